From an optimization exercise on the open Yosys and OpenROAD flow, aimed at small area, a short achievable clock period and few clock cycles per item; shortcuts taken in it are not production practice.
Where RTL was checked, it was by simulation tests only, not by an equivalence proof against the original.
Order is by start time. A run may have started before the one above it ended, and the first run may already hold edits.
Some runs may be left out. An edit can pass the tests and still lose a function that they never use.
No functional check of the RTL was part of runs 6 to 8, 11 to 14 and 29.
Power figures rest on the tool's default switching activity, not on a simulated workload.

==> design/flow/design.v <==
module SME(clk,reset,chardata,isstring,ispattern,valid,match,match_index);
input clk;
input reset;
input [7:0] chardata;
input isstring;
input ispattern;
output match;
output [4:0] match_index;
output valid;
localparam IDLE  = 2'd0;
localparam READ  = 2'd1;
localparam MATCH = 2'd2;
localparam space = 8'h20;
localparam first = 8'h5E;
localparam last  = 8'h24;
localparam dot   = 8'h2E;
localparam star  = 8'h2A;
reg [1:0]   state_r;
reg         instr_r;             
reg         inpat_r;             
reg [7:0]   string_r [31:0];
reg [7:0]   pattern_r[ 7:0];
reg [5:0]   strCnt_r;            
reg [3:0]   patCnt_r;            
reg [5:0]   start_r;             
reg [5:0]   si_r;                
reg [3:0]   pi_r;                
reg         hasStar_r;           
reg [3:0]   starPi_r;            
reg [5:0]   starSi_r;            
reg         valid_r, match_r;
reg [4:0]   matchIdx_r;
assign valid = valid_r;
assign match = match_r;
assign match_index = matchIdx_r;
integer i;
wire        anchorFirst = (pattern_r[0] == first);
wire [3:0]  patBegin    = anchorFirst ? 4'd1 : 4'd0;
wire [7:0]  pc          = pattern_r[pi_r[2:0]];
wire        atEnd       = (si_r >= strCnt_r);
wire [7:0]  sc          = string_r[si_r[4:0]];
wire [7:0]  prevc       = string_r[start_r[4:0] - 5'd1];
wire        startOk     = !anchorFirst || (start_r == 6'd0) || (prevc == space);
wire        patDone     = (pi_r >= patCnt_r);
wire        isStar      = (pc == star);
wire        chrMatch    = (pc == last) ? (atEnd || sc == space) :
                          atEnd        ? 1'b0 :
                          (pc == dot)  ? 1'b1 : (sc == pc);
wire        canRetry    = hasStar_r && (starSi_r < strCnt_r);
wire        lastStart   = (start_r + 6'd1 >= strCnt_r);
always @(posedge clk) begin
    if (reset) begin
        state_r    <= IDLE;
        instr_r    <= 1'b0;
        inpat_r    <= 1'b0;
        strCnt_r   <= 6'd0;
        patCnt_r   <= 4'd0;
        start_r    <= 6'd0;
        si_r       <= 6'd0;
        pi_r       <= 4'd0;
        hasStar_r  <= 1'b0;
        starPi_r   <= 4'd0;
        starSi_r   <= 6'd0;
        valid_r    <= 1'b0;
        match_r    <= 1'b0;
        matchIdx_r <= 5'd0;
    end
    else begin
        valid_r    <= 1'b0;
        match_r    <= 1'b0;
        matchIdx_r <= 5'd0;
        instr_r    <= isstring;
        inpat_r    <= ispattern;
        if (isstring) begin
            if (instr_r) begin
                string_r[strCnt_r[4:0]] <= chardata;
                strCnt_r <= strCnt_r + 6'd1;
            end
            else begin
                string_r[0] <= chardata;
                strCnt_r <= 6'd1;
            end
        end
        if (ispattern) begin
            if (inpat_r) begin
                pattern_r[patCnt_r[2:0]] <= chardata;
                patCnt_r <= patCnt_r + 4'd1;
            end
            else begin
                pattern_r[0] <= chardata;
                patCnt_r <= 4'd1;
            end
        end
        case (state_r)
            IDLE, READ: begin
                state_r <= (isstring || ispattern) ? READ : IDLE;
                if (inpat_r && !ispattern) begin
                    state_r   <= MATCH;
                    start_r   <= 6'd0;
                    si_r      <= 6'd0;
                    pi_r      <= patBegin;
                    hasStar_r <= 1'b0;
                end
            end
            MATCH: begin
                if (startOk && patDone) begin
                    state_r    <= IDLE;
                    valid_r    <= 1'b1;
                    match_r    <= 1'b1;
                    matchIdx_r <= start_r[4:0];
                end
                else if (startOk && isStar) begin
                    hasStar_r <= 1'b1;
                    starPi_r  <= pi_r;
                    starSi_r  <= si_r;
                    pi_r      <= pi_r + 4'd1;
                end
                else if (startOk && chrMatch) begin
                    pi_r <= pi_r + 4'd1;
                    if (!atEnd) si_r <= si_r + 6'd1;
                end
                else if (startOk && canRetry) begin
                    starSi_r <= starSi_r + 6'd1;
                    si_r     <= starSi_r + 6'd1;
                    pi_r     <= starPi_r + 4'd1;
                end
                else if (lastStart) begin
                    state_r <= IDLE;
                    valid_r <= 1'b1;
                end
                else begin
                    start_r   <= start_r + 6'd1;
                    si_r      <= start_r + 6'd1;
                    pi_r      <= patBegin;
                    hasStar_r <= 1'b0;
                end
            end
            default: state_r <= IDLE;
        endcase
    end
end
endmodule
==> design/flow/run.sh <==
#!/bin/bash
# synth_recipe.tcl (not shown) runs the flow's synth.tcl, then flattens the netlist and writes it again
# the make line also repeats each setting of config.mk as NAME=value (left out here)
make -C /OpenROAD-flow-scripts/flow DESIGN_CONFIG=/design/flow/config.mk WORK_HOME=/design/flow/orfs CLKGATE_MAP_FILE= SYNTH_SCRIPT=/design/flow/synth_recipe.tcl finish
==> design/flow/config.mk <==
export PLATFORM = sky130hd
export DESIGN_NAME = SME
export DESIGN_NICKNAME = SME
export VERILOG_FILES = /design/flow/design.v
export SDC_FILE = /design/flow/constraint.sdc
export NUM_CORES = 4
export LEC_CHECK = 0
export CAP_MARGIN = 20
export CORE_MARGIN = 2
export CORE_UTILIZATION = 40
export SLEW_MARGIN = 20
==> design/flow/constraint.sdc <==
create_clock -name core_clock -period 5.0 [get_ports {clk}]
set_input_delay 1.0000 -clock core_clock [delete_from_list [all_inputs] [get_ports {clk}]]
set_output_delay 1.0000 -clock core_clock [all_outputs]
set_load 0.01 [all_outputs]
==> results of run 1 <==
## state kept, by name, indices dropped and copies added (netlist names), named ones only
signal	flops
pi_r	4
match_r	1
patCnt_r	4
pattern_r	64
starSi_r	6
valid_r	1
state_r	2
start_r	6
strCnt_r	6
starPi_r	4
si_r	6
instr_r	1
matchIdx_r	5
string_r	256
inpat_r	1
hasStar_r	1
## routing by layer
metal | GRT usage | vias to the layer above
met5 | 0 | -
met4 | 0.07337 | 0
met3 | 0.03442 | 87
met2 | 0.3366 | 445
met1 | 0.2956 | 5516
li1 | - | 4731
## power by group through the flow
stage	clock network [mW]	logic (mW)	registers, mW
after CTS	3.19	0.165	3.42
final	3.14	0.164	3.42
after global placement	0	0.161	3.49
after global routing	3.32	0.178	3.42
after detailed placement	0	0.165	3.49
after floorplan	0	0.0736	3.49
## cells by family (layout without fill, tap and decap cells)
| kind of cell | after synthesis | count (layout) | synth area share |
|---|---|---|---|
| AND/OR/NAND/NOR | 349 | 349 | 0.1090 |
| flip-flops | 376 | 376 | 0.6304 |
| XOR/XNOR | 26 | 26 | 0.01338 |
| adder cells (fa/ha/maj) | 30 | 30 | 0.02205 |
| multiplexers | 129 | 129 | 0.1327 |
| buffers and inverters | 80 | 151 | 0.02139 |
| AO/OA/AOI/OAI | 172 | 172 | 0.07115 |
## tightest hold or removal path, cell delays in order, from the launching register on
cell     delay, ns
dfxtp_1       0.32
o21ai_0       0.07
a21oi_1       0.06
## Yosys cell counts, drive strengths merged (5+ instances only)
cell / number
inv: 29
a221oi: 5
or3: 9
nor3: 32
o2111ai: 7
nand3: 42
a211oi: 7
a21oi: 38
and2: 6
mux2i: 49
a31oi: 8
nor4b: 19
mux4: 77
o21ai: 27
nor2b: 11
nand2: 44
buf: 26
o211ai: 7
clkbuf: 25
xnor2: 13
edfxtp: 320
a22oi: 20
dfxtp: 56
ha: 30
nor2: 110
and4b: 5
nand4: 15
nor4: 21
nand2b: 10
xor2: 13
and3: 6
a21o: 6
## stage by stage
stage,hold WS [ns],util,total power [mW]
2_1_floorplan,0.4581,-,3.559
3_3_place_gp,0.4774,0.4248,3.652
3_5_place_dp,0.4826,0.4248,3.655
4_1_cts,0.5006,0.4579,6.779
5_1_grt,0.5273,0.4581,6.921
6_report,0.4970,0.4581,6.732
## how the worst min path moves through the flow
| stage | to | cells after the start |
|---|---|---|
| 2_1_floorplan | strCnt_r[5]$_SDFFE_PP0P_ | 2 |
| 3_3_place_gp | strCnt_r[5]$_SDFFE_PP0P_ | 2 |
| 3_5_place_dp | state_r[0]$_SDFFE_PP0P_ | 1 |
| 4_1_cts | state_r[0]$_SDFFE_PP0P_ | 1 |
| 5_1_grt | start_r[5]$_SDFFE_PP0P_ | 1 |
| 6_report | starPi_r[3]$_SDFFE_PP0P_ | 2 |
## cell type report
type / instances / area, µm² / area share
Sequential cell: 376 / 10740 / 0.5587
Multi-Input combinational cell: 706 / 5938 / 0.3090
Clock buffer: 53 / 1114 / 0.05795
Tap cell: 539 / 674.4 / 0.03509
Timing Repair Buffer: 45 / 372.9 / 0.01940
Clock inverter: 24 / 272.8 / 0.01419
Inverter: 29 / 108.9 / 0.005664
## timing repair
action | CTS | global route
hold endpoints to repair | 0 | 0
endpoints found under the setup margin | 0 | 24
resized for setup | 0 | 2
==> results_dict.tcl, run 1 <==
set metrics [dict create \
    path_cells "buf_4, nor2b_1, a22oi_1, a211oi_1, a2111oi_2, nor3_2, a21oi_2, nor3_2, a21oi_2, nand3_1, o221ai_1" \
    worstReg2RegEnd "start_r[2]$_SDFFE_PP0P_" \
    cts_tree "built" \
    pwr-share-clk 0.467 \
    crit_path_end_kind "flop" \
    grt_pass1_vias 10820 \
    crit_path_top_delay_cell "dfxtp_2" \
    clock-sinks 376 \
    pwr-share-seq 0.509 \
    cts_made_buffers 42 \
    root_buffer "clkbuf_16" \
    power.leakage_nw 5.984 \
    overflow 0 \
    vias 10780 \
    r2r_cells 11 \
    status "complete, no violations" \
    rows 75 \
    crit_cells 11 \
    drt_iter0_drc 1318 \
    setup_slack_ns 0.4589 \
    grt_first_pass_wirelength_mm 69.27 \
    path_clk_slew_ns 0.06 \
    min_from "starPi_r[3]$_SDFFE_PP0P_" \
    clkLatencyLatePin_ns 0.57 \
    syn-cell-area_um2 17020 \
    syn_nets 1204 \
    syn-instance-count 1162 \
    placed_cells 1695 \
    fin_skew_ns 0.02668 \
    top_layer "met4" \
    relSlewSlack 0.2843 \
    via_per_inst 6.083 \
    path_class "reg -> reg" \
    yosysWarnings 1 \
    power.density_nw_per_um2 350.3 \
    finalInstanceArea_um2 19220 \
    setup_viol 0 \
    wl_per_cell_um 26.05 \
    drv_cap 0 \
    place_congestion 0.9113 \
    synth_top_area_frac 0.5645 \
    drive_gt1_frac 0.1582 \
    ir_worst_vdd_v 0.0002708 \
    yosys.area.top_type "edfxtp_1" \
    syn_area_per_cell_um2 14.65 \
    hold_viol 0 \
    clock.fmax_mhz 220.2 \
    track_usage 0.2112 \
    antenna_found_initial 0 \
    final_max_slew_viol_count 0 \
    instances_no_fill 1772 \
    grt_max_degree 41 \
    ant_nets 0 \
    cts_htree_levels 2 \
    startpoint_type "flop" \
    port_buffers 18 \
    switching_share 0.2061 \
    fillCellCount 3660 \
    final_common_cell "edfxtp_1" \
    crit_fanout 29 \
    die_x_um 210.3 \
    antenna_cells 0 \
    required_ns 5.46 \
    yosys-top-cells-area "edfxtp_1, mux4_2, dfxtp_1, mux2i_1, nor2_1" \
    seq_area_frac_synth 0.6304 \
    coreArea_um2 41950 \
    critPathBufInv 1 \
    hold_class "reg -> reg" \
    critPathTopFamily "compound AO/OA/AOI/OAI gates" \
    combPwrFrac 0.024 \
    place_ws_ns 0.08539 \
    min_period_ns 4.541 \
    fin_setup_tns_ns 0 \
    yosysUniqueCellTypes 74 \
    switchingPower_mw 1.388 \
    wl_met3_mm 3.099 \
    die_h_um 210.3 \
    tightest_slew_ns 1.074 \
    fp.dieArea_um2 44220 \
    met1Wirelength_mm 20.44 \
    reg2reg_slack_ns 0.46 \
    place_hpwl_mm 31.17 \
    rsz0062_at_grt "no" \
    final_cell_mix "edfxtp_1, nor2_1, mux4_2, dfxtp_1, mux2i_1" \
    met2_length_mm 21.33 \
    synthFlopType "edfxtp_1" \
    synth_edf_count 320 \
    area_growth_pct 12.89 \
    p_int_mw 5.345 \
    final_net_count 1242 \
    synthArstFlopShare 0 \
    initial_utilization 0.4058 \
    post-route-period-util 0.9082 \
    routed_wl_mm 46.16 \
    post_cts_buffers 0 \
    cts_buffer_depth 3 \
    cp.arrival_ns 5.00 \
    cp_slowest_stage_delay_ns 0.88 \
    cts_hold_buf 0 \
    timing.critical_path.to "start_r[2]$_SDFFE_PP0P_" \
    place_area_um2 17820 \
    drcViolationCount 0 \
    ys_ff_latch 376 \
    pin_count 19 \
    dr.pass1.iters 7 \
]
Testbench counts, summed over its fixed seeds: cycles 69,761, patterns 1,963.
==> run 2: changes to the inputs <==
==> design/flow/design.v (replaced) <==
module SME(clk,reset,chardata,isstring,ispattern,valid,match,match_index);
input clk;
input reset;
input [7:0] chardata;
input isstring;
input ispattern;
output match;
output [4:0] match_index;
output valid;
localparam space = 8'h20;
localparam first = 8'h5E;
localparam last  = 8'h24;
localparam dot   = 8'h2E;
localparam star  = 8'h2A;
reg         isstr_r, isstr_rr;
reg         ispat_r, ispat_rr;
reg  [7:0]  chr_r;               
reg         tStar_r, tDot_r, tLast_r, tFirst_r;
reg  [7:0]  str_r [31:0];
reg  [5:0]  strCnt_r;
reg  [32:0] act_r;
reg         hasStar_r;
reg         frozen_r;
reg  [4:0]  off_r;               
reg  [5:0]  pos_r;
reg         any_r;
reg         fin_r;
reg         valid_r, match_r;
reg  [4:0]  matchIdx_r;
assign valid = valid_r;
assign match = match_r;
assign match_index = matchIdx_r;
integer q;
wire inFirst = (chardata == first);
wire inLast  = (chardata == last);
always @(posedge clk) begin
    if (reset) begin
        isstr_r  <= 1'b0;
        isstr_rr <= 1'b0;
        ispat_r  <= 1'b0;
        ispat_rr <= 1'b0;
    end
    else begin
        isstr_r  <= isstring;
        isstr_rr <= isstr_r;
        ispat_r  <= ispattern;
        ispat_rr <= ispat_r;
    end
    chr_r    <= (inFirst || inLast) ? space : chardata;
    tStar_r  <= (chardata == star);
    tDot_r   <= (chardata == dot);
    tLast_r  <= inLast;
    tFirst_r <= inFirst;
end
always @(posedge clk) begin
    if (isstr_r) begin
        for (q = 0; q < 31; q = q + 1)
            str_r[q] <= str_r[q+1];
        str_r[31] <= chr_r;
    end
end
always @(posedge clk) begin
    if (reset)
        strCnt_r <= 6'd0;
    else if (isstr_r)
        strCnt_r <= isstr_rr ? strCnt_r + 6'd1 : 6'd1;
end
reg  [31:0] eq;
reg  [32:0] startSet;
reg  [32:0] src;
reg  [32:0] nxt;
reg  [32:0] pre;
wire        patFirst = ispat_r && !ispat_rr;
always @(*) begin
    for (q = 0; q < 32; q = q + 1) begin
        eq[q]       = (str_r[q] == chr_r);
        startSet[q] = ({1'b0, strCnt_r} + q >= 7'd32);
    end
    startSet[32] = 1'b0;
    src = patFirst ? startSet : act_r;
    pre[0] = src[0];
    for (q = 1; q < 33; q = q + 1)
        pre[q] = pre[q-1] | src[q];
    if (tStar_r)
        nxt = pre;
    else if (tFirst_r) begin
        nxt[0] = src[0];
        for (q = 1; q < 33; q = q + 1)
            nxt[q] = src[q] & (!src[q-1] | eq[q-1]);
        nxt[32] = 1'b0;
    end
    else if (tLast_r) begin
        for (q = 0; q < 32; q = q + 1)
            nxt[q] = src[q] & eq[q];
        nxt[32] = src[32];
    end
    else begin
        nxt[0] = 1'b0;
        for (q = 0; q < 32; q = q + 1)
            nxt[q+1] = src[q] & (tDot_r | eq[q]);
    end
end
wire       curStar = hasStar_r && !patFirst;
wire [4:0] curOff  = patFirst ? strCnt_r[4:0] : off_r;
wire       consume = !(tStar_r || tFirst_r || tLast_r);
always @(posedge clk) begin
    if (ispat_r) begin
        act_r <= nxt;
        off_r <= (consume && !curStar) ? curOff - 5'd1 : curOff;
    end
end
always @(posedge clk) begin
    if (reset) begin
        hasStar_r <= 1'b0;
        frozen_r  <= 1'b0;
    end
    else begin
        hasStar_r <= ispat_r && (curStar || tStar_r);
        frozen_r  <= hasStar_r;
    end
end
reg [5:0] lead;
always @(*) begin
    lead = 6'd0;
    for (q = 32; q >= 0; q = q - 1)
        if (act_r[q]) lead = q;
end
always @(posedge clk) begin
    if (!frozen_r) pos_r <= lead;
    any_r <= |act_r;
end
always @(posedge clk) begin
    if (reset) begin
        fin_r      <= 1'b0;
        valid_r    <= 1'b0;
        match_r    <= 1'b0;
        matchIdx_r <= 5'd0;
    end
    else begin
        fin_r      <= ispat_rr && !ispat_r;
        valid_r    <= fin_r;
        match_r    <= fin_r && any_r;
        matchIdx_r <= (fin_r && any_r) ? pos_r[4:0] + off_r : 5'd0;
    end
end
endmodule
==> run 2 against run 1 <==
Net effect:
- sequential power decreased by 5%
- clock power decreased by 15%
- design area decreased by 7.2%
- largest cell class unchanged
- critical endpoint is now act_r[30]$_DFFE_PP_
- critical path type unchanged
==> results_dict.tcl, run 2 <==
set metrics [dict create \
    root_buffer "clkbuf_16" \
    clkLatencyLatePin_ns 0.55 \
    die_x_um 203.5 \
    track_usage 0.1755 \
    hold_viol 0 \
    power.density_nw_per_um2 355.0 \
    pin_count 19 \
    synth_xor_area_frac 0.1463 \
    synth_top_area_frac 0.5638 \
    syn-cell-area_um2 15930 \
    synth_fa_ha_area_frac 0.007542 \
    place_ws_ns 1.363 \
    syn-instance-count 1310 \
    synth_top_family_by_area "XOR/XNOR gates" \
    reg2reg_slack_ns 1.34 \
    synth-simple-area-share 0.1120 \
    largest_reg_flops 256 \
    yosys.area.top_type "edfxtp_1" \
    die_h_um 203.5 \
    cp.arrival_ns 3.91 \
    yosys-top-cells-area "edfxtp_1, xnor2_1, xor2_1, dfxtp_1, nor2_1" \
    drive_gt1_frac 0.07154 \
    switchingPower_mw 1.455 \
    dr.pass1.iters 5 \
    setup_slack_ns 1.344 \
    rows 73 \
    grt_pass1_vias 10160 \
    synthFlopType "edfxtp_1" \
    required_ns 5.26 \
    overflow 0 \
    vias 10170 \
    largest-register "str_r" \
    yosysMostFrequentCell "edfxtp_1" \
    syn_nets 1331 \
    drv_cap 0 \
    cts_tree "built" \
    rsz0062_at_grt "no" \
    relSlewSlack 0.3487 \
    wl_per_cell_um 18.96 \
    ir_worst_vdd_v 0.0002569 \
    final_common_cell "edfxtp_1" \
    busiest_layer "met2" \
    grt_use_met1 0.2439 \
    synthArstFlopShare 0 \
    place_congestion 0.9288 \
    routed_wl_mm 35.40 \
    synth.area.mux_share 0.002593 \
    min_period_ns 3.656 \
    antenna_found_initial 0 \
    post_cts_buffers 0 \
    drt_iter0_drc 840 \
    seq_area_frac_synth 0.6052 \
    crit_fanout 25 \
    power.leakage_nw 5.684 \
    final_max_slew_viol_count 0 \
    finalHoldWorstSlack_ns 0.4602 \
    synth-compound-area-share 0.1008 \
    startpoint_type "flop" \
    yosysUniqueCellTypes 72 \
    cts_hold_buf 0 \
    ys_ff_latch 332 \
    fin_setup_tns_ns 0 \
    coreArea_um2 39550 \
    combPwrFrac 0.064 \
    synthTopCellsByCount "edfxtp_1, xnor2_1, nor2_1" \
    crit_path_end_kind "flop" \
    path_clk_slew_ns 0.06 \
    drcViolationCount 0 \
    pwr-share-seq 0.514 \
    final_net_count 1335 \
    pwr-share-clk 0.423 \
    syn_area_per_cell_um2 12.16 \
    p_int_mw 4.874 \
    initial_utilization 0.4027 \
    tightest_slew_ns 0.9756 \
    cts_htree_levels 2 \
    synth_edf_count 299 \
    yosysWarnings 2 \
    hold_class "reg -> reg" \
    place_hpwl_mm 23.97 \
    clock-sinks 332 \
    cts_buffer_depth 3 \
    status "complete, no violations" \
    gr-usage-met2 0.2772 \
    grt_max_degree 167 \
    cts_made_buffers 38 \
    switching_share 0.2299 \
    fin_skew_ns 0.02012 \
    fp.dieArea_um2 41430 \
    antenna_cells 0 \
    via_per_inst 5.449 \
    top_regs "str_r: 256 flops, act_r: 33 flops, chr_r: 8 flops" \
    cts_resized 0 \
    final_cell_mix "edfxtp_1, xnor2_1, nor2_1, xor2_1, nand2_1" \
    clock.fmax_mhz 273.5 \
    path_class "reg -> reg" \
    post-route-period-util 0.7312 \
    grtUsageMet3 0.03180 \
    area_growth_pct 11.95 \
    grt_first_pass_wirelength_mm 56.58 \
    setup_viol 0 \
    port_buffers 18 \
    ant_nets 0 \
]
==> run 2: cell count changes in the layout (fill, tap and decap cells not counted), moves of 21 or more <==
cell,delta
dfxtp_1,-30
mux2i_1,-46
a21oi_1,+25
nand2_1,+25
edfxtp_1,-21
nand3_1,-25
xor2_1,+71
ha_1,-22
mux4_2,-77
o21ai_0,+33
nand4_1,+31
xnor2_1,+169
==> run 2: layout make-up <==
class	count	area, µm²
Timing Repair Buffer	37	335.3
Sequential cell	332	9654
Inverter	27	101.3
Clock buffer	49	1023
Tap cell	525	656.9
Clock inverter	19	175.2
Fill cell	3627	21720
Multi-Input combinational cell	878	5883
==> run 2: worst paths after layout <==
kind / endpoint / start / depth (start not counted)
worst min-delay path: str_r[9][6]$_DFFE_PP_ / str_r[10][6]$_DFFE_PP_ / 0
worst min register to register: str_r[9][6]$_DFFE_PP_ / str_r[10][6]$_DFFE_PP_ / 0
worst max-delay path: act_r[30]$_DFFE_PP_ / ispat_r$_SDFF_PP0_ / 7
worst max register to register: act_r[30]$_DFFE_PP_ / ispat_r$_SDFF_PP0_ / 7
==> run 2: logic make-up (layout without fill, tap and decap cells) <==
family,count (synthesis),count (layout)
and+or+nand+nor,359,359
DFF,332,332
xor gates and xnor gates,266,266
AOI/OAI and AO/OA,240,240
buffers and inverters,100,132
adders and majority gates,9,9
muxes,4,4
==> run 2: stage by stage <==
step                std cells  utilization  power [mW]  area (µm²)
floorplan                1310            -       3.598       15930
global placement         1799       0.4205       3.706       16630
detailed placement       1799       0.4205       3.715       16630
CTS                      1867       0.4508       6.405       17830
global route             1867       0.4508       6.579       17830
finish                   1867       0.4508       6.329       17830
==> run 2: routing by layer <==
metal  wire [µm]  vias up
li1            -     4827
met1       16250     5003
met2       16190      279
met3        2072       64
met4         886        0
met5           0        -
==> run 2: worst max-delay path: stages (launching register included) <==
cell	delay (ns)
dfxtp_2	0.61
nor2b_2	0.70
buf_4	0.41
o2111ai_1	0.23
a2111oi_4	0.52
nand3_1	0.30
o31ai_2	0.41
o221ai_1	0.19
==> run 2: power groups by stage <==
stage	logic [mW]	registers, mW	clock network [mW]
after global routing	0.449	3.27	2.86
final	0.404	3.25	2.68
after global placement	0.401	3.30	0
after CTS	0.408	3.25	2.74
after detailed placement	0.406	3.31	0
after floorplan	0.312	3.29	0
Testbench counts for the RTL of run 2, summed over its fixed seeds: cycles 25,363, patterns 1,963.
==> run 3: changes to the inputs <==
--- a/design/flow/design.v
+++ b/design/flow/design.v
@@ -64,4 +64,4 @@
         strCnt_r <= 6'd0;
-    else if (isstr_r)
-        strCnt_r <= isstr_rr ? strCnt_r + 6'd1 : 6'd1;
+    else if (isstring)
+        strCnt_r <= isstr_r ? strCnt_r + 6'd1 : 6'd1;
 end
@@ -79,6 +79,10 @@
     startSet[32] = 1'b0;
-    src = patFirst ? startSet : act_r;
-    pre[0] = src[0];
-    for (q = 1; q < 33; q = q + 1)
-        pre[q] = pre[q-1] | src[q];
+    src = act_r;
+    pre = src;
+    for (q = 32; q >= 1; q = q - 1) pre[q] = pre[q] | pre[q-1];
+    for (q = 32; q >= 2; q = q - 1) pre[q] = pre[q] | pre[q-2];
+    for (q = 32; q >= 4; q = q - 1) pre[q] = pre[q] | pre[q-4];
+    for (q = 32; q >= 8; q = q - 1) pre[q] = pre[q] | pre[q-8];
+    for (q = 32; q >= 16; q = q - 1) pre[q] = pre[q] | pre[q-16];
+    for (q = 32; q >= 32; q = q - 1) pre[q] = pre[q] | pre[q-32];
     if (tStar_r)
@@ -106,6 +110,5 @@
 always @(posedge clk) begin
-    if (ispat_r) begin
-        act_r <= nxt;
+    act_r <= ispat_r ? nxt : startSet;
+    if (ispat_r)
         off_r <= (consume && !curStar) ? curOff - 5'd1 : curOff;
-    end
 end
==> run 3 against run 2 <==
Net effect:
- worst hold slack improved by 0.0040 ns
- sequential power barely moved
- global-route usage rose by 0.38 points
- clock skew fell by 0.0079 ns
- cell count fell by 4.0%
- area after synthesis fell by 3.4%
- worst setup slack improved by 0.92 ns
- register-to-register slack improved by 0.92 ns
- die area fell by 3.4%
- still clean on timing, DRC and antenna
- largest cell class unchanged
==> results_dict.tcl, run 3 <==
set metrics [dict create \
    yosysWarnings 2 \
    synthFlopType "edfxtp_1" \
    final_net_count 1273 \
    startpoint_type "flop" \
    routed_wl_mm 35.02 \
    finalInstanceArea_um2 17180 \
    via_per_inst 5.501 \
    yosysUniqueCellTypes 67 \
    synthTopCellsByCount "edfxtp_1, xnor2_1, nor2_1" \
    cts_hold_buf 0 \
    fp.dieArea_um2 40030 \
    track_usage 0.1793 \
    reg2reg_from "tFirst_r$_DFF_P_" \
    overflow 0 \
    fin_skew_ns 0.01223 \
    drv_cap 0 \
    min_period_ns 2.738 \
    cts_resized 0 \
    coreArea_um2 37760 \
    timing.critical_path.to "act_r[29]$_DFF_P_" \
    die_h_um 200.1 \
    clock.fmax_mhz 365.3 \
    place_hpwl_mm 22.42 \
    dr.pass1.iters 5 \
    yosysMostFrequentCell "edfxtp_1" \
    synthArstFlopShare 0 \
    largest_reg_flops 256 \
    critical_path.startpoint "tFirst_r$_DFF_P_" \
    largest-register "str_r" \
    die_x_um 200.1 \
    area_growth_pct 11.73 \
    ant_nets 0 \
    grt_first_pass_wirelength_mm 55.01 \
    clkLatencyLatePin_ns 0.54 \
    cp.arrival_ns 3.21 \
    relSlewSlack 0.3165 \
    final_cell_mix "edfxtp_1, xnor2_1, nor2_1, xor2_1, nand2_1" \
    fin_setup_tns_ns 0 \
    setup_viol 0 \
    cts_buffer_depth 3 \
    ir_worst_vdd_v 0.0002615 \
    r2r_cells 6 \
    status "complete, no violations" \
    rows 71 \
    cts_htree_levels 2 \
    cts_made_buffers 37 \
    synth_edf_count 267 \
    path_clk_slew_ns 0.06 \
    path_class "reg -> reg" \
    reg2reg_slack_ns 2.26 \
    grt_max_degree 133 \
    ys_ff_latch 331 \
    antenna_found_initial 0 \
    root_buffer "clkbuf_16" \
    initial_utilization 0.4073 \
    final_max_slew_viol_count 0 \
    place_congestion 0.9123 \
    hold_viol 0 \
    seq_area_frac_synth 0.6047 \
    top_regs "str_r: 256 flops, act_r: 33 flops, chr_r: 8 flops" \
    crit_fanout 22 \
    crit_path_end_kind "flop" \
    final_common_cell "edfxtp_1" \
    worstReg2RegEnd "act_r[29]$_DFF_P_" \
    syn_area_per_cell_um2 12.19 \
    drt_iter0_drc 1098 \
    port_buffers 18 \
    power.density_nw_per_um2 367.9 \
    cts_tree "built" \
    synth_top_area_frac 0.5214 \
    wl_per_cell_um 19.54 \
    finalHoldWorstSlack_ns 0.4642 \
    clock-sinks 331 \
    required_ns 5.47 \
    syn-instance-count 1261 \
    syn_nets 1282 \
    yosys.area.top_type "edfxtp_1" \
    power.leakage_nw 5.488 \
    syn-cell-area_um2 15380 \
    tightest_slew_ns 1.024 \
    yosys-top-cells-area "edfxtp_1, xnor2_1, dfxtp_1, xor2_1, nand4_1" \
    antenna_cells 0 \
    rsz0062_at_grt "no" \
    place_area_um2 16000 \
    drcViolationCount 0 \
    hold_class "reg -> reg" \
    post-route-period-util 0.5475 \
    pin_count 19 \
    drive_gt1_frac 0.07416 \
    post_cts_buffers 0 \
    vias 9858 \
    grt_pass1_vias 9620 \
]
## run 3: critical path, stage by stage (launching register included)
cell and delay, ns:
dfxtp_1 0.60, or2_2 0.51, nor2_2 0.71, buf_4 0.32, a22oi_1 0.10, o2111a_1 0.28, a21oi_1 0.12
## run 3: per-stage QoR
| step | total power [mW] | instances | utilization | worst slack (ns) |
|---|---|---|---|---|
| global route | 6.548 | 1792 | 0.4551 | 2.076 |
| detailed placement | 3.711 | 1724 | 0.4237 | 2.168 |
| finish | 6.321 | 1792 | 0.4551 | 2.262 |
| global placement | 3.705 | 1724 | 0.4237 | 2.095 |
| floorplan | 3.587 | 1261 | - | 0.8429 |
| CTS | 6.390 | 1792 | 0.4551 | 2.261 |
## run 3: area by class of cell
type | count | area (µm²)
Clock buffer | 55 | 1066
Clock inverter | 13 | 117.6
Fill cell | 3422 | 20570
Inverter | 30 | 112.6
Multi-Input combinational cell | 816 | 5605
Sequential cell | 331 | 9313
Tap cell | 511 | 639.4
Timing Repair Buffer | 36 | 327.8
## run 3: how the worst min path moves through the flow
stage	start	to	slack, ns	depth (start not counted)
finish	str_r[9][7]$_DFFE_PP_	str_r[8][7]$_DFFE_PP_	0.46	0
global route	str_r[5][1]$_DFFE_PP_	str_r[4][1]$_DFFE_PP_	0.47	0
CTS	str_r[27][6]$_DFFE_PP_	str_r[26][6]$_DFFE_PP_	0.46	0
detailed placement	str_r[27][6]$_DFFE_PP_	str_r[26][6]$_DFFE_PP_	0.45	0
global placement	str_r[7][6]$_DFFE_PP_	str_r[6][6]$_DFFE_PP_	0.45	0
floorplan	chr_r[0]$_SDFF_PP0_	str_r[31][0]$_DFFE_PP_	0.40	0
## run 3: per-layer routing
| layer | global-route usage | vias to the layer above | wire [µm] |
|---|---|---|---|
| met4 | 0.06173 | 0 | 918 |
| met3 | 0.03175 | 72 | 2119 |
| li1 | - | 4608 | - |
| met2 | 0.2652 | 318 | 15290 |
| met5 | 0 | - | 0 |
| met1 | 0.2651 | 4860 | 16690 |
## run 3: logic make-up after synthesis
group,count (synthesis),synth area share
and+or+nand+nor,314,0.1055
muxes,6,0.003987
xor gates and xnor gates,265,0.1509
AOI/OAI and AO/OA,222,0.09610
buffers and inverters,114,0.03092
DFF,331,0.6047
adders and majority gates,9,0.007812
## run 3: report_power, final
group	leakage [nW]	internal, mW	switching [mW]
combinational	1.86	0.190	0.229
clock	0.579	1.58	1.08
sequential	3.05	3.10	0.138
Testbench counts for the RTL of run 3, summed over its fixed seeds: cycles 25,363, patterns 1,963.
==> run 4: changes to the inputs <==
--- a/design/flow/config.mk
+++ b/design/flow/config.mk
@@ -7,5 +7,8 @@
 export LEC_CHECK = 0
+export ABC_CLOCK_PERIOD_IN_PS = 2000
 export CAP_MARGIN = 20
 export CORE_MARGIN = 2
-export CORE_UTILIZATION = 40
+export CORE_UTILIZATION = 70
+export CTS_BUF_LIST = sky130_fd_sc_hd__clkbuf_8
+export SETUP_SLACK_MARGIN = 2.8
 export SLEW_MARGIN = 20
==> run 4 against run 3 <==
Net effect:
- fmax rose by 25%
- total power down 3.6%
- highest routed layer unchanged
- critical path type unchanged
- register-to-register slack gained 0.55 ns
==> results_dict.tcl, run 4 <==
set metrics [dict create \
    status "complete, no violations" \
    largest_reg_flops 256 \
    final_max_slew_viol_count 0 \
    synthArstFlopShare 0 \
    syn-cell-area_um2 15380 \
    cts_htree_levels 2 \
    hold_depth 0 \
    r2r_cells 5 \
    yosysUniqueCellTypes 67 \
    port_buffers 18 \
    clock.fmax_mhz 456.4 \
    grt_max_degree 137 \
    reg2reg_from "act_r[0]$_DFFE_PP_" \
    initial_utilization 0.7090 \
    ant_nets 0 \
    setup_viol 0 \
    drt_iter0_drc 986 \
    cts_tree "built" \
    synthTopCellsByCount "edfxtp_1, xnor2_1, nor2_1" \
    grt_pass1_vias 10030 \
    crit_path_end_kind "flop" \
    required_ns 5.47 \
    min_from "str_r[24][7]$_DFFE_PP_" \
    fp.dieArea_um2 23170 \
    synth_top_area_frac 0.5214 \
    syn_area_per_cell_um2 12.19 \
    die_x_um 152.2 \
    cts_made_buffers 52 \
    crit_fanout 9 \
    hold_class "reg -> reg" \
    drv_cap 0 \
    critical_path.startpoint "act_r[0]$_DFFE_PP_" \
    post-route-util 0.7856 \
    final_net_count 1293 \
    setup_slack_ns 2.809 \
    hold_viol 0 \
    area_growth_pct 10.81 \
    clock-sinks 331 \
    rsz0062_at_grt "yes" \
    place_congestion 0.9429 \
    place_hpwl_mm 21.63 \
    path_clk_slew_ns 0.07 \
    relSlewSlack 0.3078 \
    top_regs "str_r: 256 flops, act_r: 33 flops, chr_r: 8 flops" \
    yosys-top-cells-area "edfxtp_1, xnor2_1, dfxtp_1, xor2_1, nand4_1" \
    seq_area_frac_synth 0.6047 \
    ir_worst_vdd_v 0.0003867 \
    antenna_found_initial 0 \
    synthFlopType "edfxtp_1" \
    coreArea_um2 21690 \
    pin_count 19 \
    power.leakage_nw 5.632 \
    post-route-period-util 0.4382 \
    grt_first_pass_wirelength_mm 53.56 \
    path_class "reg -> reg" \
    track_usage 0.2934 \
    fin_setup_tns_ns 0 \
    die_h_um 152.2 \
    power.density_nw_per_um2 357.5 \
    vias 10170 \
    drcViolationCount 0 \
    tightest_slew_ns 1.037 \
    syn_nets 1282 \
    routed_wl_mm 34.13 \
    synth_edf_count 267 \
    syn-instance-count 1261 \
    cp.arrival_ns 2.66 \
    drive_gt1_frac 0.1094 \
    overflow 0 \
    fin_skew_ns 0.02592 \
    cts_buffer_depth 3 \
    yosys.area.top_type "edfxtp_1" \
    largest-register "str_r" \
    yosysMostFrequentCell "edfxtp_1" \
    root_buffer "clkbuf_8" \
    wl_per_cell_um 21.38 \
    yosysWarnings 2 \
    min_period_ns 2.191 \
    ys_ff_latch 331 \
    clkLatencyLatePin_ns 0.60 \
    place_ws_ns 2.047 \
    final_common_cell "edfxtp_1" \
    dr.pass1.iters 5 \
    antenna_cells 0 \
    final_cell_mix "edfxtp_1, xnor2_1, nor2_1, xor2_1, clkbuf_8" \
    power_mw 6.092 \
    via_per_inst 6.371 \
    startpoint_type "flop" \
    rows 54 \
]
## run 4: cell count changes in the layout (fill, tap and decap cells not counted), sizes merged
cell,delta
buf,+4
inv,+15
clkbuf,+11
bufinv,+1
clkinvlp,+3
clkdlybuf4s50,-7
clkinv,+1
dlygate4sd2,+7
## run 4: final timing paths
path / to / slack, ns
worst min-delay path: str_r[23][7]$_DFFE_PP_ / 0.46
worst max register to register: act_r[26]$_DFF_P_ / 2.81
worst min register to register: str_r[23][7]$_DFFE_PP_ / 0.46
worst max-delay path: act_r[26]$_DFF_P_ / 2.81
## run 4: logic make-up after synthesis
logic type / share of synthesized area
AO/OA/AOI/OAI: 0.09610
multiplexers: 0.003987
XOR/XNOR: 0.1509
flip-flops: 0.6047
AND/OR/NAND/NOR: 0.1055
adder cells (fa/ha/maj): 0.007812
buffers and inverters: 0.03092
## run 4: worst max-delay path: stages (launching register included)
cell      delay [ns]
edfxtp_1        0.48
nor4_4          0.48
nand4_4         0.23
nor2_1          0.23
a41oi_1         0.25
o311a_1         0.39
## run 4: power breakdown
| part | switching [mW] | leakage (nW) | internal [mW] | total [mW] |
|---|---|---|---|---|
| clock network | 1.08 | 0.629 | 1.34 | 2.42 |
| registers | 0.136 | 3.05 | 3.10 | 3.23 |
| logic | 0.240 | 1.95 | 0.199 | 0.440 |
| total | 1.46 | 5.63 | 4.64 | 6.09 |
## run 4: cell type report
cell class | count | area [µm²]
well taps | 280 | 350.3
flip-flops and latches | 331 | 9333
fillers | 1354 | 4649
clock buffers | 65 | 894.6
clock inverters | 33 | 239.0
multi-input cells | 816 | 5708
inverters | 30 | 116.4
repair buffers | 41 | 397.9
## run 4: what timing repair did
item | CTS | global route
setup endpoints to repair | 43 | 46
cloned | 0 | 0
setup buffers | 3 | 7
resized for setup | 28 | 17
hold buffers | 0 | 0
pin swaps | 3 | 4
## run 4: layer usage
layer / vias up / share of wire / wire [µm] / global-route usage
met5: - / 0 / 0 / 0
met4: 0 / 0.042 / 1432 / 0.1402
met3: 118 / 0.069 / 2343 / 0.05319
met2: 458 / 0.48 / 16540 / 0.4747
met1: 4939 / 0.40 / 13810 / 0.3897
li1: 4653 / - / - / -
## run 4: stage by stage
stage	instances	hold WS, ns	area [µm²]
floorplan	1261	0.4029	15380
global placement	1488	0.4485	15670
detailed placement	1488	0.4540	15670
CTS	1589	0.4577	16910
global route	1596	0.4698	17040
finish	1596	0.4622	17040
==> run 5: changes to the inputs <==
--- a/design/flow/config.mk
+++ b/design/flow/config.mk
@@ -10,4 +10,6 @@
 export CORE_MARGIN = 2
-export CORE_UTILIZATION = 70
+export CORE_UTILIZATION = 60
 export CTS_BUF_LIST = sky130_fd_sc_hd__clkbuf_8
+export CTS_CLUSTER_DIAMETER = 60
+export CTS_CLUSTER_SIZE = 20
 export SETUP_SLACK_MARGIN = 2.8
==> run 5 against run 4 <==
Net effect:
- largest power group unchanged
- first-iteration DRC count decreased by 4.2%
- wire length increased by 0.20%
- sequential share of layout area increased by 1.2 points
- clock power decreased by 28%
- largest cell class unchanged
- via count decreased by 3.3%
- sequential cell count unchanged
- global-route usage decreased by 3.7 points
- critical path depth unchanged
==> results_dict.tcl, run 5 <==
set metrics [dict create \
    wl_per_cell_um 21.32 \
    synth_xor_area_frac 0.1509 \
    crit_path_end_kind "flop" \
    power_mw 5.416 \
    dr.pass1.iters 5 \
    seq_area_frac_synth 0.6047 \
    clkLatencyLatePin_ns 0.61 \
    rows 58 \
    final_net_count 1273 \
    syn-cell-area_um2 15380 \
    ys_ff_latch 331 \
    required_ns 5.39 \
    die_x_um 164.1 \
    fin_skew_ns 0.03364 \
    worstReg2RegEnd "pos_r[2]$_SDFFCE_PP0N_" \
    initial_utilization 0.6107 \
    final_max_slew_viol_count 0 \
    syn-instance-count 1261 \
    cts_tree "built" \
    die_h_um 164.1 \
    yosys-top-cells-area "edfxtp_1, xnor2_1, dfxtp_1, xor2_1, nand4_1" \
    synth_fa_ha_area_frac 0.007811 \
    routed_wl_mm 34.19 \
    crit_fanout 10 \
    port_buffers 18 \
    timing.critical_path.to "pos_r[2]$_SDFFCE_PP0N_" \
    critical_path.startpoint "act_r[25]$_DFF_P_" \
    cts_hold_buf 0 \
    power.density_nw_per_um2 325.4 \
    busiest_layer "met2" \
    drv_cap 0 \
    relSlewSlack 0.4295 \
    area_growth_pct 8.242 \
    coreArea_um2 25180 \
    antenna_cells 0 \
    clock.fmax_mhz 454.8 \
    reg2reg_from "act_r[25]$_DFF_P_" \
    cts_htree_levels 1 \
    synth_edf_count 267 \
    grt_max_degree 137 \
    place_ws_ns 2.282 \
    min_period_ns 2.199 \
    reg2reg_slack_ns 2.80 \
    cts_buffer_depth 3 \
    vias 9828 \
    synth_top_area_frac 0.5214 \
    cp.arrival_ns 2.59 \
    status "complete, no violations" \
    drcViolationCount 0 \
    power.leakage_nw 5.353 \
    grt_pass1_vias 9456 \
    place_hpwl_mm 22.45 \
    fp.dieArea_um2 26930 \
    via_per_inst 6.127 \
    antenna_found_initial 0 \
    largest_reg_flops 256 \
    syn_nets 1282 \
    r2r_cells 5 \
    synth.area.mux_share 0.003987 \
    syn_area_per_cell_um2 12.19 \
    setup_slack_ns 2.801 \
    ir_worst_vdd_v 0.0003456 \
    synth-compound-area-share 0.09609 \
    min_from "str_r[14][3]$_DFFE_PP_" \
    grt_use_met1 0.3493 \
    fin_setup_tns_ns 0 \
    path_class "reg -> reg" \
    overflow 0 \
    yosysWarnings 2 \
    synth_top_family_by_area "XOR/XNOR gates" \
    yosysMostFrequentCell "edfxtp_1" \
    synthArstFlopShare 0 \
    track_usage 0.2565 \
    root_buffer "clkbuf_8" \
    pin_count 19 \
    setup_viol 0 \
    final_common_cell "edfxtp_1" \
    synthFlopType "edfxtp_1" \
    cts_made_buffers 28 \
    clock-sinks 331 \
    drive_gt1_frac 0.09184 \
    place_congestion 0.9481 \
    hold_class "reg -> reg" \
    synthTopCellsByCount "edfxtp_1, xnor2_1, nor2_1" \
    gr-usage-met2 0.4386 \
    ant_nets 0 \
    tightest_slew_ns 0.8557 \
    path_clk_slew_ns 0.12 \
    yosys.area.top_type "edfxtp_1" \
    top_regs "str_r: 256 flops, act_r: 33 flops, chr_r: 8 flops" \
    grt_first_pass_wirelength_mm 53.30 \
    fillCellCount 1882 \
    synth-simple-area-share 0.1055 \
    largest-register "str_r" \
    startpoint_type "flop" \
    rsz0062_at_grt "yes" \
    yosysUniqueCellTypes 67 \
    final_cell_mix "edfxtp_1, xnor2_1, nor2_1, xor2_1, nand2_1" \
    grtUsageMet3 0.02525 \
    hold_viol 0 \
    post-route-period-util 0.4397 \
    post-route-util 0.6610 \
    drt_iter0_drc 945 \
]
## run 5: cell counts after synthesis
No cell type changed its count.
## run 5: metrics by stage
step | instances | hold WS (ns) | instance area (µm²)
floorplan | 1261 | 0.4029 | 15380
global placement | 1544 | 0.4491 | 15780
detailed placement | 1544 | 0.4518 | 15780
CTS | 1596 | 0.4642 | 16490
global route | 1604 | 0.4651 | 16640
finish | 1604 | 0.4604 | 16640
## run 5: final cells by class
cell class | instances | area, µm² | area share
Timing Repair Buffer | 45 | 446.7 | 0.02684
Multi-Input combinational cell | 816 | 5680 | 0.3413
Sequential cell | 331 | 9323 | 0.5601
Clock inverter | 23 | 270.3 | 0.01624
Tap cell | 330 | 412.9 | 0.02481
Clock buffer | 29 | 399.1 | 0.02398
Inverter | 30 | 112.6 | 0.006765
## run 5: worst max-delay path: stages, from the launching register on
cell,delay [ns]
dfxtp_1,0.44
nor4_1,0.65
a2111oi_0,0.27
o21ai_0,0.20
nand2_1,0.09
a21oi_1,0.34
## run 5: worst min path at each step
stage / cells after the start / slack (ns) / to
after detailed placement: 1 / 0.45 / any_r$_DFF_P_
after floorplan: 0 / 0.40 / str_r[31][0]$_DFFE_PP_
final: 0 / 0.46 / str_r[13][3]$_DFFE_PP_
after CTS: 0 / 0.46 / str_r[13][3]$_DFFE_PP_
after global placement: 0 / 0.45 / str_r[11][0]$_DFFE_PP_
after global routing: 0 / 0.47 / str_r[13][3]$_DFFE_PP_
## run 5: what timing repair did
item	CTS	global route
buffers inserted	0	8
resized for setup	29	25
endpoints found under the setup margin	39	29
pin swaps	1	4
## run 5: cell families (layout without fill, tap and decap cells)
logic type,after synthesis,count (layout)
and+or+nand+nor,314,314
adders and majority gates,9,9
xor gates and xnor gates,265,265
AOI/OAI and AO/OA,222,222
DFF,331,331
muxes,6,6
buffers and inverters,114,127
## run 5: per-layer routing
| layer | share of wire | vias up |
|---|---|---|
| li1 | - | 4606 |
| met1 | 0.44 | 4877 |
| met2 | 0.49 | 274 |
| met3 | 0.039 | 71 |
| met4 | 0.027 | 0 |
| met5 | 0 | - |
## run 5: where the power goes
part	internal [mW]	leakage (nW)	switching, mW
combinational	0.201	1.95	0.265
clock	0.720	0.354	1.03
sequential	3.09	3.05	0.109
==> run 6: changes to the inputs <==
==> design/flow/design.v (replaced) <==
module SME(clk,reset,chardata,isstring,ispattern,valid,match,match_index);
input clk;
input reset;
input [7:0] chardata;
input isstring;
input ispattern;
output match;
output [4:0] match_index;
output valid;
localparam space = 8'h20;
localparam first = 8'h5E;
localparam last  = 8'h24;
localparam dot   = 8'h2E;
localparam star  = 8'h2A;
reg         isstr_r;             
reg         ispat_r;             
reg  [7:0]  str_r [31:0];
reg  [5:0]  strCnt_r;
reg  [32:0] act_r;
reg         hasStar_r;
reg         frozen_r;
reg  [4:0]  off_r;               
reg  [5:0]  pos_r;
reg         any_r;
reg         fin_r;
reg         valid_r, match_r;
reg  [4:0]  matchIdx_r;
assign valid = valid_r;
assign match = match_r;
assign match_index = matchIdx_r;
integer q;
always @(posedge clk) begin
    if (reset) begin
        isstr_r <= 1'b0;
        ispat_r <= 1'b0;
    end
    else begin
        isstr_r <= isstring;
        ispat_r <= ispattern;
    end
end
always @(posedge clk) begin
    if (isstring) begin
        for (q = 0; q < 31; q = q + 1)
            str_r[q] <= str_r[q+1];
        str_r[31] <= chardata;
    end
end
wire [5:0] strCntNxt = !isstring ? strCnt_r :
                       isstr_r   ? strCnt_r + 6'd1 : 6'd1;
always @(posedge clk) begin
    if (reset)
        strCnt_r <= 6'd0;
    else
        strCnt_r <= strCntNxt;
end
wire        tStar  = (chardata == star);
wire        tDot   = (chardata == dot);
wire        tFirst = (chardata == first);
wire        tLast  = (chardata == last);
reg  [31:0] eq, sp;
reg  [32:0] startSet;
reg  [32:0] src;
reg  [32:0] nxt;
reg  [32:0] pre;
always @(*) begin
    for (q = 0; q < 32; q = q + 1) begin
        eq[q]       = (str_r[q] == chardata);
        sp[q]       = (str_r[q] == space);
        startSet[q] = ({1'b0, strCntNxt} + q >= 7'd32);
    end
    startSet[32] = 1'b0;
    src = act_r;
    pre = src;
    for (q = 32; q >= 1; q = q - 1) pre[q] = pre[q] | pre[q-1];
    for (q = 32; q >= 2; q = q - 1) pre[q] = pre[q] | pre[q-2];
    for (q = 32; q >= 4; q = q - 1) pre[q] = pre[q] | pre[q-4];
    for (q = 32; q >= 8; q = q - 1) pre[q] = pre[q] | pre[q-8];
    for (q = 32; q >= 16; q = q - 1) pre[q] = pre[q] | pre[q-16];
    for (q = 32; q >= 32; q = q - 1) pre[q] = pre[q] | pre[q-32];
    if (tStar)
        nxt = pre;
    else if (tFirst) begin
        nxt[0] = src[0];
        for (q = 1; q < 33; q = q + 1)
            nxt[q] = src[q] & (!src[q-1] | sp[q-1]);
        nxt[32] = 1'b0;
    end
    else if (tLast) begin
        for (q = 0; q < 32; q = q + 1)
            nxt[q] = src[q] & sp[q];
        nxt[32] = src[32];
    end
    else begin
        nxt[0] = 1'b0;
        for (q = 0; q < 32; q = q + 1)
            nxt[q+1] = src[q] & (tDot | eq[q]);
    end
end
wire       patFirst = ispattern && !ispat_r;
wire       curStar  = hasStar_r && !patFirst;
wire [4:0] curOff   = patFirst ? strCnt_r[4:0] : off_r;
wire       consume  = !(tStar || tFirst || tLast);
always @(posedge clk) begin
    act_r <= ispattern ? nxt : startSet;
    if (ispattern)
        off_r <= (consume && !curStar) ? curOff - 5'd1 : curOff;
end
always @(posedge clk) begin
    if (reset) begin
        hasStar_r <= 1'b0;
        frozen_r  <= 1'b0;
    end
    else begin
        hasStar_r <= ispattern && (curStar || tStar);
        frozen_r  <= hasStar_r;
    end
end
reg [5:0] lead;
always @(*) begin
    lead = 6'd0;
    for (q = 32; q >= 0; q = q - 1)
        if (act_r[q]) lead = q;
end
always @(posedge clk) begin
    if (!frozen_r) pos_r <= lead;
    any_r <= |act_r;
end
always @(posedge clk) begin
    if (reset) begin
        fin_r      <= 1'b0;
        valid_r    <= 1'b0;
        match_r    <= 1'b0;
        matchIdx_r <= 5'd0;
    end
    else begin
        fin_r      <= ispat_r && !ispattern;
        valid_r    <= fin_r;
        match_r    <= fin_r && any_r;
        matchIdx_r <= (fin_r && any_r) ? pos_r[4:0] + off_r : 5'd0;
    end
end
endmodule
--- a/design/flow/config.mk
+++ b/design/flow/config.mk
@@ -11,5 +11,2 @@
 export CORE_UTILIZATION = 60
-export CTS_BUF_LIST = sky130_fd_sc_hd__clkbuf_8
-export CTS_CLUSTER_DIAMETER = 60
-export CTS_CLUSTER_SIZE = 20
 export SETUP_SLACK_MARGIN = 2.8
==> run 6 against run 5 <==
Net effect:
- sequential power about the same
- clock skew down 0.019 ns
- total power up 18%
- synthesized cell count up 2.1%
- fmax down 4.6%
- worst hold slack better by 0.0093 ns
- wire length up 25%
- critical endpoint is now act_r[17]$_DFF_P_
==> results_dict.tcl, run 6 <==
set metrics [dict create \
    status "complete, no violations" \
    fin_setup_tns_ns 0 \
    cts_made_buffers 36 \
    min_to "valid_r$_SDFF_PP0_" \
    fin_skew_ns 0.01451 \
    required_ns 5.39 \
    ant_nets 0 \
    clock-sinks 318 \
    hold_viol 0 \
    largest_reg_flops 256 \
    crit_fanout 7 \
    coreArea_um2 25330 \
    startpoint_type "input pin" \
    syn-instance-count 1287 \
    via_per_inst 6.503 \
    yosysWarnings 2 \
    root_buffer "clkbuf_16" \
    reg2reg_slack_ns 2.83 \
    clock.fmax_mhz 433.9 \
    post-route-period-util 0.4610 \
    synth_top_area_frac 0.5163 \
    grt_first_pass_wirelength_mm 62.67 \
    final_max_slew_viol_count 0 \
    die_h_um 164.9 \
    syn_nets 1306 \
    area_growth_pct 19.30 \
    place_congestion 0.9235 \
    clkLatencyLatePin_ns 0.53 \
    yosys.area.top_type "edfxtp_1" \
    vias 11260 \
    yosysUniqueCellTypes 73 \
    cts_htree_levels 2 \
    placed_cells 1584 \
    final_net_count 1396 \
    syn_area_per_cell_um2 12.07 \
    power.density_nw_per_um2 344.7 \
    path_class "in -> reg" \
    multi_input_area_um2 6470 \
    cts_hold_buf 0 \
    rows 58 \
    cts_buffer_depth 3 \
    yosysMostFrequentCell "edfxtp_1" \
    setup_viol 0 \
    initial_utilization 0.6132 \
    switchingPower_mw 1.529 \
    cp.arrival_ns 2.70 \
    instances_no_fill 1731 \
    relSlewSlack 0.2764 \
    synthFlopType "edfxtp_1" \
    fp.dieArea_um2 27190 \
    track_usage 0.3055 \
    syn-cell-area_um2 15530 \
    synth_edf_count 267 \
    min_from "fin_r$_SDFF_PP0_" \
    overflow 0 \
    grt_pass1_vias 10830 \
    final_cell_mix "edfxtp_1, xnor2_1, buf_4, nand4_1, a21oi_1" \
    reg2reg_from "strCnt_r[0]$_SDFF_PP0_" \
    seq_area_frac_synth 0.5820 \
    antenna_cells 0 \
    drv_cap 0 \
    die_x_um 164.9 \
    grt_max_degree 89 \
    crit_path_end_kind "flop" \
    pwr-share-seq 0.504 \
    pin_count 19 \
    largest-register "str_r" \
    switching_share 0.2394 \
    port_buffers 18 \
    fillCellCount 1682 \
    yosys-top-cells-area "edfxtp_1, xnor2_1, dfxtp_1, nand4_1, a21oi_1" \
    path_clk_slew_ns 0.06 \
    hold_depth 1 \
    r2r_cells 8 \
    pwr-share-clk 0.397 \
    place_hpwl_mm 25.94 \
    synthArstFlopShare 0 \
    antenna_found_initial 1 \
    drt_iter0_drc 1223 \
    drive_gt1_frac 0.1706 \
    p_int_mw 4.858 \
    final_common_cell "edfxtp_1" \
    ir_worst_vdd_v 0.0003771 \
    tightest_slew_ns 1.085 \
    rsz0062_at_grt "yes" \
    dr.pass1.iters 5 \
    seq_area_um2 9044 \
    power.leakage_nw 6.038 \
    drcViolationCount 0 \
    routed_wl_mm 42.84 \
    wl_per_cell_um 24.75 \
    cts_tree "built" \
    worstReg2RegEnd "act_r[29]$_DFF_P_" \
    combPwrFrac 0.099 \
    ys_ff_latch 318 \
    synthTopCellsByCount "edfxtp_1, xnor2_1, a21oi_1" \
    hold_class "reg -> reg" \
    top_regs "str_r: 256 flops, act_r: 33 flops, strCnt_r: 6 flops" \
    min_period_ns 2.305 \
]
## run 6: layout make-up
cell class,instances,area share
Multi-Input combinational cell,880,0.3492
Timing Repair Buffer,120,0.07611
Tap cell,330,0.02229
Inverter,21,0.004660
Sequential cell,318,0.4881
Clock buffer,47,0.05200
Clock inverter,15,0.007631
## run 6: logic make-up (layout without fill, tap and decap cells)
logic type,Yosys count,after routing,synth area share
simple gates,352,353,0.1323
flops,318,318,0.5820
mux,7,7,0.004512
buf+inv,90,203,0.02675
compound gates,243,243,0.09604
fa+ha+maj,7,7,0.006123
xor+xnor,270,270,0.1523
## run 6: per-layer routing
metal,track usage,vias up,part of all wire
li1,-,5020,-
met1,0.4044,5489,0.40
met2,0.5008,589,0.46
met3,0.05650,157,0.085
met4,0.1225,2,0.047
met5,0,-,0.00030
## run 6: how the worst max path moves through the flow
stage / from / to / slack (ns)
floorplan: chardata[7] / act_r[10]$_DFF_P_ / 2.43
global placement: chardata[3] / act_r[17]$_DFF_P_ / 1.44
CTS: chardata[2] / act_r[13]$_DFF_P_ / 2.77
finish: chardata[7] / act_r[17]$_DFF_P_ / 2.70
global route: chardata[7] / act_r[17]$_DFF_P_ / 2.69
detailed placement: chardata[3] / act_r[13]$_DFF_P_ / 1.38
## run 6: critical path: stages
cell	delay, ns
buf_12	0.11
buf_12	0.12
nor4bb_4	0.39
nand3_4	0.16
buf_6	0.15
o21a_4	0.15
buf_12	0.15
a31oi_1	0.20
o21ai_1	0.11
a21boi_1	0.14
## run 6: stage by stage
step / setup slack, ns / instance area (µm²) / power [mW] / utilization / hold WS, ns
3_3_place_gp: 1.441 / 15940 / 3.783 / 0.6295 / 0.4673
5_1_grt: 2.687 / 18530 / 6.569 / 0.7315 / 0.4907
2_1_floorplan: 2.435 / 15680 / 3.603 / - / 0.4163
4_1_cts: 2.774 / 17920 / 6.348 / 0.7075 / 0.4717
6_report: 2.695 / 18530 / 6.387 / 0.7315 / 0.4697
3_5_place_dp: 1.379 / 15940 / 3.794 / 0.6295 / 0.4663
## run 6: what timing repair did
item,in CTS,in global routing
resized for setup,98,60
buffers inserted,48,28
cloned,3,6
setup endpoints to repair,213,36
pin swaps,13,27
## run 6: power groups by stage
| stage | registers [mW] | logic (mW) | clock network [mW] |
|---|---|---|---|
| floorplan | 3.20 | 0.399 | 0 |
| global placement | 3.26 | 0.522 | 0 |
| detailed placement | 3.26 | 0.531 | 0 |
| CTS | 3.21 | 0.592 | 2.55 |
| global route | 3.24 | 0.677 | 2.66 |
| finish | 3.22 | 0.631 | 2.54 |
==> run 7: changes to the inputs <==
--- a/design/flow/design.v
+++ b/design/flow/design.v
@@ -60,2 +60,3 @@
 wire        tLast  = (chardata == last);
+wire        tNorm  = !(tStar || tFirst || tLast);
 reg  [31:0] eq, sp;
@@ -80,19 +81,7 @@
     for (q = 32; q >= 32; q = q - 1) pre[q] = pre[q] | pre[q-32];
-    if (tStar)
-        nxt = pre;
-    else if (tFirst) begin
-        nxt[0] = src[0];
-        for (q = 1; q < 33; q = q + 1)
-            nxt[q] = src[q] & (!src[q-1] | sp[q-1]);
-        nxt[32] = 1'b0;
-    end
-    else if (tLast) begin
-        for (q = 0; q < 32; q = q + 1)
-            nxt[q] = src[q] & sp[q];
-        nxt[32] = src[32];
-    end
-    else begin
-        nxt[0] = 1'b0;
-        for (q = 0; q < 32; q = q + 1)
-            nxt[q+1] = src[q] & (tDot | eq[q]);
+    for (q = 0; q < 33; q = q + 1) begin
+        nxt[q] = (tStar && pre[q]) ||
+                 (tFirst && q < 32 && src[q] && (q == 0 || !src[q-1] || sp[q-1])) ||
+                 (tLast && src[q] && (q == 32 || sp[q])) ||
+                 (tNorm && q > 0 && src[q-1] && (tDot || eq[q-1]));
     end
--- a/design/flow/config.mk
+++ b/design/flow/config.mk
@@ -11,3 +11,3 @@
 export CORE_UTILIZATION = 60
-export SETUP_SLACK_MARGIN = 2.8
+export SETUP_SLACK_MARGIN = 2.5
 export SLEW_MARGIN = 20
==> run 7 against run 6 <==
Net effect:
- non-clock buffer count decreased by 57
- utilization shrank 3.7 points
- global-route usage fell by 2.1 points
- worst hold slack gained 0.019 ns
- clock-buffer cell count rose by 3
- fmax is 10% lower
- design area down 6.6%
- via count decreased by 7.1%
- register-to-register slack got worse by 0.37 ns
- clock skew decreased by 0.0011 ns
- critical path depth shrank 3
- sequential power barely moved
- critical path type unchanged
- largest cell class unchanged
- highest routed layer is now met4
==> results_dict.tcl, run 7 <==
set metrics [dict create \
    yosys-top-cells-area "edfxtp_1, xnor2_1, dfxtp_1, o21ai_0, nand4_1" \
    die_h_um 162.5 \
    synthTopCellsByCount "edfxtp_1, xnor2_1, o21ai_0" \
    fp.dieArea_um2 26400 \
    dr.pass1.iters 7 \
    ir_worst_vdd_v 0.0003420 \
    clock-sinks 318 \
    crit_path_end_kind "flop" \
    cts_tree "built" \
    final_max_slew_viol_count 0 \
    syn-cell-area_um2 15070 \
    path_clk_slew_ns 0.06 \
    seq_area_frac_synth 0.5991 \
    die_x_um 162.5 \
    yosys.area.top_type "edfxtp_1" \
    fin_setup_tns_ns 0 \
    antenna_found_initial 0 \
    area_growth_pct 14.80 \
    rows 58 \
    drv_cap 0 \
    power.density_nw_per_um2 360.1 \
    multi_input_area_um2 5927 \
    required_ns 5.37 \
    clkLatencyLatePin_ns 0.52 \
    finalHoldWorstSlack_ns 0.4887 \
    initial_utilization 0.6054 \
    syn-instance-count 1236 \
    post-route-period-util 0.5123 \
    place_ws_ns 1.519 \
    vias 10460 \
    overflow 0 \
    grt_max_degree 188 \
    cts_buffer_depth 3 \
    seq_area_um2 9029 \
    hold_viol 0 \
    ant_nets 0 \
    routed_wl_mm 38.17 \
    synth_edf_count 266 \
    setup_slack_ns 2.438 \
    port_buffers 18 \
    min_period_ns 2.562 \
    largest-register "str_r" \
    hold_class "reg -> reg" \
    track_usage 0.2845 \
    tightest_slew_ns 1.095 \
    synth_top_area_frac 0.5301 \
    clock.fmax_mhz 390.4 \
    crit_fanout 7 \
    relSlewSlack 0.2702 \
    fillCellCount 1773 \
    synthArstFlopShare 0 \
    final_net_count 1299 \
    syn_nets 1255 \
    yosysWarnings 7 \
    final_cell_mix "edfxtp_1, xnor2_1, o21ai_0, nand4_1, nand2_1" \
    fin_skew_ns 0.01338 \
    drt_iter0_drc 1097 \
    ys_ff_latch 318 \
    largest_reg_flops 256 \
    power.leakage_nw 5.577 \
    yosysUniqueCellTypes 56 \
    cts_htree_levels 2 \
    pin_count 19 \
    antenna_cells 0 \
    drive_gt1_frac 0.1094 \
    wl_per_cell_um 23.32 \
    rsz0062_at_grt "yes" \
    syn_area_per_cell_um2 12.19 \
    setup_viol 0 \
    cp.arrival_ns 2.93 \
    power_mw 6.230 \
    via_per_inst 6.390 \
    final_common_cell "edfxtp_1" \
    yosysMostFrequentCell "edfxtp_1" \
    place_congestion 0.8960 \
    synthFlopType "edfxtp_1" \
    top_regs "str_r: 256 flops, act_r: 33 flops, strCnt_r: 6 flops" \
    place_hpwl_mm 22.91 \
    path_class "in -> reg" \
    grt_first_pass_wirelength_mm 57.76 \
    coreArea_um2 24890 \
    grt_pass1_vias 10190 \
    drcViolationCount 0 \
    status "complete, no violations" \
    startpoint_type "input pin" \
    root_buffer "clkbuf_16" \
    cts_made_buffers 36 \
]
run 7: cell types whose count changed after synthesis, moves of 7 or more:
cell	delta
nor4_1	+8
buf_2	-36
nor2_1	-13
xnor2_1	-18
nand3_1	-15
a21oi_1	-17
nand2_1	+9
o21ai_0	+17
clkbuf_1	+24
xor2_1	+15
buf_1	+7
run 7: cell families after synthesis:
family,count (synthesis),synth area share
and+or+nand+nor,329,0.1226
DFF,318,0.5991
xor gates and xnor gates,267,0.1552
AOI/OAI and AO/OA,229,0.09092
buffers and inverters,80,0.02184
adders and majority gates,7,0.006310
muxes,6,0.003986
run 7: critical path: stages:
cell and delay, ns:
buf_8 0.09, or4b_4 0.58, or4_4 0.48, buf_12 0.17
and3_4 0.23, a311oi_2 0.26, a22oi_1 0.11
run 7: metrics by stage:
step,util,instance area (µm²),cells
finish,0.6950,17300,1637
global route,0.6950,17300,1637
CTS,0.6848,17050,1623
detailed placement,0.6234,15520,1538
global placement,0.6234,15520,1538
floorplan,-,15100,1236
run 7: layout make-up:
class	count	area share
Clock buffer	50	0.05808
Clock inverter	15	0.006437
Inverter	17	0.003906
Multi-Input combinational cell	844	0.3426
Sequential cell	318	0.5219
Tap cell	330	0.02387
Timing Repair Buffer	63	0.04318
run 7: timing repair:
action,in CTS,in global routing
hold buffers,0,0
buffers inserted,13,10
gates cloned,7,4
pin swaps,9,19
endpoints found under the setup margin,38,38
gates resized for setup,50,34
run 7: final timing paths:
kind / from / to / slack, ns / depth (start not counted)
max: chardata[6] / act_r[13]$_DFF_P_ / 2.44 / 7
min: str_r[29][5]$_DFFE_PP_ / str_r[28][5]$_DFFE_PP_ / 0.49 / 0
max reg2reg: act_r[12]$_DFF_P_ / act_r[30]$_DFF_P_ / 2.46 / 6
min reg2reg: str_r[29][5]$_DFFE_PP_ / str_r[28][5]$_DFFE_PP_ / 0.49 / 0
run 7: routing by layer:
| metal | track usage | vias to the layer above | wire [µm] |
|---|---|---|---|
| met5 | 0 | - | 0 |
| met4 | 0.09292 | 0 | 1094 |
| met3 | 0.04125 | 90 | 2971 |
| met2 | 0.4739 | 462 | 18110 |
| met1 | 0.3884 | 5155 | 16000 |
| li1 | - | 4754 | - |
run 7: power breakdown:
group | total [mW] | internal, mW | switching (mW) | leakage (nW)
sequential | 3.20 | 3.05 | 0.151 | 3.04
combinational | 0.524 | 0.238 | 0.286 | 1.99
clock | 2.51 | 1.46 | 1.05 | 0.546
total | 6.23 | 4.75 | 1.48 | 5.58
==> run 8: changes to the inputs <==
--- a/design/flow/config.mk
+++ b/design/flow/config.mk
@@ -11,3 +11,3 @@
 export CORE_UTILIZATION = 60
-export SETUP_SLACK_MARGIN = 2.5
+export SETUP_SLACK_MARGIN = 2.8
 export SLEW_MARGIN = 20
==> run 8 against run 7 <==
Net effect:
- clock skew grew 0.0074 ns
- design area is essentially flat
- combinational power grew 2%
- worst hold slack lost 0.0028 ns
- clock power is essentially flat
- sequential share of layout area is essentially flat
- register-to-register slack gained 0.22 ns
==> results_dict.tcl, run 8 <==
set metrics [dict create \
    fin_skew_ns 0.02078 \
    yosysMostFrequentCell "edfxtp_1" \
    initial_utilization 0.6054 \
    drcViolationCount 0 \
    rsz0062_at_grt "yes" \
    ant_nets 0 \
    finalInstanceArea_um2 17300 \
    cts_htree_levels 2 \
    antenna_found_initial 0 \
    pin_count 19 \
    startpoint_type "input pin" \
    largest_reg_flops 256 \
    syn_nets 1255 \
    post-route-util 0.6952 \
    post-route-period-util 0.4963 \
    required_ns 5.38 \
    final_cell_mix "edfxtp_1, xnor2_1, o21ai_0, nand4_1, nand2_1" \
    drive_gt1_frac 0.1145 \
    vias 10420 \
    yosysUniqueCellTypes 56 \
    syn-instance-count 1236 \
    reg2reg_from "strCnt_r[0]$_SDFF_PP0_" \
    setup_viol 0 \
    crit_path_end_kind "flop" \
    synth_edf_count 266 \
    wl_met3_mm 2.930 \
    synthTopCellsByCount "edfxtp_1, xnor2_1, o21ai_0" \
    hold_viol 0 \
    instances_no_fill 1631 \
    root_buffer "clkbuf_16" \
    antenna_cells 0 \
    area_growth_pct 14.83 \
    routed_wl_mm 37.93 \
    yosysWarnings 7 \
    yosys-top-cells-area "edfxtp_1, xnor2_1, dfxtp_1, o21ai_0, nand4_1" \
    synth_top_area_frac 0.5301 \
    cts_buffer_depth 3 \
    top_regs "str_r: 256 flops, act_r: 33 flops, strCnt_r: 6 flops" \
    overflow 0 \
    grt_max_degree 180 \
    cts_tree "built" \
    fin_setup_tns_ns 0 \
    track_usage 0.2886 \
    placed_cells 1539 \
    syn-cell-area_um2 15070 \
    synthArstFlopShare 0 \
    clkLatencyLatePin_ns 0.52 \
    met2_length_mm 17.83 \
    relSlewSlack 0.3066 \
    cts_made_buffers 36 \
    place_congestion 0.8971 \
    fp.dieArea_um2 26400 \
    grt_first_pass_wirelength_mm 58.17 \
    met1Wirelength_mm 16.35 \
    synthFlopType "edfxtp_1" \
    min_period_ns 2.481 \
    power.leakage_nw 5.599 \
    ir_worst_vdd_v 0.0002782 \
    min_from "fin_r$_SDFF_PP0_" \
    status "complete, no violations" \
    drv_cap 0 \
    tightest_slew_ns 1.040 \
    largest-register "str_r" \
    path_clk_slew_ns 0.06 \
    place_hpwl_mm 22.99 \
    yosys.area.top_type "edfxtp_1" \
    die_h_um 162.5 \
    critical_path.startpoint "chardata[0]" \
    drt_iter0_drc 910 \
    cp_slowest_stage_delay_ns 0.52 \
    wl_per_cell_um 23.26 \
    dr.pass1.iters 6 \
    cp.arrival_ns 2.86 \
    coreArea_um2 24890 \
    power.density_nw_per_um2 359.4 \
    top_layer "met4" \
    final_max_slew_viol_count 0 \
    syn_area_per_cell_um2 12.19 \
    hold_class "reg -> reg" \
    crit_path_top_delay_cell "or4_4" \
    clock-sinks 318 \
    via_per_inst 6.388 \
    rows 58 \
    crit_fanout 24 \
    seq_area_frac_synth 0.5991 \
    final_net_count 1297 \
    grt_pass1_vias 10060 \
    path_class "in -> reg" \
    final_common_cell "edfxtp_1" \
    place_area_um2 15520 \
    clock.fmax_mhz 403.0 \
    ys_ff_latch 318 \
    port_buffers 18 \
    path_cells "buf_2, nand2b_1, or4_4, buf_4, and3_2, nand4_1, o211ai_1" \
    die_x_um 162.5 \
]
-- run 8: layout make-up --
type                       instances  area [µm²]
inverter                          17       67.56
tap                              330       412.9
clock buffer                      47       973.4
fill                            1739        7587
clock inverter                    14       117.6
timing repair buffer              62       691.9
sequential                       318        9029
multi-input combinational        843        6012
-- run 8: cell families (layout without fill, tap and decap cells) --
| kind of cell | Yosys count | after routing | synth area share |
|---|---|---|---|
| muxes | 6 | 6 | 0.003986 |
| adders and majority gates | 7 | 7 | 0.006310 |
| buffers and inverters | 80 | 140 | 0.02184 |
| AOI/OAI and AO/OA | 229 | 229 | 0.09092 |
| and+or+nand+nor | 329 | 334 | 0.1226 |
| DFF | 318 | 318 | 0.5991 |
| xor gates and xnor gates | 267 | 267 | 0.1552 |
-- run 8: report_power, final --
group	leakage, nW	internal [mW]	switching, mW
clock	0.538	1.47	1.02
sequential	3.04	3.05	0.149
combinational	2.02	0.245	0.289
total	5.60	4.76	1.46
-- run 8: routing by layer --
metal	track usage	vias up
met1	0.4092	5172
met2	0.4584	424
li1	-	4751
met3	0.06061	72
met5	0	-
met4	0.07562	0
-- run 8: worst paths after layout --
| kind | endpoint | slack [ns] | cells after the start |
|---|---|---|---|
| hold / removal | valid_r$_SDFF_PP0_ | 0.49 | 1 |
| hold reg to reg | valid_r$_SDFF_PP0_ | 0.49 | 1 |
| setup reg to reg | act_r[17]$_DFF_P_ | 2.68 | 6 |
| setup / recovery | act_r[14]$_DFF_P_ | 2.52 | 7 |
-- run 8: critical path: cells and delay by family --
kind	cells	cell delay, ns
and+or+nand+nor	4	1.42
buffers and inverters	2	0.35
AOI/OAI and AO/OA	1	0.09
-- run 8: timing repair --
action                                 CTS  global route
setup buffers                           20             4
gates resized for setup                 71            38
pin swaps                               22            19
cloned                                   5             2
endpoints found under the hold margin    0             0
hold buffers                             0             0
setup endpoints to repair               51            42
-- run 8: through the flow --
stage          power [mW]  setup WS [ns]  hold slack [ns]
2_1_floorplan       3.549          2.044           0.4179
3_3_place_gp        3.724          1.348           0.4745
3_5_place_dp        3.731          1.288           0.4774
4_1_cts             6.227          2.495           0.4901
5_1_grt             6.414          2.503           0.5027
6_report            6.219          2.519           0.4858
==> run 9: changes to the inputs <==
==> design/flow/design.v: back to that of run 3 <==
==> run 9 against run 8 <==
Net effect:
- sequential share of layout area grew 2.0 points
- non-clock buffer count shrank 14
- sequential cell count grew 13
- via count shrank 4.8%
- worst setup slack gained 0.33 ns
- still clean on timing, DRC and antenna
- wire length shrank 8.8%
- total power grew 1.2%
- register-to-register slack gained 0.17 ns
- clock skew grew 0.0024 ns
==> results_dict.tcl, run 9 <==
set metrics [dict create \
    port_buffers 18 \
    drive_gt1_frac 0.09992 \
    ys_ff_latch 331 \
    wl_per_cell_um 21.33 \
    synth_top_area_frac 0.5214 \
    min_to "str_r[26][5]$_DFFE_PP_" \
    hold_viol 0 \
    initial_utilization 0.6107 \
    cts_hold_buf 0 \
    clock-sinks 331 \
    post-route-period-util 0.4294 \
    cts_tree "built" \
    yosys-top-cells-area "edfxtp_1, xnor2_1, dfxtp_1, xor2_1, nand4_1" \
    r2r_cells 6 \
    pin_count 19 \
    clkLatencyLatePin_ns 0.52 \
    hold_class "reg -> reg" \
    power.leakage_nw 5.644 \
    antenna_found_initial 0 \
    die_x_um 164.1 \
    path_cells "nor4_4, buf_4, nand2_1, o41ai_1, nand3_1, o21a_1" \
    fp.dieArea_um2 26930 \
    syn_nets 1282 \
    synth_edf_count 267 \
    fillCellCount 1831 \
    final_cell_mix "edfxtp_1, xnor2_1, nor2_1, xor2_1, nand2_1" \
    via_per_inst 6.117 \
    critPathBufInv 1 \
    grt_first_pass_wirelength_mm 54.21 \
    drv_cap 0 \
    largest-register "str_r" \
    min_from "str_r[27][5]$_DFFE_PP_" \
    root_buffer "clkbuf_16" \
    finalHoldWorstSlack_ns 0.4642 \
    coreArea_um2 25180 \
    yosys.area.top_type "edfxtp_1" \
    top_regs "str_r: 256 flops, act_r: 33 flops, chr_r: 8 flops" \
    antenna_cells 0 \
    fin_skew_ns 0.02319 \
    min_period_ns 2.147 \
    path_clk_slew_ns 0.06 \
    status "complete, no violations" \
    yosysMostFrequentCell "edfxtp_1" \
    seq_area_frac_synth 0.6047 \
    tightest_slew_ns 0.8378 \
    power_mw 6.291 \
    hold_depth 0 \
    ant_nets 0 \
    finalInstanceArea_um2 17210 \
    synthTopCellsByCount "edfxtp_1, xnor2_1, nor2_1" \
    synth_xor_area_frac 0.1509 \
    crit_path_top_delay_cell "edfxtp_1" \
    path_class "reg -> reg" \
    crit_path_end_kind "flop" \
    synthArstFlopShare 0 \
    required_ns 5.39 \
    die_h_um 164.1 \
    cts_htree_levels 2 \
    yosysWarnings 2 \
    drt_iter0_drc 913 \
    reg2reg_from "act_r[0]$_DFFE_PP_" \
    largest_reg_flops 256 \
    track_usage 0.2614 \
    rows 58 \
    final_common_cell "edfxtp_1" \
    routed_wl_mm 34.58 \
    reg2reg_slack_ns 2.85 \
    cts_made_buffers 36 \
    place_area_um2 15780 \
    ir_worst_vdd_v 0.0003344 \
    cp_slowest_stage_delay_ns 0.50 \
    cts_buffer_depth 3 \
    final_max_slew_viol_count 0 \
    place_hpwl_mm 22.45 \
    syn-instance-count 1261 \
    power.density_nw_per_um2 365.6 \
    relSlewSlack 0.4415 \
    grt_max_degree 137 \
    dr.pass1.iters 5 \
    synth-compound-area-share 0.09609 \
    vias 9916 \
    fin_setup_tns_ns 0 \
    clock.fmax_mhz 465.8 \
    rsz0062_at_grt "yes" \
    startpoint_type "flop" \
    crit_fanout 6 \
    synthFlopType "edfxtp_1" \
    synth_fa_ha_area_frac 0.007811 \
    yosysUniqueCellTypes 67 \
    synth-simple-area-share 0.1055 \
    drcViolationCount 0 \
    critPathTopFamily "compound AO/OA/AOI/OAI gates" \
    synth.area.mux_share 0.003987 \
    place_congestion 0.9481 \
    cp.arrival_ns 2.54 \
    syn_area_per_cell_um2 12.19 \
    synth_top_family_by_area "XOR/XNOR gates" \
    syn-cell-area_um2 15380 \
    area_growth_pct 11.89 \
    final_net_count 1284 \
    overflow 0 \
    worstReg2RegEnd "act_r[10]$_DFF_P_" \
    setup_viol 0 \
    grt_pass1_vias 9595 \
]
## run 9: changes by cell type after synthesis, moves of 25 or more
| cell | previous run | this run |
|---|---|---|
| o21ai_0 | 87 | 46 |
| nor4_1 | 47 | 22 |
| nor2_1 | 46 | 84 |
| buf_2 | 5 | 38 |
| xnor2_1 | 237 | 197 |
| nor4b_1 | 32 | 1 |
| xor2_1 | 30 | 68 |
## run 9: repair_timing
item                                    CTS  global route
setup buffers                             0            11
gates resized for setup                  20            25
pin swaps                                 1             4
endpoints found under the setup margin   38            28
hold endpoints to repair                  0             0
## run 9: final cells by class
type                            count  area, µm²  area share
Clock buffer                       49       1041     0.06050
Clock inverter                     17      141.4    0.008218
Inverter                           30      112.6    0.006545
Multi-Input combinational cell    816       5700      0.3313
Sequential cell                   331       9323      0.5418
Tap cell                          330      412.9     0.02400
Timing Repair Buffer               48      474.2     0.02756
## run 9: cells by family after synthesis
family          Yosys count
buf+inv                 114
fa+ha+maj                 9
xor+xnor                265
compound gates          222
simple gates            314
flops                   331
mux                       6
## run 9: report_power, final
group	internal [mW]	leakage [nW]	switching (mW)
registers	3.10	3.05	0.110
clock network	1.57	0.590	1.05
logic	0.203	2.00	0.267
total	4.87	5.64	1.42
## run 9: worst max path at each step
stage / startpoint / to / slack, ns / depth (start not counted)
after floorplan: isstr_r$_SDFF_PP0_ / strCnt_r[2]$_SDFFE_PP0P_ / 2.27 / 4
after global placement: chardata[7] / chr_r[2]$_SDFF_PP0_ / 2.40 / 5
after detailed placement: chardata[7] / chr_r[2]$_SDFF_PP0_ / 2.28 / 5
after CTS: act_r[25]$_DFF_P_ / pos_r[2]$_SDFFCE_PP0N_ / 2.80 / 5
after global routing: chardata[4] / chr_r[2]$_SDFF_PP0_ / 2.80 / 5
final: act_r[0]$_DFFE_PP_ / act_r[10]$_DFF_P_ / 2.85 / 6
## run 9: layer usage
layer,track usage,vias up,share of wire
met5,0,-,0
met4,0.08533,0,0.033
met3,0.03763,84,0.050
met2,0.4376,326,0.49
met1,0.3533,4877,0.43
li1,-,4629,-
## run 9: stage by stage
stage	worst slack, ns	util	instances
after CTS	2.803	0.6751	1610
after global placement	2.402	0.6265	1544
final	2.853	0.6832	1621
after detailed placement	2.282	0.6266	1544
after floorplan	2.270	-	1261
after global routing	2.796	0.6832	1621
Testbench counts for the RTL of run 9, summed over its fixed seeds: cycles 25,363, patterns 1,963.
==> run 10: changes to the inputs <==
--- a/design/flow/config.mk
+++ b/design/flow/config.mk
@@ -7,3 +7,3 @@
 export LEC_CHECK = 0
-export ABC_CLOCK_PERIOD_IN_PS = 2000
+export ABC_CLOCK_PERIOD_IN_PS = 1500
 export CAP_MARGIN = 20
@@ -11,3 +11,3 @@
 export CORE_UTILIZATION = 60
-export SETUP_SLACK_MARGIN = 2.8
+export SETUP_SLACK_MARGIN = 3.2
 export SLEW_MARGIN = 20
==> run 10 against run 9 <==
Net effect:
- first-iteration DRC count increased by 46%
- non-clock buffer count up 120
- register-to-register slack gained 0.16 ns
- worst hold slack improved by 0.0015 ns
- sequential power is essentially flat
- clock-buffer cell count rose by 4
- combinational power grew 46%
- largest power group unchanged
==> results_dict.tcl, run 10 <==
set metrics [dict create \
    yosys.area.top_type "edfxtp_1" \
    hold_viol 0 \
    path_clk_slew_ns 0.06 \
    cp_slowest_stage_delay_ns 0.44 \
    syn_nets 1282 \
    synthTopCellsByCount "edfxtp_1, xnor2_1, nor2_1" \
    yosysUniqueCellTypes 67 \
    pwr-share-seq 0.504 \
    clock.fmax_mhz 504.6 \
    ir_worst_vdd_v 0.0003276 \
    place_area_um2 15800 \
    drive_gt1_frac 0.2601 \
    final_cell_mix "edfxtp_1, xnor2_1, buf_4, nor2_1, xor2_1" \
    port_buffers 18 \
    grt_first_pass_wirelength_mm 58.54 \
    path_cells "nor4_4, nand4_4, nand2b_4, buf_4, o31ai_2, a31oi_1" \
    overflow 0 \
    grt_max_degree 108 \
    area_growth_pct 25.83 \
    top_regs "str_r: 256 flops, act_r: 33 flops, chr_r: 8 flops" \
    antenna_found_initial 1 \
    syn-cell-area_um2 15380 \
    ant_nets 0 \
    min_period_ns 1.982 \
    via_per_inst 6.335 \
    pwr-share-clk 0.389 \
    yosysMostFrequentCell "edfxtp_1" \
    cts_buffer_depth 3 \
    critPathBufInv 1 \
    finalInstanceArea_um2 19350 \
    hold_class "reg -> reg" \
    fin_setup_tns_ns 0 \
    dr.pass1.iters 9 \
    status "complete, no violations" \
    largest-register "str_r" \
    p_int_mw 4.867 \
    post-route-util 0.7684 \
    synth-simple-area-share 0.1055 \
    drt_iter0_drc 1337 \
    power.leakage_nw 6.541 \
    rows 58 \
    place_hpwl_mm 22.54 \
    switchingPower_mw 1.516 \
    place_congestion 0.9397 \
    initial_utilization 0.6107 \
    final_max_slew_viol_count 0 \
    coreArea_um2 25180 \
    fin_skew_ns 0.01399 \
    synthFlopType "edfxtp_1" \
    routed_wl_mm 42.64 \
    track_usage 0.2875 \
    drcViolationCount 0 \
    synth_edf_count 267 \
    power_mw 6.383 \
    relSlewSlack 0.4022 \
    root_buffer "clkbuf_16" \
    synth_top_area_frac 0.5214 \
    crit_fanout 6 \
    syn_area_per_cell_um2 12.19 \
    post-route-period-util 0.3964 \
    vias 11040 \
    pin_count 19 \
    grt_pass1_vias 10190 \
    switching_share 0.2375 \
    startpoint_type "flop" \
    crit_path_top_delay_cell "edfxtp_1" \
    cts_made_buffers 36 \
    setup_viol 0 \
    synth-compound-area-share 0.09609 \
    finalHoldWorstSlack_ns 0.4657 \
    cts_hold_buf 0 \
    synth.area.mux_share 0.003987 \
    cp.arrival_ns 2.38 \
    drv_cap 0 \
    yosysWarnings 2 \
    seq_area_frac_synth 0.6047 \
    synth_top_family_by_area "XOR/XNOR gates" \
    tightest_slew_ns 0.8898 \
    wl_per_cell_um 24.48 \
    yosys-top-cells-area "edfxtp_1, xnor2_1, dfxtp_1, xor2_1, nand4_1" \
    clkLatencyLatePin_ns 0.52 \
    power.density_nw_per_um2 329.9 \
    synth_fa_ha_area_frac 0.007811 \
    synthArstFlopShare 0 \
    combPwrFrac 0.108 \
    fp.dieArea_um2 26930 \
    final_common_cell "edfxtp_1" \
    cts_tree "built" \
    path_class "reg -> reg" \
    cts_htree_levels 2 \
    syn-instance-count 1261 \
    crit_path_end_kind "flop" \
    largest_reg_flops 256 \
    ys_ff_latch 331 \
    rsz0062_at_grt "yes" \
    die_x_um 164.1 \
    required_ns 5.39 \
    clock-sinks 331 \
    die_h_um 164.1 \
    synth_xor_area_frac 0.1509 \
    final_net_count 1406 \
    critPathTopFamily "simple AND/OR/NAND/NOR gates" \
]
[run 10: cell type report]
| class | count | area (µm²) |
|---|---|---|
| timing repair buffer | 168 | 1926 |
| antenna | 1 | 2.502 |
| clock inverter | 11 | 77.57 |
| clock buffer | 53 | 1006 |
| tap | 330 | 412.9 |
| multi-input combinational | 818 | 6405 |
| fill | 1588 | 5832 |
| sequential | 331 | 9398 |
| inverter | 30 | 122.6 |
[run 10: worst paths after layout]
path	from	end	slack (ns)	cells after the start
max	act_r[0]$_DFFE_PP_	act_r[23]$_DFF_P_	3.02	6
max reg2reg	act_r[0]$_DFFE_PP_	act_r[23]$_DFF_P_	3.02	6
min	str_r[16][0]$_DFFE_PP_	str_r[15][0]$_DFFE_PP_	0.47	0
min reg2reg	str_r[16][0]$_DFFE_PP_	str_r[15][0]$_DFFE_PP_	0.47	0
[run 10: power by group through the flow]
stage          sequential [mW]  combinational (mW)  clock (mW)
3_5_place_dp              3.27               0.442           0
4_1_cts                   3.20               0.558        2.51
6_report                  3.22               0.687        2.48
5_1_grt                   3.23               0.729        2.62
2_1_floorplan             3.24               0.346           0
3_3_place_gp              3.27               0.437           0
[run 10: routing by layer]
layer / vias to the layer above / track usage / share of wire / wire length [µm]
met3: 159 / 0.05556 / 0.083 / 3520
li1: 4875 / - / - / -
met5: - / 0 / 0 / 0
met4: 0 / 0.1061 / 0.043 / 1819
met1: 5424 / 0.3799 / 0.40 / 17010
met2: 577 / 0.4745 / 0.48 / 20290
[run 10: cell families (layout without fill, tap and decap cells)]
family,Yosys count,count (layout)
muxes,6,6
AOI/OAI and AO/OA,222,222
other,0,1
DFF,331,331
xor gates and xnor gates,265,265
and+or+nand+nor,314,316
buffers and inverters,114,262
adders and majority gates,9,9
[run 10: repair_timing]
item / CTS / global route
gates resized for setup: 150 / 148
gates cloned: 5 / 11
pin swaps: 34 / 94
buffers inserted: 55 / 65
setup endpoints to repair: 258 / 56
[run 10: per-stage QoR]
stage	cells	setup slack (ns)
2_1_floorplan	1261	2.270
3_3_place_gp	1541	2.259
3_5_place_dp	1541	2.279
4_1_cts	1665	3.030
5_1_grt	1742	2.984
6_report	1742	3.018
[run 10: worst register-to-register path, stage by stage (launching register included)]
cell and delay, ns:
edfxtp_1 0.44, nor4_4 0.38, nand4_4 0.25, nand2b_4 0.26, buf_4 0.16, o31ai_2 0.32, a31oi_1 0.08
==> run 11: changes to the inputs <==
==> design/flow/design.v (replaced) <==
module SME(clk,reset,chardata,isstring,ispattern,valid,match,match_index);
input clk;
input reset;
input [7:0] chardata;
input isstring;
input ispattern;
output match;
output [4:0] match_index;
output valid;
localparam space = 8'h20;
localparam first = 8'h5E;
localparam last  = 8'h24;
localparam dot   = 8'h2E;
localparam star  = 8'h2A;
reg         isstr_r;             
reg         ispat_r, ispat_rr;   
reg  [31:0] eq_r;                
reg         tStar_r, tDot_r, tLast_r, tFirst_r;
reg  [7:0]  str_r [31:0];
reg  [5:0]  strCnt_r;
reg  [32:0] act_r;
reg         hasStar_r;           
reg  [4:0]  off_r;               
reg  [5:0]  pos_r;
reg         any_r;
reg         fin_r;
reg         valid_r, match_r;
reg  [4:0]  matchIdx_r;
assign valid = valid_r;
assign match = match_r;
assign match_index = matchIdx_r;
integer q;
wire       inFirst = (chardata == first);
wire       inLast  = (chardata == last);
wire [7:0] cmpChr  = (inFirst || inLast) ? space : chardata;
always @(posedge clk) begin
    if (reset) begin
        isstr_r  <= 1'b0;
        ispat_r  <= 1'b0;
        ispat_rr <= 1'b0;
    end
    else begin
        isstr_r  <= isstring;
        ispat_r  <= ispattern;
        ispat_rr <= ispat_r;
    end
    for (q = 0; q < 32; q = q + 1)
        eq_r[q] <= (str_r[q] == cmpChr);
    tStar_r  <= (chardata == star);
    tDot_r   <= (chardata == dot);
    tLast_r  <= inLast;
    tFirst_r <= inFirst;
end
always @(posedge clk) begin
    if (isstring) begin
        for (q = 0; q < 31; q = q + 1)
            str_r[q] <= str_r[q+1];
        str_r[31] <= chardata;
    end
end
always @(posedge clk) begin
    if (reset)
        strCnt_r <= 6'd0;
    else if (isstring)
        strCnt_r <= isstr_r ? strCnt_r + 6'd1 : 6'd1;
end
reg  [32:0] startSet;
reg  [32:0] nxt;                 
reg  [32:0] pre;
reg  [32:0] peIn;                
always @(*) begin
    for (q = 0; q < 32; q = q + 1)
        startSet[q] = ({1'b0, strCnt_r} + q >= 7'd32);
    startSet[32] = 1'b0;
    pre = act_r;
    for (q = 32; q >= 1; q = q - 1) pre[q] = pre[q] | pre[q-1];
    for (q = 32; q >= 2; q = q - 1) pre[q] = pre[q] | pre[q-2];
    for (q = 32; q >= 4; q = q - 1) pre[q] = pre[q] | pre[q-4];
    for (q = 32; q >= 8; q = q - 1) pre[q] = pre[q] | pre[q-8];
    for (q = 32; q >= 16; q = q - 1) pre[q] = pre[q] | pre[q-16];
    for (q = 32; q >= 32; q = q - 1) pre[q] = pre[q] | pre[q-32];
    if (tFirst_r) begin
        peIn[0] = act_r[0];
        for (q = 1; q < 33; q = q + 1)
            peIn[q] = act_r[q] & (!act_r[q-1] | eq_r[q-1]);
        peIn[32] = 1'b0;
    end
    else if (tLast_r) begin
        for (q = 0; q < 32; q = q + 1)
            peIn[q] = act_r[q] & eq_r[q];
        peIn[32] = act_r[32];
    end
    else if (tStar_r)
        peIn = act_r;
    else begin
        peIn[0] = 1'b0;
        for (q = 0; q < 32; q = q + 1)
            peIn[q+1] = act_r[q] & (tDot_r | eq_r[q]);
    end
    nxt = tStar_r ? pre : peIn;
end
function [2:0] pe8;
    input [7:0] v;
    begin
        pe8[2] = ~|v[3:0];
        pe8[1] = pe8[2] ? ~|v[5:4] : ~|v[1:0];
        pe8[0] = pe8[2] ? (pe8[1] ? ~v[6] : ~v[4]) : (pe8[1] ? ~v[2] : ~v[0]);
    end
endfunction
wire [3:0] grpAny = {|peIn[31:24], |peIn[23:16], |peIn[15:8], |peIn[7:0]};
wire [2:0] grpLo0 = pe8(peIn[7:0]);
wire [2:0] grpLo1 = pe8(peIn[15:8]);
wire [2:0] grpLo2 = pe8(peIn[23:16]);
wire [2:0] grpLo3 = pe8(peIn[31:24]);
wire [1:0] grpSel;
assign grpSel[1] = !grpAny[0] && !grpAny[1];
assign grpSel[0] = grpSel[1] ? !grpAny[2] : !grpAny[0];
wire [2:0] grpLo  = grpSel[1] ? (grpSel[0] ? grpLo3 : grpLo2) : (grpSel[0] ? grpLo1 : grpLo0);
wire [5:0] lead   = (|grpAny) ? {1'b0, grpSel, grpLo} : 6'd32;
wire       patFirst = ispat_r && !ispat_rr;
wire       consume  = !(tStar_r || tFirst_r || tLast_r);
wire [4:0] strDec   = strCnt_r[4:0] - 5'd1;
wire [4:0] offDec   = off_r - 5'd1;
wire [4:0] offNxt   = patFirst ? (consume ? strDec : strCnt_r[4:0]) :
                      (consume && !hasStar_r) ? offDec : off_r;
always @(posedge clk) begin
    act_r <= ispat_r ? nxt : startSet;
    if (ispat_r) begin
        off_r <= offNxt;
        any_r <= (|peIn[31:0]) || peIn[32];
        if (!hasStar_r) pos_r <= lead;
    end
end
always @(posedge clk) begin
    if (reset) begin
        hasStar_r  <= 1'b0;
        fin_r      <= 1'b0;
        valid_r    <= 1'b0;
        match_r    <= 1'b0;
        matchIdx_r <= 5'd0;
    end
    else begin
        hasStar_r  <= ispat_r && ((hasStar_r && !patFirst) || tStar_r);
        fin_r      <= ispat_r && !ispattern;
        valid_r    <= fin_r;
        match_r    <= fin_r && any_r;
        matchIdx_r <= (fin_r && any_r) ? pos_r[4:0] + off_r : 5'd0;
    end
end
endmodule
--- a/design/flow/config.mk
+++ b/design/flow/config.mk
@@ -7,3 +7,2 @@
 export LEC_CHECK = 0
-export ABC_CLOCK_PERIOD_IN_PS = 1500
 export CAP_MARGIN = 20
@@ -11,3 +10,3 @@
 export CORE_UTILIZATION = 60
-export SETUP_SLACK_MARGIN = 3.2
+export SETUP_SLACK_MARGIN = 2.8
 export SLEW_MARGIN = 20
==> run 11 against run 10 <==
Net effect:
- register-to-register slack worse by 0.92 ns
- worst setup slack worse by 0.92 ns
- sequential power rose by 7.1%
- clock power is 11% higher
==> results_dict.tcl, run 11 <==
set metrics [dict create \
    syn-cell-area_um2 16520 \
    cp_slowest_stage_delay_ns 0.46 \
    path_cells "buf_4, nor4_4, buf_4, a21oi_1, o22ai_2, nand4_1, or3_1, o21ai_2, o31ai_1, a32o_2" \
    yosys.area.top_type "edfxtp_1" \
    cts_made_buffers 38 \
    min_period_ns 2.905 \
    clkLatencyLatePin_ns 0.54 \
    relSlewSlack 0.4159 \
    vias 11500 \
    overflow 0 \
    cts_htree_levels 2 \
    place_hpwl_mm 24.32 \
    die_x_um 169.9 \
    seq_area_frac_synth 0.5913 \
    fin_setup_tns_ns 0 \
    drcViolationCount 0 \
    post-route-period-util 0.5809 \
    antenna_cells 0 \
    hold_class "reg -> reg" \
    ys_ff_latch 354 \
    crit_top_cell "buf_4" \
    min_from "str_r[17][5]$_DFFE_PP_" \
    coreArea_um2 27030 \
    yosysMostFrequentCell "edfxtp_1" \
    track_usage 0.2867 \
    syn-instance-count 1407 \
    startpoint_type "flop" \
    grt_max_degree 114 \
    die_h_um 169.9 \
    path_clk_slew_ns 0.06 \
    cts_buffer_depth 3 \
    fp.dieArea_um2 28880 \
    top_regs "str_r: 256 flops, act_r: 33 flops, eq_r: 32 flops" \
    power.density_nw_per_um2 339.5 \
    drv_cap 0 \
    place_congestion 0.8654 \
    largest-register "str_r" \
    synth_edf_count 268 \
    crit_path_end_kind "flop" \
    fin_skew_ns 0.02659 \
    reg2reg_from "tLast_r$_DFF_P_" \
    final_cell_mix "edfxtp_1, xnor2_1, xor2_1, a21oi_1, nand2_1" \
    top_layer "met4" \
    synthTopCellsByCount "edfxtp_1, xnor2_1, xor2_1" \
    synthArstFlopShare 0 \
    path_class "reg -> reg" \
    largest_reg_flops 256 \
    yosysUniqueCellTypes 77 \
    root_buffer "clkbuf_16" \
    ir_worst_vdd_v 0.0003408 \
    yosysWarnings 2 \
    rows 60 \
    place_ws_ns 1.081 \
    syn_area_per_cell_um2 11.74 \
    yosys-top-cells-area "edfxtp_1, dfxtp_1, xnor2_1, xor2_1, a21oi_1" \
    cp.arrival_ns 3.17 \
    dr.pass1.iters 5 \
    rsz0062_at_grt "yes" \
    final_common_cell "edfxtp_1" \
    tightest_slew_ns 0.8762 \
    drt_iter0_drc 938 \
    setup_viol 0 \
    cts_tree "built" \
    syn_nets 1428 \
    final_max_slew_viol_count 0 \
    critical_path.startpoint "tLast_r$_DFF_P_" \
    met2_length_mm 20.32 \
    drive_gt1_frac 0.2264 \
    clock-sinks 354 \
    instances_no_fill 1865 \
    port_buffers 18 \
    power_mw 6.863 \
    pin_count 19 \
    antenna_found_initial 0 \
    crit_path_top_delay_cell "or3_1" \
    cts_hold_buf 0 \
    required_ns 5.27 \
    hold_viol 0 \
    ant_nets 0 \
    final_net_count 1515 \
    power.leakage_nw 7.246 \
    grt_first_pass_wirelength_mm 63.12 \
    wl_per_cell_um 22.09 \
    met1Wirelength_mm 17.46 \
    crit_fanout 10 \
    setup_slack_ns 2.095 \
    grt_pass1_vias 11210 \
    synthFlopType "edfxtp_1" \
    area_growth_pct 22.35 \
    initial_utilization 0.6113 \
    clock.fmax_mhz 344.3 \
    wl_met3_mm 2.299 \
    via_per_inst 6.168 \
    status "complete, no violations" \
    synth_top_area_frac 0.4871 \
    placed_cells 1705 \
    routed_wl_mm 41.20 \
]
## run 11: report_power, final
part	internal, mW	switching [mW]
clock network	1.62	1.14
logic	0.312	0.335
registers	3.33	0.123
total	5.27	1.60
## run 11: critical path: cells and delay by family, from the launching register on
kind                   cells  cell delay, ns
AOI/OAI and AO/OA          5            0.94
buffers and inverters      2            0.40
DFF                        1            0.38
and+or+nand+nor            3            0.90
## run 11: through the flow
stage | cell area [µm²] | utilization | hold WS [ns]
finish | 20210 | 0.7480 | 0.4586
global route | 20210 | 0.7480 | 0.4677
CTS | 19560 | 0.7239 | 0.4631
detailed placement | 17180 | 0.6357 | 0.4550
global placement | 17180 | 0.6357 | 0.4484
floorplan | 16940 | - | 0.4476
## run 11: worst paths after layout
check	endpoint	slack (ns)	cells after the start
worst min register to register	str_r[16][5]$_DFFE_PP_	0.46	0
worst min-delay path	str_r[16][5]$_DFFE_PP_	0.46	0
worst max-delay path	pos_r[0]$_SDFFCE_PN0P_	2.10	10
worst max register to register	pos_r[0]$_SDFFCE_PN0P_	2.10	10
## run 11: area by class of cell
cell class | count | area [µm²]
Multi-Input combinational cell | 943 | 7232
Tap cell | 341 | 426.7
Inverter | 30 | 121.4
Clock buffer | 60 | 1135
Timing Repair Buffer | 127 | 1406
Clock inverter | 10 | 98.84
Sequential cell | 354 | 9794
Fill cell | 1745 | 6812
## run 11: routing by layer
layer,global-route usage,vias to the layer above
li1,-,5314
met1,0.3855,5708
met2,0.4900,410
met3,0.03535,72
met4,0.08993,0
met5,0,-
## run 11: what timing repair did
item / 4_1_cts / 5_1_grt
setup buffers: 62 / 17
pin swaps: 46 / 44
resized for setup: 151 / 97
setup endpoints to repair: 82 / 66
gates cloned: 10 / 1
## run 11: cell families (layout without fill, tap and decap cells)
| family | count (synthesis) | in the layout | share of synthesized area |
|---|---|---|---|
| and+or+nand+nor | 376 | 381 | 0.1225 |
| buffers and inverters | 115 | 227 | 0.02726 |
| DFF | 354 | 354 | 0.5913 |
| adders and majority gates | 9 | 9 | 0.007270 |
| muxes | 4 | 4 | 0.002650 |
| xor gates and xnor gates | 267 | 267 | 0.1415 |
| AOI/OAI and AO/OA | 282 | 282 | 0.1075 |
==> run 12: changes to the inputs <==
--- a/design/flow/config.mk
+++ b/design/flow/config.mk
@@ -10,3 +10,3 @@
 export CORE_UTILIZATION = 60
-export SETUP_SLACK_MARGIN = 2.8
+export SETUP_SLACK_MARGIN = 3.0
 export SLEW_MARGIN = 20
==> run 12 against run 11 <==
Net effect:
- via count increased by 0.69%
- sequential power about the same
- global-route usage increased by 0.15 points
- utilization increased by 0.16 points
- worst hold slack improved by 0.0059 ns
- non-clock buffer count increased by 9
- first-iteration DRC count increased by 41%
- clock-buffer cell count decreased by 17
- cell count increased by 0.38%
- total power about the same
- largest power group unchanged
==> results_dict.tcl, run 12 <==
set metrics [dict create \
    critPathTopFamily "simple AND/OR/NAND/NOR gates" \
    required_ns 5.26 \
    clkLatencyLatePin_ns 0.54 \
    grt_first_pass_wirelength_mm 63.63 \
    ir_worst_vdd_v 0.0004103 \
    synth_top_area_frac 0.4871 \
    combPwrFrac 0.096 \
    ant_nets 0 \
    power.density_nw_per_um2 338.8 \
    cp_slowest_stage_delay_ns 0.52 \
    place_area_um2 17160 \
    grt_pass1_vias 11170 \
    rows 60 \
    syn_area_per_cell_um2 11.74 \
    syn-cell-area_um2 16520 \
    cts_made_buffers 38 \
    pwr-share-seq 0.503 \
    cts_tree "built" \
    synthFlopType "edfxtp_1" \
    yosysMostFrequentCell "edfxtp_1" \
    yosysWarnings 2 \
    rsz0062_at_grt "yes" \
    cp.arrival_ns 3.19 \
    finalInstanceArea_um2 20260 \
    p_int_mw 5.235 \
    place_hpwl_mm 24.03 \
    cts_hold_buf 0 \
    port_buffers 18 \
    drt_iter0_drc 1320 \
    cts_htree_levels 2 \
    crit_path_top_delay_cell "or4_4" \
    path_cells "buf_12, nor2b_4, and3_4, o32a_1, or4_4, nor4_4, and4_4, nor2_4, a32o_2" \
    tightest_slew_ns 0.6961 \
    critPathBufInv 1 \
    instances_no_fill 1872 \
    hold_viol 0 \
    top_layer "met4" \
    synthArstFlopShare 0 \
    final_max_slew_viol_count 0 \
    drive_gt1_frac 0.2312 \
    drcViolationCount 0 \
    r2r_cells 9 \
    crit_cells 9 \
    met1Wirelength_mm 17.37 \
    routed_wl_mm 41.48 \
    fin_skew_ns 0.03045 \
    pin_count 19 \
    place_ws_ns 1.131 \
    yosysUniqueCellTypes 77 \
    switchingPower_mw 1.628 \
    crit_fanout 5 \
    fin_setup_tns_ns 0 \
    yosys-top-cells-area "edfxtp_1, dfxtp_1, xnor2_1, xor2_1, a21oi_1" \
    dr.pass1.iters 7 \
    met2_length_mm 20.41 \
    via_per_inst 6.188 \
    root_buffer "clkbuf_16" \
    final_cell_mix "edfxtp_1, xnor2_1, xor2_1, a21oi_1, nand2_1" \
    path_clk_slew_ns 0.07 \
    coreArea_um2 27030 \
    pwr-share-clk 0.401 \
    final_common_cell "edfxtp_1" \
    wl_per_cell_um 22.16 \
    status "complete, no violations" \
    syn_nets 1428 \
    hold_depth 0 \
    min_period_ns 2.934 \
    synth_edf_count 268 \
    syn-instance-count 1407 \
    path_class "reg -> reg" \
    initial_utilization 0.6113 \
    finalHoldWorstSlack_ns 0.4646 \
    placed_cells 1704 \
    die_x_um 169.9 \
    clock-sinks 354 \
    grt_max_degree 123 \
    startpoint_type "flop" \
    top_regs "str_r: 256 flops, act_r: 33 flops, eq_r: 32 flops" \
    antenna_found_initial 0 \
    fillCellCount 1746 \
    switching_share 0.2372 \
    setup_slack_ns 2.066 \
    antenna_cells 0 \
    drv_cap 0 \
    largest-register "str_r" \
    relSlewSlack 0.5240 \
    post-route-period-util 0.5867 \
    fp.dieArea_um2 28880 \
    cts_buffer_depth 3 \
    wl_met3_mm 2.804 \
    clock.fmax_mhz 340.9 \
    power.leakage_nw 7.159 \
    crit_path_end_kind "flop" \
    die_h_um 169.9 \
    area_growth_pct 22.61 \
    seq_area_um2 9791 \
    seq_area_frac_synth 0.5913 \
    multi_input_area_um2 7131 \
    synthTopCellsByCount "edfxtp_1, xnor2_1, xor2_1" \
    overflow 0 \
    hold_class "reg -> reg" \
    track_usage 0.2882 \
    place_congestion 0.8577 \
    ys_ff_latch 354 \
    final_net_count 1523 \
    setup_viol 0 \
    vias 11580 \
    yosys.area.top_type "edfxtp_1" \
    largest_reg_flops 256 \
]
run 12: cell counts after synthesis:
No cell type changed its count.
run 12: cell families after synthesis:
kind of cell | after synthesis | synth area share
and+or+nand+nor | 376 | 0.1225
xor gates and xnor gates | 267 | 0.1415
muxes | 4 | 0.002650
DFF | 354 | 0.5913
AOI/OAI and AO/OA | 282 | 0.1075
buffers and inverters | 115 | 0.02726
adders and majority gates | 9 | 0.007270
run 12: final cells by class:
| type | instances | share of cell area |
|---|---|---|
| clock buffers | 43 | 0.04885 |
| well taps | 341 | 0.02106 |
| inverters | 30 | 0.006300 |
| multi-input cells | 942 | 0.3520 |
| clock inverters | 26 | 0.01143 |
| repair buffers | 136 | 0.07708 |
| flip-flops and latches | 354 | 0.4833 |
run 12: final timing paths:
check / endpoint / slack (ns) / from
worst min register to register: str_r[6][3]$_DFFE_PP_ / 0.46 / str_r[7][3]$_DFFE_PP_
worst max register to register: pos_r[0]$_SDFFCE_PN0P_ / 2.07 / tLast_r$_DFF_P_
worst min-delay path: str_r[6][3]$_DFFE_PP_ / 0.46 / str_r[7][3]$_DFFE_PP_
worst max-delay path: pos_r[0]$_SDFFCE_PN0P_ / 2.07 / tLast_r$_DFF_P_
run 12: per-stage QoR:
| stage | power, mW | util |
|---|---|---|
| floorplan | 3.860 | - |
| global placement | 3.997 | 0.6350 |
| detailed placement | 4.013 | 0.6350 |
| CTS | 6.849 | 0.7293 |
| global route | 7.087 | 0.7496 |
| finish | 6.863 | 0.7496 |
run 12: routing by layer:
metal | vias to the layer above | global-route usage
li1 | 5317 | -
met4 | 0 | 0.07841
met2 | 442 | 0.4825
met3 | 66 | 0.04209
met1 | 5758 | 0.3973
met5 | - | 0
run 12: power groups by stage:
stage | Clock (mW) | Combinational, mW | Sequential, mW
3_3_place_gp | 0 | 0.497 | 3.50
3_5_place_dp | 0 | 0.507 | 3.51
4_1_cts | 2.78 | 0.621 | 3.44
2_1_floorplan | 0 | 0.391 | 3.47
5_1_grt | 2.91 | 0.710 | 3.46
6_report | 2.75 | 0.658 | 3.45
run 12: timing repair:
action,4_1_cts,5_1_grt
gates cloned,12,0
endpoints found under the hold margin,0,0
buffers inserted,59,28
pin swaps,64,50
endpoints found under the setup margin,155,73
gates resized for setup,207,73
==> run 13: changes to the inputs <==
--- a/design/flow/design.v
+++ b/design/flow/design.v
@@ -23,3 +23,4 @@
 reg  [4:0]  off_r;               
-reg  [5:0]  pos_r;
+reg  [3:0]  grpAny_r;            
+reg  [2:0]  grpLo_r0, grpLo_r1, grpLo_r2, grpLo_r3;
 reg         any_r;
@@ -110,11 +111,2 @@
 wire [3:0] grpAny = {|peIn[31:24], |peIn[23:16], |peIn[15:8], |peIn[7:0]};
-wire [2:0] grpLo0 = pe8(peIn[7:0]);
-wire [2:0] grpLo1 = pe8(peIn[15:8]);
-wire [2:0] grpLo2 = pe8(peIn[23:16]);
-wire [2:0] grpLo3 = pe8(peIn[31:24]);
-wire [1:0] grpSel;
-assign grpSel[1] = !grpAny[0] && !grpAny[1];
-assign grpSel[0] = grpSel[1] ? !grpAny[2] : !grpAny[0];
-wire [2:0] grpLo  = grpSel[1] ? (grpSel[0] ? grpLo3 : grpLo2) : (grpSel[0] ? grpLo1 : grpLo0);
-wire [5:0] lead   = (|grpAny) ? {1'b0, grpSel, grpLo} : 6'd32;
 wire       patFirst = ispat_r && !ispat_rr;
@@ -129,6 +121,17 @@
         off_r <= offNxt;
-        any_r <= (|peIn[31:0]) || peIn[32];
-        if (!hasStar_r) pos_r <= lead;
+        if (!hasStar_r) begin
+            grpAny_r <= grpAny;
+            grpLo_r0 <= pe8(peIn[7:0]);
+            grpLo_r1 <= pe8(peIn[15:8]);
+            grpLo_r2 <= pe8(peIn[23:16]);
+            grpLo_r3 <= pe8(peIn[31:24]);
+        end
+        any_r <= (|grpAny) || peIn[32];
     end
 end
+wire [1:0] grpSel;
+assign grpSel[1] = !grpAny_r[0] && !grpAny_r[1];
+assign grpSel[0] = grpSel[1] ? !grpAny_r[2] : !grpAny_r[0];
+wire [2:0] grpLo  = grpSel[1] ? (grpSel[0] ? grpLo_r3 : grpLo_r2) : (grpSel[0] ? grpLo_r1 : grpLo_r0);
+wire [4:0] pos    = (|grpAny_r) ? {grpSel, grpLo} : 5'd0;
 always @(posedge clk) begin
@@ -146,3 +149,3 @@
         match_r    <= fin_r && any_r;
-        matchIdx_r <= (fin_r && any_r) ? pos_r[4:0] + off_r : 5'd0;
+        matchIdx_r <= (fin_r && any_r) ? pos + off_r : 5'd0;
     end
--- a/design/flow/config.mk
+++ b/design/flow/config.mk
@@ -10,3 +10,3 @@
 export CORE_UTILIZATION = 60
-export SETUP_SLACK_MARGIN = 3.0
+export SETUP_SLACK_MARGIN = 2.6
 export SLEW_MARGIN = 20
==> run 13 against run 12 <==
Net effect:
- wire length is 6.2% lower
- clock skew is 0.0024 ns lower
- combinational power is about 20% lower
- total power hardly changed
- sequential share of layout area is 3.2 points higher
- first-iteration DRC count is 26% lower
- design area is 3.2% lower
- sequential power is 3% higher
- clock-buffer cell count is 9 higher
- sequential cell count is 11 higher
- global-route usage is 2.0 points lower
- worst hold slack worse by 0.011 ns
- critical path type unchanged
==> results_dict.tcl, run 13 <==
set metrics [dict create \
    overflow 0 \
    synthArstFlopShare 0 \
    fp.dieArea_um2 28990 \
    clkLatencyLatePin_ns 0.53 \
    power.leakage_nw 7.207 \
    relSlewSlack 0.4234 \
    hold_class "reg -> reg" \
    place_congestion 0.8928 \
    root_buffer "clkbuf_16" \
    p_int_mw 5.305 \
    ant_nets 0 \
    final_cell_mix "edfxtp_1, xor2_1, xnor2_1, nand2_1" \
    pwr-share-clk 0.406 \
    fin_setup_tns_ns 0 \
    combPwrFrac 0.077 \
    critPathTopFamily "simple AND/OR/NAND/NOR gates" \
    path_cells "or4_4, a21oi_4, a31oi_4, or4_1, or3_4, or4_1" \
    fillCellCount 1864 \
    grt_pass1_vias 10580 \
    switching_share 0.2273 \
    area_growth_pct 18.25 \
    power.density_nw_per_um2 350.0 \
    port_buffers 18 \
    largest_reg_flops 256 \
    drv_cap 0 \
    synth_top_area_frac 0.5051 \
    syn-cell-area_um2 16590 \
    crit_fanout 7 \
    tightest_slew_ns 0.8637 \
    finalHoldWorstSlack_ns 0.4538 \
    drive_gt1_frac 0.1756 \
    required_ns 5.24 \
    cts_tree "built" \
    yosys.area.top_type "edfxtp_1" \
    yosysWarnings 2 \
    setup_viol 0 \
    post-route-period-util 0.5939 \
    seq_area_um2 10110 \
    die_h_um 170.3 \
    drt_iter0_drc 981 \
    initial_utilization 0.6137 \
    fin_skew_ns 0.02804 \
    place_hpwl_mm 24.95 \
    crit_path_top_delay_cell "or4_4" \
    syn_area_per_cell_um2 12.08 \
    status "complete, no violations" \
    crit_path_end_kind "flop" \
    path_class "reg -> reg" \
    cts_htree_levels 2 \
    path_clk_slew_ns 0.07 \
    yosysMostFrequentCell "edfxtp_1" \
    via_per_inst 6.030 \
    rows 60 \
    wl_per_cell_um 21.29 \
    syn-instance-count 1373 \
    grt_max_degree 109 \
    seq_area_frac_synth 0.6089 \
    grt_first_pass_wirelength_mm 58.97 \
    startpoint_type "flop" \
    drcViolationCount 0 \
    antenna_found_initial 1 \
    dr.pass1.iters 6 \
    final_net_count 1478 \
    cts_buffer_depth 3 \
    synthFlopType "edfxtp_1" \
    hold_viol 0 \
    routed_wl_mm 38.90 \
    cp.arrival_ns 3.21 \
    syn_nets 1394 \
    ir_worst_vdd_v 0.0003564 \
    yosysUniqueCellTypes 66 \
    coreArea_um2 27030 \
    synthTopCellsByCount "edfxtp_1, xor2_1, xnor2_1" \
    yosys-top-cells-area "edfxtp_1, dfxtp_1, xor2_1, xnor2_1, a21oi_1" \
    critPathBufInv 0 \
    min_period_ns 2.969 \
    ys_ff_latch 365 \
    final_max_slew_viol_count 0 \
    clock-sinks 365 \
    synth_edf_count 279 \
    cts_made_buffers 38 \
    clock.fmax_mhz 336.8 \
    switchingPower_mw 1.561 \
    track_usage 0.2680 \
    cp_slowest_stage_delay_ns 0.63 \
    die_x_um 170.3 \
    largest-register "str_r" \
    cts_hold_buf 0 \
    pwr-share-seq 0.517 \
    rsz0062_at_grt "yes" \
    antenna_cells 0 \
    vias 11020 \
    multi_input_area_um2 6548 \
    final_common_cell "edfxtp_1" \
    top_regs "str_r: 256 flops, act_r: 33 flops, eq_r: 32 flops" \
    crit_top_cell "or4_1" \
    pin_count 19 \
]
==> run 13: worst paths after layout <==
| check | startpoint | endpoint | slack, ns | cells after the start |
|---|---|---|---|---|
| setup / recovery | tStar_r$_DFF_P_ | any_r$_DFFE_PP_ | 2.03 | 6 |
| hold reg to reg | str_r[7][5]$_DFFE_PP_ | str_r[6][5]$_DFFE_PP_ | 0.45 | 0 |
| setup reg to reg | tStar_r$_DFF_P_ | any_r$_DFFE_PP_ | 2.03 | 6 |
| hold / removal | str_r[7][5]$_DFFE_PP_ | str_r[6][5]$_DFFE_PP_ | 0.45 | 0 |
==> run 13: stage by stage <==
step	total power [mW]	util	worst slack (ns)	cell area, µm²	std cells
6_report	6.866	0.7258	2.031	19620	1827
2_1_floorplan	3.879	-	2.279	16680	1373
3_3_place_gp	4.047	0.6344	1.365	17140	1678
3_5_place_dp	4.056	0.6344	1.256	17150	1678
4_1_cts	6.867	0.7050	2.068	19050	1796
5_1_grt	7.082	0.7258	1.969	19620	1827
==> run 13: cells by family (layout without fill, tap and decap cells) <==
family	after synthesis	in the layout	synth area share
xor+xnor	267	267	0.1410
flops	365	365	0.6089
buf+inv	102	212	0.02459
fa+ha+maj	9	9	0.007242
compound gates	252	252	0.09912
simple gates	368	371	0.1131
mux	10	10	0.006110
==> run 13: layer usage <==
metal | up-vias | part of all wire | track usage
met5 | - | 0.00023 | 0
met4 | 2 | 0.026 | 0.08250
met3 | 65 | 0.066 | 0.04372
met2 | 347 | 0.47 | 0.4343
met1 | 5438 | 0.43 | 0.3745
li1 | 5164 | - | -
==> run 13: area by class of cell <==
class,instances,share of cell area
clock buffer,52,0.05581
clock inverter,17,0.007463
inverter,20,0.004019
multi-input combinational,909,0.3338
sequential,365,0.5155
tap,341,0.02175
timing repair buffer,123,0.06162
==> run 13: power by group through the flow <==
stage	logic (mW)	registers [mW]	clock network, mW
after CTS	0.491	3.54	2.83
after global placement	0.446	3.60	0
after detailed placement	0.450	3.61	0
final	0.529	3.55	2.79
after global routing	0.578	3.56	2.94
after floorplan	0.312	3.57	0
==> run 13: what timing repair did <==
item	4_1_cts	5_1_grt
hold endpoints to repair	0	0
cloned	3	0
gates resized for setup	78	63
endpoints found under the setup margin	72	57
pin swaps	24	23
buffers inserted	46	31
==> run 13: worst register-to-register path, stage by stage, from the launching register on <==
cell and delay (ns):
dfxtp_4 0.39, or4_4 0.63, a21oi_4 0.21, a31oi_4 0.05
or4_1 0.53, or3_4 0.39, or4_1 0.48
==> run 14: changes to the inputs <==
--- a/design/flow/config.mk
+++ b/design/flow/config.mk
@@ -10,3 +10,3 @@
 export CORE_UTILIZATION = 60
-export SETUP_SLACK_MARGIN = 2.6
+export SETUP_SLACK_MARGIN = 2.8
 export SLEW_MARGIN = 20
==> run 14 against run 13 <==
Net effect:
- still clean on timing, DRC and antenna
- global-route usage shrank 0.45 points
- total power increased by 2.2%
- sequential cell count unchanged
- clock power increased by 5%
- worst setup slack worse by 0.0076 ns
- worst hold slack improved by 0.0060 ns
- critical path depth rose by 1
- clock skew fell by 0.012 ns
- combinational power about the same
- critical endpoint unchanged
- largest cell class unchanged
==> results_dict.tcl, run 14 <==
set metrics [dict create \
    status "complete, no violations" \
    synthArstFlopShare 0 \
    dr.pass1.iters 5 \
    ys_ff_latch 365 \
    fin_setup_tns_ns 0 \
    finalHoldWorstSlack_ns 0.4598 \
    hold_depth 0 \
    syn_area_per_cell_um2 12.08 \
    antenna_found_initial 0 \
    cp.arrival_ns 3.24 \
    synth_edf_count 279 \
    yosys.area.top_type "edfxtp_1" \
    r2r_cells 7 \
    place_area_um2 17120 \
    cts_htree_levels 2 \
    min_period_ns 2.977 \
    path_clk_slew_ns 0.06 \
    yosys-top-cells-area "edfxtp_1, dfxtp_1, xor2_1, xnor2_1, a21oi_1" \
    final_common_cell "edfxtp_1" \
    place_congestion 0.8757 \
    area_growth_pct 20.83 \
    post-route-period-util 0.5954 \
    wl_per_cell_um 20.73 \
    cts_made_buffers 39 \
    fillCellCount 1785 \
    coreArea_um2 27030 \
    synth-compound-area-share 0.09912 \
    yosysMostFrequentCell "edfxtp_1" \
    synthFlopType "edfxtp_1" \
    cts_tree "built" \
    final_max_slew_viol_count 0 \
    top_regs "str_r: 256 flops, act_r: 33 flops, eq_r: 32 flops" \
    yosysUniqueCellTypes 66 \
    drcViolationCount 0 \
    hold_viol 0 \
    cts_buffer_depth 3 \
    synth_top_area_frac 0.5051 \
    fp.dieArea_um2 28990 \
    root_buffer "clkbuf_16" \
    tightest_slew_ns 0.8343 \
    seq_area_frac_synth 0.6089 \
    track_usage 0.2635 \
    syn_nets 1394 \
    synth_fa_ha_area_frac 0.007241 \
    drv_cap 0 \
    syn-instance-count 1373 \
    rsz0062_at_grt "yes" \
    path_class "reg -> reg" \
    clock-sinks 365 \
    cts_hold_buf 0 \
    power.density_nw_per_um2 350.1 \
    die_h_um 170.3 \
    largest-register "str_r" \
    drt_iter0_drc 963 \
    grt_pass1_vias 10780 \
    port_buffers 18 \
    initial_utilization 0.6137 \
    vias 10940 \
    power_mw 7.016 \
    routed_wl_mm 38.19 \
    hold_class "reg -> reg" \
    startpoint_type "flop" \
    place_hpwl_mm 23.69 \
    synth_xor_area_frac 0.1410 \
    antenna_cells 0 \
    fin_skew_ns 0.01601 \
    final_cell_mix "edfxtp_1, xor2_1, xnor2_1, nand2_1, nor2_1" \
    ant_nets 0 \
    relSlewSlack 0.4438 \
    largest_reg_flops 256 \
    final_net_count 1491 \
    yosysWarnings 2 \
    reg2reg_slack_ns 2.02 \
    clkLatencyLatePin_ns 0.53 \
    synth_top_family_by_area "XOR/XNOR gates" \
    grt_max_degree 108 \
    power.leakage_nw 7.379 \
    overflow 0 \
    drive_gt1_frac 0.1999 \
    crit_fanout 5 \
    via_per_inst 5.939 \
    synthTopCellsByCount "edfxtp_1, xor2_1, xnor2_1" \
    grt_first_pass_wirelength_mm 58.88 \
    required_ns 5.26 \
    finalInstanceArea_um2 20040 \
    crit_path_end_kind "flop" \
    pin_count 19 \
    rows 60 \
    syn-cell-area_um2 16590 \
    synth-simple-area-share 0.1131 \
    ir_worst_vdd_v 0.0002833 \
    die_x_um 170.3 \
    clock.fmax_mhz 335.9 \
    setup_viol 0 \
    synth.area.mux_share 0.006110 \
]
-- run 14: cells by family (layout without fill, tap and decap cells) --
group           Yosys count  in the layout
buf+inv                 102            230
xor+xnor                267            267
mux                      10             10
compound gates          252            252
fa+ha+maj                 9              9
simple gates            368            368
flops                   365            365
-- run 14: routing by layer --
layer	part of all wire	track usage	vias to the layer above
li1	-	-	5197
met1	0.42	0.3461	5389
met2	0.51	0.4581	276
met3	0.040	0.03558	78
met4	0.028	0.07990	0
met5	0	0	-
-- run 14: metrics by stage --
stage	utilization	setup slack [ns]	instances
3_5_place_dp	0.6335	1.159	1673
3_3_place_gp	0.6335	1.193	1673
2_1_floorplan	-	2.279	1373
6_report	0.7416	2.023	1842
5_1_grt	0.7416	1.977	1842
4_1_cts	0.7173	2.042	1813
-- run 14: worst paths after layout --
check / start / end
max: tFirst_r$_DFF_P_ / any_r$_DFFE_PP_
min: str_r[20][6]$_DFFE_PP_ / str_r[19][6]$_DFFE_PP_
max reg2reg: tFirst_r$_DFF_P_ / any_r$_DFFE_PP_
min reg2reg: str_r[20][6]$_DFFE_PP_ / str_r[19][6]$_DFFE_PP_
-- run 14: area by class of cell --
cell class / count / area (µm²) / share of cell area
well taps: 341 / 426.7 / 0.02129
clock buffers: 53 / 1100 / 0.05488
multi-input cells: 906 / 6693 / 0.3339
repair buffers: 137 / 1410 / 0.07036
flip-flops and latches: 365 / 10120 / 0.5047
repair inverters: 1 / 7.507 / 0.0003746
inverters: 20 / 78.83 / 0.003933
clock inverters: 19 / 210.2 / 0.01049
-- run 14: what timing repair did --
item | in CTS | in global routing
setup endpoints to repair | 86 | 66
gates cloned | 4 | 0
resized for setup | 117 | 95
setup buffers | 64 | 29
pin swaps | 32 | 42
-- run 14: report_power, final --
| group | internal (mW) | switching, mW |
|---|---|---|
| Clock | 1.76 | 1.18 |
| Combinational | 0.245 | 0.286 |
| Sequential | 3.43 | 0.119 |
| Total | 5.43 | 1.58 |
-- run 14: worst max-delay path: stages (launching register included) --
cell and delay (ns):
dfxtp_4 0.39, buf_12 0.13, or4_4 0.57, a21oi_4 0.19, a31oi_4 0.05, or4_4 0.54
or3_4 0.35, or4_4 0.47
==> run 15: changes to the inputs <==
==> design/flow/design.v (replaced) <==
module SME(clk,reset,chardata,isstring,ispattern,valid,match,match_index);
input clk;
input reset;
input [7:0] chardata;
input isstring;
input ispattern;
output match;
output [4:0] match_index;
output valid;
localparam space = 8'h20;
localparam first = 8'h5E;
localparam last  = 8'h24;
localparam dot   = 8'h2E;
localparam star  = 8'h2A;
reg         isstr_r, isstr_rr;
reg         ispat_r, ispat_rr;
reg  [7:0]  chr_r;               
reg         tStar_r, tDot_r, tLast_r, tFirst_r;
reg  [7:0]  str_r [31:0];
reg  [5:0]  strCnt_r;
reg  [33:0] act_r;
reg         hasStar_r;
reg         frozen_r;
reg  [4:0]  off_r;               
reg  [4:0]  pos_r;
reg         any_r;
reg         fin_r;
reg         valid_r, match_r;
reg  [4:0]  matchIdx_r;
assign valid = valid_r;
assign match = match_r;
assign match_index = matchIdx_r;
integer q;
wire inFirst = (chardata == first);
wire inLast  = (chardata == last);
always @(posedge clk) begin
    if (reset) begin
        isstr_r  <= 1'b0;
        isstr_rr <= 1'b0;
        ispat_r  <= 1'b0;
        ispat_rr <= 1'b0;
    end
    else begin
        isstr_r  <= isstring;
        isstr_rr <= isstr_r;
        ispat_r  <= ispattern;
        ispat_rr <= ispat_r;
    end
    chr_r    <= (inFirst || inLast) ? space : chardata;
    tStar_r  <= (chardata == star);
    tDot_r   <= (chardata == dot);
    tLast_r  <= inLast;
    tFirst_r <= inFirst;
end
always @(posedge clk) begin
    if (isstr_r) begin
        for (q = 0; q < 31; q = q + 1)
            str_r[q] <= str_r[q+1];
        str_r[31] <= chr_r;
    end
end
always @(posedge clk) begin
    if (reset)
        strCnt_r <= 6'd0;
    else if (isstring)
        strCnt_r <= isstr_r ? strCnt_r + 6'd1 : 6'd1;
end
reg  [31:0] eq;
reg  [33:0] startSet;
reg  [33:0] first1;              
reg  [33:0] src;
reg  [33:0] nxt;
reg  [33:0] pre;
reg  [32:0] adv;                 
wire        patFirst = ispat_r && !ispat_rr;
always @(*) begin
    for (q = 0; q < 32; q = q + 1) begin
        eq[q]       = (str_r[q] == chr_r);
        startSet[q] = ({1'b0, strCnt_r} + q >= 7'd32);
    end
    startSet[33:32] = 2'b00;
    first1[0] = startSet[0];
    for (q = 1; q < 34; q = q + 1)
        first1[q] = startSet[q] & !startSet[q-1];
    src = act_r;
    pre = src;
    for (q = 32; q >= 1; q = q - 1) pre[q] = pre[q] | pre[q-1];
    for (q = 32; q >= 2; q = q - 1) pre[q] = pre[q] | pre[q-2];
    for (q = 32; q >= 4; q = q - 1) pre[q] = pre[q] | pre[q-4];
    for (q = 32; q >= 8; q = q - 1) pre[q] = pre[q] | pre[q-8];
    for (q = 32; q >= 16; q = q - 1) pre[q] = pre[q] | pre[q-16];
    for (q = 32; q >= 32; q = q - 1) pre[q] = pre[q] | pre[q-32];
    pre[33] = 1'b0;
    for (q = 0; q < 32; q = q + 1)
        adv[q] = tDot_r | eq[q];
    adv[32] = tLast_r;
    nxt[0] = tFirst_r & first1[0];
    for (q = 1; q < 34; q = q + 1)
        nxt[q] = (src[q-1] & adv[q-1]) | (tFirst_r & first1[q]);
    if (tStar_r)
        nxt = pre;
end
wire       curStar = hasStar_r && !patFirst;
wire       consume = !(tStar_r || tFirst_r);
wire [4:0] strDec  = strCnt_r[4:0] - 5'd1;
wire [4:0] offDec  = off_r - 5'd1;
wire [4:0] offNxt  = patFirst ? (consume ? strDec : strCnt_r[4:0]) :
                     (consume && !hasStar_r) ? offDec : off_r;
always @(posedge clk) begin
    act_r <= ispat_r ? nxt : startSet;
    if (ispat_r)
        off_r <= offNxt;
end
always @(posedge clk) begin
    if (reset) begin
        hasStar_r <= 1'b0;
        frozen_r  <= 1'b0;
    end
    else begin
        hasStar_r <= ispat_r && (curStar || tStar_r);
        frozen_r  <= hasStar_r;
    end
end
function [2:0] pe8;
    input [7:0] v;
    begin
        pe8[2] = ~|v[3:0];
        pe8[1] = pe8[2] ? ~|v[5:4] : ~|v[1:0];
        pe8[0] = pe8[2] ? (pe8[1] ? ~v[6] : ~v[4]) : (pe8[1] ? ~v[2] : ~v[0]);
    end
endfunction
wire [3:0] grpAny = {|act_r[31:24], |act_r[23:16], |act_r[15:8], |act_r[7:0]};
wire [2:0] grpLo0 = pe8(act_r[7:0]);
wire [2:0] grpLo1 = pe8(act_r[15:8]);
wire [2:0] grpLo2 = pe8(act_r[23:16]);
wire [2:0] grpLo3 = pe8(act_r[31:24]);
wire [1:0] grpSel;
assign grpSel[1] = !grpAny[0] && !grpAny[1];
assign grpSel[0] = grpSel[1] ? !grpAny[2] : !grpAny[0];
wire [2:0] grpLo  = grpSel[1] ? (grpSel[0] ? grpLo3 : grpLo2) : (grpSel[0] ? grpLo1 : grpLo0);
wire [4:0] lead   = (|grpAny) ? {grpSel, grpLo} : {4'd0, !act_r[32]};
always @(posedge clk) begin
    if (!frozen_r) pos_r <= lead;
    any_r <= |act_r;
end
always @(posedge clk) begin
    if (reset) begin
        fin_r      <= 1'b0;
        valid_r    <= 1'b0;
        match_r    <= 1'b0;
        matchIdx_r <= 5'd0;
    end
    else begin
        fin_r      <= ispat_rr && !ispat_r;
        valid_r    <= fin_r;
        match_r    <= fin_r && any_r;
        matchIdx_r <= (fin_r && any_r) ? pos_r + off_r : 5'd0;
    end
end
endmodule
--- a/design/flow/config.mk
+++ b/design/flow/config.mk
@@ -7,2 +7,3 @@
 export LEC_CHECK = 0
+export ABC_CLOCK_PERIOD_IN_PS = 2000
 export CAP_MARGIN = 20
==> run 15 against run 14 <==
Net effect:
- combinational power shrank 27%
- sequential power decreased by 9.6%
- register-to-register slack gained 0.77 ns
- area after synthesis fell by 9.9%
- non-clock buffer count fell by 90
- fmax grew 35%
- via count down 15%
- critical path type unchanged
- largest cell class unchanged
- highest routed layer unchanged
==> results_dict.tcl, run 15 <==
set metrics [dict create \
    busiest_layer "met2" \
    wl_per_cell_um 21.38 \
    timing.critical_path.to "pos_r[2]$_SDFFCE_PN0N_" \
    cts_buffer_depth 3 \
    largest-register "str_r" \
    coreArea_um2 24390 \
    final_net_count 1209 \
    fillCellCount 1765 \
    place_hpwl_mm 21.24 \
    final_max_slew_viol_count 0 \
    grt_use_met1 0.3438 \
    antenna_found_initial 0 \
    yosysWarnings 2 \
    fp.dieArea_um2 26180 \
    required_ns 5.26 \
    power.leakage_nw 5.818 \
    dr.pass1.iters 5 \
    crit_fanout 7 \
    fin_setup_tns_ns 0 \
    path_cells "or4_4, nor4b_4, buf_4, nand2_4, nor4_4, buf_4, o32ai_2" \
    final_cell_mix "edfxtp_1, xor2_1, xnor2_1, nor2_1, a21oi_1" \
    critPathTopFamily "simple AND/OR/NAND/NOR gates" \
    grt_max_degree 131 \
    worstReg2RegEnd "pos_r[2]$_SDFFCE_PN0N_" \
    instances_no_fill 1540 \
    grt_first_pass_wirelength_mm 50.69 \
    clock.fmax_mhz 452.2 \
    overflow 0 \
    seq_area_frac_synth 0.6238 \
    crit_path_end_kind "flop" \
    port_buffers 18 \
    crit_path_top_delay_cell "or4_4" \
    multi_input_area_um2 5336 \
    hold_class "reg -> reg" \
    cts_htree_levels 2 \
    rsz0062_at_grt "yes" \
    die_x_um 161.8 \
    post-route-period-util 0.4423 \
    cp_slowest_stage_delay_ns 0.58 \
    setup_viol 0 \
    grtUsageMet3 0.03524 \
    placed_cells 1459 \
    relSlewSlack 0.3971 \
    synthTopCellsByCount "edfxtp_1, xor2_1, xnor2_1" \
    place_congestion 0.9626 \
    area_growth_pct 12.26 \
    cts_tree "built" \
    syn_nets 1194 \
    ant_nets 0 \
    status "complete, no violations" \
    initial_utilization 0.6125 \
    drt_iter0_drc 924 \
    cts_made_buffers 36 \
    crit_top_cell "buf_4" \
    clock-sinks 332 \
    critPathBufInv 2 \
    fin_skew_ns 0.01967 \
    syn-instance-count 1173 \
    synthArstFlopShare 0 \
    via_per_inst 6.047 \
    final_common_cell "edfxtp_1" \
    startpoint_type "flop" \
    path_class "reg -> reg" \
    cp.arrival_ns 2.47 \
    gr-usage-met2 0.4242 \
    synth_top_area_frac 0.5367 \
    clkLatencyLatePin_ns 0.53 \
    min_period_ns 2.211 \
    drv_cap 0 \
    hold_viol 0 \
    reg2reg_from "act_r[0]$_DFFE_PP_" \
    tightest_slew_ns 0.9043 \
    power.density_nw_per_um2 371.1 \
    synth_edf_count 267 \
    syn-cell-area_um2 14940 \
    reg2reg_slack_ns 2.79 \
    path_clk_slew_ns 0.06 \
    yosys-top-cells-area "edfxtp_1, dfxtp_1, xor2_1, xnor2_1, a21oi_1" \
    yosys.area.top_type "edfxtp_1" \
    crit_cells 7 \
    yosysMostFrequentCell "edfxtp_1" \
    die_h_um 161.8 \
    vias 9313 \
    syn_area_per_cell_um2 12.74 \
    top_regs "str_r: 256 flops, act_r: 34 flops, chr_r: 8 flops" \
    pin_count 19 \
    root_buffer "clkbuf_16" \
    ys_ff_latch 332 \
    antenna_cells 0 \
    yosysUniqueCellTypes 68 \
    seq_area_um2 9351 \
    rows 57 \
    r2r_cells 7 \
    ir_worst_vdd_v 0.0004332 \
    synthFlopType "edfxtp_1" \
    critical_path.startpoint "act_r[0]$_DFFE_PP_" \
    grt_pass1_vias 9081 \
    track_usage 0.2507 \
    drive_gt1_frac 0.09704 \
    largest_reg_flops 256 \
    drcViolationCount 0 \
    routed_wl_mm 32.93 \
]
-- run 15: cell types whose count changed in the layout (fill, tap and decap cells not counted), moves of 13 or more --
cell,before,now
xor2_1,161,147
buf_6,22,3
o21ai_0,42,28
nor4_1,26,40
a22o_1,13,0
a21o_1,20,7
xnor2_1,96,118
dfxtp_1,81,51
buf_12,14,1
buf_4,78,24
nor2_1,82,63
a21oi_2,20,0
nand2_1,86,49
-- run 15: layout make-up --
cell class / count / area share
sequential: 332 / 0.5576
multi-input combinational: 749 / 0.3182
clock buffer: 47 / 0.05864
timing repair buffer: 47 / 0.02507
tap: 324 / 0.02417
clock inverter: 19 / 0.01141
inverter: 22 / 0.004924
-- run 15: layer usage --
layer	wire, µm	up-vias
met3	1672	53
met1	14400	4627
met4	636	0
met5	0	-
li1	-	4343
met2	16210	290
-- run 15: repair_timing --
item / 4_1_cts / 5_1_grt
hold buffers: 0 / 0
pin swaps: 1 / 6
setup buffers: 4 / 11
setup endpoints to repair: 40 / 85
gates resized for setup: 19 / 19
gates cloned: 0 / 0
-- run 15: kinds of logic after synthesis --
group	count (synthesis)	share of synthesized area
compound gates	185	0.08267
xor+xnor	265	0.1554
fa+ha+maj	9	0.008041
buf+inv	92	0.02412
flops	332	0.6238
mux	4	0.002764
simple gates	286	0.1033
-- run 15: worst min path at each step --
stage | depth (start not counted) | to | slack, ns | from
after CTS | 2 | any_r$_DFF_P_ | 0.42 | act_r[33]$_SDFF_PP0_
after detailed placement | 2 | any_r$_DFF_P_ | 0.41 | act_r[33]$_SDFF_PP0_
after global routing | 2 | any_r$_DFF_P_ | 0.45 | act_r[33]$_SDFF_PP0_
after global placement | 2 | any_r$_DFF_P_ | 0.40 | act_r[33]$_SDFF_PP0_
after floorplan | 2 | any_r$_DFF_P_ | 0.39 | act_r[33]$_SDFF_PP0_
final | 2 | any_r$_DFF_P_ | 0.42 | act_r[33]$_SDFF_PP0_
-- run 15: through the flow --
step	total power [mW]	util	worst slack, ns	cell area [µm²]	hold WS, ns
3_5_place_dp	3.631	0.6306	2.314	15380	0.4087
6_report	6.224	0.6876	2.789	16770	0.4150
5_1_grt	6.413	0.6876	2.761	16770	0.4487
4_1_cts	6.258	0.6810	2.806	16610	0.4174
2_1_floorplan	3.510	-	2.156	14940	0.3892
3_3_place_gp	3.624	0.6306	2.381	15380	0.4021
-- run 15: worst register-to-register path, stage by stage (launching register included) --
cell	delay (ns)
edfxtp_1	0.41
or4_4	0.58
nor4b_4	0.31
buf_4	0.19
nand2_4	0.06
nor4_4	0.12
buf_4	0.20
o32ai_2	0.09
-- run 15: where the power goes --
part | internal [mW] | switching (mW) | total [mW]
clock network | 1.59 | 1.03 | 2.63
registers | 3.10 | 0.114 | 3.21
logic | 0.172 | 0.214 | 0.387
total | 4.86 | 1.36 | 6.22
Testbench counts for the RTL of run 15, summed over its fixed seeds: cycles 25,363, patterns 1,963.
==> run 16: changes to the inputs <==
--- a/design/flow/config.mk
+++ b/design/flow/config.mk
@@ -7,3 +7,2 @@
 export LEC_CHECK = 0
-export ABC_CLOCK_PERIOD_IN_PS = 2000
 export CAP_MARGIN = 20
@@ -11,2 +10,5 @@
 export CORE_UTILIZATION = 60
+export CTS_BUF_LIST = sky130_fd_sc_hd__clkbuf_16
+export CTS_CLUSTER_DIAMETER = 50
+export CTS_CLUSTER_SIZE = 20
 export SETUP_SLACK_MARGIN = 2.8
==> run 16 against run 15 <==
Net effect:
- first-iteration DRC count is 13% higher
- critical path depth unchanged
- clock skew up 0.0012 ns
- critical path type unchanged
- still clean on timing, DRC and antenna
- fmax rose by 1.1%
- total power is 2.1% lower
==> results_dict.tcl, run 16 <==
set metrics [dict create \
    crit_path_top_delay_cell "or4_4" \
    synth_edf_count 267 \
    yosysMostFrequentCell "edfxtp_1" \
    path_clk_slew_ns 0.07 \
    power.leakage_nw 5.794 \
    drcViolationCount 0 \
    synthTopCellsByCount "edfxtp_1, xor2_1, xnor2_1" \
    pin_count 19 \
    grt_pass1_vias 9112 \
    die_x_um 161.8 \
    hold_depth 2 \
    top_regs "str_r: 256 flops, act_r: 34 flops, chr_r: 8 flops" \
    syn-instance-count 1173 \
    post-route-util 0.6841 \
    drv_cap 0 \
    syn_area_per_cell_um2 12.74 \
    path_cells "or4_4, nor4b_4, buf_4, nand2_4, nor4_4, buf_4, o32ai_1" \
    cts_tree "built" \
    path_class "reg -> reg" \
    critPathBufInv 2 \
    yosys-top-cells-area "edfxtp_1, dfxtp_1, xor2_1, xnor2_1, a21oi_1" \
    drive_gt1_frac 0.1022 \
    clkLatencyLatePin_ns 0.52 \
    tightest_slew_ns 0.8944 \
    root_buffer "clkbuf_16" \
    die_h_um 161.8 \
    cts_made_buffers 34 \
    cts_htree_levels 2 \
    crit_cells 7 \
    final_cell_mix "edfxtp_1, xor2_1, xnor2_1, nor2_1, a21oi_1" \
    yosysUniqueCellTypes 68 \
    ir_worst_vdd_v 0.0003763 \
    relSlewSlack 0.4038 \
    ys_ff_latch 332 \
    worstReg2RegEnd "pos_r[2]$_SDFFCE_PN0N_" \
    wl_met3_mm 1.789 \
    clock-sinks 332 \
    hold_class "reg -> reg" \
    overflow 0 \
    place_hpwl_mm 21.24 \
    reg2reg_from "act_r[0]$_DFFE_PP_" \
    largest_reg_flops 256 \
    cp.arrival_ns 2.44 \
    ant_nets 0 \
    area_growth_pct 11.69 \
    critPathTopFamily "simple AND/OR/NAND/NOR gates" \
    r2r_cells 7 \
    final_net_count 1209 \
    antenna_cells 0 \
    rsz0062_at_grt "yes" \
    vias 9314 \
    post-route-period-util 0.4375 \
    port_buffers 18 \
    startpoint_type "flop" \
    crit_path_end_kind "flop" \
    clock.fmax_mhz 457.1 \
    track_usage 0.2516 \
    critical_path.startpoint "act_r[0]$_DFFE_PP_" \
    cp_slowest_stage_delay_ns 0.57 \
    top_layer "met4" \
    crit_fanout 7 \
    antenna_found_initial 0 \
    drt_iter0_drc 1041 \
    timing.critical_path.to "pos_r[2]$_SDFFCE_PN0N_" \
    final_max_slew_viol_count 0 \
    syn_nets 1194 \
    fillCellCount 1782 \
    grt_max_degree 131 \
    synthFlopType "edfxtp_1" \
    yosys.area.top_type "edfxtp_1" \
    cts_buffer_depth 3 \
    status "complete, no violations" \
    wl_per_cell_um 21.43 \
    cts_hold_buf 0 \
    synthArstFlopShare 0 \
    min_period_ns 2.188 \
    dr.pass1.iters 5 \
    hold_viol 0 \
    power_mw 6.092 \
    via_per_inst 6.060 \
    rows 57 \
    setup_viol 0 \
    initial_utilization 0.6125 \
    met2_length_mm 15.99 \
    required_ns 5.25 \
    reg2reg_slack_ns 2.81 \
    fp.dieArea_um2 26180 \
    met1Wirelength_mm 14.37 \
    seq_area_frac_synth 0.6238 \
    yosysWarnings 2 \
    place_ws_ns 2.314 \
    synth_top_area_frac 0.5367 \
    fin_setup_tns_ns 0 \
    fin_skew_ns 0.02091 \
    setup_slack_ns 2.812 \
    routed_wl_mm 32.94 \
    crit_top_cell "buf_4" \
    largest-register "str_r" \
    final_common_cell "edfxtp_1" \
    syn-cell-area_um2 14940 \
    grt_first_pass_wirelength_mm 50.86 \
    coreArea_um2 24390 \
    power.density_nw_per_um2 365.1 \
    place_congestion 0.9626 \
]
==> run 16: kinds of logic (layout without fill, tap and decap cells) <==
family,after synthesis,count (layout),synth area share
flip-flops,332,332,0.6238
AND/OR/NAND/NOR,286,286,0.1033
XOR/XNOR,265,265,0.1554
AO/OA/AOI/OAI,185,185,0.08267
buffers and inverters,92,132,0.02412
adder cells (fa/ha/maj),9,9,0.008041
multiplexers,4,4,0.002764
==> run 16: worst min-delay path by stage <==
stage	startpoint	end	slack, ns
final	act_r[33]$_SDFF_PP0_	any_r$_DFF_P_	0.43
after global routing	act_r[33]$_SDFF_PP0_	any_r$_DFF_P_	0.45
after floorplan	act_r[33]$_SDFF_PP0_	any_r$_DFF_P_	0.39
after CTS	act_r[33]$_SDFF_PP0_	any_r$_DFF_P_	0.43
after global placement	act_r[33]$_SDFF_PP0_	any_r$_DFF_P_	0.40
after detailed placement	act_r[33]$_SDFF_PP0_	any_r$_DFF_P_	0.41
==> run 16: final cells by class <==
type	instances	area (µm²)	area share
Clock inverter	26	236.5	0.01417
Tap cell	324	405.4	0.02430
Multi-Input combinational cell	749	5301	0.3177
Sequential cell	332	9349	0.5603
Clock buffer	35	875.8	0.05249
Inverter	22	82.58	0.004949
Timing Repair Buffer	49	435.4	0.02609
==> run 16: tightest hold or removal path, cell delays in order (launching register included) <==
cell     delay, ns
dfxtp_1       0.32
nor2_1        0.04
nand2_1       0.05
==> run 16: repair_timing <==
| action | 4_1_cts | 5_1_grt |
|---|---|---|
| buffers inserted | 4 | 13 |
| pin swaps | 1 | 1 |
| endpoints found under the setup margin | 40 | 82 |
| resized for setup | 20 | 10 |
==> run 16: report_power, final <==
group / internal [mW] / switching (mW) / total [mW]
logic: 0.171 / 0.212 / 0.383
clock network: 1.38 / 1.13 / 2.50
registers: 3.09 / 0.114 / 3.21
total: 4.64 / 1.45 / 6.09
==> run 16: metrics by stage <==
stage | hold slack [ns] | std cells | instance area [µm²]
2_1_floorplan | 0.3892 | 1173 | 14940
3_3_place_gp | 0.4021 | 1459 | 15380
3_5_place_dp | 0.4087 | 1459 | 15380
4_1_cts | 0.4265 | 1524 | 16550
5_1_grt | 0.4525 | 1537 | 16690
6_report | 0.4326 | 1537 | 16690
==> run 16: per-layer routing <==
layer,vias up,global-route usage
met5,-,0
li1,4326,-
met4,0,0.07039
met2,309,0.4238
met1,4612,0.3467
met3,67,0.03371
==> run 17: changes to the inputs <==
--- a/design/flow/config.mk
+++ b/design/flow/config.mk
@@ -13,3 +13,3 @@
 export CTS_CLUSTER_SIZE = 20
-export SETUP_SLACK_MARGIN = 2.8
+export SETUP_SLACK_MARGIN = 3.0
 export SLEW_MARGIN = 20
==> run 17 against run 16 <==
Net effect:
- sequential power barely moved
- area after synthesis unchanged
- worst hold slack improved by 0.022 ns
- still clean
- largest cell class unchanged
- combinational power increased by 15%
- sequential cell count unchanged
- total power increased by 2.4%
- clock skew rose by 0.0040 ns
- critical path depth grew 1
- clock power is 4% higher
- worst setup slack got worse by 0.028 ns
==> results_dict.tcl, run 17 <==
set metrics [dict create \
    status "complete, no violations" \
    synth-compound-area-share 0.08266 \
    min_period_ns 2.216 \
    synth_top_area_frac 0.5367 \
    crit_path_top_delay_cell "or4_4" \
    hold_depth 2 \
    die_x_um 161.8 \
    fin_setup_tns_ns 0 \
    port_buffers 18 \
    routed_wl_mm 33.94 \
    syn_area_per_cell_um2 12.74 \
    hold_class "reg -> reg" \
    cp_slowest_stage_delay_ns 0.58 \
    setup_viol 0 \
    wl_met3_mm 1.776 \
    synth_top_family_by_area "XOR/XNOR gates" \
    rsz0062_at_grt "yes" \
    yosys.area.top_type "edfxtp_1" \
    tightest_slew_ns 1.041 \
    synthTopCellsByCount "edfxtp_1, xor2_1, xnor2_1" \
    drt_iter0_drc 833 \
    cp.arrival_ns 2.46 \
    yosysUniqueCellTypes 68 \
    fp.dieArea_um2 26180 \
    ant_nets 0 \
    setup_slack_ns 2.784 \
    path_cells "or4_4, nor4b_4, buf_4, buf_12, nand2_4, nor4_4, buf_6, o32ai_2" \
    ir_worst_vdd_v 0.0003714 \
    antenna_found_initial 0 \
    grt_max_degree 161 \
    pin_count 19 \
    largest-register "str_r" \
    cts_hold_buf 0 \
    top_regs "str_r: 256 flops, act_r: 34 flops, chr_r: 8 flops" \
    coreArea_um2 24390 \
    switchingPower_mw 1.539 \
    drive_gt1_frac 0.1439 \
    ys_ff_latch 332 \
    die_h_um 161.8 \
    r2r_cells 8 \
    cts_made_buffers 35 \
    antenna_cells 0 \
    place_congestion 0.9413 \
    power_mw 6.236 \
    drv_cap 0 \
    crit_path_end_kind "flop" \
    clkLatencyLatePin_ns 0.52 \
    area_growth_pct 14.41 \
    largest_reg_flops 256 \
    fin_skew_ns 0.02494 \
    grt_pass1_vias 9130 \
    root_buffer "clkbuf_16" \
    yosysMostFrequentCell "edfxtp_1" \
    path_clk_slew_ns 0.07 \
    final_max_slew_viol_count 0 \
    syn_nets 1194 \
    yosys-top-cells-area "edfxtp_1, dfxtp_1, xor2_1, xnor2_1, a21oi_1" \
    cts_buffer_depth 3 \
    synth.area.mux_share 0.002764 \
    via_per_inst 6.042 \
    dr.pass1.iters 7 \
    met2_length_mm 16.41 \
    pwr-share-clk 0.419 \
    yosysWarnings 2 \
    final_net_count 1227 \
    startpoint_type "flop" \
    required_ns 5.25 \
    post-route-period-util 0.4432 \
    syn-cell-area_um2 14940 \
    initial_utilization 0.6125 \
    seq_area_frac_synth 0.6238 \
    combPwrFrac 0.071 \
    power.density_nw_per_um2 364.9 \
    final_cell_mix "edfxtp_1, xor2_1, xnor2_1, nor2_1, a21oi_1" \
    top_layer "met4" \
    final_common_cell "edfxtp_1" \
    crit_fanout 6 \
    syn-instance-count 1173 \
    cts_htree_levels 2 \
    clock.fmax_mhz 451.2 \
    synth-simple-area-share 0.1033 \
    path_class "reg -> reg" \
    track_usage 0.2586 \
    pwr-share-seq 0.511 \
    met1Wirelength_mm 14.89 \
    synthFlopType "edfxtp_1" \
    place_hpwl_mm 22.07 \
    grt_first_pass_wirelength_mm 52.15 \
    switching_share 0.2467 \
    clock-sinks 332 \
    synth_fa_ha_area_frac 0.008040 \
    cts_tree "built" \
    place_ws_ns 2.397 \
    rows 57 \
    hold_viol 0 \
    vias 9389 \
    synthArstFlopShare 0 \
    synth_edf_count 267 \
    power.leakage_nw 5.944 \
    drcViolationCount 0 \
    wl_per_cell_um 21.84 \
    relSlewSlack 0.3061 \
    synth_xor_area_frac 0.1554 \
    overflow 0 \
    p_int_mw 4.697 \
]
run 17: cell counts after synthesis:
No cell type changed its count.
run 17: worst paths after layout:
kind / end / from / slack [ns]
max: pos_r[2]$_SDFFCE_PN0N_ / act_r[6]$_DFF_P_ / 2.78
min: act_r[16]$_DFF_P_ / act_r[15]$_DFF_P_ / 0.45
max reg2reg: pos_r[2]$_SDFFCE_PN0N_ / act_r[6]$_DFF_P_ / 2.78
min reg2reg: act_r[16]$_DFF_P_ / act_r[15]$_DFF_P_ / 0.45
run 17: layout make-up:
cell class | count | area [µm²]
Timing Repair Buffer | 65 | 585.6
Tap cell | 324 | 405.4
Clock inverter | 26 | 282.8
Clock buffer | 35 | 875.8
Fill cell | 1711 | 7300
Inverter | 22 | 86.33
Multi-Input combinational cell | 750 | 5484
Sequential cell | 332 | 9371
run 17: per-layer routing:
layer / track usage / up-vias
li1: - / 4383
met1: 0.3586 / 4667
met2: 0.4290 / 267
met3: 0.04162 / 72
met4: 0.06959 / 0
met5: 0 / -
run 17: cell families (layout without fill, tap and decap cells):
kind of cell / count (synthesis) / after routing
xor+xnor: 265 / 265
buf+inv: 92 / 148
mux: 4 / 4
fa+ha+maj: 9 / 9
flops: 332 / 332
simple gates: 286 / 287
compound gates: 185 / 185
run 17: through the flow:
step,cells,util,hold slack [ns],cell area (µm²)
2_1_floorplan,1173,-,0.3892,14980
3_3_place_gp,1459,0.6317,0.4475,15410
3_5_place_dp,1459,0.6317,0.4515,15410
4_1_cts,1535,0.6877,0.4584,16770
5_1_grt,1554,0.7007,0.4699,17090
6_report,1554,0.7007,0.4547,17090
run 17: worst max-delay path: cells and delay by family, from the launching register on:
kind	cells	cell delay, ns
buffers and inverters	3	0.47
DFF	1	0.33
and+or+nand+nor	4	1.08
AOI/OAI and AO/OA	1	0.08
run 17: power groups by stage:
stage               Combinational (mW)  Sequential (mW)  Clock [mW]
floorplan                        0.282             3.23           0
global placement                 0.365             3.26           0
global route                     0.480             3.20        2.75
detailed placement               0.372             3.26           0
CTS                              0.400             3.20        2.65
finish                           0.441             3.18        2.61
run 17: timing repair:
action | in CTS | in global routing
gates cloned | 0 | 1
gates resized for setup | 68 | 34
pin swaps | 5 | 6
setup buffers | 15 | 18
setup endpoints to repair | 46 | 40
hold endpoints to repair | 0 | 0
==> run 18: changes to the inputs <==
==> design/flow/flow/run.sh (new file) <==
#!/bin/bash
# The standard layout, with the port buffers made as plain buf_4 cells
# instead of the delay-type buffer the placer picks by default.
set -euo pipefail
export BUFFER_PORTS_ARGS="-buffer_cell sky130_fd_sc_hd__buf_4"
bash standard.sh > layout.log 2>&1
==> design/flow/standard.sh (new file) <==
#!/bin/bash
# synth_recipe.tcl (not shown) runs the flow's synth.tcl, then flattens the netlist and writes it again
# the make line also repeats each setting of config.mk as NAME=value (left out here)
make -C /OpenROAD-flow-scripts/flow DESIGN_CONFIG=/design/flow/config.mk WORK_HOME=/design/flow/orfs CLKGATE_MAP_FILE= SYNTH_SCRIPT=/design/flow/synth_recipe.tcl "${@:-finish}"
--- a/design/flow/config.mk
+++ b/design/flow/config.mk
@@ -13,3 +13,3 @@
 export CTS_CLUSTER_SIZE = 20
-export SETUP_SLACK_MARGIN = 3.0
+export SETUP_SLACK_MARGIN = 2.8
 export SLEW_MARGIN = 20
removed: design/flow/run.sh
==> run 18 against run 17 <==
Net effect:
- clock power is 3% higher
- worst hold slack better by 0.0043 ns
- wire length is 2.9% lower
==> results_dict.tcl, run 18 <==
set metrics [dict create \
    routed_wl_mm 32.94 \
    required_ns 5.26 \
    hold_depth 0 \
    cts_buffer_depth 3 \
    wl_per_cell_um 21.43 \
    cp.arrival_ns 2.45 \
    ant_nets 0 \
    reg2reg_slack_ns 2.81 \
    syn_nets 1194 \
    drive_gt1_frac 0.1220 \
    cts_tree "built" \
    gr-usage-met2 0.4242 \
    yosys-top-cells-area "edfxtp_1, dfxtp_1, xor2_1, xnor2_1, a21oi_1" \
    vias 9271 \
    yosysUniqueCellTypes 68 \
    fp.dieArea_um2 26180 \
    die_x_um 161.8 \
    instances_no_fill 1537 \
    power_mw 6.261 \
    reg2reg_from "act_r[3]$_DFF_P_" \
    path_class "reg -> reg" \
    post-route-period-util 0.4377 \
    final_net_count 1208 \
    syn-cell-area_um2 14940 \
    final_max_slew_viol_count 0 \
    min_from "str_r[22][7]$_DFFE_PP_" \
    post-route-util 0.6869 \
    worstReg2RegEnd "pos_r[2]$_SDFFCE_PN0N_" \
    top_regs "str_r: 256 flops, act_r: 34 flops, chr_r: 8 flops" \
    placed_cells 1460 \
    ys_ff_latch 332 \
    cts_made_buffers 35 \
    relSlewSlack 0.4055 \
    power.density_nw_per_um2 373.7 \
    rsz0062_at_grt "yes" \
    final_common_cell "edfxtp_1" \
    antenna_found_initial 0 \
    synthFlopType "edfxtp_1" \
    rows 57 \
    min_to "str_r[21][7]$_DFFE_PP_" \
    syn-instance-count 1173 \
    grt_use_met1 0.3409 \
    yosysWarnings 2 \
    fillCellCount 1718 \
    crit_fanout 5 \
    place_congestion 0.9467 \
    via_per_inst 6.032 \
    synth_edf_count 267 \
    grt_max_degree 183 \
    area_growth_pct 12.14 \
    initial_utilization 0.6125 \
    root_buffer "clkbuf_16" \
    die_h_um 161.8 \
    largest_reg_flops 256 \
    status "complete, no violations" \
    drt_iter0_drc 903 \
    antenna_cells 0 \
    startpoint_type "flop" \
    busiest_layer "met2" \
    coreArea_um2 24390 \
    synthArstFlopShare 0 \
    min_period_ns 2.189 \
    path_clk_slew_ns 0.08 \
    largest-register "str_r" \
    seq_area_frac_synth 0.6238 \
    final_cell_mix "edfxtp_1, xor2_1, xnor2_1, nor2_1, a21oi_1" \
    grt_first_pass_wirelength_mm 51.54 \
    clock-sinks 332 \
    yosys.area.top_type "edfxtp_1" \
    synth_top_area_frac 0.5367 \
    hold_viol 0 \
    grtUsageMet3 0.04086 \
    dr.pass1.iters 5 \
    setup_viol 0 \
    hold_class "reg -> reg" \
    place_hpwl_mm 21.60 \
    r2r_cells 7 \
    cts_htree_levels 2 \
    power.leakage_nw 5.825 \
    track_usage 0.2551 \
    drcViolationCount 0 \
    port_buffers 18 \
    yosysMostFrequentCell "edfxtp_1" \
    fin_skew_ns 0.02959 \
    syn_area_per_cell_um2 12.74 \
    grt_pass1_vias 9236 \
    pin_count 19 \
    clkLatencyLatePin_ns 0.53 \
    drv_cap 0 \
    tightest_slew_ns 0.8917 \
    clock.fmax_mhz 456.9 \
    synthTopCellsByCount "edfxtp_1, xor2_1, xnor2_1" \
    ir_worst_vdd_v 0.0003898 \
    fin_setup_tns_ns 0 \
    overflow 0 \
    crit_path_end_kind "flop" \
]
[run 18: power by group]
part           internal (mW)  total [mW]  leakage (nW)  switching, mW
Combinational          0.170       0.388          2.18          0.218
Sequential              3.09        3.20          3.05          0.105
Clock                   1.47        2.68         0.593           1.20
[run 18: final cells by class]
cell class | count | area, µm² | area share
inverter | 22 | 82.58 | 0.004929
clock buffer | 37 | 925.9 | 0.05527
multi-input combinational | 749 | 5320 | 0.3175
tap | 324 | 405.4 | 0.02420
sequential | 332 | 9361 | 0.5588
timing repair buffer | 47 | 380.4 | 0.02270
clock inverter | 26 | 277.8 | 0.01658
[run 18: cell families (layout without fill, tap and decap cells)]
| group | count (synthesis) | in the layout | share of synthesized area |
|---|---|---|---|
| xor gates and xnor gates | 265 | 265 | 0.1554 |
| buffers and inverters | 92 | 132 | 0.02412 |
| and+or+nand+nor | 286 | 286 | 0.1033 |
| adders and majority gates | 9 | 9 | 0.008041 |
| AOI/OAI and AO/OA | 185 | 185 | 0.08267 |
| muxes | 4 | 4 | 0.002764 |
| DFF | 332 | 332 | 0.6238 |
[run 18: worst max-delay path by stage]
stage / from / endpoint / cells past startpoint
final: act_r[3]$_DFF_P_ / pos_r[2]$_SDFFCE_PN0N_ / 7
after global routing: act_r[20]$_DFF_P_ / pos_r[1]$_SDFFCE_PN0N_ / 5
after CTS: act_r[2]$_DFF_P_ / act_r[29]$_DFF_P_ / 6
after detailed placement: act_r[0]$_DFFE_PP_ / pos_r[2]$_SDFFCE_PN0N_ / 5
after global placement: act_r[0]$_DFFE_PP_ / pos_r[2]$_SDFFCE_PN0N_ / 5
after floorplan: isstr_r$_SDFF_PP0_ / strCnt_r[4]$_SDFFE_PP0P_ / 3
[run 18: per-layer routing]
metal,vias to the layer above,part of all wire
met3,73,0.050
met1,4595,0.44
met4,0,0.033
met5,-,0
li1,4326,-
met2,277,0.48
[run 18: critical path, stage by stage, from the launching register on]
cell	delay (ns)
dfxtp_2	0.33
or4_4	0.59
nor4b_4	0.36
buf_4	0.19
nand2_4	0.05
nor4_4	0.17
buf_4	0.17
o32ai_1	0.08
[run 18: timing repair]
action / 4_1_cts / 5_1_grt
gates cloned: 0 / 0
hold buffers: 0 / 0
endpoints found under the setup margin: 34 / 91
setup buffers: 6 / 8
pin swaps: 2 / 5
hold endpoints to repair: 0 / 0
resized for setup: 11 / 21
[run 18: through the flow]
stage | hold WS (ns) | cell area, µm² | setup WS [ns]
global route | 0.4667 | 16750 | 2.758
detailed placement | 0.4434 | 15340 | 2.418
floorplan | 0.3892 | 14940 | 2.156
global placement | 0.4486 | 15340 | 2.516
CTS | 0.4622 | 16620 | 2.804
finish | 0.4590 | 16750 | 2.811
==> run 19: changes to the inputs <==
==> design/flow/run.sh (new file) <==
#!/bin/bash
# synth_recipe.tcl (not shown) runs the flow's synth.tcl, then flattens the netlist and writes it again
# the make line also repeats each setting of config.mk as NAME=value (left out here)
make -C /OpenROAD-flow-scripts/flow DESIGN_CONFIG=/design/flow/config.mk WORK_HOME=/design/flow/orfs CLKGATE_MAP_FILE= SYNTH_SCRIPT=/design/flow/synth_recipe.tcl finish
--- a/design/flow/config.mk
+++ b/design/flow/config.mk
@@ -11,4 +11,4 @@
 export CTS_BUF_LIST = sky130_fd_sc_hd__clkbuf_16
-export CTS_CLUSTER_DIAMETER = 50
-export CTS_CLUSTER_SIZE = 20
+export CTS_CLUSTER_DIAMETER = 60
+export CTS_CLUSTER_SIZE = 24
 export SETUP_SLACK_MARGIN = 2.8
removed: design/flow/flow/run.sh
removed: design/flow/standard.sh
==> run 19 against run 18 <==
Net effect:
- utilization fell by 1.1 points
- area after synthesis is the same
- total power fell by 8.1%
- global-route usage shrank 0.84 points
- sequential share of layout area is 0.84 points higher
- register-to-register slack barely moved
- critical path depth did not move
- clock-buffer cell count down 10
- clock power is 19% lower
- cell count down 1.1%
- highest routed layer unchanged
- worst setup slack lost 0.0027 ns
- largest power group unchanged
==> results_dict.tcl, run 19 <==
set metrics [dict create \
    status "complete, no violations" \
    grt_pass1_vias 8990 \
    syn-instance-count 1173 \
    yosysWarnings 2 \
    drive_gt1_frac 0.08863 \
    reg2reg_from "act_r[15]$_DFF_P_" \
    place_congestion 0.9626 \
    final_net_count 1197 \
    ant_nets 0 \
    cts_hold_buf 0 \
    cts_tree "built" \
    die_x_um 161.8 \
    cts_made_buffers 26 \
    area_growth_pct 10.33 \
    root_buffer "clkbuf_16" \
    routed_wl_mm 32.52 \
    synthFlopType "edfxtp_1" \
    antenna_cells 0 \
    drt_iter0_drc 830 \
    via_per_inst 6.056 \
    final_common_cell "edfxtp_1" \
    r2r_cells 7 \
    startpoint_type "flop" \
    clkLatencyLatePin_ns 0.55 \
    synthArstFlopShare 0 \
    relSlewSlack 0.4070 \
    dr.pass1.iters 5 \
    clock-sinks 332 \
    final_cell_mix "edfxtp_1, xor2_1, xnor2_1, nor2_1, a21oi_1" \
    clock.fmax_mhz 456.3 \
    path_class "reg -> reg" \
    rows 57 \
    reg2reg_slack_ns 2.81 \
    yosys.area.top_type "edfxtp_1" \
    hold_depth 2 \
    grt_max_degree 131 \
    rsz0062_at_grt "yes" \
    ys_ff_latch 332 \
    required_ns 5.28 \
    grt_first_pass_wirelength_mm 50.10 \
    place_area_um2 15380 \
    path_clk_slew_ns 0.08 \
    yosysUniqueCellTypes 68 \
    crit_fanout 7 \
    largest-register "str_r" \
    power.leakage_nw 5.671 \
    power.density_nw_per_um2 349.2 \
    top_regs "str_r: 256 flops, act_r: 34 flops, chr_r: 8 flops" \
    drv_cap 0 \
    overflow 0 \
    port_buffers 18 \
    ir_worst_vdd_v 0.0003796 \
    syn_area_per_cell_um2 12.74 \
    antenna_found_initial 0 \
    setup_viol 0 \
    power_mw 5.756 \
    post-route-period-util 0.4383 \
    cts_htree_levels 1 \
    fin_skew_ns 0.02099 \
    min_to "any_r$_DFF_P_" \
    die_h_um 161.8 \
    syn-cell-area_um2 14940 \
    finalInstanceArea_um2 16480 \
    syn_nets 1194 \
    crit_path_end_kind "flop" \
    hold_class "reg -> reg" \
    min_period_ns 2.191 \
    seq_area_um2 9349 \
    tightest_slew_ns 0.8895 \
    coreArea_um2 24390 \
    largest_reg_flops 256 \
    synth_top_area_frac 0.5367 \
    cp.arrival_ns 2.47 \
    yosysMostFrequentCell "edfxtp_1" \
    hold_viol 0 \
    multi_input_area_um2 5310 \
    pin_count 19 \
    vias 9205 \
    place_hpwl_mm 21.24 \
    final_max_slew_viol_count 0 \
    track_usage 0.2466 \
    fillCellCount 1818 \
    cts_buffer_depth 3 \
    wl_per_cell_um 21.40 \
    fin_setup_tns_ns 0 \
    yosys-top-cells-area "edfxtp_1, dfxtp_1, xor2_1, xnor2_1, a21oi_1" \
    fp.dieArea_um2 26180 \
    synth_edf_count 267 \
    min_from "act_r[33]$_SDFF_PP0_" \
    worstReg2RegEnd "pos_r[2]$_SDFFCE_PN0N_" \
    initial_utilization 0.6125 \
    seq_area_frac_synth 0.6238 \
    synthTopCellsByCount "edfxtp_1, xor2_1, xnor2_1" \
    drcViolationCount 0 \
]
run 19: changes by cell type in the layout (fill, tap and decap cells not counted), moves of 3 or more:
| cell | before | now |
|---|---|---|
| clkdlybuf4s50_1 | 0 | 11 |
| inv_8 | 6 | 3 |
| dlygate4sd2_1 | 0 | 5 |
| clkbuf_16 | 37 | 27 |
| dfxtp_2 | 10 | 6 |
| dfxtp_1 | 47 | 53 |
| buf_4 | 44 | 22 |
run 19: power by group:
group / leakage, nW / switching (mW) / internal [mW]
logic: 2.18 / 0.210 / 0.170
registers: 3.05 / 0.114 / 3.09
clock network: 0.448 / 1.10 / 1.07
total: 5.67 / 1.43 / 4.33
run 19: how the worst max path moves through the flow:
stage                        startpoint  slack (ns)                       end
2_1_floorplan        isstr_r$_SDFF_PP0_        2.16  strCnt_r[4]$_SDFFE_PP0P_
3_3_place_gp         act_r[0]$_DFFE_PP_        2.38        pos_r[0]$_DFFE_PN_
3_5_place_dp           act_r[9]$_DFF_P_        2.31    pos_r[2]$_SDFFCE_PN0N_
4_1_cts        matchIdx_r[1]$_SDFF_PP0_        2.81            match_index[1]
5_1_grt               act_r[14]$_DFF_P_        2.77        pos_r[0]$_DFFE_PN_
6_report              act_r[15]$_DFF_P_        2.81    pos_r[2]$_SDFFCE_PN0N_
run 19: metrics by stage:
stage	instances	util	setup slack, ns	hold slack, ns
after floorplan	1173	-	2.156	0.3892
after global placement	1459	0.6306	2.381	0.4021
after detailed placement	1459	0.6306	2.314	0.4087
after CTS	1511	0.6712	2.811	0.4358
after global routing	1520	0.6757	2.774	0.4634
final	1520	0.6757	2.809	0.4335
run 19: final cells by class:
cell class	count	share of cell area
multi-input combinational	749	0.3222
tap	324	0.02460
clock buffer	27	0.04099
sequential	332	0.5672
timing repair buffer	45	0.02475
inverter	22	0.005010
clock inverter	21	0.01526
run 19: worst max-delay path, stage by stage (launching register included):
cell and delay [ns]:
dfxtp_1 0.33, or4_4 0.57, nor4b_4 0.31, buf_4 0.19, nand2_4 0.06, nor4_4 0.19
buf_4 0.18, o32ai_1 0.09
run 19: per-layer routing:
metal  track usage  routed length (µm)
met1        0.3406               14300
met2        0.4195               15800
met3       0.02962                1756
met4       0.06396                 667
met5             0                   0
run 19: kinds of logic (layout without fill, tap and decap cells):
kind of cell,count (synthesis),count (layout),share of synthesized area
adder cells (fa/ha/maj),9,9,0.008041
multiplexers,4,4,0.002764
AND/OR/NAND/NOR,286,286,0.1033
buffers and inverters,92,115,0.02412
flip-flops,332,332,0.6238
XOR/XNOR,265,265,0.1554
AO/OA/AOI/OAI,185,185,0.08267
run 19: what timing repair did:
action / 4_1_cts / 5_1_grt
setup buffers: 4 / 9
pin swaps: 1 / 0
resized for setup: 22 / 10
endpoints found under the setup margin: 40 / 85
==> run 20: changes to the inputs <==
--- a/design/flow/config.mk
+++ b/design/flow/config.mk
@@ -11,4 +11,4 @@
 export CTS_BUF_LIST = sky130_fd_sc_hd__clkbuf_16
-export CTS_CLUSTER_DIAMETER = 60
-export CTS_CLUSTER_SIZE = 24
+export CTS_CLUSTER_DIAMETER = 70
+export CTS_CLUSTER_SIZE = 36
 export SETUP_SLACK_MARGIN = 2.8
==> run 20 against run 19 <==
Net effect:
- utilization down 1.1 points
- sequential cell count unchanged
- sequential share of layout area increased by 0.96 points
- global-route usage about the same
- clock-buffer cell count is 7 lower
- critical endpoint is now match_index[1]
==> results_dict.tcl, run 20 <==
set metrics [dict create \
    status "complete, no violations" \
    drt_iter0_drc 996 \
    fillCellCount 1829 \
    yosys-top-cells-area "edfxtp_1, dfxtp_1, xor2_1, xnor2_1, a21oi_1" \
    cts_hold_buf 0 \
    place_ws_ns 2.314 \
    synth_fa_ha_area_frac 0.008040 \
    grt_pass1_vias 8959 \
    area_growth_pct 8.509 \
    syn-instance-count 1173 \
    root_buffer "clkbuf_16" \
    crit_fanout 1 \
    path_class "reg -> out" \
    final_common_cell "edfxtp_1" \
    final_max_slew_viol_count 0 \
    largest-register "str_r" \
    path_cells "dlygate4sd2_1" \
    synthArstFlopShare 0 \
    grt_max_degree 131 \
    startpoint_type "flop" \
    switchingPower_mw 1.255 \
    clock-sinks 332 \
    seq_area_frac_synth 0.6238 \
    drcViolationCount 0 \
    switching_share 0.2352 \
    pwr-share-seq 0.601 \
    rsz0062_at_grt "no" \
    cp.arrival_ns 1.16 \
    path_clk_slew_ns 0.10 \
    hold_viol 0 \
    yosysUniqueCellTypes 68 \
    power.leakage_nw 5.559 \
    required_ns 4.00 \
    yosysMostFrequentCell "edfxtp_1" \
    wl_per_cell_um 21.55 \
    synth.area.mux_share 0.002764 \
    drive_gt1_frac 0.07868 \
    cts_made_buffers 18 \
    synthFlopType "edfxtp_1" \
    yosys.area.top_type "edfxtp_1" \
    final_cell_mix "edfxtp_1, xor2_1, xnor2_1, nor2_1, a21oi_1" \
    track_usage 0.2465 \
    p_int_mw 4.080 \
    combPwrFrac 0.071 \
    pwr-share-clk 0.328 \
    cts_buffer_depth 3 \
    placed_cells 1459 \
    clock.fmax_mhz 463.4 \
    instances_no_fill 1506 \
    setup_slack_ns 2.842 \
    finalInstanceArea_um2 16210 \
    die_h_um 161.8 \
    ir_worst_vdd_v 0.0002997 \
    synth_top_area_frac 0.5367 \
    die_x_um 161.8 \
    synth_edf_count 267 \
    syn-cell-area_um2 14940 \
    vias 9184 \
    ant_nets 0 \
    ys_ff_latch 332 \
    syn_area_per_cell_um2 12.74 \
    fin_setup_tns_ns 0 \
    critPathTopFamily "flip-flops" \
    post-route-period-util 0.4316 \
    critPathBufInv 1 \
    synth-simple-area-share 0.1033 \
    dr.pass1.iters 5 \
    power.density_nw_per_um2 329.1 \
    cts_tree "built" \
    cts_htree_levels 1 \
    setup_viol 0 \
    antenna_found_initial 0 \
    via_per_inst 6.098 \
    top_regs "str_r: 256 flops, act_r: 34 flops, chr_r: 8 flops" \
    relSlewSlack 0.3940 \
    place_hpwl_mm 21.24 \
    port_buffers 18 \
    hold_class "reg -> reg" \
    syn_nets 1194 \
    crit_path_end_kind "output port" \
    synth-compound-area-share 0.08266 \
    pin_count 19 \
    initial_utilization 0.6125 \
    cp_slowest_stage_delay_ns 0.37 \
    synth_xor_area_frac 0.1554 \
    power_mw 5.335 \
    antenna_cells 0 \
    drv_cap 0 \
    min_period_ns 2.158 \
    routed_wl_mm 32.45 \
    grt_first_pass_wirelength_mm 49.95 \
    tightest_slew_ns 0.9090 \
    crit_path_top_delay_cell "dfxtp_1" \
    clkLatencyLatePin_ns 0.53 \
    overflow 0 \
    fin_skew_ns 0.02185 \
    fp.dieArea_um2 26180 \
    coreArea_um2 24390 \
    largest_reg_flops 256 \
    rows 57 \
    synthTopCellsByCount "edfxtp_1, xor2_1, xnor2_1" \
    synth_top_family_by_area "XOR/XNOR gates" \
    final_net_count 1191 \
    place_area_um2 15380 \
    yosysWarnings 2 \
    place_congestion 0.9626 \
]
## run 20: cell count changes in the layout (fill, tap and decap cells not counted), sizes merged, moves of 2 or more
cell,delta
clkdlybuf4s15,-2
buf,+2
clkbuf,-7
clkinv,-3
dlygate4sd2,+2
inv,-6
## run 20: layout make-up
| type | instances | area, µm² | share of cell area |
|---|---|---|---|
| Sequential cell | 332 | 9350 | 0.5768 |
| Multi-Input combinational cell | 749 | 5301 | 0.3270 |
| Clock buffer | 20 | 500.5 | 0.03087 |
| Timing Repair Buffer | 47 | 424.2 | 0.02617 |
| Tap cell | 324 | 405.4 | 0.02501 |
| Clock inverter | 12 | 146.4 | 0.009031 |
| Inverter | 22 | 82.58 | 0.005094 |
## run 20: cell families (layout without fill, tap and decap cells)
logic type / after synthesis / in the layout
compound gates: 185 / 185
xor+xnor: 265 / 265
simple gates: 286 / 286
flops: 332 / 332
buf+inv: 92 / 101
mux: 4 / 4
fa+ha+maj: 9 / 9
## run 20: worst paths after layout
path	start	end	cells past startpoint	slack, ns
max	matchIdx_r[1]$_SDFF_PP0_	match_index[1]	1	2.84
min	act_r[33]$_SDFF_PP0_	any_r$_DFF_P_	2	0.43
max reg2reg	act_r[6]$_DFF_P_	pos_r[0]$_DFFE_PN_	7	2.86
min reg2reg	act_r[33]$_SDFF_PP0_	any_r$_DFF_P_	2	0.43
## run 20: timing repair
| action | 4_1_cts | 5_1_grt |
|---|---|---|
| pin swaps | 1 | 3 |
| buffers inserted | 5 | 10 |
| gates resized for setup | 20 | 12 |
| endpoints found under the setup margin | 40 | 84 |
| endpoints found under the hold margin | 0 | 0 |
## run 20: per-stage QoR
stage | utilization | hold WS [ns]
floorplan | - | 0.3892
global placement | 0.6306 | 0.4021
detailed placement | 0.6306 | 0.4087
CTS | 0.6598 | 0.4244
global route | 0.6646 | 0.4502
finish | 0.6646 | 0.4298
## run 20: power groups by stage
stage | combinational [mW] | clock [mW] | sequential [mW]
after detailed placement | 0.361 | 0 | 3.27
after global routing | 0.419 | 1.86 | 3.22
after global placement | 0.356 | 0 | 3.27
final | 0.381 | 1.75 | 3.20
after floorplan | 0.280 | 0 | 3.23
after CTS | 0.372 | 1.79 | 3.21
## run 20: per-layer routing
| layer | track usage | vias to the layer above | wire length, µm |
|---|---|---|---|
| met5 | 0 | - | 0 |
| li1 | - | 4275 | - |
| met2 | 0.4228 | 304 | 15860 |
| met1 | 0.3394 | 4558 | 14210 |
| met4 | 0.06195 | 0 | 733 |
| met3 | 0.02758 | 47 | 1650 |
==> run 21: changes to the inputs <==
--- a/design/flow/config.mk
+++ b/design/flow/config.mk
@@ -12,3 +12,3 @@
 export CTS_CLUSTER_DIAMETER = 70
-export CTS_CLUSTER_SIZE = 36
+export CTS_CLUSTER_SIZE = 30
 export SETUP_SLACK_MARGIN = 2.8
==> run 21 against run 20 <==
Net effect:
- still clean
- non-clock buffer count unchanged
- worst hold slack worse by 0.0032 ns
- clock-buffer cell count stayed put
- critical endpoint unchanged
- largest cell class unchanged
- largest power group unchanged
==> results_dict.tcl, run 21 <==
set metrics [dict create \
    overflow 0 \
    grt_first_pass_wirelength_mm 49.95 \
    synthArstFlopShare 0 \
    finalInstanceArea_um2 16210 \
    yosys.area.top_type "edfxtp_1" \
    place_area_um2 15380 \
    path_cells "dlygate4sd2_1" \
    final_common_cell "edfxtp_1" \
    syn_area_per_cell_um2 12.74 \
    final_cell_mix "edfxtp_1, xor2_1, xnor2_1, nor2_1, a21oi_1" \
    cts_made_buffers 18 \
    setup_slack_ns 2.842 \
    syn-instance-count 1173 \
    hold_viol 0 \
    power.leakage_nw 5.559 \
    pin_count 19 \
    instances_no_fill 1506 \
    clock.fmax_mhz 463.5 \
    path_class "reg -> out" \
    reg2reg_slack_ns 2.87 \
    hold_depth 2 \
    place_congestion 0.9626 \
    synth_edf_count 267 \
    drt_iter0_drc 917 \
    yosysWarnings 2 \
    coreArea_um2 24390 \
    cts_tree "built" \
    synthTopCellsByCount "edfxtp_1, xor2_1, xnor2_1" \
    place_ws_ns 2.314 \
    final_max_slew_viol_count 0 \
    yosysUniqueCellTypes 68 \
    reg2reg_from "act_r[6]$_DFF_P_" \
    seq_area_frac_synth 0.6238 \
    cts_htree_levels 1 \
    rsz0062_at_grt "no" \
    clock-sinks 332 \
    die_x_um 161.8 \
    placed_cells 1459 \
    min_from "act_r[33]$_SDFF_PP0_" \
    fp.dieArea_um2 26180 \
    post-route-period-util 0.4315 \
    drcViolationCount 0 \
    drv_cap 0 \
    area_growth_pct 8.484 \
    cp.arrival_ns 1.16 \
    r2r_cells 7 \
    hold_class "reg -> reg" \
    setup_viol 0 \
    syn_nets 1194 \
    grt_max_degree 131 \
    crit_path_end_kind "output port" \
    vias 9148 \
    power.density_nw_per_um2 328.9 \
    fin_setup_tns_ns 0 \
    min_to "any_r$_DFF_P_" \
    grt_pass1_vias 8957 \
    dr.pass1.iters 5 \
    relSlewSlack 0.4031 \
    largest-register "str_r" \
    crit_fanout 1 \
    routed_wl_mm 32.37 \
    status "complete, no violations" \
    port_buffers 18 \
    track_usage 0.2464 \
    clkLatencyLatePin_ns 0.54 \
    min_period_ns 2.158 \
    largest_reg_flops 256 \
    rows 57 \
    worstReg2RegEnd "pos_r[0]$_DFFE_PN_" \
    yosys-top-cells-area "edfxtp_1, dfxtp_1, xor2_1, xnor2_1, a21oi_1" \
    syn-cell-area_um2 14940 \
    required_ns 4.00 \
    drive_gt1_frac 0.07868 \
    fin_skew_ns 0.03004 \
    cp_slowest_stage_delay_ns 0.37 \
    path_clk_slew_ns 0.10 \
    die_h_um 161.8 \
    cts_buffer_depth 3 \
    top_regs "str_r: 256 flops, act_r: 34 flops, chr_r: 8 flops" \
    wl_per_cell_um 21.49 \
    place_hpwl_mm 21.24 \
    ys_ff_latch 332 \
    finalHoldWorstSlack_ns 0.4267 \
    synthFlopType "edfxtp_1" \
    startpoint_type "flop" \
    antenna_cells 0 \
    crit_path_top_delay_cell "dfxtp_1" \
    ant_nets 0 \
    synth_top_area_frac 0.5367 \
    ir_worst_vdd_v 0.0002997 \
    root_buffer "clkbuf_16" \
    final_net_count 1191 \
    yosysMostFrequentCell "edfxtp_1" \
    critPathTopFamily "flip-flops" \
    critPathBufInv 1 \
    via_per_inst 6.074 \
    crit_cells 1 \
    initial_utilization 0.6125 \
    antenna_found_initial 0 \
    tightest_slew_ns 0.8953 \
]
-- run 21: cell counts after synthesis --
Identical to the previous run, type by type.
-- run 21: metrics by stage --
stage,power [mW],util
2_1_floorplan,3.510,-
4_1_cts,5.358,0.6596
5_1_grt,5.495,0.6645
3_5_place_dp,3.631,0.6306
3_3_place_gp,3.624,0.6306
6_report,5.331,0.6645
-- run 21: what timing repair did --
action | 4_1_cts | 5_1_grt
resized for setup | 20 | 12
pin swaps | 1 | 3
endpoints found under the setup margin | 40 | 84
setup buffers | 5 | 10
hold buffers | 0 | 0
-- run 21: layer usage --
metal / global-route usage / vias up / wire length [µm]
li1: - / 4277 / -
met1: 0.3394 / 4550 / 14190
met2: 0.4228 / 272 / 15850
met3: 0.02835 / 49 / 1567
met4: 0.05994 / 0 / 761
met5: 0 / - / 0
-- run 21: area by class of cell --
| type | count | area [µm²] |
|---|---|---|
| Timing Repair Buffer | 47 | 424.2 |
| Inverter | 22 | 82.58 |
| Sequential cell | 332 | 9350 |
| Tap cell | 324 | 405.4 |
| Clock inverter | 12 | 142.6 |
| Clock buffer | 20 | 500.5 |
| Fill cell | 1831 | 8184 |
| Multi-Input combinational cell | 749 | 5301 |
-- run 21: worst max-delay path by stage --
stage,from,to,slack [ns]
final,matchIdx_r[1]$_SDFF_PP0_,match_index[1],2.84
after global routing,act_r[2]$_DFF_P_,act_r[26]$_DFF_P_,2.80
after CTS,act_r[16]$_DFF_P_,pos_r[0]$_DFFE_PN_,2.81
after detailed placement,act_r[9]$_DFF_P_,pos_r[2]$_SDFFCE_PN0N_,2.31
after global placement,act_r[0]$_DFFE_PP_,pos_r[0]$_DFFE_PN_,2.38
after floorplan,isstr_r$_SDFF_PP0_,strCnt_r[4]$_SDFFE_PP0P_,2.16
-- run 21: kinds of logic after synthesis --
kind of cell,after synthesis,share of synthesized area
buffers and inverters,92,0.02412
AOI/OAI and AO/OA,185,0.08267
adders and majority gates,9,0.008041
DFF,332,0.6238
xor gates and xnor gates,265,0.1554
muxes,4,0.002764
and+or+nand+nor,286,0.1033
-- run 21: report_power, final --
group,switching (mW),leakage [nW],internal (mW)
combinational,0.209,2.19,0.171
clock,0.929,0.321,0.816
sequential,0.115,3.05,3.09
==> run 22: changes to the inputs <==
--- a/design/flow/config.mk
+++ b/design/flow/config.mk
@@ -9,3 +9,3 @@
 export CORE_MARGIN = 2
-export CORE_UTILIZATION = 60
+export CORE_UTILIZATION = 70
 export CTS_BUF_LIST = sky130_fd_sc_hd__clkbuf_16
==> run 22 against run 21 <==
Net effect:
- worst hold slack improved by 0.031 ns
- sequential power barely moved
- wire length fell by 1.0%
- clock-buffer cell count fell by 3
- non-clock buffer count fell by 5
- synthesized cell count did not move
- die area fell by 14%
- largest power group unchanged
- via count rose by 1.7%
- worst setup slack got worse by 0.051 ns
- critical path depth rose by 6
- first-iteration DRC count fell by 15%
- highest routed layer unchanged
==> results_dict.tcl, run 22 <==
set metrics [dict create \
    antenna_found_initial 0 \
    cp_slowest_stage_delay_ns 0.58 \
    r2r_cells 7 \
    ant_nets 0 \
    fillCellCount 1306 \
    place_hpwl_mm 21.60 \
    cp.arrival_ns 2.47 \
    crit_fanout 7 \
    synth_top_area_frac 0.5367 \
    clock-sinks 332 \
    relSlewSlack 0.3841 \
    clkLatencyLatePin_ns 0.52 \
    final_common_cell "edfxtp_1" \
    reg2reg_slack_ns 2.79 \
    overflow 0 \
    seq_area_um2 9355 \
    required_ns 5.26 \
    initial_utilization 0.7129 \
    final_max_slew_viol_count 0 \
    hold_class "reg -> reg" \
    syn_area_per_cell_um2 12.74 \
    drt_iter0_drc 782 \
    final_net_count 1184 \
    coreArea_um2 20960 \
    cts_made_buffers 16 \
    yosys.area.top_type "edfxtp_1" \
    wl_per_cell_um 22.13 \
    routed_wl_mm 32.05 \
    ys_ff_latch 332 \
    synthFlopType "edfxtp_1" \
    critPathTopFamily "simple AND/OR/NAND/NOR gates" \
    yosysUniqueCellTypes 68 \
    status "complete, no violations" \
    path_cells "or4_4, nor4b_4, buf_4, nand2_4, nor4_4, buf_6, o32ai_2" \
    seq_area_frac_synth 0.6238 \
    track_usage 0.2900 \
    syn-cell-area_um2 14940 \
    grt_max_degree 166 \
    crit_path_top_delay_cell "or4_4" \
    syn-instance-count 1173 \
    ir_worst_vdd_v 0.0002965 \
    clock.fmax_mhz 452.8 \
    antenna_cells 0 \
    grt_first_pass_wirelength_mm 50.29 \
    yosysWarnings 2 \
    die_h_um 150.1 \
    top_regs "str_r: 256 flops, act_r: 34 flops, chr_r: 8 flops" \
    reg2reg_from "act_r[6]$_DFF_P_" \
    cts_htree_levels 1 \
    post-route-util 0.7642 \
    root_buffer "clkbuf_16" \
    setup_viol 0 \
    synthArstFlopShare 0 \
    power.leakage_nw 5.484 \
    largest_reg_flops 256 \
    rows 53 \
    drv_cap 0 \
    yosysMostFrequentCell "edfxtp_1" \
    power.density_nw_per_um2 321.3 \
    min_from "act_r[33]$_SDFF_PP0_" \
    yosys-top-cells-area "edfxtp_1, dfxtp_1, xor2_1, xnor2_1, a21oi_1" \
    synth_edf_count 267 \
    rsz0062_at_grt "yes" \
    cts_hold_buf 0 \
    tightest_slew_ns 0.9239 \
    vias 9307 \
    port_buffers 18 \
    dr.pass1.iters 5 \
    fin_skew_ns 0.02527 \
    pin_count 19 \
    syn_nets 1194 \
    largest-register "str_r" \
    path_clk_slew_ns 0.11 \
    hold_viol 0 \
    area_growth_pct 7.194 \
    post-route-period-util 0.4417 \
    die_x_um 150.1 \
    drcViolationCount 0 \
    critPathBufInv 2 \
    place_congestion 1.010 \
    worstReg2RegEnd "pos_r[2]$_SDFFCE_PN0N_" \
    min_period_ns 2.209 \
    crit_path_end_kind "flop" \
    multi_input_area_um2 5318 \
    min_to "any_r$_DFF_P_" \
    cts_buffer_depth 3 \
    via_per_inst 6.427 \
    grt_pass1_vias 9021 \
    synthTopCellsByCount "edfxtp_1, xor2_1, xnor2_1" \
    cts_tree "built" \
    fp.dieArea_um2 22530 \
    path_class "reg -> reg" \
    fin_setup_tns_ns 0 \
    hold_depth 2 \
    startpoint_type "flop" \
    final_cell_mix "edfxtp_1, xor2_1, xnor2_1, nor2_1, a21oi_1" \
    drive_gt1_frac 0.08014 \
]
## run 22: stage by stage
stage	hold slack, ns	std cells	worst slack (ns)	cell area [µm²]	power, mW
after floorplan	0.3892	1173	2.156	14940	3.510
after global placement	0.4250	1410	2.462	15320	3.613
after detailed placement	0.4290	1410	2.309	15320	3.629
after CTS	0.4547	1442	2.775	15910	5.157
after global routing	0.4679	1448	2.764	16010	5.299
final	0.4575	1448	2.791	16010	5.146
## run 22: worst max path at each step
stage                             startpoint                  endpoint  slack [ns]  depth (start not counted)
after floorplan           isstr_r$_SDFF_PP0_  strCnt_r[4]$_SDFFE_PP0P_        2.16                          3
after global placement    act_r[0]$_DFFE_PP_    pos_r[2]$_SDFFCE_PN0N_        2.46                          5
after detailed placement    act_r[9]$_DFF_P_    pos_r[2]$_SDFFCE_PN0N_        2.31                          5
after CTS                   tFirst_r$_DFF_P_          act_r[8]$_DFF_P_        2.78                          5
after global routing        act_r[6]$_DFF_P_    pos_r[2]$_SDFFCE_PN0N_        2.76                          7
final                       act_r[6]$_DFF_P_    pos_r[2]$_SDFFCE_PN0N_        2.79                          7
## run 22: tightest hold or removal path, cell delays in order (launching register included)
cell     delay [ns]
dfxtp_1        0.32
nor2_1         0.06
nand2_1        0.06
## run 22: area by class of cell
class | instances | area share
multi-input cells | 749 | 0.3321
inverters | 22 | 0.005391
flip-flops and latches | 332 | 0.5842
repair buffers | 42 | 0.02391
clock inverters | 11 | 0.006407
well taps | 275 | 0.02149
clock buffers | 17 | 0.02656
## run 22: cell families after synthesis
group	Yosys count	synth area share
AOI/OAI and AO/OA	185	0.08267
xor gates and xnor gates	265	0.1554
adders and majority gates	9	0.008041
buffers and inverters	92	0.02412
DFF	332	0.6238
muxes	4	0.002764
and+or+nand+nor	286	0.1033
## run 22: timing repair
item,CTS,global route
endpoints found under the setup margin,40,28
gates resized for setup,21,19
setup buffers,4,6
pin swaps,1,1
## run 22: where the power goes
| part | total, mW | switching [mW] | internal (mW) | leakage (nW) |
|---|---|---|---|---|
| logic | 0.386 | 0.216 | 0.170 | 2.16 |
| registers | 3.20 | 0.108 | 3.09 | 3.05 |
| clock network | 1.56 | 0.862 | 0.698 | 0.270 |
| total | 5.15 | 1.19 | 3.96 | 5.48 |
## run 22: routing by layer
layer | GRT usage | vias to the layer above | share of wire
li1 | - | 4264 | -
met1 | 0.4024 | 4612 | 0.42
met2 | 0.4890 | 370 | 0.49
met3 | 0.04030 | 61 | 0.063
met4 | 0.07642 | 0 | 0.025
met5 | 0 | - | 0
==> run 23: changes to the inputs <==
==> design/flow/flow/run.sh (new file) <==
#!/bin/bash
# The standard layout, with the port buffers made as plain buf_4 cells
# instead of the delay-type buffer the placer picks by default.
set -euo pipefail
export BUFFER_PORTS_ARGS="-buffer_cell sky130_fd_sc_hd__buf_4"
bash standard.sh > layout.log 2>&1
==> design/flow/standard.sh (new file) <==
#!/bin/bash
# synth_recipe.tcl (not shown) runs the flow's synth.tcl, then flattens the netlist and writes it again
# the make line also repeats each setting of config.mk as NAME=value (left out here)
make -C /OpenROAD-flow-scripts/flow DESIGN_CONFIG=/design/flow/config.mk WORK_HOME=/design/flow/orfs CLKGATE_MAP_FILE= SYNTH_SCRIPT=/design/flow/synth_recipe.tcl "${@:-finish}"
--- a/design/flow/config.mk
+++ b/design/flow/config.mk
@@ -9,3 +9,3 @@
 export CORE_MARGIN = 2
-export CORE_UTILIZATION = 70
+export CORE_UTILIZATION = 60
 export CTS_BUF_LIST = sky130_fd_sc_hd__clkbuf_16
@@ -13,3 +13,3 @@
 export CTS_CLUSTER_SIZE = 30
-export SETUP_SLACK_MARGIN = 2.8
+export SETUP_SLACK_MARGIN = 2.9
 export SLEW_MARGIN = 20
removed: design/flow/run.sh
==> run 23 against run 22 <==
Net effect:
- still clean on timing, DRC and antenna
- clock skew grew 0.015 ns
- sequential power barely moved
- synthesized cell count is the same
- wire length rose by 8.1%
- critical path type unchanged
==> results_dict.tcl, run 23 <==
set metrics [dict create \
    status "complete, no violations" \
    multi_input_area_um2 5390 \
    coreArea_um2 24390 \
    fp.dieArea_um2 26180 \
    die_h_um 161.8 \
    required_ns 5.43 \
    tightest_slew_ns 0.8002 \
    cp_slowest_stage_delay_ns 0.54 \
    initial_utilization 0.6125 \
    place_hpwl_mm 22.09 \
    dr.pass1.iters 7 \
    synthArstFlopShare 0 \
    fin_setup_tns_ns 0 \
    power.density_nw_per_um2 330.8 \
    yosys-top-cells-area "edfxtp_1, dfxtp_1, xor2_1, xnor2_1, a21oi_1" \
    pin_count 19 \
    clock.fmax_mhz 461.1 \
    startpoint_type "flop" \
    synthTopCellsByCount "edfxtp_1, xor2_1, xnor2_1" \
    cp.arrival_ns 2.60 \
    final_cell_mix "edfxtp_1, xor2_1, xnor2_1, nor2_1, a21oi_1" \
    yosys.area.top_type "edfxtp_1" \
    synth_top_area_frac 0.5367 \
    critPathBufInv 1 \
    drive_gt1_frac 0.1192 \
    die_x_um 161.8 \
    top_regs "str_r: 256 flops, act_r: 34 flops, chr_r: 8 flops" \
    switching_share 0.2487 \
    finalInstanceArea_um2 16510 \
    syn_area_per_cell_um2 12.74 \
    min_period_ns 2.169 \
    cts_tree "built" \
    p_int_mw 4.104 \
    post-route-period-util 0.4337 \
    track_usage 0.2624 \
    rsz0062_at_grt "yes" \
    path_cells "or4_4, nor4b_4, buf_4, nand2_8, o21a_1, a211o_1" \
    relSlewSlack 0.4665 \
    place_area_um2 15350 \
    ant_nets 0 \
    final_max_slew_viol_count 0 \
    synth_edf_count 267 \
    crit_fanout 7 \
    combPwrFrac 0.078 \
    antenna_found_initial 0 \
    switchingPower_mw 1.358 \
    antenna_cells 0 \
    path_clk_slew_ns 0.11 \
    drcViolationCount 0 \
    ir_worst_vdd_v 0.0004113 \
    pwr-share-seq 0.585 \
    seq_area_um2 9366 \
    clock-sinks 332 \
    synthFlopType "edfxtp_1" \
    overflow 0 \
    vias 9333 \
    crit_path_top_delay_cell "or4_4" \
    yosysMostFrequentCell "edfxtp_1" \
    seq_area_frac_synth 0.6238 \
    final_net_count 1209 \
    final_common_cell "edfxtp_1" \
    hold_viol 0 \
    cts_made_buffers 19 \
    yosysWarnings 2 \
    root_buffer "clkbuf_16" \
    via_per_inst 6.124 \
    setup_viol 0 \
    grt_max_degree 139 \
    grt_pass1_vias 9212 \
    crit_path_end_kind "flop" \
    grt_first_pass_wirelength_mm 52.93 \
    largest_reg_flops 256 \
    syn-cell-area_um2 14940 \
    fin_skew_ns 0.03992 \
    post-route-util 0.6770 \
    drv_cap 0 \
    wl_per_cell_um 22.74 \
    syn_nets 1194 \
    finalHoldWorstSlack_ns 0.4680 \
    largest-register "str_r" \
    yosysUniqueCellTypes 68 \
    cts_buffer_depth 3 \
    fillCellCount 1800 \
    place_congestion 0.9304 \
    drt_iter0_drc 989 \
    syn-instance-count 1173 \
    path_class "reg -> reg" \
    power.leakage_nw 5.685 \
    ys_ff_latch 332 \
    rows 57 \
    area_growth_pct 10.53 \
    port_buffers 18 \
    routed_wl_mm 34.65 \
    critPathTopFamily "simple AND/OR/NAND/NOR gates" \
    pwr-share-clk 0.338 \
    clkLatencyLatePin_ns 0.54 \
    hold_class "reg -> reg" \
    cts_htree_levels 1 \
]
-- run 23: timing repair --
| action | 4_1_cts | 5_1_grt |
|---|---|---|
| setup endpoints to repair | 40 | 31 |
| resized for setup | 27 | 21 |
| setup buffers | 16 | 16 |
| hold buffers | 0 | 0 |
| pin swaps | 5 | 4 |
-- run 23: per-layer routing --
metal / vias up / share of wire / track usage / wire, µm
met1: 4645 / 0.44 / 0.3621 / 15170
met4: 0 / 0.031 / 0.08166 / 1090
met2: 304 / 0.48 / 0.4397 / 16650
met5: - / 0 / 0 / 0
met3: 65 / 0.050 / 0.03218 / 1742
li1: 4319 / - / - / -
-- run 23: cells by family (layout without fill, tap and decap cells) --
family | after synthesis | count (layout) | synth area share
AOI/OAI and AO/OA | 185 | 185 | 0.08267
xor gates and xnor gates | 265 | 265 | 0.1554
adders and majority gates | 9 | 9 | 0.008041
buffers and inverters | 92 | 119 | 0.02412
DFF | 332 | 332 | 0.6238
muxes | 4 | 4 | 0.002764
and+or+nand+nor | 286 | 286 | 0.1033
-- run 23: final timing paths --
path / startpoint / end / slack, ns / cells past startpoint
setup / recovery: act_r[14]$_DFF_P_ / act_r[20]$_DFF_P_ / 2.83 / 6
hold / removal: str_r[20][2]$_DFFE_PP_ / str_r[19][2]$_DFFE_PP_ / 0.47 / 0
setup reg to reg: act_r[14]$_DFF_P_ / act_r[20]$_DFF_P_ / 2.83 / 6
hold reg to reg: str_r[20][2]$_DFFE_PP_ / str_r[19][2]$_DFFE_PP_ / 0.47 / 0
-- run 23: power groups by stage --
| stage | sequential, mW | combinational, mW | clock [mW] |
|---|---|---|---|
| floorplan | 3.23 | 0.281 | 0 |
| detailed placement | 3.28 | 0.352 | 0 |
| global route | 3.21 | 0.464 | 1.97 |
| global placement | 3.28 | 0.348 | 0 |
| CTS | 3.20 | 0.395 | 1.88 |
| finish | 3.19 | 0.423 | 1.84 |
-- run 23: through the flow --
stage | instances | worst slack, ns | power, mW
after floorplan | 1173 | 2.156 | 3.511
after global placement | 1459 | 2.523 | 3.623
after detailed placement | 1459 | 2.443 | 3.630
after CTS | 1508 | 2.783 | 5.474
after global routing | 1524 | 2.719 | 5.635
final | 1524 | 2.831 | 5.462
-- run 23: final cells by class --
type,instances,area share
multi-input cells,749,0.3264
repair buffers,64,0.03539
flip-flops and latches,332,0.5672
inverters,22,0.005001
well taps,324,0.02455
clock buffers,19,0.02879
clock inverters,14,0.01258
==> run 24: changes to the inputs <==
==> design/flow/run.sh (new file) <==
#!/bin/bash
# synth_recipe.tcl (not shown) runs the flow's synth.tcl, then flattens the netlist and writes it again
# the make line also repeats each setting of config.mk as NAME=value (left out here)
make -C /OpenROAD-flow-scripts/flow DESIGN_CONFIG=/design/flow/config.mk WORK_HOME=/design/flow/orfs CLKGATE_MAP_FILE= SYNTH_SCRIPT=/design/flow/synth_recipe.tcl finish
removed: design/flow/flow/run.sh
removed: design/flow/standard.sh
==> run 24 against run 23 <==
Net effect:
- via count about the same
- first-iteration DRC count increased by 4.7%
- non-clock buffer count is 8 lower
- global-route usage shrank 1.3 points
- clock-buffer cell count decreased by 2
- total power decreased by 5.5%
- worst hold slack worse by 0.024 ns
- still clean on timing, DRC and antenna
- area after synthesis stayed put
==> results_dict.tcl, run 24 <==
set metrics [dict create \
    status "complete, no violations" \
    port_buffers 18 \
    fin_skew_ns 0.01815 \
    switching_share 0.2385 \
    fp.dieArea_um2 26180 \
    ys_ff_latch 332 \
    grt_max_degree 127 \
    seq_area_frac_synth 0.6238 \
    drive_gt1_frac 0.1001 \
    routed_wl_mm 33.76 \
    pwr-share-clk 0.300 \
    pin_count 19 \
    die_x_um 161.8 \
    cts_tree "built" \
    drcViolationCount 0 \
    top_regs "str_r: 256 flops, act_r: 34 flops, chr_r: 8 flops" \
    place_hpwl_mm 22.06 \
    switchingPower_mw 1.231 \
    antenna_found_initial 0 \
    cts_htree_levels 1 \
    final_net_count 1199 \
    r2r_cells 5 \
    place_ws_ns 2.288 \
    power.leakage_nw 5.571 \
    clock.fmax_mhz 462.5 \
    reg2reg_from "act_r[3]$_DFF_P_" \
    wl_per_cell_um 22.31 \
    yosys-top-cells-area "edfxtp_1, dfxtp_1, xor2_1, xnor2_1, a21oi_1" \
    cts_buffer_depth 3 \
    area_growth_pct 9.054 \
    rows 57 \
    clkLatencyLatePin_ns 0.53 \
    crit_fanout 4 \
    combPwrFrac 0.079 \
    power.density_nw_per_um2 316.9 \
    grt_pass1_vias 9024 \
    critical_path.startpoint "act_r[3]$_DFF_P_" \
    die_h_um 161.8 \
    overflow 0 \
    hold_viol 0 \
    final_common_cell "edfxtp_1" \
    startpoint_type "flop" \
    path_class "reg -> reg" \
    yosysUniqueCellTypes 68 \
    place_congestion 0.9488 \
    yosysMostFrequentCell "edfxtp_1" \
    largest-register "str_r" \
    root_buffer "clkbuf_16" \
    synth_edf_count 267 \
    vias 9324 \
    drv_cap 0 \
    clock-sinks 332 \
    cp.arrival_ns 2.43 \
    grt_first_pass_wirelength_mm 50.65 \
    coreArea_um2 24390 \
    syn-instance-count 1173 \
    synthFlopType "edfxtp_1" \
    min_period_ns 2.162 \
    relSlewSlack 0.4221 \
    synthTopCellsByCount "edfxtp_1, xor2_1, xnor2_1" \
    reg2reg_slack_ns 2.84 \
    setup_slack_ns 2.838 \
    crit_path_end_kind "flop" \
    track_usage 0.2491 \
    fin_setup_tns_ns 0 \
    antenna_cells 0 \
    p_int_mw 3.932 \
    required_ns 5.26 \
    syn-cell-area_um2 14940 \
    yosysWarnings 2 \
    yosys.area.top_type "edfxtp_1" \
    final_max_slew_viol_count 0 \
    initial_utilization 0.6125 \
    setup_viol 0 \
    syn_nets 1194 \
    cts_made_buffers 17 \
    pwr-share-seq 0.620 \
    hold_class "reg -> reg" \
    synth_top_area_frac 0.5367 \
    ir_worst_vdd_v 0.0003314 \
    timing.critical_path.to "pos_r[0]$_DFFE_PN_" \
    largest_reg_flops 256 \
    worstReg2RegEnd "pos_r[0]$_DFFE_PN_" \
    via_per_inst 6.163 \
    ant_nets 0 \
    dr.pass1.iters 5 \
    path_clk_slew_ns 0.10 \
    final_cell_mix "edfxtp_1, xor2_1, xnor2_1, nor2_1, a21oi_1" \
    post-route-period-util 0.4325 \
    rsz0062_at_grt "yes" \
    drt_iter0_drc 1035 \
    fillCellCount 1836 \
    syn_area_per_cell_um2 12.74 \
    finalHoldWorstSlack_ns 0.4444 \
    tightest_slew_ns 0.8559 \
    synthArstFlopShare 0 \
]
run 24: what timing repair did:
action	CTS	global route
gates resized for setup	42	29
endpoints found under the setup margin	45	31
hold buffers	0	0
buffers inserted	11	11
pin swaps	3	4
run 24: kinds of logic (layout without fill, tap and decap cells):
group | Yosys count | in the layout | synth area share
multiplexers | 4 | 4 | 0.002764
XOR/XNOR | 265 | 265 | 0.1554
buffers and inverters | 92 | 108 | 0.02412
adder cells (fa/ha/maj) | 9 | 9 | 0.008041
AND/OR/NAND/NOR | 286 | 286 | 0.1033
flip-flops | 332 | 332 | 0.6238
AO/OA/AOI/OAI | 185 | 185 | 0.08267
run 24: area by class of cell:
class	count	area [µm²]	area share
Sequential cell	332	9375	0.5755
Multi-Input combinational cell	749	5373	0.3298
Timing Repair Buffer	56	535.5	0.03287
Clock buffer	17	425.4	0.02611
Tap cell	324	405.4	0.02488
Clock inverter	13	95.09	0.005837
Inverter	22	82.58	0.005069
run 24: how the worst min path moves through the flow:
stage / depth (start not counted) / endpoint / slack [ns] / start
after floorplan: 2 / any_r$_DFF_P_ / 0.39 / act_r[33]$_SDFF_PP0_
after global routing: 2 / any_r$_DFF_P_ / 0.47 / act_r[33]$_SDFF_PP0_
final: 2 / any_r$_DFF_P_ / 0.44 / act_r[33]$_SDFF_PP0_
after CTS: 2 / any_r$_DFF_P_ / 0.45 / act_r[33]$_SDFF_PP0_
after global placement: 2 / any_r$_DFF_P_ / 0.41 / act_r[33]$_SDFF_PP0_
after detailed placement: 2 / any_r$_DFF_P_ / 0.42 / act_r[33]$_SDFF_PP0_
run 24: layer usage:
metal  GRT usage  wire [µm]  vias to the layer above  share of wire
li1            -          -                     4286              -
met1      0.3447      14740                     4658           0.44
met2      0.4186      16440                      312           0.49
met3     0.03269       1711                       68          0.051
met4     0.06999        869                        0          0.026
met5           0          0                        -              0
run 24: worst max-delay path, cell delays in order, from the launching register on:
cell and delay, ns:
dfxtp_2 0.35, or4_4 0.58, buf_4 0.16, or2_2 0.35
o21ai_0 0.38, a22oi_2 0.09
run 24: power groups by stage:
stage	Sequential, mW	Combinational [mW]	Clock (mW)
final	3.20	0.410	1.55
after global routing	3.21	0.447	1.67
after CTS	3.21	0.379	1.58
after detailed placement	3.27	0.359	0
after global placement	3.27	0.353	0
after floorplan	3.23	0.281	0
run 24: stage by stage:
step           std cells    util  total power, mW  area (µm²)
4_1_cts             1502  0.6597            5.172       16090
3_5_place_dp        1461  0.6316            3.633       15410
2_1_floorplan       1173       -            3.511       14960
3_3_place_gp        1461  0.6316            3.624       15410
5_1_grt             1513  0.6679            5.330       16290
6_report            1513  0.6679            5.163       16290
==> run 25: changes to the inputs <==
--- a/design/flow/config.mk
+++ b/design/flow/config.mk
@@ -9,3 +9,3 @@
 export CORE_MARGIN = 2
-export CORE_UTILIZATION = 60
+export CORE_UTILIZATION = 50
 export CTS_BUF_LIST = sky130_fd_sc_hd__clkbuf_16
@@ -13,3 +13,3 @@
 export CTS_CLUSTER_SIZE = 30
-export SETUP_SLACK_MARGIN = 2.9
+export SETUP_SLACK_MARGIN = 2.8
 export SLEW_MARGIN = 20
==> run 25 against run 24 <==
Net effect:
- clock skew grew 0.0027 ns
- clock power grew 34%
- first-iteration DRC count shrank 11%
- critical path depth is the same
- worst setup slack lost 0.10 ns
- via count shrank 2.5%
- design area grew 1.2%
- non-clock buffer count shrank 15
- area after synthesis is the same
- die area grew 19%
- highest routed layer unchanged
==> results_dict.tcl, run 25 <==
set metrics [dict create \
    min_from "act_r[33]$_SDFF_PP0_" \
    track_usage 0.2097 \
    r2r_cells 5 \
    hold_depth 2 \
    die_h_um 176.9 \
    syn_area_per_cell_um2 12.74 \
    cts_tree "built" \
    drive_gt1_frac 0.08861 \
    final_cell_mix "edfxtp_1, xor2_1, xnor2_1, nor2_1, a21oi_1" \
    p_int_mw 4.240 \
    clkLatencyLatePin_ns 0.55 \
    overflow 0 \
    relSlewSlack 0.4559 \
    fin_skew_ns 0.02086 \
    place_congestion 0.9498 \
    antenna_cells 0 \
    seq_area_frac_synth 0.6238 \
    power.leakage_nw 5.609 \
    ant_nets 0 \
    cts_buffer_depth 3 \
    synth_top_family_by_area "XOR/XNOR gates" \
    path_class "reg -> reg" \
    top_regs "str_r: 256 flops, act_r: 34 flops, chr_r: 8 flops" \
    place_hpwl_mm 21.38 \
    hold_class "reg -> reg" \
    yosys.area.top_type "edfxtp_1" \
    grt_max_degree 145 \
    switching_share 0.2508 \
    yosysWarnings 2 \
    root_buffer "clkbuf_16" \
    drcViolationCount 0 \
    synthTopCellsByCount "edfxtp_1, xor2_1, xnor2_1" \
    synth.area.mux_share 0.002764 \
    coreArea_um2 29560 \
    worstReg2RegEnd "pos_r[0]$_DFFE_PN_" \
    cts_htree_levels 1 \
    yosys-top-cells-area "edfxtp_1, dfxtp_1, xor2_1, xnor2_1, a21oi_1" \
    min_period_ns 2.263 \
    drv_cap 0 \
    crit_path_top_delay_cell "or4_4" \
    fillCellCount 2469 \
    grt_first_pass_wirelength_mm 50.88 \
    power.density_nw_per_um2 343.2 \
    place_area_um2 15470 \
    pwr-share-clk 0.367 \
    final_max_slew_viol_count 0 \
    synthFlopType "edfxtp_1" \
    syn-cell-area_um2 14940 \
    pwr-share-seq 0.565 \
    initial_utilization 0.5054 \
    status "complete, no violations" \
    yosysUniqueCellTypes 68 \
    cp_slowest_stage_delay_ns 0.60 \
    syn-instance-count 1173 \
    dr.pass1.iters 5 \
    synth-compound-area-share 0.08266 \
    port_buffers 18 \
    hold_viol 0 \
    crit_fanout 4 \
    rsz0062_at_grt "yes" \
    combPwrFrac 0.068 \
    area_growth_pct 10.38 \
    setup_viol 0 \
    path_clk_slew_ns 0.10 \
    startpoint_type "flop" \
    yosysMostFrequentCell "edfxtp_1" \
    routed_wl_mm 32.69 \
    die_x_um 176.9 \
    reg2reg_from "act_r[0]$_DFFE_PP_" \
    synth_edf_count 267 \
    required_ns 5.28 \
    path_cells "or4_4, buf_4, or2_2, o21ai_0, a22oi_2" \
    grt_pass1_vias 9011 \
    via_per_inst 5.775 \
    final_net_count 1190 \
    synth-simple-area-share 0.1033 \
    syn_nets 1194 \
    synth_top_area_frac 0.5367 \
    ys_ff_latch 332 \
    cts_hold_buf 0 \
    wl_per_cell_um 20.76 \
    vias 9095 \
    synth_fa_ha_area_frac 0.008040 \
    reg2reg_slack_ns 2.74 \
    fp.dieArea_um2 31280 \
    switchingPower_mw 1.420 \
    min_to "any_r$_DFF_P_" \
    clock-sinks 332 \
    fin_setup_tns_ns 0 \
    cts_made_buffers 23 \
    drt_iter0_drc 916 \
    clock.fmax_mhz 441.9 \
    largest_reg_flops 256 \
    crit_path_end_kind "flop" \
    final_common_cell "edfxtp_1" \
    synth_xor_area_frac 0.1554 \
    largest-register "str_r" \
    rows 63 \
    pin_count 19 \
    post-route-period-util 0.4526 \
    synthArstFlopShare 0 \
    ir_worst_vdd_v 0.0002974 \
    finalInstanceArea_um2 16490 \
    antenna_found_initial 0 \
    tightest_slew_ns 0.8162 \
    cp.arrival_ns 2.54 \
]
run 25: power groups by stage:
stage	clock network (mW)	logic [mW]	registers, mW
floorplan	0	0.280	3.23
global placement	0	0.366	3.26
detailed placement	0	0.369	3.26
CTS	2.13	0.381	3.20
global route	2.22	0.425	3.21
finish	2.08	0.385	3.20
run 25: what timing repair did:
| action | in CTS | in global routing |
|---|---|---|
| setup endpoints to repair | 35 | 23 |
| hold endpoints to repair | 0 | 0 |
| resized for setup | 19 | 25 |
| buffers inserted | 7 | 1 |
| pin swaps | 2 | 6 |
run 25: kinds of logic after synthesis:
| family | Yosys count |
|---|---|
| DFF | 332 |
| adders and majority gates | 9 |
| buffers and inverters | 92 |
| and+or+nand+nor | 286 |
| xor gates and xnor gates | 265 |
| AOI/OAI and AO/OA | 185 |
| muxes | 4 |
run 25: layout make-up:
class / instances / area (µm²) / area share
Sequential cell: 332 / 9355 / 0.5673
Clock buffer: 23 / 575.6 / 0.03490
Multi-Input combinational cell: 749 / 5351 / 0.3245
Tap cell: 390 / 488.0 / 0.02959
Clock inverter: 18 / 260.3 / 0.01578
Inverter: 22 / 82.58 / 0.005008
Timing Repair Buffer: 41 / 376.6 / 0.02284
run 25: worst max-delay path: cells and delay by family (launching register included):
| kind | cells | cell delay, ns |
|---|---|---|
| buffers and inverters | 1 | 0.19 |
| DFF | 1 | 0.42 |
| AOI/OAI and AO/OA | 2 | 0.44 |
| and+or+nand+nor | 2 | 0.95 |
run 25: metrics by stage:
stage,setup WS (ns),power [mW],util,cells,hold WS [ns]
floorplan,2.156,3.510,-,1173,0.3892
global placement,2.406,3.624,0.5234,1526,0.4101
detailed placement,2.336,3.631,0.5234,1526,0.4167
CTS,2.791,5.711,0.5543,1574,0.4387
global route,2.701,5.857,0.5578,1575,0.4680
finish,2.737,5.660,0.5578,1575,0.4377
run 25: layer usage:
metal	GRT usage	wire length, µm
met1	0.2882	14570
met2	0.3540	15920
met3	0.02599	1361
met4	0.05510	845
met5	0	0
run 25: worst max path at each step:
stage	from	to	slack [ns]	cells after the start
6_report	act_r[0]$_DFFE_PP_	pos_r[0]$_DFFE_PN_	2.74	5
5_1_grt	act_r[0]$_DFFE_PP_	act_r[26]$_DFF_P_	2.70	6
4_1_cts	act_r[6]$_DFF_P_	pos_r[0]$_DFFE_PN_	2.79	7
3_5_place_dp	act_r[0]$_DFFE_PP_	pos_r[2]$_SDFFCE_PN0N_	2.34	5
3_3_place_gp	act_r[0]$_DFFE_PP_	pos_r[2]$_SDFFCE_PN0N_	2.41	5
2_1_floorplan	isstr_r$_SDFF_PP0_	strCnt_r[4]$_SDFFE_PP0P_	2.16	3
==> run 26: changes to the inputs <==
==> design/flow/flow/run.sh (new file) <==
#!/bin/bash
# The standard layout, with the port buffers made as plain buf_4 cells
# instead of the delay-type buffer the placer picks by default.
set -euo pipefail
export BUFFER_PORTS_ARGS="-buffer_cell sky130_fd_sc_hd__buf_4"
bash standard.sh > layout.log 2>&1
==> design/flow/standard.sh (new file) <==
#!/bin/bash
# synth_recipe.tcl (not shown) runs the flow's synth.tcl, then flattens the netlist and writes it again
# the make line also repeats each setting of config.mk as NAME=value (left out here)
make -C /OpenROAD-flow-scripts/flow DESIGN_CONFIG=/design/flow/config.mk WORK_HOME=/design/flow/orfs CLKGATE_MAP_FILE= SYNTH_SCRIPT=/design/flow/synth_recipe.tcl "${@:-finish}"
--- a/design/flow/config.mk
+++ b/design/flow/config.mk
@@ -9,3 +9,3 @@
 export CORE_MARGIN = 2
-export CORE_UTILIZATION = 50
+export CORE_UTILIZATION = 60
 export CTS_BUF_LIST = sky130_fd_sc_hd__clkbuf_16
removed: design/flow/run.sh
==> run 26 against run 25 <==
Net effect:
- worst hold slack improved by 0.028 ns
- critical endpoint is now pos_r[2]$_SDFFCE_PN0N_
- utilization grew 10 points
- still clean
- sequential power is essentially flat
- critical path type unchanged
- die area fell by 16%
- highest routed layer unchanged
- sequential share of layout area rose by 1.2 points
- total power shrank 6.7%
==> results_dict.tcl, run 26 <==
set metrics [dict create \
    die_h_um 161.8 \
    reg2reg_from "act_r[7]$_DFF_P_" \
    largest-register "str_r" \
    synthFlopType "edfxtp_1" \
    clock-sinks 332 \
    path_clk_slew_ns 0.11 \
    synth_xor_area_frac 0.1554 \
    largest_reg_flops 256 \
    ir_worst_vdd_v 0.0003135 \
    grt_first_pass_wirelength_mm 50.82 \
    critical_path.startpoint "act_r[7]$_DFF_P_" \
    fin_setup_tns_ns 0 \
    clkLatencyLatePin_ns 0.53 \
    final_max_slew_viol_count 0 \
    yosys-top-cells-area "edfxtp_1, dfxtp_1, xor2_1, xnor2_1, a21oi_1" \
    final_net_count 1188 \
    vias 9091 \
    drcViolationCount 0 \
    antenna_found_initial 0 \
    pin_count 19 \
    relSlewSlack 0.4012 \
    crit_path_end_kind "flop" \
    power.density_nw_per_um2 327.3 \
    cts_htree_levels 1 \
    hold_class "reg -> reg" \
    ys_ff_latch 332 \
    cts_tree "built" \
    syn_area_per_cell_um2 12.74 \
    worstReg2RegEnd "pos_r[2]$_SDFFCE_PN0N_" \
    routed_wl_mm 32.63 \
    drv_cap 0 \
    final_cell_mix "edfxtp_1, xor2_1, xnor2_1, nor2_1, a21oi_1" \
    place_congestion 0.9467 \
    initial_utilization 0.6125 \
    fp.dieArea_um2 26180 \
    antenna_cells 0 \
    multi_input_area_um2 5320 \
    port_buffers 18 \
    yosys.area.top_type "edfxtp_1" \
    root_buffer "clkbuf_16" \
    clock.fmax_mhz 447.3 \
    ant_nets 0 \
    place_hpwl_mm 21.60 \
    status "complete, no violations" \
    syn-cell-area_um2 14940 \
    cts_hold_buf 0 \
    timing.critical_path.to "pos_r[2]$_SDFFCE_PN0N_" \
    cp.arrival_ns 2.50 \
    synth_edf_count 267 \
    seq_area_frac_synth 0.6238 \
    power_mw 5.282 \
    place_ws_ns 2.418 \
    finalHoldWorstSlack_ns 0.4659 \
    grt_pass1_vias 9033 \
    overflow 0 \
    synth_top_area_frac 0.5367 \
    top_regs "str_r: 256 flops, act_r: 34 flops, chr_r: 8 flops" \
    via_per_inst 6.049 \
    post-route-util 0.6616 \
    dr.pass1.iters 5 \
    final_common_cell "edfxtp_1" \
    drive_gt1_frac 0.09584 \
    fin_skew_ns 0.02909 \
    synthTopCellsByCount "edfxtp_1, xor2_1, xnor2_1" \
    synth.area.mux_share 0.002764 \
    yosysWarnings 2 \
    grt_max_degree 183 \
    area_growth_pct 8.015 \
    cts_buffer_depth 3 \
    r2r_cells 6 \
    path_class "reg -> reg" \
    yosysMostFrequentCell "edfxtp_1" \
    post-route-period-util 0.4471 \
    setup_slack_ns 2.764 \
    synth-compound-area-share 0.08266 \
    syn-instance-count 1173 \
    fillCellCount 1798 \
    min_period_ns 2.236 \
    synth_fa_ha_area_frac 0.008040 \
    power.leakage_nw 5.514 \
    synth_top_family_by_area "XOR/XNOR gates" \
    required_ns 5.26 \
    rsz0062_at_grt "yes" \
    tightest_slew_ns 0.8982 \
    rows 57 \
    crit_fanout 3 \
    setup_viol 0 \
    hold_viol 0 \
    startpoint_type "flop" \
    track_usage 0.2509 \
    synthArstFlopShare 0 \
    yosysUniqueCellTypes 68 \
    reg2reg_slack_ns 2.76 \
    seq_area_um2 9356 \
    cts_made_buffers 18 \
    drt_iter0_drc 823 \
    coreArea_um2 24390 \
    synth-simple-area-share 0.1033 \
    syn_nets 1194 \
    die_x_um 161.8 \
    wl_per_cell_um 21.71 \
]
## run 26: worst min path at each step
stage | start | end | cells after the start
finish | str_r[18][2]$_DFFE_PP_ | str_r[17][2]$_DFFE_PP_ | 0
detailed placement | act_r[33]$_SDFF_PP0_ | any_r$_DFF_P_ | 2
global placement | str_r[2][4]$_DFFE_PP_ | str_r[1][4]$_DFFE_PP_ | 0
floorplan | act_r[33]$_SDFF_PP0_ | any_r$_DFF_P_ | 2
global route | str_r[22][2]$_DFFE_PP_ | str_r[21][2]$_DFFE_PP_ | 0
CTS | str_r[18][2]$_DFFE_PP_ | str_r[17][2]$_DFFE_PP_ | 0
## run 26: report_power, final
group	internal [mW]	switching, mW
registers	3.09	0.105
logic	0.168	0.219
clock network	0.748	0.952
total	4.01	1.28
## run 26: repair_timing
| item | CTS | global route |
|---|---|---|
| buffers inserted | 5 | 6 |
| setup endpoints to repair | 33 | 74 |
| endpoints found under the hold margin | 0 | 0 |
| pin swaps | 2 | 3 |
| resized for setup | 11 | 19 |
## run 26: through the flow
stage / cell area, µm² / std cells
after global routing: 16140 / 1503
after global placement: 15340 / 1460
after detailed placement: 15340 / 1460
after floorplan: 14940 / 1173
final: 16140 / 1503
after CTS: 16030 / 1497
## run 26: area by class of cell
class / count / share of cell area
Multi-Input combinational cell: 749 / 0.3297
Clock buffer: 19 / 0.02946
Sequential cell: 332 / 0.5798
Inverter: 22 / 0.005117
Clock inverter: 13 / 0.008607
Timing Repair Buffer: 44 / 0.02218
Tap cell: 324 / 0.02512
## run 26: critical path, cell delays in order, from the launching register on
cell and delay [ns]:
dfxtp_2 0.34, or4_4 0.57, nor4b_4 0.44, nand2_4 0.11, nor4_4 0.26, buf_4 0.17, o32ai_1 0.08
## run 26: kinds of logic (layout without fill, tap and decap cells)
logic type               Yosys count  in the layout
AND/OR/NAND/NOR                  286            286
flip-flops                       332            332
multiplexers                       4              4
buffers and inverters             92             98
AO/OA/AOI/OAI                    185            185
adder cells (fa/ha/maj)            9              9
XOR/XNOR                         265            265
## run 26: routing by layer
layer  share of wire  global-route usage  vias up  wire length [µm]
met5               0                   0        -                 0
met1            0.44              0.3416     4529             14350
met3           0.040             0.02988       48              1321
met4           0.029             0.07804        0               932
met2            0.49              0.4265      243             16030
li1                -                   -     4271                 -
==> run 27: changes to the inputs <==
==> design/flow/run.sh (new file) <==
#!/bin/bash
# synth_recipe.tcl (not shown) runs the flow's synth.tcl, then flattens the netlist and writes it again
# the make line also repeats each setting of config.mk as NAME=value (left out here)
make -C /OpenROAD-flow-scripts/flow DESIGN_CONFIG=/design/flow/config.mk WORK_HOME=/design/flow/orfs CLKGATE_MAP_FILE= SYNTH_SCRIPT=/design/flow/synth_recipe.tcl finish
--- a/design/flow/config.mk
+++ b/design/flow/config.mk
@@ -13,2 +13,3 @@
 export CTS_CLUSTER_SIZE = 30
+export GPL_ROUTABILITY_DRIVEN = 0
 export SETUP_SLACK_MARGIN = 2.8
removed: design/flow/flow/run.sh
removed: design/flow/standard.sh
==> run 27 against run 26 <==
Net effect:
- critical path depth increased by 1
- design area increased by 0.78%
- sequential share of layout area decreased by 0.44 points
- utilization increased by 0.51 points
- largest cell class unchanged
- area after synthesis unchanged
- still clean
==> results_dict.tcl, run 27 <==
set metrics [dict create \
    fin_setup_tns_ns 0 \
    dr.pass1.iters 5 \
    final_max_slew_viol_count 0 \
    critPathBufInv 2 \
    rsz0062_at_grt "yes" \
    port_buffers 18 \
    synth_edf_count 267 \
    cp.arrival_ns 2.49 \
    drcViolationCount 0 \
    clock-sinks 332 \
    antenna_cells 0 \
    yosysMostFrequentCell "edfxtp_1" \
    pin_count 19 \
    r2r_cells 7 \
    final_common_cell "edfxtp_1" \
    coreArea_um2 24390 \
    place_hpwl_mm 21.27 \
    path_cells "or4_4, nor4b_4, buf_4, nand2_4, nor4_4, buf_6, a211oi_2" \
    syn_nets 1194 \
    largest-register "str_r" \
    yosys.area.top_type "edfxtp_1" \
    largest_reg_flops 256 \
    power.density_nw_per_um2 327.5 \
    fillCellCount 1802 \
    syn-cell-area_um2 14940 \
    p_int_mw 4.054 \
    syn-instance-count 1173 \
    die_x_um 161.8 \
    top_regs "str_r: 256 flops, act_r: 34 flops, chr_r: 8 flops" \
    drt_iter0_drc 1016 \
    yosys-top-cells-area "edfxtp_1, dfxtp_1, xor2_1, xnor2_1, a21oi_1" \
    cts_htree_levels 1 \
    synthArstFlopShare 0 \
    overflow 0 \
    power_mw 5.326 \
    cts_made_buffers 18 \
    fp.dieArea_um2 26180 \
    min_period_ns 2.259 \
    path_class "reg -> reg" \
    multi_input_area_um2 5353 \
    synth_xor_area_frac 0.1554 \
    clock.fmax_mhz 442.7 \
    crit_cells 7 \
    area_growth_pct 8.852 \
    hold_viol 0 \
    seq_area_frac_synth 0.6238 \
    relSlewSlack 0.3123 \
    final_net_count 1188 \
    synthFlopType "edfxtp_1" \
    syn_area_per_cell_um2 12.74 \
    pwr-share-seq 0.599 \
    power.leakage_nw 5.552 \
    cts_buffer_depth 3 \
    post-route-period-util 0.4517 \
    yosysUniqueCellTypes 68 \
    startpoint_type "flop" \
    tightest_slew_ns 1.030 \
    path_clk_slew_ns 0.10 \
    pwr-share-clk 0.325 \
    antenna_found_initial 0 \
    ant_nets 0 \
    critPathTopFamily "simple AND/OR/NAND/NOR gates" \
    crit_path_end_kind "flop" \
    cts_hold_buf 0 \
    drive_gt1_frac 0.07810 \
    final_cell_mix "edfxtp_1, xor2_1, xnor2_1, nor2_1, a21oi_1" \
    combPwrFrac 0.076 \
    synth_top_family_by_area "XOR/XNOR gates" \
    ir_worst_vdd_v 0.0003178 \
    fin_skew_ns 0.02248 \
    ys_ff_latch 332 \
    rows 57 \
    grt_pass1_vias 8653 \
    die_h_um 161.8 \
    clkLatencyLatePin_ns 0.53 \
    wl_per_cell_um 21.79 \
    setup_viol 0 \
    drv_cap 0 \
    via_per_inst 6.061 \
    synth-simple-area-share 0.1033 \
    required_ns 5.23 \
    crit_fanout 7 \
    status "complete, no violations" \
    vias 9104 \
    synth-compound-area-share 0.08266 \
    cts_tree "built" \
    grt_max_degree 129 \
    grt_first_pass_wirelength_mm 49.63 \
    hold_depth 2 \
    yosysWarnings 2 \
    cp_slowest_stage_delay_ns 0.59 \
    switchingPower_mw 1.272 \
    synthTopCellsByCount "edfxtp_1, xor2_1, xnor2_1" \
    crit_path_top_delay_cell "or4_4" \
    synth_top_area_frac 0.5367 \
    initial_utilization 0.6125 \
    hold_class "reg -> reg" \
    seq_area_um2 9358 \
    switching_share 0.2388 \
    track_usage 0.2430 \
    root_buffer "clkbuf_16" \
    synth_fa_ha_area_frac 0.008040 \
    routed_wl_mm 32.73 \
    synth.area.mux_share 0.002764 \
]
==> run 27: cell counts after synthesis <==
Identical to the previous run, type by type.
==> run 27: worst paths after layout <==
| path | start | slack [ns] | endpoint |
|---|---|---|---|
| hold / removal | act_r[33]$_SDFF_PP0_ | 0.43 | any_r$_DFF_P_ |
| hold reg to reg | act_r[33]$_SDFF_PP0_ | 0.43 | any_r$_DFF_P_ |
| setup / recovery | act_r[0]$_DFFE_PP_ | 2.74 | pos_r[1]$_SDFFCE_PN0N_ |
| setup reg to reg | act_r[0]$_DFFE_PP_ | 2.74 | pos_r[1]$_SDFFCE_PN0N_ |
==> run 27: cell families (layout without fill, tap and decap cells) <==
| family | after synthesis | after routing |
|---|---|---|
| compound gates | 185 | 185 |
| xor+xnor | 265 | 265 |
| fa+ha+maj | 9 | 9 |
| buf+inv | 92 | 97 |
| flops | 332 | 332 |
| mux | 4 | 4 |
| simple gates | 286 | 286 |
==> run 27: layer usage <==
metal,vias to the layer above,part of all wire,global-route usage
li1,4281,-,-
met1,4493,0.44,0.3473
met2,289,0.48,0.4060
met3,41,0.051,0.02758
met4,0,0.021,0.05390
met5,-,0,0
==> run 27: power groups by stage <==
stage	Clock (mW)	Sequential, mW	Combinational [mW]
floorplan	0	3.23	0.280
global placement	0	3.26	0.367
detailed placement	0	3.26	0.372
CTS	1.76	3.20	0.381
global route	1.85	3.20	0.440
finish	1.73	3.19	0.402
==> run 27: stage by stage <==
step	area [µm²]	std cells	hold WS [ns]	util	worst slack [ns]
floorplan	14940	1173	0.3892	-	2.156
global placement	15390	1459	0.4088	0.6311	2.370
detailed placement	15390	1459	0.4101	0.6311	2.335
CTS	16080	1494	0.4284	0.6592	2.790
global route	16260	1502	0.4496	0.6667	2.712
finish	16260	1502	0.4268	0.6667	2.741
==> run 27: cell type report <==
cell class                      instances  area share
Sequential cell                       332      0.5754
Multi-Input combinational cell        749      0.3292
Clock buffer                           19     0.02924
Timing Repair Buffer                   44     0.02716
Tap cell                              324     0.02493
Clock inverter                         12    0.009002
Inverter                               22    0.005078
==> run 27: what timing repair did <==
action,in CTS,in global routing
resized for setup,22,19
pin swaps,1,6
setup buffers,4,8
endpoints found under the setup margin,41,15
==> run 27: worst reg2reg max path: stages (launching register included) <==
cell and delay [ns]:
edfxtp_1 0.46, or4_4 0.59, nor4b_4 0.32, buf_4 0.19
nand2_4 0.07, nor4_4 0.15, buf_6 0.16, a211oi_2 0.05
==> run 28: changes to the inputs <==
--- a/design/flow/config.mk
+++ b/design/flow/config.mk
@@ -13,3 +13,3 @@
 export CTS_CLUSTER_SIZE = 30
-export GPL_ROUTABILITY_DRIVEN = 0
+export PLACE_DENSITY = 0.75
 export SETUP_SLACK_MARGIN = 2.8
==> run 28 against run 27 <==
Net effect:
- die area unchanged
- critical path depth unchanged
- sequential power about the same
- still clean
- fmax increased by 0.39%
- clock skew decreased by 0.0014 ns
- global-route usage decreased by 0.082 points
==> results_dict.tcl, run 28 <==
set metrics [dict create \
    dr.pass1.iters 5 \
    port_buffers 18 \
    fp.dieArea_um2 26180 \
    ant_nets 0 \
    min_from "str_r[16][4]$_DFFE_PP_" \
    synthTopCellsByCount "edfxtp_1, xor2_1, xnor2_1" \
    antenna_found_initial 0 \
    r2r_cells 7 \
    cp.arrival_ns 2.52 \
    overflow 0 \
    grt_max_degree 146 \
    seq_area_frac_synth 0.6238 \
    cp_slowest_stage_delay_ns 0.50 \
    grt_first_pass_wirelength_mm 49.40 \
    place_hpwl_mm 20.68 \
    relSlewSlack 0.4774 \
    die_x_um 161.8 \
    cts_htree_levels 1 \
    initial_utilization 0.6125 \
    required_ns 5.27 \
    path_class "reg -> reg" \
    wl_per_cell_um 21.08 \
    worstReg2RegEnd "pos_r[2]$_SDFFCE_PN0N_" \
    coreArea_um2 24390 \
    fin_setup_tns_ns 0 \
    fin_skew_ns 0.02109 \
    ir_worst_vdd_v 0.0002708 \
    tightest_slew_ns 0.7838 \
    drv_cap 0 \
    synth_edf_count 267 \
    final_max_slew_viol_count 0 \
    antenna_cells 0 \
    reg2reg_from "act_r[0]$_DFFE_PP_" \
    post-route-period-util 0.4500 \
    yosys-top-cells-area "edfxtp_1, dfxtp_1, xor2_1, xnor2_1, a21oi_1" \
    cts_made_buffers 18 \
    synthArstFlopShare 0 \
    pin_count 19 \
    yosysWarnings 2 \
    path_clk_slew_ns 0.10 \
    top_regs "str_r: 256 flops, act_r: 34 flops, chr_r: 8 flops" \
    instances_no_fill 1501 \
    hold_class "reg -> reg" \
    setup_slack_ns 2.750 \
    synthFlopType "edfxtp_1" \
    syn-instance-count 1173 \
    placed_cells 1459 \
    cts_buffer_depth 3 \
    rsz0062_at_grt "yes" \
    root_buffer "clkbuf_16" \
    ys_ff_latch 332 \
    routed_wl_mm 31.63 \
    die_h_um 161.8 \
    syn_nets 1194 \
    min_period_ns 2.250 \
    area_growth_pct 8.651 \
    rows 57 \
    status "complete, no violations" \
    setup_viol 0 \
    place_area_um2 15380 \
    hold_viol 0 \
    syn_area_per_cell_um2 12.74 \
    clock.fmax_mhz 444.4 \
    track_usage 0.2421 \
    drcViolationCount 0 \
    place_congestion 0.9316 \
    clkLatencyLatePin_ns 0.54 \
    crit_path_top_delay_cell "or4_4" \
    yosysMostFrequentCell "edfxtp_1" \
    path_cells "or4_4, nor4b_4, buf_4, nand2_4, nor4_4, buf_4, o32ai_2" \
    cts_tree "built" \
    reg2reg_slack_ns 2.75 \
    syn-cell-area_um2 14940 \
    drive_gt1_frac 0.08241 \
    via_per_inst 6.099 \
    final_common_cell "edfxtp_1" \
    hold_depth 0 \
    place_ws_ns 2.391 \
    largest_reg_flops 256 \
    grt_pass1_vias 8957 \
    clock-sinks 332 \
    final_net_count 1187 \
    largest-register "str_r" \
    min_to "str_r[15][4]$_DFFE_PP_" \
    final_cell_mix "edfxtp_1, xor2_1, xnor2_1, nor2_1, a21oi_1" \
    crit_path_end_kind "flop" \
    vias 9154 \
    power.density_nw_per_um2 332.5 \
    yosys.area.top_type "edfxtp_1" \
    finalInstanceArea_um2 16230 \
    power.leakage_nw 5.551 \
    crit_fanout 5 \
    startpoint_type "flop" \
    critical_path.startpoint "act_r[0]$_DFFE_PP_" \
    drt_iter0_drc 997 \
    yosysUniqueCellTypes 68 \
    crit_top_cell "buf_4" \
    synth_top_area_frac 0.5367 \
]
## run 28: changes by cell type in the layout (fill, tap and decap cells not counted), sizes merged
cell and change:
buf -1, bufinv +1, clkinv +2, inv -3
## run 28: final cells by class
| cell class | count | area (µm²) |
|---|---|---|
| Sequential cell | 332 | 9356 |
| Timing Repair Buffer | 43 | 386.6 |
| Inverter | 22 | 82.58 |
| Clock inverter | 12 | 198.9 |
| Fill cell | 1766 | 8159 |
| Tap cell | 324 | 405.4 |
| Clock buffer | 19 | 475.5 |
| Multi-Input combinational cell | 749 | 5326 |
## run 28: worst max-delay path, delay by kind of cell (launching register included)
kind	cells	cell delay [ns]
and+or+nand+nor	4	1.07
DFF	1	0.47
buffers and inverters	2	0.37
AOI/OAI and AO/OA	1	0.09
## run 28: how the worst max path moves through the flow
stage                     cells past startpoint  slack (ns)                  endpoint
after floorplan                               3        2.16  strCnt_r[4]$_SDFFE_PP0P_
after global placement                        5        2.52        pos_r[0]$_DFFE_PN_
after detailed placement                      5        2.39        pos_r[0]$_DFFE_PN_
after CTS                                     6        2.80        pos_r[0]$_DFFE_PN_
after global routing                          7        2.70        pos_r[0]$_DFFE_PN_
final                                         7        2.75    pos_r[2]$_SDFFCE_PN0N_
## run 28: metal layers
metal	GRT usage	part of all wire	vias up
li1	-	-	4267
met1	0.3348	0.43	4496
met3	0.02911	0.055	72
met2	0.4039	0.48	319
met4	0.07924	0.031	0
met5	0	0	-
## run 28: through the flow
stage	util	power [mW]	hold WS (ns)
3_5_place_dp	0.6306	3.623	0.4507
6_report	0.6655	5.396	0.4635
2_1_floorplan	-	3.510	0.3892
4_1_cts	0.6599	5.416	0.4650
3_3_place_gp	0.6306	3.610	0.4480
5_1_grt	0.6655	5.553	0.4674
## run 28: repair_timing
item,in CTS,in global routing
hold buffers,0,0
setup buffers,3,8
pin swaps,0,1
setup endpoints to repair,41,26
resized for setup,17,23
## run 28: kinds of logic (layout without fill, tap and decap cells)
kind of cell / after synthesis / in the layout / synth area share
AOI/OAI and AO/OA: 185 / 185 / 0.08267
muxes: 4 / 4 / 0.002764
adders and majority gates: 9 / 9 / 0.008041
and+or+nand+nor: 286 / 286 / 0.1033
DFF: 332 / 332 / 0.6238
buffers and inverters: 92 / 96 / 0.02412
xor gates and xnor gates: 265 / 265 / 0.1554
## run 28: where the power goes
group          switching [mW]  total [mW]  internal, mW
logic                   0.222       0.392         0.170
registers              0.0952        3.19          3.09
clock network           0.965        1.82         0.854
==> run 29: changes to the inputs <==
--- a/design/flow/design.v
+++ b/design/flow/design.v
@@ -14,6 +14,4 @@
 localparam star  = 8'h2A;
-reg         isstr_r, isstr_rr;
-reg         ispat_r, ispat_rr;
-reg  [7:0]  chr_r;               
-reg         tStar_r, tDot_r, tLast_r, tFirst_r;
+reg         isstr_r;             
+reg         ispat_r;             
 reg  [7:0]  str_r [31:0];
@@ -33,28 +31,10 @@
 integer q;
-wire inFirst = (chardata == first);
-wire inLast  = (chardata == last);
 always @(posedge clk) begin
     if (reset) begin
-        isstr_r  <= 1'b0;
-        isstr_rr <= 1'b0;
-        ispat_r  <= 1'b0;
-        ispat_rr <= 1'b0;
+        isstr_r <= 1'b0;
+        ispat_r <= 1'b0;
     end
     else begin
-        isstr_r  <= isstring;
-        isstr_rr <= isstr_r;
-        ispat_r  <= ispattern;
-        ispat_rr <= ispat_r;
-    end
-    chr_r    <= (inFirst || inLast) ? space : chardata;
-    tStar_r  <= (chardata == star);
-    tDot_r   <= (chardata == dot);
-    tLast_r  <= inLast;
-    tFirst_r <= inFirst;
-end
-always @(posedge clk) begin
-    if (isstr_r) begin
-        for (q = 0; q < 31; q = q + 1)
-            str_r[q] <= str_r[q+1];
-        str_r[31] <= chr_r;
+        isstr_r <= isstring;
+        ispat_r <= ispattern;
     end
@@ -62,8 +42,22 @@
 always @(posedge clk) begin
+    if (isstring) begin
+        for (q = 0; q < 31; q = q + 1)
+            str_r[q] <= str_r[q+1];
+        str_r[31] <= chardata;
+    end
+end
+wire [5:0] strCntNxt = !isstring ? strCnt_r :
+                       isstr_r   ? strCnt_r + 6'd1 : 6'd1;
+always @(posedge clk) begin
     if (reset)
         strCnt_r <= 6'd0;
-    else if (isstring)
-        strCnt_r <= isstr_r ? strCnt_r + 6'd1 : 6'd1;
+    else
+        strCnt_r <= strCntNxt;
 end
-reg  [31:0] eq;
+wire        tStar  = (chardata == star);
+wire        tDot   = (chardata == dot);
+wire        tFirst = (chardata == first);
+wire        tLast  = (chardata == last);
+wire        tSpace = tFirst || tLast;    
+reg  [31:0] eq, sp;
 reg  [33:0] startSet;
@@ -74,12 +68,12 @@
 reg  [32:0] adv;                 
-wire        patFirst = ispat_r && !ispat_rr;
 always @(*) begin
     for (q = 0; q < 32; q = q + 1) begin
-        eq[q]       = (str_r[q] == chr_r);
-        startSet[q] = ({1'b0, strCnt_r} + q >= 7'd32);
+        eq[q]       = (str_r[q] == chardata);
+        sp[q]       = (str_r[q] == space);
+        startSet[q] = ({1'b0, strCntNxt} + q >= 7'd32);
     end
     startSet[33:32] = 2'b00;
-    first1[0] = startSet[0];
+    first1[0] = act_r[0];
     for (q = 1; q < 34; q = q + 1)
-        first1[q] = startSet[q] & !startSet[q-1];
+        first1[q] = act_r[q] & !act_r[q-1];
     src = act_r;
@@ -94,20 +88,18 @@
     for (q = 0; q < 32; q = q + 1)
-        adv[q] = tDot_r | eq[q];
-    adv[32] = tLast_r;
-    nxt[0] = tFirst_r & first1[0];
+        adv[q] = tDot | (tSpace ? sp[q] : eq[q]);
+    adv[32] = tLast;
+    nxt[0] = tFirst & first1[0];
     for (q = 1; q < 34; q = q + 1)
-        nxt[q] = (src[q-1] & adv[q-1]) | (tFirst_r & first1[q]);
-    if (tStar_r)
+        nxt[q] = (src[q-1] & adv[q-1]) | (tFirst & first1[q]);
+    if (tStar)
         nxt = pre;
 end
-wire       curStar = hasStar_r && !patFirst;
-wire       consume = !(tStar_r || tFirst_r);
-wire [4:0] strDec  = strCnt_r[4:0] - 5'd1;
-wire [4:0] offDec  = off_r - 5'd1;
-wire [4:0] offNxt  = patFirst ? (consume ? strDec : strCnt_r[4:0]) :
-                     (consume && !hasStar_r) ? offDec : off_r;
+wire       patFirst = ispattern && !ispat_r;
+wire       curStar  = hasStar_r && !patFirst;
+wire [4:0] curOff   = patFirst ? strCnt_r[4:0] : off_r;
+wire       consume  = !(tStar || tFirst);
 always @(posedge clk) begin
-    act_r <= ispat_r ? nxt : startSet;
-    if (ispat_r)
-        off_r <= offNxt;
+    act_r <= ispattern ? nxt : startSet;
+    if (ispattern)
+        off_r <= (consume && !curStar) ? curOff - 5'd1 : curOff;
 end
@@ -119,3 +111,3 @@
     else begin
-        hasStar_r <= ispat_r && (curStar || tStar_r);
+        hasStar_r <= ispattern && (curStar || tStar);
         frozen_r  <= hasStar_r;
@@ -153,3 +145,3 @@
     else begin
-        fin_r      <= ispat_rr && !ispat_r;
+        fin_r      <= ispat_r && !ispattern;
         valid_r    <= fin_r;
--- a/design/flow/config.mk
+++ b/design/flow/config.mk
@@ -13,4 +13,3 @@
 export CTS_CLUSTER_SIZE = 30
-export PLACE_DENSITY = 0.75
-export SETUP_SLACK_MARGIN = 2.8
+export SETUP_SLACK_MARGIN = 2.7
 export SLEW_MARGIN = 20
==> run 29 against run 28 <==
Net effect:
- die area grew 7.2%
- global-route usage increased by 10 points
- clock-buffer cell count is the same
- largest power group unchanged
- critical endpoint is now act_r[21]$_DFF_P_
==> results_dict.tcl, run 29 <==
set metrics [dict create \
    status "complete, no violations" \
    cts_buffer_depth 3 \
    synth_fa_ha_area_frac 0.005929 \
    crit_fanout 9 \
    cp.arrival_ns 2.85 \
    yosys-top-cells-area "edfxtp_1, dfxtp_1, xnor2_1, xor2_1, a21oi_1" \
    synth_edf_count 267 \
    fp.dieArea_um2 28060 \
    instances_no_fill 1819 \
    reg2reg_slack_ns 2.59 \
    cts_made_buffers 18 \
    final_common_cell "edfxtp_1" \
    path_clk_slew_ns 0.11 \
    yosysUniqueCellTypes 79 \
    ys_ff_latch 319 \
    startpoint_type "input pin" \
    rows 59 \
    min_period_ns 2.444 \
    critPathTopFamily "simple AND/OR/NAND/NOR gates" \
    drive_gt1_frac 0.2185 \
    initial_utilization 0.6138 \
    grt_max_degree 172 \
    hold_depth 0 \
    synthArstFlopShare 0 \
    drcViolationCount 0 \
    synth_top_family_by_area "compound AO/OA/AOI/OAI gates" \
    setup_viol 0 \
    place_congestion 1.020 \
    largest_reg_flops 256 \
    coreArea_um2 26130 \
    root_buffer "clkbuf_16" \
    syn-cell-area_um2 16040 \
    synthTopCellsByCount "edfxtp_1, xnor2_1, xor2_1" \
    synth-simple-area-share 0.1304 \
    wl_per_cell_um 27.70 \
    final_net_count 1490 \
    fin_setup_tns_ns 0 \
    cp_slowest_stage_delay_ns 0.50 \
    die_x_um 167.5 \
    syn-instance-count 1369 \
    pin_count 19 \
    synth-compound-area-share 0.1508 \
    drt_iter0_drc 1841 \
    synthFlopType "edfxtp_1" \
    synth_xor_area_frac 0.1054 \
    crit_cells 7 \
    relSlewSlack 0.5464 \
    path_class "in -> reg" \
    fin_skew_ns 0.02254 \
    fillCellCount 1713 \
    cts_tree "built" \
    vias 12630 \
    via_per_inst 6.943 \
    hold_viol 0 \
    yosysWarnings 2 \
    crit_path_end_kind "flop" \
    required_ns 5.41 \
    grt_pass1_vias 11780 \
    power.density_nw_per_um2 289.9 \
    critPathBufInv 1 \
    routed_wl_mm 50.38 \
    crit_path_top_delay_cell "or3_4" \
    ir_worst_vdd_v 0.0003375 \
    port_buffers 18 \
    post-route-period-util 0.4888 \
    grt_first_pass_wirelength_mm 72.71 \
    final_max_slew_viol_count 0 \
    seq_area_frac_synth 0.5648 \
    rsz0062_at_grt "yes" \
    ant_nets 0 \
    yosys.area.top_type "edfxtp_1" \
    clock-sinks 319 \
    largest-register "str_r" \
    place_hpwl_mm 31.42 \
    cts_hold_buf 0 \
    tightest_slew_ns 0.6797 \
    synth_top_area_frac 0.4999 \
    top_regs "str_r: 256 flops, act_r: 34 flops, strCnt_r: 6 flops" \
    cts_htree_levels 1 \
    syn_nets 1388 \
    hold_class "reg -> reg" \
    antenna_found_initial 0 \
    dr.pass1.iters 19 \
    synth.area.mux_share 0.006397 \
    area_growth_pct 21.62 \
    r2r_cells 6 \
    power.leakage_nw 6.755 \
    track_usage 0.3453 \
    clock.fmax_mhz 409.2 \
    placed_cells 1663 \
    final_cell_mix "edfxtp_1, xnor2_1, buf_4, xor2_1, a21oi_1" \
    path_cells "buf_16, and4_4, a31o_4, nand3_2, or3_4, a221oi_4, o21ai_1" \
    clkLatencyLatePin_ns 0.55 \
    overflow 0 \
    die_h_um 167.5 \
    yosysMostFrequentCell "edfxtp_1" \
    syn_area_per_cell_um2 11.72 \
    drv_cap 0 \
]
-- run 29: path summary, 6_finish.rpt --
check	from	end
worst max-delay path	isstring	act_r[21]$_DFF_P_
worst min-delay path	str_r[10][2]$_DFFE_PP_	str_r[9][2]$_DFFE_PP_
worst max register to register	strCnt_r[2]$_SDFF_PP0_	act_r[21]$_DFF_P_
worst min register to register	str_r[10][2]$_DFFE_PP_	str_r[9][2]$_DFFE_PP_
-- run 29: layer usage --
layer	up-vias	part of all wire	global-route usage	routed length [µm]
li1	5481	-	-	-
met1	6089	0.39	0.4788	19570
met2	843	0.45	0.5425	22600
met3	216	0.10	0.06311	5189
met4	0	0.060	0.1429	3018
met5	-	0	0	0
-- run 29: worst reg2reg max path, delay by kind of cell, from the launching register on --
kind / cells / cell delay, ns
flops: 1 / 0.48
compound gates: 3 / 0.85
mux: 1 / 0.33
simple gates: 2 / 0.62
-- run 29: area by class of cell --
class / instances / area [µm²] / share of cell area
inverters: 40 / 162.7 / 0.008339
clock inverters: 13 / 178.9 / 0.009173
repair buffers: 173 / 1969 / 0.1010
diodes: 1 / 2.502 / 0.0001283
flip-flops and latches: 319 / 9069 / 0.4649
clock buffers: 19 / 475.5 / 0.02437
well taps: 335 / 419.2 / 0.02149
multi-input cells: 919 / 7229 / 0.3706
-- run 29: repair_timing --
action / 4_1_cts / 5_1_grt
pin swaps: 40 / 31
setup buffers: 79 / 34
endpoints found under the setup margin: 224 / 142
resized for setup: 161 / 89
gates cloned: 6 / 4
-- run 29: kinds of logic after synthesis --
group	count (synthesis)
buffers and inverters	132
AOI/OAI and AO/OA	345
xor gates and xnor gates	193
adders and majority gates	7
DFF	319
and+or+nand+nor	363
muxes	10
-- run 29: stage by stage --
stage / worst slack, ns / utilization / area [µm²] / total power, mW / hold slack, ns
after floorplan: 2.312 / - / 16280 / 3.563 / 0.4149
after global placement: 1.128 / 0.6334 / 16550 / 3.766 / 0.4494
after detailed placement: 1.100 / 0.6334 / 16550 / 3.781 / 0.4548
after CTS: 2.629 / 0.7158 / 18710 / 5.601 / 0.4697
after global routing: 2.579 / 0.7463 / 19500 / 5.814 / 0.4762
final: 2.556 / 0.7464 / 19510 / 5.656 / 0.4701
-- run 29: report_power, final --
group          internal [mW]  switching (mW)
Clock                  0.807           0.971
Combinational          0.311           0.388
Sequential              3.04           0.136
Total                   4.16            1.49
==> run 30: changes to the inputs <==
==> design/flow/design.v: back to that of run 15 <==
--- a/design/flow/config.mk
+++ b/design/flow/config.mk
@@ -7,3 +7,3 @@
 export LEC_CHECK = 0
-export CAP_MARGIN = 20
+export CAP_MARGIN = 5
 export CORE_MARGIN = 2
@@ -13,3 +13,3 @@
 export CTS_CLUSTER_SIZE = 30
-export SETUP_SLACK_MARGIN = 2.7
-export SLEW_MARGIN = 20
+export SETUP_SLACK_MARGIN = 2.8
+export SLEW_MARGIN = 5
==> run 30 against run 29 <==
Net effect:
- critical endpoint is now match_index[1]
- clock skew is 0.0075 ns higher
- die area is 6.7% lower
- via count is 28% lower
- critical path depth is 6 lower
- non-clock buffer count is 126 lower
- still clean
- first-iteration DRC count is 50% lower
- largest cell class unchanged
- global-route usage is 9.9 points lower
==> results_dict.tcl, run 30 <==
set metrics [dict create \
    yosysUniqueCellTypes 68 \
    finalHoldWorstSlack_ns 0.4267 \
    clock.fmax_mhz 463.5 \
    crit_cells 1 \
    cts_buffer_depth 3 \
    root_buffer "clkbuf_16" \
    rows 57 \
    drv_cap 0 \
    rsz0062_at_grt "no" \
    pin_count 19 \
    path_clk_slew_ns 0.10 \
    hold_viol 0 \
    vias 9148 \
    final_max_slew_viol_count 0 \
    grt_max_degree 131 \
    ir_worst_vdd_v 0.0002997 \
    crit_fanout 1 \
    cts_htree_levels 1 \
    clkLatencyLatePin_ns 0.54 \
    routed_wl_mm 32.37 \
    largest_reg_flops 256 \
    path_class "reg -> out" \
    via_per_inst 6.074 \
    die_h_um 161.8 \
    required_ns 4.00 \
    cts_made_buffers 18 \
    post-route-util 0.6645 \
    relSlewSlack 0.4031 \
    synth_edf_count 267 \
    startpoint_type "flop" \
    coreArea_um2 24390 \
    critPathTopFamily "flip-flops" \
    place_congestion 0.9626 \
    path_cells "dlygate4sd2_1" \
    finalInstanceArea_um2 16210 \
    critPathBufInv 1 \
    fin_setup_tns_ns 0 \
    area_growth_pct 8.484 \
    final_common_cell "edfxtp_1" \
    cp.arrival_ns 1.16 \
    drcViolationCount 0 \
    die_x_um 161.8 \
    power.leakage_nw 5.559 \
    yosys-top-cells-area "edfxtp_1, dfxtp_1, xor2_1, xnor2_1, a21oi_1" \
    crit_path_top_delay_cell "dfxtp_1" \
    antenna_found_initial 0 \
    final_cell_mix "edfxtp_1, xor2_1, xnor2_1, nor2_1, a21oi_1" \
    drt_iter0_drc 917 \
    grt_first_pass_wirelength_mm 49.95 \
    cp_slowest_stage_delay_ns 0.37 \
    synth_top_area_frac 0.5367 \
    fp.dieArea_um2 26180 \
    yosys.area.top_type "edfxtp_1" \
    cts_tree "built" \
    track_usage 0.2464 \
    syn-cell-area_um2 14940 \
    fin_skew_ns 0.03004 \
    synthArstFlopShare 0 \
    initial_utilization 0.6125 \
    port_buffers 18 \
    synthTopCellsByCount "edfxtp_1, xor2_1, xnor2_1" \
    yosysMostFrequentCell "edfxtp_1" \
    syn_nets 1194 \
    wl_per_cell_um 21.49 \
    hold_class "reg -> reg" \
    ant_nets 0 \
    r2r_cells 7 \
    ys_ff_latch 332 \
    top_regs "str_r: 256 flops, act_r: 34 flops, chr_r: 8 flops" \
    final_net_count 1191 \
    status "complete, no violations" \
    antenna_cells 0 \
    syn-instance-count 1173 \
    crit_path_end_kind "output port" \
    place_hpwl_mm 21.24 \
    post-route-period-util 0.4315 \
    place_area_um2 15380 \
    hold_depth 2 \
    power.density_nw_per_um2 328.9 \
    dr.pass1.iters 5 \
    setup_viol 0 \
    syn_area_per_cell_um2 12.74 \
    min_period_ns 2.158 \
    tightest_slew_ns 0.8953 \
    synthFlopType "edfxtp_1" \
    yosysWarnings 2 \
    clock-sinks 332 \
    largest-register "str_r" \
    seq_area_frac_synth 0.6238 \
    grt_pass1_vias 8957 \
    overflow 0 \
    drive_gt1_frac 0.07868 \
]
run 30: changes by cell type after synthesis, sizes merged, moves of 23 or more:
cell	change
a31oi	-46
buf	-27
nor3	-38
o32a	-23
o32ai	-24
xor2	+70
run 30: report_power, final:
part | leakage, nW | internal, mW | total (mW) | switching, mW
sequential | 3.05 | 3.09 | 3.21 | 0.115
clock | 0.321 | 0.816 | 1.75 | 0.929
combinational | 2.19 | 0.171 | 0.380 | 0.209
total | 5.56 | 4.08 | 5.33 | 1.25
run 30: layout make-up:
cell class	instances	area [µm²]
clock buffers	20	500.5
clock inverters	12	142.6
fillers	1831	8184
inverters	22	82.58
multi-input cells	749	5301
flip-flops and latches	332	9350
well taps	324	405.4
repair buffers	47	424.2
run 30: kinds of logic (layout without fill, tap and decap cells):
family,Yosys count,count (layout),synth area share
xor gates and xnor gates,265,265,0.1554
DFF,332,332,0.6238
muxes,4,4,0.002764
AOI/OAI and AO/OA,185,185,0.08267
adders and majority gates,9,9,0.008041
and+or+nand+nor,286,286,0.1033
buffers and inverters,92,101,0.02412
run 30: final timing paths:
check	startpoint	endpoint	slack, ns
max	matchIdx_r[1]$_SDFF_PP0_	match_index[1]	2.84
max reg2reg	act_r[6]$_DFF_P_	pos_r[0]$_DFFE_PN_	2.87
min reg2reg	act_r[33]$_SDFF_PP0_	any_r$_DFF_P_	0.43
min	act_r[33]$_SDFF_PP0_	any_r$_DFF_P_	0.43
run 30: repair_timing:
item | CTS | global route
buffers inserted | 5 | 10
endpoints found under the setup margin | 40 | 84
hold buffers | 0 | 0
pin swaps | 1 | 3
gates resized for setup | 20 | 12
run 30: tightest hold or removal path, delay by kind of cell (launching register included):
| kind | cells | cell delay [ns] |
|---|---|---|
| flops | 1 | 0.33 |
| simple gates | 2 | 0.08 |
run 30: routing by layer:
metal,part of all wire,GRT usage
met3,0.048,0.02835
met4,0.024,0.05994
met1,0.44,0.3394
met5,0,0
met2,0.49,0.4228
run 30: per-stage QoR:
stage               power [mW]  setup WS [ns]  std cells
floorplan                3.510          2.156       1173
global placement         3.624          2.381       1459
detailed placement       3.631          2.314       1459
CTS                      5.358          2.806       1496
global route             5.495          2.800       1506
finish                   5.331          2.842       1506
Testbench counts for the RTL of run 30, summed over its fixed seeds: cycles 25,363, patterns 1,963.
==> run 31: changes to the inputs <==
--- a/design/flow/config.mk
+++ b/design/flow/config.mk
@@ -7,3 +7,3 @@
 export LEC_CHECK = 0
-export CAP_MARGIN = 5
+export CAP_MARGIN = 20
 export CORE_MARGIN = 2
@@ -11,5 +11,5 @@
 export CTS_BUF_LIST = sky130_fd_sc_hd__clkbuf_16
-export CTS_CLUSTER_DIAMETER = 70
-export CTS_CLUSTER_SIZE = 30
+export CTS_CLUSTER_DIAMETER = 85
+export CTS_CLUSTER_SIZE = 26
 export SETUP_SLACK_MARGIN = 2.8
-export SLEW_MARGIN = 5
+export SLEW_MARGIN = 20
==> run 31 against run 30 <==
Net effect:
- combinational power about the same
- via count about the same
- fmax down 2.1%
- sequential share of layout area up 0.63 points
- critical path depth up 6
- total power down 5.5%
- synthesized cell count unchanged
- design area down 1.1%
- clock power down 17%
- critical path type is now reg -> reg
- highest routed layer unchanged
==> results_dict.tcl, run 31 <==
set metrics [dict create \
    reg2reg_from "act_r[14]$_DFF_P_" \
    power_mw 5.039 \
    vias 9155 \
    synth_fa_ha_area_frac 0.008040 \
    port_buffers 18 \
    overflow 0 \
    cts_buffer_depth 3 \
    track_usage 0.2447 \
    synthArstFlopShare 0 \
    synth.area.mux_share 0.002764 \
    yosysWarnings 2 \
    min_period_ns 2.203 \
    synth_top_area_frac 0.5367 \
    final_common_cell "edfxtp_1" \
    status "complete, no violations" \
    coreArea_um2 24390 \
    synth-simple-area-share 0.1033 \
    place_congestion 0.9626 \
    path_clk_slew_ns 0.11 \
    hold_class "reg -> reg" \
    cts_htree_levels 1 \
    rsz0062_at_grt "yes" \
    final_net_count 1188 \
    ant_nets 0 \
    initial_utilization 0.6125 \
    required_ns 5.25 \
    drive_gt1_frac 0.06967 \
    synth-compound-area-share 0.08266 \
    via_per_inst 6.099 \
    yosysMostFrequentCell "edfxtp_1" \
    switchingPower_mw 1.154 \
    synthFlopType "edfxtp_1" \
    area_growth_pct 7.295 \
    synthTopCellsByCount "edfxtp_1, xor2_1, xnor2_1" \
    final_max_slew_viol_count 0 \
    pwr-share-clk 0.289 \
    critical_path.startpoint "act_r[14]$_DFF_P_" \
    routed_wl_mm 32.21 \
    hold_viol 0 \
    cp.arrival_ns 2.46 \
    seq_area_frac_synth 0.6238 \
    r2r_cells 7 \
    relSlewSlack 0.4009 \
    root_buffer "clkbuf_16" \
    yosys-top-cells-area "edfxtp_1, dfxtp_1, xor2_1, xnor2_1, a21oi_1" \
    top_regs "str_r: 256 flops, act_r: 34 flops, chr_r: 8 flops" \
    yosysUniqueCellTypes 68 \
    crit_fanout 7 \
    combPwrFrac 0.075 \
    synth_edf_count 267 \
    crit_path_end_kind "flop" \
    fp.dieArea_um2 26180 \
    worstReg2RegEnd "pos_r[0]$_DFFE_PN_" \
    post-route-period-util 0.4406 \
    tightest_slew_ns 0.8987 \
    synth_top_family_by_area "XOR/XNOR gates" \
    p_int_mw 3.885 \
    grt_pass1_vias 8895 \
    final_cell_mix "edfxtp_1, xor2_1, xnor2_1, nor2_1, a21oi_1" \
    largest-register "str_r" \
    syn-cell-area_um2 14940 \
    grt_max_degree 131 \
    syn-instance-count 1173 \
    clock-sinks 332 \
    synth_xor_area_frac 0.1554 \
    antenna_cells 0 \
    setup_viol 0 \
    fin_setup_tns_ns 0 \
    yosys.area.top_type "edfxtp_1" \
    largest_reg_flops 256 \
    syn_nets 1194 \
    antenna_found_initial 0 \
    drt_iter0_drc 932 \
    cts_tree "built" \
    ir_worst_vdd_v 0.0002756 \
    power.density_nw_per_um2 314.4 \
    syn_area_per_cell_um2 12.74 \
    pwr-share-seq 0.636 \
    reg2reg_slack_ns 2.80 \
    grt_first_pass_wirelength_mm 49.69 \
    pin_count 19 \
    startpoint_type "flop" \
    wl_per_cell_um 21.46 \
    drcViolationCount 0 \
    clkLatencyLatePin_ns 0.51 \
    cts_made_buffers 16 \
    clock.fmax_mhz 453.9 \
    place_hpwl_mm 21.24 \
    path_class "reg -> reg" \
    switching_share 0.2291 \
    power.leakage_nw 5.498 \
    timing.critical_path.to "pos_r[0]$_DFFE_PN_" \
    fin_skew_ns 0.01284 \
    rows 57 \
    die_h_um 161.8 \
    ys_ff_latch 332 \
    drv_cap 0 \
    die_x_um 161.8 \
    dr.pass1.iters 5 \
]
==> run 31: changes by cell type in the layout (fill, tap and decap cells not counted), sizes merged <==
cell / delta
clkbuf: -3
inv: +6
clkinv: -5
clkinvlp: -1
buf: -1
bufinv: -1
==> run 31: logic make-up after synthesis <==
family	count (synthesis)
compound gates	185
xor+xnor	265
fa+ha+maj	9
buf+inv	92
flops	332
mux	4
simple gates	286
==> run 31: layout make-up <==
cell class                      instances  area, µm²
Inverter                               22      82.58
Clock inverter                         11      41.29
Multi-Input combinational cell        749       5313
Tap cell                              324      405.4
Clock buffer                           17      425.4
Fill cell                            1862       8362
Sequential cell                       332       9349
Timing Repair Buffer                   46      412.9
==> run 31: worst min path at each step <==
stage | from | end | slack, ns | cells past startpoint
after floorplan | act_r[33]$_SDFF_PP0_ | any_r$_DFF_P_ | 0.39 | 2
after detailed placement | act_r[33]$_SDFF_PP0_ | any_r$_DFF_P_ | 0.41 | 2
after CTS | act_r[33]$_SDFF_PP0_ | any_r$_DFF_P_ | 0.43 | 2
after global placement | act_r[33]$_SDFF_PP0_ | any_r$_DFF_P_ | 0.40 | 2
after global routing | act_r[33]$_SDFF_PP0_ | any_r$_DFF_P_ | 0.46 | 2
final | act_r[33]$_SDFF_PP0_ | any_r$_DFF_P_ | 0.43 | 2
==> run 31: metal layers <==
metal	GRT usage	part of all wire	up-vias	wire, µm
met2	0.4141	0.48	274	15610
met5	0	0	-	0
met3	0.02477	0.052	54	1667
li1	-	-	4264	-
met1	0.3428	0.44	4563	14220
met4	0.06396	0.022	0	714
==> run 31: what timing repair did <==
item	4_1_cts	5_1_grt
hold buffers	0	0
setup buffers	4	10
endpoints found under the setup margin	39	88
pin swaps	1	0
resized for setup	20	11
==> run 31: power by group through the flow <==
stage | Combinational [mW] | Sequential, mW | Clock, mW
after floorplan | 0.280 | 3.23 | 0
after global placement | 0.356 | 3.27 | 0
after detailed placement | 0.361 | 3.27 | 0
after CTS | 0.370 | 3.21 | 1.49
after global routing | 0.418 | 3.22 | 1.58
final | 0.380 | 3.20 | 1.45
==> run 31: stage by stage <==
| stage | instance area [µm²] | hold slack [ns] | util | instances | worst slack (ns) |
|---|---|---|---|---|---|
| after floorplan | 14940 | 0.3892 | - | 1173 | 2.156 |
| after global placement | 15380 | 0.4021 | 0.6306 | 1459 | 2.381 |
| after detailed placement | 15380 | 0.4087 | 0.6306 | 1459 | 2.314 |
| after CTS | 15910 | 0.4298 | 0.6521 | 1491 | 2.805 |
| after global routing | 16030 | 0.4602 | 0.6572 | 1501 | 2.773 |
| final | 16030 | 0.4278 | 0.6572 | 1501 | 2.797 |
==> run 31: critical path: stages, from the launching register on <==
cell	delay, ns
dfxtp_1	0.36
or4_4	0.56
nor4b_4	0.32
buf_4	0.19
nand2_4	0.06
nor4_4	0.19
buf_4	0.18
a22oi_1	0.09

==> re-timing with driven ports <==
Ports are ideal in the flow. The routed layouts listed here were re-timed in OpenROAD. Step 1 sets driving cells, clkbuf_16 on the clock port and buf_2 on the other inputs (assumed; they add their load-dependent delay and slew). Step 2 times the ports against the registers' clock, not the clock port: input delays grow and output delays shrink by t, the midpoint of the rising clock arrivals with the driver on. Three values: ideal ports, drivers, drivers and shift; two values: the first two.
run	shift t [ns]	slack for setup (ns)	hold WS [ns]	worst data-port slew with drivers (ns)
run 1	0.609	0.459 / 0.459 / 0.459	0.497 / 0.497 / 0.497	0.03
run 2	0.595	1.344 / 1.344 / 1.344	0.460 / 0.460 / 0.460	0.03
run 3	0.581	2.262 / 2.262 / 2.036	0.464 / 0.464 / 0.464	0.04
run 4	0.625	2.809 / 2.809 / 2.416	0.462 / 0.462 / 0.462	0.04
run 5	0.643	2.801 / 2.801 / 2.481	0.460 / 0.460 / 0.460	0.05
run 6	0.570	2.695 / 2.670 / 2.100	0.470 / 0.470 / 0.470	0.22
run 7	0.570	2.438 / 2.454 / 1.884	0.489 / 0.489 / 0.489	0.22
run 8	0.557	2.519 / 2.464 / 1.907	0.486 / 0.486 / 0.486	0.19
run 9	0.559	2.853 / 2.838 / 2.435	0.464 / 0.464 / 0.464	0.04
run 10	0.559	3.018 / 3.001 / 2.742	0.466 / 0.466 / 0.466	0.06
run 11	0.579	2.095 / 2.095 / 2.095	0.459 / 0.459 / 0.459	0.08
run 12	0.575	2.066 / 2.066 / 2.066	0.465 / 0.465 / 0.465	0.08
run 13	0.562	2.031 / 2.031 / 1.806	0.454 / 0.454 / 0.454	0.06
run 14	0.573	2.023 / 2.023 / 1.823	0.460 / 0.460 / 0.460	0.07
run 15	0.564	2.789 / 2.789 / 2.502	0.415 / 0.415 / 0.415	0.07
run 16	0.555	2.812 / 2.812 / 2.503	0.433 / 0.433 / 0.433	0.07
run 17	0.562	2.784 / 2.784 / 2.538	0.455 / 0.455 / 0.455	0.06
run 18	0.562	2.811 / 2.811 / 2.797	0.459 / 0.459 / 0.459	0.12
run 19	0.591	2.809 / 2.788 / 2.504	0.434 / 0.434 / 0.434	0.07
run 20	0.566	2.842 / 2.792 / 2.519	0.430 / 0.430 / 0.430	0.08
run 21	0.569	2.842 / 2.793 / 2.517	0.427 / 0.427 / 0.427	0.07
run 22	0.554	2.791 / 2.791 / 2.557	0.457 / 0.457 / 0.457	0.06
run 23	0.572	2.831 / 2.831 / 2.740	0.468 / 0.468 / 0.468	0.08
run 24	0.570	2.838 / 2.838 / 2.519	0.444 / 0.444 / 0.444	0.07
run 25	0.593	2.737 / 2.737 / 2.539	0.438 / 0.438 / 0.438	0.07
run 26	0.569	2.764 / 2.764 / 2.764	0.466 / 0.466 / 0.466	0.13
run 27	0.569	2.741 / 2.741 / 2.511	0.427 / 0.427 / 0.427	0.06
run 28	0.575	2.750 / 2.750 / 2.522	0.464 / 0.464 / 0.464	0.03
run 29	0.587	2.556 / 2.356 / 1.769	0.470 / 0.470 / 0.470	0.27
run 30	0.569	2.842 / 2.793 / 2.517	0.427 / 0.427 / 0.427	0.07
run 31	0.554	2.797 / 2.797 / 2.546	0.428 / 0.428 / 0.428	0.07
After both steps setup and hold are still met in every run listed. The setup slack of run 29, which loses most, moves by -0.200 ns with the drivers and by -0.787 ns with both steps.
